Background: an optimization exercise with open tools, aiming at small area and a short achievable clock period. Do not read the settings as production practice.
Function was checked by simulation only, so behaviour that the tests miss may differ from the original.
Order is by start time. A run may have started before the one above it ended, and the first run may already hold edits.
Some runs may be left out. An edit can pass the tests and still lose a function that they never use.

$ cat flow/config.mk
export PLATFORM = sky130hd
export DESIGN_NAME = advanced_hybrid_controller_fixed
export DESIGN_NICKNAME = advanced_hybrid_controller_fixed
export VERILOG_FILES = /design/flow/design.v
export SDC_FILE = /design/flow/constraint.sdc
export NUM_CORES = 4
export LEC_CHECK = 0
export CAP_MARGIN = 20
export CORE_MARGIN = 2
export CORE_UTILIZATION = 40
export SLEW_MARGIN = 20
$ cat flow/constraint.sdc
create_clock -name core_clock -period 130.0 [get_ports {clk}]
set_input_delay 26.0000 -clock core_clock [delete_from_list [all_inputs] [get_ports {clk}]]
set_output_delay 26.0000 -clock core_clock [all_outputs]
set_load 0.01 [all_outputs]
$ cat flow/design.v
module advanced_hybrid_controller_fixed (
    input wire clk,
    input wire rst_n,
    input wire start,
    output reg done,
    output reg tile_start,
    input wire tile_done,
    output reg imc_mode,
    output reg simultaneous_rows,
    output reg [63:0] row_mask,
    input wire [15:0] zero_ops_skipped,
    input wire [15:0] total_ops_executed,
    input wire [15:0] imc_energy_savings,
    input wire [7:0] computation_snr,
    output reg dram_cmd_valid,
    output reg [1:0] dram_cmd_type,
    output reg [15:0] dram_cmd_addr,
    output reg [15:0] dram_write_data,
    output reg dram_accumulate_en,
    output reg [3:0] dram_bank_activate,
    output reg dram_simultaneous_access,
    output reg [1:0] precision_mode,
    output reg sparsity_optimize_en,
    output reg adaptive_imc_en,
    output reg [7:0] system_efficiency,
    output reg [15:0] total_energy_saved,
    output reg snr_too_low
);
    reg [3:0] state;
    reg [31:0] cycle_count;
    reg [15:0] total_skipped;
    reg [15:0] total_executed;
    reg [7:0] average_snr;
    reg [2:0] imc_aggressiveness;
    reg [15:0] temp_sparsity_ratio;
    reg start_prev;
    localparam SNR_THRESHOLD_LOW = 40;
    localparam SNR_THRESHOLD_HIGH = 80;
    localparam SPARSITY_THRESHOLD = 60;
    localparam S_IDLE = 0, S_LOAD = 1, S_ANALYZE = 2, S_IMC_COMPUTE = 3, 
               S_DIGITAL_COMPUTE = 4, S_DRAM_STORE = 5, S_ADAPT = 6, S_DONE = 7;
    always @(posedge clk or negedge rst_n) begin
        if (!rst_n) begin
            state <= S_IDLE;
            done <= 0;
            precision_mode <= 2'b10;
            sparsity_optimize_en <= 1;
            adaptive_imc_en <= 1;
            imc_aggressiveness <= 3'b100;
            total_energy_saved <= 0;
            system_efficiency <= 0;
            cycle_count <= 0;
            total_skipped <= 0;
            total_executed <= 0;
            average_snr <= 100;
            snr_too_low <= 0;
            start_prev <= 0;
            tile_start <= 0;
            imc_mode <= 0;
            simultaneous_rows <= 0;
            row_mask <= 64'b0;
            dram_cmd_valid <= 0;
            dram_cmd_type <= 0;
            dram_cmd_addr <= 0;
            dram_write_data <= 0;
            dram_accumulate_en <= 0;
            dram_bank_activate <= 0;
            dram_simultaneous_access <= 0;
        end else begin
            start_prev <= start;
            tile_start <= 0;
            dram_cmd_valid <= 0;
            case (state)
                S_IDLE: begin
                    done <= 0;
                    cycle_count <= 0;
                    total_skipped <= 0;
                    total_executed <= 0;
                    average_snr <= 100;
                    if (start) state <= S_LOAD;
                end
                S_LOAD: begin
                    dram_cmd_valid <= 1;
                    dram_cmd_type <= 2'b00;  
                    dram_cmd_addr <= 0;
                    dram_bank_activate <= 4'b1111;
                    state <= S_ANALYZE;
                end
                S_ANALYZE: begin
                    if ((total_skipped + total_executed) != 0)
                        temp_sparsity_ratio = (total_skipped * 100) / (total_skipped + total_executed);
                    else
                        temp_sparsity_ratio = 0;
                    if (adaptive_imc_en) begin
                        if (temp_sparsity_ratio > SPARSITY_THRESHOLD && average_snr > SNR_THRESHOLD_LOW) begin
                            imc_mode <= 1;
                            simultaneous_rows <= 1;
                            row_mask <= 64'hFFFFFFFFFFFFFFFF;
                            imc_aggressiveness <= 3'b111;
                            state <= S_IMC_COMPUTE;
                        end else if (temp_sparsity_ratio > 30 && average_snr > SNR_THRESHOLD_HIGH) begin
                            imc_mode <= 1;
                            simultaneous_rows <= 0;
                            row_mask <= 64'h00000000FFFFFFFF;
                            imc_aggressiveness <= 3'b011;
                            state <= S_IMC_COMPUTE;
                        end else begin
                            imc_mode <= 0;
                            state <= S_DIGITAL_COMPUTE;
                        end
                    end else begin
                        imc_mode <= 1;
                        state <= S_IMC_COMPUTE;
                    end
                    tile_start <= 1;
                end
                S_IMC_COMPUTE: begin
                    if (tile_done) begin
                        total_skipped <= total_skipped + zero_ops_skipped;
                        total_executed <= total_executed + total_ops_executed;
                        total_energy_saved <= total_energy_saved + imc_energy_savings;
                        average_snr <= (average_snr + computation_snr) >> 1;
                        snr_too_low <= (computation_snr < SNR_THRESHOLD_LOW);
                        if ((zero_ops_skipped + total_ops_executed) > 0) begin
                            system_efficiency <= (zero_ops_skipped * 100) / (zero_ops_skipped + total_ops_executed);
                        end
                        state <= S_DRAM_STORE;
                    end
                end
                S_DIGITAL_COMPUTE: begin
                    if (tile_done) begin
                        total_skipped <= total_skipped + zero_ops_skipped;
                        total_executed <= total_executed + total_ops_executed;
                        if ((zero_ops_skipped + total_ops_executed) > 0) begin
                            system_efficiency <= (zero_ops_skipped * 100) / (zero_ops_skipped + total_ops_executed);
                        end
                        state <= S_DRAM_STORE;
                    end
                end
                S_DRAM_STORE: begin
                    dram_cmd_valid <= 1;
                    dram_cmd_type <= 2'b01;  
                    dram_accumulate_en <= 1;
                    dram_simultaneous_access <= 1;
                    dram_bank_activate <= 4'b1111;
                    state <= S_ADAPT;
                end
                S_ADAPT: begin
                    if (snr_too_low) begin
                        if (precision_mode > 0) begin
                            precision_mode <= precision_mode - 1;
                        end else begin
                            adaptive_imc_en <= 0;
                        end
                    end
                    if (cycle_count > 10) begin
                        state <= S_DONE;
                    end else begin
                        state <= S_ANALYZE;
                    end
                    cycle_count <= cycle_count + 1;
                end
                S_DONE: begin
                    done <= 1;
                    if (!start && start_prev) begin
                        done <= 0;
                        state <= S_IDLE;
                    end
                end
            endcase
        end
    end
endmodule
$ cat flow/run.sh
#!/bin/bash
# synth_recipe.tcl (not shown) runs the flow's synth.tcl, then flattens the netlist and writes it again
# the make line also repeats each setting of config.mk as NAME=value (left out here)
make -C /OpenROAD-flow-scripts/flow DESIGN_CONFIG=/design/flow/config.mk WORK_HOME=/design/flow/orfs CLKGATE_MAP_FILE= SYNTH_SCRIPT=/design/flow/synth_recipe.tcl finish
==> results.txt, run 1 <==
Finished Core Util=0.430; Data arrival, critical path=between 100 and 150 ns; Gate Count Post-Synth=12100; crit path launch=zero_ops_skipped[2]; Setup violations, final=0; Levels on crit path=540; reg-to-reg setup timing slack=between 9 and 10 ns; vias per inst=~6.3; fin worst setup slack=6.69 ns; hold path cells=1; Clock transition at path regs=0.11 ns; vias in the first global route=roughly 89000; Critical Path End=system_efficiency[0]$_DFFE_PN0P_; dpl ws=between 2 and 3 ns; DRC=0; initial antenna violation count=14; element type at the critical path end=register; largest net degree at the start of global routing=72; asr flop ratio synth=1.00; Post-synth EDFFs=0; Port-buffer cells=163; Max Clk Rate=a little over 8 MHz; DPL Wire Length=272000 um; Layout Skew=about 0.033 ns; min-delay src=total_energy_saved[15]$_DFFE_PN0P_; Slowest-stage cell, CP=or4b_2; FF-to-FF End=row_mask[62]$_DFFE_PN0P_; most frequent cells after synthesis=nor2_1 (1240), a21oi_1 (1190), ha_1 (1009); Synth Warn #=1; Pre-antenna DRT Iters=8; GRT Resource Usage Total=0.290; layout cells sized above 1=0.116; Clk Latency, worst-skew pair=approximately 0.40 ns; CP startpoint kind=primary input; DR iter-0 viols=approximately 7800; Most used DFF post-synth=dfrtp_1; std cell rows=169; count leader, synth=nor2_1; part of the cycle the worst path needs=0.949; Area contributors post-synth=ha_1 (15%), xnor2_1 (7.3%), a21oi_1 (7.0%), nor2_1 (5.5%), a21o_1 (4.3%); Final min period=123.31 ns; synthesized area per cell=7.06 um^2; total wire length=333000 um; Worst Hold Endpoint=total_energy_saved[15]$_DFFE_PN0P_; CP Class=in -> reg; GP Congestion=about 1; # IOs=198; WP buf/inv=30; Worst Hold Class=reg -> reg; CTS Hold Bufs=0; Worst path most repeated cell=a21o_1; Unique masters post-synth=201; Rel. slew slack=0.256; max-slew violation count=0; DR WL/cell=22.2 um; area grow syn2layout=6.86%; core area=212000 um^2; total gr overflow=0; CTS sink cnt=between 100 and 150; crit-path max cell delay=0.74 ns; final hold vios=0; via count=94000; global-route wire length before repair=512000 um; crit-path max FO=21; share of Yosys cell area claimed by the top area cell type=0.148; Clock Tree Buf Depth=2; Root Buffer=clkbuf_16; WP data required=130.29 ns; cell area after synthesis=85400 um^2; CTS tree=yes; Num CTS Buffers=9; Yosys reg bits=112; htree depth=3; Reg2Reg Depth=566; die area=approximately 220000 um^2; status=no timing/DRC/antenna violations; area leader, netlist=ha_1; sequential area share after synthesis=0.0329; worst slew pin tran=1.11 ns; nets@finish=13300; initial core utilization=0.403; CP top delay family=compound AO/OA/AOI/OAI gates; max cap viols=0; Die X=roughly 470 um; Hold Worst Slack=0.493 ns; chip height=466 um; R2R Path Start=total_skipped[2]$_DFFE_PN0P_; remaining antenna violation count=0
cells by family (layout without fill, tap and decap cells):
kind of cell,after synthesis,count (layout),synth area share
compound gates,4047,4047,0.319
other cells,2,43,0.0000880
buf+inv,950,1026,0.0599
mux,393,393,0.0508
simple gates,4477,4478,0.269
xor+xnor,1067,1067,0.112
fa+ha+maj,1047,1047,0.156
flops,112,112,0.0329
sequential cells by signal, summed over array words and instances (netlist names), 2 cells and up:
name	count
total_skipped	16
precision_mode	2
row_mask	2
total_energy_saved	16
total_executed	16
state	3
cycle_count	32
system_efficiency	8
average_snr	7
cell usage in the layout, fill, tap and decap left out, types with 154 or more instances in the layout:
cell / netlist / routed
nor2_1: 1240 / 1225
a21oi_1: 1190 / 1155
ha_1: 1009 / 1005
nand2_1: 953 / 947
o21ai_0: 718 / 712
xnor2_1: 712 / 703
a21o_1: 493 / 493
inv_1: 494 / 484
nand3_1: 357 / 356
buf_4: 118 / 343
xor2_1: 334 / 328
nor3_1: 327 / 317
mux2_2: 243 / 243
nand4_1: 219 / 219
nand2b_1: 219 / 215
o21a_1: 188 / 186
nor2b_1: 158 / 157
clkdlybuf4s50_1: 0 / 157
o21bai_1: 155 / 154
final cells by class:
cell class / instances / area (um^2)
inverter: 500 / 1890
sequential: 112 / 2810
multi-input combinational: 11100 / 78400
clock inverter: 7 / 72.6
fill: 21800 / 121000
antenna: 9 / 22.5
clock buffer: 9 / 225
timing repair buffer: 510 / 4280
tap: 2821 / 3530
layer usage:
layer	GRT usage	vias up	share of wire
met5	0	-	0.000033
met2	0.495	3352	0.46
met4	0.113	2	0.047
li1	-	45200	-
met3	0.0180	692	0.054
met1	0.380	44700	0.44
stage by stage:
stage                     TNS (ns)  std cells  area [um^2]
after floorplan                  0      12100        85500
after global placement           0      15000        89900
after detailed placement         0      15000        89900
after CTS                        0      15000        90200
after global routing        -0.364      15000        91200
final                            0      15000        91200
repair_timing:
action,CTS,global route
resized for setup,0,146
endpoints found under the setup margin,0,9
setup buffers,0,47
Power of run 1 is not shown: the default activity estimate is doubtful for this run.
==> inputs of run 2 (changes only) <==
==> flow/design.v (replaced) <==
module advanced_hybrid_controller_fixed (
    input wire clk,
    input wire rst_n,
    input wire start,
    output reg done,
    output reg tile_start,
    input wire tile_done,
    output reg imc_mode,
    output wire simultaneous_rows,
    output wire [63:0] row_mask,
    input wire [15:0] zero_ops_skipped,
    input wire [15:0] total_ops_executed,
    input wire [15:0] imc_energy_savings,
    input wire [7:0] computation_snr,
    output reg dram_cmd_valid,
    output wire [1:0] dram_cmd_type,
    output wire [15:0] dram_cmd_addr,
    output wire [15:0] dram_write_data,
    output wire dram_accumulate_en,
    output wire [3:0] dram_bank_activate,
    output wire dram_simultaneous_access,
    output reg [1:0] precision_mode,
    output wire sparsity_optimize_en,
    output reg adaptive_imc_en,
    output wire [7:0] system_efficiency,
    output reg [15:0] total_energy_saved,
    output reg snr_too_low
);
    localparam SNR_THRESHOLD_LOW = 40;
    localparam SNR_THRESHOLD_HIGH = 80;
    localparam [2:0] S_IDLE    = 3'b000,
                     S_LOAD    = 3'b001,
                     S_ANALYZE = 3'b011,
                     S_COMPUTE = 3'b010,
                     S_STORE   = 3'b110,
                     S_ADAPT   = 3'b111,
                     S_DONE    = 3'b101;
    reg [2:0] state;
    reg [3:0] cycle_count;
    reg [15:0] total_skipped;
    reg [15:0] total_executed;
    reg [6:0] average_snr;       
    reg start_prev;
    reg rows_hi, rows_lo;
    reg cmd_type0, bank_act, acc_en;
    reg [6:0] eff;
    assign simultaneous_rows = rows_hi;
    assign row_mask = {{32{rows_hi}}, {32{rows_lo}}};
    assign dram_cmd_type = {1'b0, cmd_type0};
    assign dram_cmd_addr = 16'd0;
    assign dram_write_data = 16'd0;
    assign dram_accumulate_en = acc_en;
    assign dram_simultaneous_access = acc_en;
    assign dram_bank_activate = {4{bank_act}};
    assign sparsity_optimize_en = 1'b1;
    assign system_efficiency = {1'b0, eff};
    wire in_analyze = (state == S_ANALYZE);
    wire [15:0] div_a = in_analyze ? total_skipped : zero_ops_skipped;
    wire [15:0] div_b = in_analyze ? total_executed : total_ops_executed;
    wire div_nz = (|div_a) | (|div_b);
    wire [16:0] div_d = {1'b0, div_a} + {1'b0, div_b};
    wire [23:0] div_n = {8'd0, div_a} * 24'd100;
    reg [23:0] rem;
    reg [6:0] q;
    reg [18:0] diff;
    integer i;
    always @* begin
        rem = div_n;
        for (i = 6; i >= 0; i = i - 1) begin
            diff = {1'b0, rem[i +: 18]} - {2'b00, div_d};
            q[i] = ~diff[18];
            if (~diff[18]) rem[i +: 18] = diff[17:0];
        end
    end
    wire ratio_gt60 = div_nz & (q > 7'd60);
    wire ratio_gt30 = div_nz & (q > 7'd30);
    wire [7:0] snr_sum = {1'b0, average_snr} + computation_snr;
    always @(posedge clk or negedge rst_n) begin
        if (!rst_n) begin
            state <= S_IDLE;
            done <= 0;
            precision_mode <= 2'b10;
            adaptive_imc_en <= 1;
            total_energy_saved <= 0;
            eff <= 0;
            cycle_count <= 0;
            total_skipped <= 0;
            total_executed <= 0;
            average_snr <= 100;
            snr_too_low <= 0;
            start_prev <= 0;
            tile_start <= 0;
            imc_mode <= 0;
            rows_hi <= 0;
            rows_lo <= 0;
            dram_cmd_valid <= 0;
            cmd_type0 <= 0;
            bank_act <= 0;
            acc_en <= 0;
        end else begin
            start_prev <= start;
            tile_start <= 0;
            dram_cmd_valid <= 0;
            done <= 0;
            case (state)
                S_IDLE: begin
                    cycle_count <= 0;
                    total_skipped <= 0;
                    total_executed <= 0;
                    average_snr <= 100;
                    if (start) state <= S_LOAD;
                end
                S_LOAD: begin
                    dram_cmd_valid <= 1;
                    cmd_type0 <= 0;
                    bank_act <= 1;
                    state <= S_ANALYZE;
                end
                S_ANALYZE: begin
                    if (adaptive_imc_en) begin
                        if (ratio_gt60 && average_snr > SNR_THRESHOLD_LOW) begin
                            imc_mode <= 1;
                            rows_hi <= 1;
                            rows_lo <= 1;
                        end else if (ratio_gt30 && average_snr > SNR_THRESHOLD_HIGH) begin
                            imc_mode <= 1;
                            rows_hi <= 0;
                            rows_lo <= 1;
                        end else begin
                            imc_mode <= 0;
                        end
                    end else begin
                        imc_mode <= 1;
                    end
                    tile_start <= 1;
                    state <= S_COMPUTE;
                end
                S_COMPUTE: begin
                    if (tile_done) begin
                        total_skipped <= total_skipped + zero_ops_skipped;
                        total_executed <= total_executed + total_ops_executed;
                        if (imc_mode) begin
                            total_energy_saved <= total_energy_saved + imc_energy_savings;
                            average_snr <= snr_sum[7:1];
                            snr_too_low <= (computation_snr < SNR_THRESHOLD_LOW);
                        end
                        if (div_nz) eff <= q;
                        state <= S_STORE;
                    end
                end
                S_STORE: begin
                    dram_cmd_valid <= 1;
                    cmd_type0 <= 1;
                    acc_en <= 1;
                    bank_act <= 1;
                    state <= S_ADAPT;
                end
                S_ADAPT: begin
                    if (snr_too_low) begin
                        if (precision_mode != 0)
                            precision_mode <= precision_mode - 1;
                        else
                            adaptive_imc_en <= 0;
                    end
                    if (cycle_count > 10) state <= S_DONE;
                    else state <= S_ANALYZE;
                    cycle_count <= cycle_count + 1;
                end
                S_DONE: begin
                    if (!start && start_prev) state <= S_IDLE;
                    else done <= 1;
                end
                default: state <= S_IDLE;
            endcase
        end
    end
endmodule
==> run 2 against run 1 <==
Die area decreased by 81%. Cell count down 83%. Global-route usage is 8.6 points lower. Clock skew shrank 0.024 ns. Routed wire length is 87% lower. First-iteration DRC count down 91%. Critical path type unchanged. Highest routed layer unchanged. Critical path depth shrank 454.
==> results.txt, run 2 <==
std cell rows=slightly above 70; total gr overflow=0; layout cells sized above 1=0.0783; GRT Resource Usage Total=0.204; Setup violations, final=0; Num CTS Buffers=9; vias per inst=5.45; Max Clk Rate=21.0 MHz; DPL Wire Length=approximately 34000 um; die area=40300 um^2; most frequent cells in the layout=ha_1 (239), clkdlybuf4s50_1 (161), nand2_1 (153); Gate Count Post-Synth=1890; Die X=201 um; Pre-antenna DRT Iters=5; status=no timing/DRC/antenna violations; biggest regs=total_energy_saved (16), total_executed (16), total_skipped (16); Yosys reg bits=83; Unique masters post-synth=91; GP Congestion=0.893; Clk Latency, worst-skew pair=~0.34 ns; CTS tree=yes; Worst path most repeated cell=a21oi_1; CP startpoint kind=primary input; ANT cells=0; total wire length=41900 um; element type at the critical path end=register; part of the cycle the worst path needs=0.367; register area=2080 um^2; remaining antenna violation count=0; crit-path max cell delay=0.74 ns; Port-buffer cells=roughly 160; Non-Filler Instances=between 2000 and 2500; asr flop ratio synth=1.00; Final min period=between 40 and 50 ns; final hold vios=0; post-CTS setup buffers=0; DRC=0; # fillers=between 3000 and 4000; largest net degree at the start of global routing=slightly above 70; max-slew violation count=0; share of Yosys cell area claimed by the top area cell type=0.193; worst slew pin tran=1.21 ns; Clock transition at path regs=roughly 0.060 ns; Area contributors post-synth=ha_1 (19%), dfrtp_1 (13%), xnor2_1 (5.9%), buf_4 (5.1%), mux2_2 (4.6%); RSZ-0062 raised after global routing=false; chip height=~200 um; sequential area share after synthesis=0.135; total negative slack=0 ns; commonest non-fill, non-tap cell in the layout=ha_1; Worst Hold Class=reg -> reg; Placed Cells=approximately 2500; Root Buffer=clkbuf_16; CP Class=in -> reg; global-route wire length before repair=67800 um; crit-path max FO=30; DR WL/cell=16.8 um; via count=13600; area grow syn2layout=12.1%; Most used DFF post-synth=dfrtp_1; vias in the first global route=13100; initial core utilization=0.403; # IOs=198; Layout Skew=0.00888 ns; most frequent cells after synthesis=ha_1 (239), nand2_1 (153), a21oi_1 (139); Post-synth EDFFs=0; core area=38400 um^2; cell area after synthesis=15500 um^2; htree depth=3; Synth Warn #=1; DR iter-0 viols=691; nets@finish=2294; Data arrival, critical path=47.88 ns; Slowest-stage cell, CP=mux2i_4; CTS sink cnt=83; CTS Hold Bufs=0; Finished Core Util=0.452; initial antenna violation count=1; synthesized area per cell=8.19 um^2; footprint of the multi-input gates=12100 um^2; Clock Tree Buf Depth=2; WP data required=130.22 ns; post-CTS sizing=0; area leader, netlist=ha_1; max cap viols=0; count leader, synth=ha_1; Rel. slew slack=0.195
==> run 2: cell types whose count changed after synthesis, moves of 180 or more <==
cell      change
xnor2_1     -608
a21oi_1    -1051
nand3_1     -335
a21o_1      -432
o21ai_0     -602
ha_1        -770
inv_1       -371
nand2_1     -800
mux2_2      -180
nor2_1     -1114
nand2b_1    -202
xor2_1      -296
nor3_1      -288
nand4_1     -209
==> run 2: through the flow <==
| stage | hold WS [ns] | setup slack [ns] | cell area, um^2 |
|---|---|---|---|
| 3_5_place_dp | 0.469 | 82.19 | 17100 |
| 2_1_floorplan | 0.459 | 85.26 | 15600 |
| 3_3_place_gp | 0.475 | 82.81 | 17100 |
| 5_1_grt | 0.519 | 80.67 | 17300 |
| 6_report | 0.487 | 82.33 | 17300 |
| 4_1_cts | 0.487 | 82.53 | 17300 |
==> run 2: worst paths after layout <==
path	from	to	slack, ns	depth (start not counted)
setup / recovery	zero_ops_skipped[1]	rows_lo$_DFFE_PN0P_	82.33	86
hold / removal	total_energy_saved[15]$_DFFE_PN0P_	total_energy_saved[15]$_DFFE_PN0P_	0.49	1
setup reg to reg	state[2]$_DFFE_PN0P_	rows_lo$_DFFE_PN0P_	107.08	87
hold reg to reg	total_energy_saved[15]$_DFFE_PN0P_	total_energy_saved[15]$_DFFE_PN0P_	0.49	1
max in group asynchronous	rst_n	total_energy_saved[8]$_DFFE_PN0P_	103.32	2
min in group asynchronous	rst_n	total_skipped[6]$_DFFE_PN0P_	25.51	1
==> run 2: critical path, delay by kind of cell <==
kind,cells,cell delay (ns)
AOI/OAI and AO/OA,48,10.53
and+or+nand+nor,13,3.39
adders and majority gates,9,3.19
muxes,7,2.40
buffers and inverters,7,1.93
xor gates and xnor gates,2,0.35
==> run 2: final cells by class <==
cell class              count  share of cell area
clock buffers              13              0.0144
clock inverters             3             0.00231
inverters                 123              0.0266
multi-input cells        1576               0.697
flip-flops and latches     83               0.120
well taps                 518              0.0374
repair buffers            182               0.102
==> run 2: cells by family (layout without fill, tap and decap cells) <==
logic type,Yosys count,in the layout,synth area share
other cells,2,35,0.000485
mux,116,116,0.0852
buf+inv,264,321,0.0928
xor+xnor,143,143,0.0822
compound gates,548,548,0.236
simple gates,469,469,0.145
flops,83,83,0.135
fa+ha+maj,265,265,0.223
==> run 2: metal layers <==
layer,vias up,routed length [um],part of all wire,track usage
met5,-,13,0.00031,0
met4,2,777,0.019,0.0500
met3,46,1820,0.043,0.0266
met2,261,19500,0.46,0.351
met1,6417,19800,0.47,0.271
li1,6894,-,-,-
Power of run 2 is not shown: default switching activity piles up to over one toggle a cycle in this logic, so the estimate is an artifact.
==> inputs of run 3 (changes only) <==
--- a/flow/config.mk
+++ b/flow/config.mk
@@ -6,6 +6,7 @@
 export NUM_CORES = 4
 export LEC_CHECK = 0
+export ABC_AREA = 1
 export CAP_MARGIN = 20
 export CORE_MARGIN = 2
-export CORE_UTILIZATION = 40
+export CORE_UTILIZATION = 65
 export SLEW_MARGIN = 20
==> run 3 against run 2 <==
Die area shrank 38%. Largest cell class unchanged. Synthesized area decreased by 0.81%. Highest routed layer is now met4. Routed wire length up 2.4%.
==> results.txt, run 3 <==
DR WL/cell=15.7 um; Yosys reg bits=83; Design Area, Final=17000 um^2; CTS tree=yes; total wire length=42900 um; part of the cycle the worst path needs=0.341; commonest non-fill, non-tap cell in the layout=nand2_1; max-slew violation count=0; Slowest-stage cell, CP=fa_1; Max Clk Rate=22.6 MHz; post-synthesis compound-gate area fraction=0.163; status=no timing/DRC/antenna violations; layout cells sized above 1=0.0513; Post-Synth XOR/XNOR Area=0.0679; share of Yosys cell area claimed by the top area cell type=0.195; Die X=about 160 um; Worst Hold Class=reg -> reg; total negative slack=0 ns; WP data required=about 130 ns; GP Congestion=0.964; final hold vios=0; vias per inst=5.55; Setup violations, final=0; worst slew pin tran=approximately 1.1 ns; RSZ-0062 raised after global routing=false; remaining antenna violation count=0; synthesized-area fraction occupied by adder cells=0.221; asr flop ratio synth=1.00; element type at the critical path end=register; Clock Tree Buf Depth=2; CP startpoint kind=primary input; most frequent cells after synthesis=nand2_1 (563), inv_1 (341), ha_1 (239); Placed Area=16700 um^2; Unique masters post-synth=slightly below 60; # IOs=198; crit-path max FO=30; post-CTS setup buffers=0; CTS sink cnt=83; Gate Count Post-Synth=2335; Worst path most repeated cell=nand2_1; sequential area share after synthesis=0.136; vias in the first global route=14100; initial core utilization=0.658; core area=23300 um^2; Post-Synth Simple-Gate Area=0.262; Pre-antenna DRT Iters=6; Hold Worst Slack=0.470 ns; Rel. slew slack=0.275; DPL Wire Length=between 30000 and 40000 um; Num CTS Buffers=9; Final min period=44.27 ns; die area=roughly 25000 um^2; crit-path max cell delay=approximately 0.49 ns; total gr overflow=0; Area contributors post-synth=ha_1 (19%), nand2_1 (14%), dfrtp_1 (13%), inv_1 (8.3%), o21ai_0 (6.4%); chip height=158 um; ANT cells=0; Root Buffer=clkbuf_16; nets@finish=2732; post-CTS sizing=0; main combinational cell family by area after synthesis=simple AND/OR/NAND/NOR gates; area grow syn2layout=10.9%; CTS Hold Bufs=0; CP Class=in -> reg; Clk Latency, worst-skew pair=0.35 ns; Synth Warn #=1; biggest regs=total_energy_saved (16), total_executed (16), total_skipped (16); Port-buffer cells=162; synthesized area per cell=6.57 um^2; Data arrival, critical path=44.55 ns; Most used DFF post-synth=dfrtp_1; max cap viols=0; global-route wire length before repair=around 67000 um; std cell rows=56; initial antenna violation count=0; DR iter-0 viols=1312; mux cell area share after synthesis=0.000652; via count=about 15000; Post-synth EDFFs=0; cell area after synthesis=about 15000 um^2; area leader, netlist=ha_1; most frequent cells in the layout=nand2_1 (563), inv_1 (341), ha_1 (239); count leader, synth=nand2_1; GRT Resource Usage Total=0.338; htree depth=3; largest net degree at the start of global routing=75; Layout Skew=0.00913 ns; Clock transition at path regs=roughly 0.070 ns; DRC=0
## run 3: cell types whose count changed after synthesis, moves of 24 or more
cell	previous run	this run
o21a_1	30	6
xnor2_1	104	63
mux2i_1	39	1
mux2_2	63	0
nand2_1	153	563
a21o_1	61	8
o21ai_0	116	196
nand3_1	22	119
inv_1	123	341
## run 3: routing by layer
layer	global-route usage	wire [um]
met5	0	0
met4	0.141	1740
met3	0.0474	2880
met2	0.577	19900
met1	0.428	18400
## run 3: final cells by class
type | instances | area (um^2)
flip-flops and latches | 83 | 2080
inverters | 356 | 1340
multi-input cells | 1788 | 11100
well taps | 319 | 399
fillers | 2049 | 6310
clock buffers | 11 | 253
clock inverters | 5 | 61.3
repair buffers | 175 | 1740
## run 3: worst max-delay path: cells and delay by family
kind | cells | cell delay [ns]
adders and majority gates | 11 | 3.99
AOI/OAI and AO/OA | 27 | 5.08
and+or+nand+nor | 55 | 6.17
buffers and inverters | 14 | 2.85
xor gates and xnor gates | 1 | 0.36
## run 3: cell families after synthesis
family | after synthesis
buf+inv | 497
compound gates | 449
xor+xnor | 119
other cells | 2
flops | 83
fa+ha+maj | 259
mux | 1
simple gates | 925
## run 3: through the flow
stage | setup slack (ns) | cells | util
after floorplan | 88.58 | 2368 | -
after global placement | 86.26 | 2720 | 0.715
after detailed placement | 85.73 | 2720 | 0.715
after CTS | 86.00 | 2736 | 0.728
after global routing | 83.89 | 2737 | 0.730
final | 85.73 | 2737 | 0.730
## run 3: worst paths after layout
check,end,startpoint,slack [ns],cells after the start
min in group asynchronous,total_energy_saved[7]$_DFFE_PN0P_,rst_n,25.47,1
min,total_energy_saved[15]$_DFFE_PN0P_,total_energy_saved[15]$_DFFE_PN0P_,0.47,1
min reg2reg,total_energy_saved[15]$_DFFE_PN0P_,total_energy_saved[15]$_DFFE_PN0P_,0.47,1
max in group asynchronous,average_snr[5]$_DFFE_PN1P_,rst_n,103.61,3
max reg2reg,rows_hi$_DFFE_PN0P_,state[2]$_DFFE_PN0P_,110.35,110
max,rows_hi$_DFFE_PN0P_,zero_ops_skipped[6],85.73,108
Power of run 3 is left out for the same reason.
==> inputs of run 4 (changes only) <==
--- a/flow/design.v
+++ b/flow/design.v
@@ -54,25 +54,29 @@
     assign dram_bank_activate = {4{bank_act}};
     assign sparsity_optimize_en = 1'b1;
-    assign system_efficiency = {1'b0, eff};
-    wire in_analyze = (state == S_ANALYZE);
-    wire [15:0] div_a = in_analyze ? total_skipped : zero_ops_skipped;
-    wire [15:0] div_b = in_analyze ? total_executed : total_ops_executed;
+    wire in_compute = (state == S_COMPUTE);
+    wire [15:0] div_a = in_compute ? zero_ops_skipped : total_skipped;
+    wire [15:0] div_b = in_compute ? total_ops_executed : total_executed;
     wire div_nz = (|div_a) | (|div_b);
-    wire [16:0] div_d = {1'b0, div_a} + {1'b0, div_b};
-    wire [23:0] div_n = {8'd0, div_a} * 24'd100;
-    reg [23:0] rem;
-    reg [6:0] q;
-    reg [18:0] diff;
-    integer i;
-    always @* begin
-        rem = div_n;
-        for (i = 6; i >= 0; i = i - 1) begin
-            diff = {1'b0, rem[i +: 18]} - {2'b00, div_d};
-            q[i] = ~diff[18];
-            if (~diff[18]) rem[i +: 18] = diff[17:0];
-        end
+    wire [16:0] div_d;
+    wire [23:0] div_rem;
+    wire [2:0] div_qh;
+    hic_div_a u_div_a (.a(div_a), .b(div_b), .d(div_d), .rem(div_rem), .qh(div_qh));
+    reg [16:0] p_d;
+    reg [20:2] p_rem;
+    reg [2:0] p_qh;
+    reg p_nz;
+    always @(posedge clk) begin
+        p_d <= div_d;
+        p_rem <= div_rem[20:2];
+        p_qh <= div_qh;
+        p_nz <= div_nz;
     end
-    wire ratio_gt60 = div_nz & (q > 7'd60);
-    wire ratio_gt30 = div_nz & (q > 7'd30);
+    wire [3:0] div_ql;
+    hic_div_b u_div_b (.d(p_d), .rem({3'd0, p_rem, 2'b00}), .ql(div_ql));
+    wire [6:0] q = {p_qh, div_ql};
+    reg show_new;
+    assign system_efficiency = {1'b0, show_new ? q : eff};
+    wire ratio_gt60 = p_nz & (q > 7'd60);
+    wire ratio_gt30 = p_nz & (q > 7'd30);
     wire [7:0] snr_sum = {1'b0, average_snr} + computation_snr;
     always @(posedge clk or negedge rst_n) begin
@@ -84,4 +88,5 @@
             total_energy_saved <= 0;
             eff <= 0;
+            show_new <= 0;
             cycle_count <= 0;
             total_skipped <= 0;
@@ -100,4 +105,6 @@
         end else begin
             start_prev <= start;
+            show_new <= in_compute & tile_done & div_nz;
+            if (show_new) eff <= q;
             tile_start <= 0;
             dram_cmd_valid <= 0;
@@ -145,5 +152,4 @@
                             snr_too_low <= (computation_snr < SNR_THRESHOLD_LOW);
                         end
-                        if (div_nz) eff <= q;
                         state <= S_STORE;
                     end
@@ -176,2 +182,571 @@
     end
 endmodule
+module hic_div_a (input wire [15:0] a, input wire [15:0] b,
+                  output wire [16:0] d, output wire [23:0] rem,
+                  output wire [2:0] qh);
+    assign d = {1'b0, a} + {1'b0, b};
+    wire [23:0] r7 = {8'd0, a} * 24'd100;
+    wire [17:0] x6 = r7[23:6];
+    wire [17:0] y6 = {1'b0, d};
+    wire [17:0] g6 = x6 & ~y6;
+    wire [17:0] p6 = ~(x6 ^ y6);
+    wire G6_0_1 = g6[1] | (p6[1] & (g6[0] | p6[0]));
+    wire G6_0_3 = g6[3] | (p6[3] & g6[2]);
+    wire P6_0_3 = p6[3] & p6[2];
+    wire G6_0_5 = g6[5] | (p6[5] & g6[4]);
+    wire P6_0_5 = p6[5] & p6[4];
+    wire G6_0_7 = g6[7] | (p6[7] & g6[6]);
+    wire P6_0_7 = p6[7] & p6[6];
+    wire G6_0_9 = g6[9] | (p6[9] & g6[8]);
+    wire P6_0_9 = p6[9] & p6[8];
+    wire G6_0_11 = g6[11] | (p6[11] & g6[10]);
+    wire P6_0_11 = p6[11] & p6[10];
+    wire G6_0_13 = g6[13] | (p6[13] & g6[12]);
+    wire P6_0_13 = p6[13] & p6[12];
+    wire G6_0_15 = g6[15] | (p6[15] & g6[14]);
+    wire P6_0_15 = p6[15] & p6[14];
+    wire G6_0_17 = g6[17] | (p6[17] & g6[16]);
+    wire P6_0_17 = p6[17] & p6[16];
+    wire G6_1_2 = g6[2] | (p6[2] & G6_0_1);
+    wire G6_1_3 = G6_0_3 | (P6_0_3 & G6_0_1);
+    wire G6_1_6 = g6[6] | (p6[6] & G6_0_5);
+    wire P6_1_6 = p6[6] & P6_0_5;
+    wire G6_1_7 = G6_0_7 | (P6_0_7 & G6_0_5);
+    wire P6_1_7 = P6_0_7 & P6_0_5;
+    wire G6_1_10 = g6[10] | (p6[10] & G6_0_9);
+    wire P6_1_10 = p6[10] & P6_0_9;
+    wire G6_1_11 = G6_0_11 | (P6_0_11 & G6_0_9);
+    wire P6_1_11 = P6_0_11 & P6_0_9;
+    wire G6_1_14 = g6[14] | (p6[14] & G6_0_13);
+    wire P6_1_14 = p6[14] & P6_0_13;
+    wire G6_1_15 = G6_0_15 | (P6_0_15 & G6_0_13);
+    wire P6_1_15 = P6_0_15 & P6_0_13;
+    wire G6_2_4 = g6[4] | (p6[4] & G6_1_3);
+    wire G6_2_5 = G6_0_5 | (P6_0_5 & G6_1_3);
+    wire G6_2_6 = G6_1_6 | (P6_1_6 & G6_1_3);
+    wire G6_2_7 = G6_1_7 | (P6_1_7 & G6_1_3);
+    wire G6_2_12 = g6[12] | (p6[12] & G6_1_11);
+    wire P6_2_12 = p6[12] & P6_1_11;
+    wire G6_2_13 = G6_0_13 | (P6_0_13 & G6_1_11);
+    wire P6_2_13 = P6_0_13 & P6_1_11;
+    wire G6_2_14 = G6_1_14 | (P6_1_14 & G6_1_11);
+    wire P6_2_14 = P6_1_14 & P6_1_11;
+    wire G6_2_15 = G6_1_15 | (P6_1_15 & G6_1_11);
+    wire P6_2_15 = P6_1_15 & P6_1_11;
+    wire G6_3_8 = g6[8] | (p6[8] & G6_2_7);
+    wire G6_3_9 = G6_0_9 | (P6_0_9 & G6_2_7);
+    wire G6_3_10 = G6_1_10 | (P6_1_10 & G6_2_7);
+    wire G6_3_11 = G6_1_11 | (P6_1_11 & G6_2_7);
+    wire G6_3_12 = G6_2_12 | (P6_2_12 & G6_2_7);
+    wire G6_3_13 = G6_2_13 | (P6_2_13 & G6_2_7);
+    wire G6_3_14 = G6_2_14 | (P6_2_14 & G6_2_7);
+    wire G6_3_15 = G6_2_15 | (P6_2_15 & G6_2_7);
+    wire G6_4_16 = g6[16] | (p6[16] & G6_3_15);
+    wire G6_4_17 = G6_0_17 | (P6_0_17 & G6_3_15);
+    wire [18:0] c6;
+    assign c6[0] = 1'b1;
+    assign c6[1] = (g6[0] | p6[0]);
+    assign c6[2] = G6_0_1;
+    assign c6[3] = G6_1_2;
+    assign c6[4] = G6_1_3;
+    assign c6[5] = G6_2_4;
+    assign c6[6] = G6_2_5;
+    assign c6[7] = G6_2_6;
+    assign c6[8] = G6_2_7;
+    assign c6[9] = G6_3_8;
+    assign c6[10] = G6_3_9;
+    assign c6[11] = G6_3_10;
+    assign c6[12] = G6_3_11;
+    assign c6[13] = G6_3_12;
+    assign c6[14] = G6_3_13;
+    assign c6[15] = G6_3_14;
+    assign c6[16] = G6_3_15;
+    assign c6[17] = G6_4_16;
+    assign c6[18] = G6_4_17;
+    assign qh[2] = c6[18];
+    wire [17:0] s6 = p6 ^ c6[17:0];
+    wire [23:0] r6 = {(qh[2] ? s6 : x6), r7[5:0]};
+    wire [17:0] x5 = r6[22:5];
+    wire [17:0] y5 = {1'b0, d};
+    wire [17:0] g5 = x5 & ~y5;
+    wire [17:0] p5 = ~(x5 ^ y5);
+    wire G5_0_1 = g5[1] | (p5[1] & (g5[0] | p5[0]));
+    wire G5_0_3 = g5[3] | (p5[3] & g5[2]);
+    wire P5_0_3 = p5[3] & p5[2];
+    wire G5_0_5 = g5[5] | (p5[5] & g5[4]);
+    wire P5_0_5 = p5[5] & p5[4];
+    wire G5_0_7 = g5[7] | (p5[7] & g5[6]);
+    wire P5_0_7 = p5[7] & p5[6];
+    wire G5_0_9 = g5[9] | (p5[9] & g5[8]);
+    wire P5_0_9 = p5[9] & p5[8];
+    wire G5_0_11 = g5[11] | (p5[11] & g5[10]);
+    wire P5_0_11 = p5[11] & p5[10];
+    wire G5_0_13 = g5[13] | (p5[13] & g5[12]);
+    wire P5_0_13 = p5[13] & p5[12];
+    wire G5_0_15 = g5[15] | (p5[15] & g5[14]);
+    wire P5_0_15 = p5[15] & p5[14];
+    wire G5_0_17 = g5[17] | (p5[17] & g5[16]);
+    wire P5_0_17 = p5[17] & p5[16];
+    wire G5_1_2 = g5[2] | (p5[2] & G5_0_1);
+    wire G5_1_3 = G5_0_3 | (P5_0_3 & G5_0_1);
+    wire G5_1_6 = g5[6] | (p5[6] & G5_0_5);
+    wire P5_1_6 = p5[6] & P5_0_5;
+    wire G5_1_7 = G5_0_7 | (P5_0_7 & G5_0_5);
+    wire P5_1_7 = P5_0_7 & P5_0_5;
+    wire G5_1_10 = g5[10] | (p5[10] & G5_0_9);
+    wire P5_1_10 = p5[10] & P5_0_9;
+    wire G5_1_11 = G5_0_11 | (P5_0_11 & G5_0_9);
+    wire P5_1_11 = P5_0_11 & P5_0_9;
+    wire G5_1_14 = g5[14] | (p5[14] & G5_0_13);
+    wire P5_1_14 = p5[14] & P5_0_13;
+    wire G5_1_15 = G5_0_15 | (P5_0_15 & G5_0_13);
+    wire P5_1_15 = P5_0_15 & P5_0_13;
+    wire G5_2_4 = g5[4] | (p5[4] & G5_1_3);
+    wire G5_2_5 = G5_0_5 | (P5_0_5 & G5_1_3);
+    wire G5_2_6 = G5_1_6 | (P5_1_6 & G5_1_3);
+    wire G5_2_7 = G5_1_7 | (P5_1_7 & G5_1_3);
+    wire G5_2_12 = g5[12] | (p5[12] & G5_1_11);
+    wire P5_2_12 = p5[12] & P5_1_11;
+    wire G5_2_13 = G5_0_13 | (P5_0_13 & G5_1_11);
+    wire P5_2_13 = P5_0_13 & P5_1_11;
+    wire G5_2_14 = G5_1_14 | (P5_1_14 & G5_1_11);
+    wire P5_2_14 = P5_1_14 & P5_1_11;
+    wire G5_2_15 = G5_1_15 | (P5_1_15 & G5_1_11);
+    wire P5_2_15 = P5_1_15 & P5_1_11;
+    wire G5_3_8 = g5[8] | (p5[8] & G5_2_7);
+    wire G5_3_9 = G5_0_9 | (P5_0_9 & G5_2_7);
+    wire G5_3_10 = G5_1_10 | (P5_1_10 & G5_2_7);
+    wire G5_3_11 = G5_1_11 | (P5_1_11 & G5_2_7);
+    wire G5_3_12 = G5_2_12 | (P5_2_12 & G5_2_7);
+    wire G5_3_13 = G5_2_13 | (P5_2_13 & G5_2_7);
+    wire G5_3_14 = G5_2_14 | (P5_2_14 & G5_2_7);
+    wire G5_3_15 = G5_2_15 | (P5_2_15 & G5_2_7);
+    wire G5_4_16 = g5[16] | (p5[16] & G5_3_15);
+    wire G5_4_17 = G5_0_17 | (P5_0_17 & G5_3_15);
+    wire [18:0] c5;
+    assign c5[0] = 1'b1;
+    assign c5[1] = (g5[0] | p5[0]);
+    assign c5[2] = G5_0_1;
+    assign c5[3] = G5_1_2;
+    assign c5[4] = G5_1_3;
+    assign c5[5] = G5_2_4;
+    assign c5[6] = G5_2_5;
+    assign c5[7] = G5_2_6;
+    assign c5[8] = G5_2_7;
+    assign c5[9] = G5_3_8;
+    assign c5[10] = G5_3_9;
+    assign c5[11] = G5_3_10;
+    assign c5[12] = G5_3_11;
+    assign c5[13] = G5_3_12;
+    assign c5[14] = G5_3_13;
+    assign c5[15] = G5_3_14;
+    assign c5[16] = G5_3_15;
+    assign c5[17] = G5_4_16;
+    assign c5[18] = G5_4_17;
+    assign qh[1] = c5[18];
+    wire [17:0] s5 = p5 ^ c5[17:0];
+    wire [23:0] r5 = {r6[23:23], (qh[1] ? s5 : x5), r6[4:0]};
+    wire [17:0] x4 = r5[21:4];
+    wire [17:0] y4 = {1'b0, d};
+    wire [17:0] g4 = x4 & ~y4;
+    wire [17:0] p4 = ~(x4 ^ y4);
+    wire G4_0_1 = g4[1] | (p4[1] & (g4[0] | p4[0]));
+    wire G4_0_3 = g4[3] | (p4[3] & g4[2]);
+    wire P4_0_3 = p4[3] & p4[2];
+    wire G4_0_5 = g4[5] | (p4[5] & g4[4]);
+    wire P4_0_5 = p4[5] & p4[4];
+    wire G4_0_7 = g4[7] | (p4[7] & g4[6]);
+    wire P4_0_7 = p4[7] & p4[6];
+    wire G4_0_9 = g4[9] | (p4[9] & g4[8]);
+    wire P4_0_9 = p4[9] & p4[8];
+    wire G4_0_11 = g4[11] | (p4[11] & g4[10]);
+    wire P4_0_11 = p4[11] & p4[10];
+    wire G4_0_13 = g4[13] | (p4[13] & g4[12]);
+    wire P4_0_13 = p4[13] & p4[12];
+    wire G4_0_15 = g4[15] | (p4[15] & g4[14]);
+    wire P4_0_15 = p4[15] & p4[14];
+    wire G4_0_17 = g4[17] | (p4[17] & g4[16]);
+    wire P4_0_17 = p4[17] & p4[16];
+    wire G4_1_2 = g4[2] | (p4[2] & G4_0_1);
+    wire G4_1_3 = G4_0_3 | (P4_0_3 & G4_0_1);
+    wire G4_1_6 = g4[6] | (p4[6] & G4_0_5);
+    wire P4_1_6 = p4[6] & P4_0_5;
+    wire G4_1_7 = G4_0_7 | (P4_0_7 & G4_0_5);
+    wire P4_1_7 = P4_0_7 & P4_0_5;
+    wire G4_1_10 = g4[10] | (p4[10] & G4_0_9);
+    wire P4_1_10 = p4[10] & P4_0_9;
+    wire G4_1_11 = G4_0_11 | (P4_0_11 & G4_0_9);
+    wire P4_1_11 = P4_0_11 & P4_0_9;
+    wire G4_1_14 = g4[14] | (p4[14] & G4_0_13);
+    wire P4_1_14 = p4[14] & P4_0_13;
+    wire G4_1_15 = G4_0_15 | (P4_0_15 & G4_0_13);
+    wire P4_1_15 = P4_0_15 & P4_0_13;
+    wire G4_2_4 = g4[4] | (p4[4] & G4_1_3);
+    wire G4_2_5 = G4_0_5 | (P4_0_5 & G4_1_3);
+    wire G4_2_6 = G4_1_6 | (P4_1_6 & G4_1_3);
+    wire G4_2_7 = G4_1_7 | (P4_1_7 & G4_1_3);
+    wire G4_2_12 = g4[12] | (p4[12] & G4_1_11);
+    wire P4_2_12 = p4[12] & P4_1_11;
+    wire G4_2_13 = G4_0_13 | (P4_0_13 & G4_1_11);
+    wire P4_2_13 = P4_0_13 & P4_1_11;
+    wire G4_2_14 = G4_1_14 | (P4_1_14 & G4_1_11);
+    wire P4_2_14 = P4_1_14 & P4_1_11;
+    wire G4_2_15 = G4_1_15 | (P4_1_15 & G4_1_11);
+    wire P4_2_15 = P4_1_15 & P4_1_11;
+    wire G4_3_8 = g4[8] | (p4[8] & G4_2_7);
+    wire G4_3_9 = G4_0_9 | (P4_0_9 & G4_2_7);
+    wire G4_3_10 = G4_1_10 | (P4_1_10 & G4_2_7);
+    wire G4_3_11 = G4_1_11 | (P4_1_11 & G4_2_7);
+    wire G4_3_12 = G4_2_12 | (P4_2_12 & G4_2_7);
+    wire G4_3_13 = G4_2_13 | (P4_2_13 & G4_2_7);
+    wire G4_3_14 = G4_2_14 | (P4_2_14 & G4_2_7);
+    wire G4_3_15 = G4_2_15 | (P4_2_15 & G4_2_7);
+    wire G4_4_16 = g4[16] | (p4[16] & G4_3_15);
+    wire G4_4_17 = G4_0_17 | (P4_0_17 & G4_3_15);
+    wire [18:0] c4;
+    assign c4[0] = 1'b1;
+    assign c4[1] = (g4[0] | p4[0]);
+    assign c4[2] = G4_0_1;
+    assign c4[3] = G4_1_2;
+    assign c4[4] = G4_1_3;
+    assign c4[5] = G4_2_4;
+    assign c4[6] = G4_2_5;
+    assign c4[7] = G4_2_6;
+    assign c4[8] = G4_2_7;
+    assign c4[9] = G4_3_8;
+    assign c4[10] = G4_3_9;
+    assign c4[11] = G4_3_10;
+    assign c4[12] = G4_3_11;
+    assign c4[13] = G4_3_12;
+    assign c4[14] = G4_3_13;
+    assign c4[15] = G4_3_14;
+    assign c4[16] = G4_3_15;
+    assign c4[17] = G4_4_16;
+    assign c4[18] = G4_4_17;
+    assign qh[0] = c4[18];
+    wire [17:0] s4 = p4 ^ c4[17:0];
+    wire [23:0] r4 = {r5[23:22], (qh[0] ? s4 : x4), r5[3:0]};
+    assign rem = r4;
+endmodule
+module hic_div_b (input wire [16:0] d, input wire [23:0] rem,
+                  output wire [3:0] ql);
+    wire [23:0] r4 = rem;
+    wire [17:0] x3 = r4[20:3];
+    wire [17:0] y3 = {1'b0, d};
+    wire [17:0] g3 = x3 & ~y3;
+    wire [17:0] p3 = ~(x3 ^ y3);
+    wire G3_0_1 = g3[1] | (p3[1] & (g3[0] | p3[0]));
+    wire G3_0_3 = g3[3] | (p3[3] & g3[2]);
+    wire P3_0_3 = p3[3] & p3[2];
+    wire G3_0_5 = g3[5] | (p3[5] & g3[4]);
+    wire P3_0_5 = p3[5] & p3[4];
+    wire G3_0_7 = g3[7] | (p3[7] & g3[6]);
+    wire P3_0_7 = p3[7] & p3[6];
+    wire G3_0_9 = g3[9] | (p3[9] & g3[8]);
+    wire P3_0_9 = p3[9] & p3[8];
+    wire G3_0_11 = g3[11] | (p3[11] & g3[10]);
+    wire P3_0_11 = p3[11] & p3[10];
+    wire G3_0_13 = g3[13] | (p3[13] & g3[12]);
+    wire P3_0_13 = p3[13] & p3[12];
+    wire G3_0_15 = g3[15] | (p3[15] & g3[14]);
+    wire P3_0_15 = p3[15] & p3[14];
+    wire G3_0_17 = g3[17] | (p3[17] & g3[16]);
+    wire P3_0_17 = p3[17] & p3[16];
+    wire G3_1_2 = g3[2] | (p3[2] & G3_0_1);
+    wire G3_1_3 = G3_0_3 | (P3_0_3 & G3_0_1);
+    wire G3_1_6 = g3[6] | (p3[6] & G3_0_5);
+    wire P3_1_6 = p3[6] & P3_0_5;
+    wire G3_1_7 = G3_0_7 | (P3_0_7 & G3_0_5);
+    wire P3_1_7 = P3_0_7 & P3_0_5;
+    wire G3_1_10 = g3[10] | (p3[10] & G3_0_9);
+    wire P3_1_10 = p3[10] & P3_0_9;
+    wire G3_1_11 = G3_0_11 | (P3_0_11 & G3_0_9);
+    wire P3_1_11 = P3_0_11 & P3_0_9;
+    wire G3_1_14 = g3[14] | (p3[14] & G3_0_13);
+    wire P3_1_14 = p3[14] & P3_0_13;
+    wire G3_1_15 = G3_0_15 | (P3_0_15 & G3_0_13);
+    wire P3_1_15 = P3_0_15 & P3_0_13;
+    wire G3_2_4 = g3[4] | (p3[4] & G3_1_3);
+    wire G3_2_5 = G3_0_5 | (P3_0_5 & G3_1_3);
+    wire G3_2_6 = G3_1_6 | (P3_1_6 & G3_1_3);
+    wire G3_2_7 = G3_1_7 | (P3_1_7 & G3_1_3);
+    wire G3_2_12 = g3[12] | (p3[12] & G3_1_11);
+    wire P3_2_12 = p3[12] & P3_1_11;
+    wire G3_2_13 = G3_0_13 | (P3_0_13 & G3_1_11);
+    wire P3_2_13 = P3_0_13 & P3_1_11;
+    wire G3_2_14 = G3_1_14 | (P3_1_14 & G3_1_11);
+    wire P3_2_14 = P3_1_14 & P3_1_11;
+    wire G3_2_15 = G3_1_15 | (P3_1_15 & G3_1_11);
+    wire P3_2_15 = P3_1_15 & P3_1_11;
+    wire G3_3_8 = g3[8] | (p3[8] & G3_2_7);
+    wire G3_3_9 = G3_0_9 | (P3_0_9 & G3_2_7);
+    wire G3_3_10 = G3_1_10 | (P3_1_10 & G3_2_7);
+    wire G3_3_11 = G3_1_11 | (P3_1_11 & G3_2_7);
+    wire G3_3_12 = G3_2_12 | (P3_2_12 & G3_2_7);
+    wire G3_3_13 = G3_2_13 | (P3_2_13 & G3_2_7);
+    wire G3_3_14 = G3_2_14 | (P3_2_14 & G3_2_7);
+    wire G3_3_15 = G3_2_15 | (P3_2_15 & G3_2_7);
+    wire G3_4_16 = g3[16] | (p3[16] & G3_3_15);
+    wire G3_4_17 = G3_0_17 | (P3_0_17 & G3_3_15);
+    wire [18:0] c3;
+    assign c3[0] = 1'b1;
+    assign c3[1] = (g3[0] | p3[0]);
+    assign c3[2] = G3_0_1;
+    assign c3[3] = G3_1_2;
+    assign c3[4] = G3_1_3;
+    assign c3[5] = G3_2_4;
+    assign c3[6] = G3_2_5;
+    assign c3[7] = G3_2_6;
+    assign c3[8] = G3_2_7;
+    assign c3[9] = G3_3_8;
+    assign c3[10] = G3_3_9;
+    assign c3[11] = G3_3_10;
+    assign c3[12] = G3_3_11;
+    assign c3[13] = G3_3_12;
+    assign c3[14] = G3_3_13;
+    assign c3[15] = G3_3_14;
+    assign c3[16] = G3_3_15;
+    assign c3[17] = G3_4_16;
+    assign c3[18] = G3_4_17;
+    assign ql[3] = c3[18];
+    wire [17:0] s3 = p3 ^ c3[17:0];
+    wire [23:0] r3 = {r4[23:21], (ql[3] ? s3 : x3), r4[2:0]};
+    wire [17:0] x2 = r3[19:2];
+    wire [17:0] y2 = {1'b0, d};
+    wire [17:0] g2 = x2 & ~y2;
+    wire [17:0] p2 = ~(x2 ^ y2);
+    wire G2_0_1 = g2[1] | (p2[1] & (g2[0] | p2[0]));
+    wire G2_0_3 = g2[3] | (p2[3] & g2[2]);
+    wire P2_0_3 = p2[3] & p2[2];
+    wire G2_0_5 = g2[5] | (p2[5] & g2[4]);
+    wire P2_0_5 = p2[5] & p2[4];
+    wire G2_0_7 = g2[7] | (p2[7] & g2[6]);
+    wire P2_0_7 = p2[7] & p2[6];
+    wire G2_0_9 = g2[9] | (p2[9] & g2[8]);
+    wire P2_0_9 = p2[9] & p2[8];
+    wire G2_0_11 = g2[11] | (p2[11] & g2[10]);
+    wire P2_0_11 = p2[11] & p2[10];
+    wire G2_0_13 = g2[13] | (p2[13] & g2[12]);
+    wire P2_0_13 = p2[13] & p2[12];
+    wire G2_0_15 = g2[15] | (p2[15] & g2[14]);
+    wire P2_0_15 = p2[15] & p2[14];
+    wire G2_0_17 = g2[17] | (p2[17] & g2[16]);
+    wire P2_0_17 = p2[17] & p2[16];
+    wire G2_1_2 = g2[2] | (p2[2] & G2_0_1);
+    wire G2_1_3 = G2_0_3 | (P2_0_3 & G2_0_1);
+    wire G2_1_6 = g2[6] | (p2[6] & G2_0_5);
+    wire P2_1_6 = p2[6] & P2_0_5;
+    wire G2_1_7 = G2_0_7 | (P2_0_7 & G2_0_5);
+    wire P2_1_7 = P2_0_7 & P2_0_5;
+    wire G2_1_10 = g2[10] | (p2[10] & G2_0_9);
+    wire P2_1_10 = p2[10] & P2_0_9;
+    wire G2_1_11 = G2_0_11 | (P2_0_11 & G2_0_9);
+    wire P2_1_11 = P2_0_11 & P2_0_9;
+    wire G2_1_14 = g2[14] | (p2[14] & G2_0_13);
+    wire P2_1_14 = p2[14] & P2_0_13;
+    wire G2_1_15 = G2_0_15 | (P2_0_15 & G2_0_13);
+    wire P2_1_15 = P2_0_15 & P2_0_13;
+    wire G2_2_4 = g2[4] | (p2[4] & G2_1_3);
+    wire G2_2_5 = G2_0_5 | (P2_0_5 & G2_1_3);
+    wire G2_2_6 = G2_1_6 | (P2_1_6 & G2_1_3);
+    wire G2_2_7 = G2_1_7 | (P2_1_7 & G2_1_3);
+    wire G2_2_12 = g2[12] | (p2[12] & G2_1_11);
+    wire P2_2_12 = p2[12] & P2_1_11;
+    wire G2_2_13 = G2_0_13 | (P2_0_13 & G2_1_11);
+    wire P2_2_13 = P2_0_13 & P2_1_11;
+    wire G2_2_14 = G2_1_14 | (P2_1_14 & G2_1_11);
+    wire P2_2_14 = P2_1_14 & P2_1_11;
+    wire G2_2_15 = G2_1_15 | (P2_1_15 & G2_1_11);
+    wire P2_2_15 = P2_1_15 & P2_1_11;
+    wire G2_3_8 = g2[8] | (p2[8] & G2_2_7);
+    wire G2_3_9 = G2_0_9 | (P2_0_9 & G2_2_7);
+    wire G2_3_10 = G2_1_10 | (P2_1_10 & G2_2_7);
+    wire G2_3_11 = G2_1_11 | (P2_1_11 & G2_2_7);
+    wire G2_3_12 = G2_2_12 | (P2_2_12 & G2_2_7);
+    wire G2_3_13 = G2_2_13 | (P2_2_13 & G2_2_7);
+    wire G2_3_14 = G2_2_14 | (P2_2_14 & G2_2_7);
+    wire G2_3_15 = G2_2_15 | (P2_2_15 & G2_2_7);
+    wire G2_4_16 = g2[16] | (p2[16] & G2_3_15);
+    wire G2_4_17 = G2_0_17 | (P2_0_17 & G2_3_15);
+    wire [18:0] c2;
+    assign c2[0] = 1'b1;
+    assign c2[1] = (g2[0] | p2[0]);
+    assign c2[2] = G2_0_1;
+    assign c2[3] = G2_1_2;
+    assign c2[4] = G2_1_3;
+    assign c2[5] = G2_2_4;
+    assign c2[6] = G2_2_5;
+    assign c2[7] = G2_2_6;
+    assign c2[8] = G2_2_7;
+    assign c2[9] = G2_3_8;
+    assign c2[10] = G2_3_9;
+    assign c2[11] = G2_3_10;
+    assign c2[12] = G2_3_11;
+    assign c2[13] = G2_3_12;
+    assign c2[14] = G2_3_13;
+    assign c2[15] = G2_3_14;
+    assign c2[16] = G2_3_15;
+    assign c2[17] = G2_4_16;
+    assign c2[18] = G2_4_17;
+    assign ql[2] = c2[18];
+    wire [17:0] s2 = p2 ^ c2[17:0];
+    wire [23:0] r2 = {r3[23:20], (ql[2] ? s2 : x2), r3[1:0]};
+    wire [17:0] x1 = r2[18:1];
+    wire [17:0] y1 = {1'b0, d};
+    wire [17:0] g1 = x1 & ~y1;
+    wire [17:0] p1 = ~(x1 ^ y1);
+    wire G1_0_1 = g1[1] | (p1[1] & (g1[0] | p1[0]));
+    wire G1_0_3 = g1[3] | (p1[3] & g1[2]);
+    wire P1_0_3 = p1[3] & p1[2];
+    wire G1_0_5 = g1[5] | (p1[5] & g1[4]);
+    wire P1_0_5 = p1[5] & p1[4];
+    wire G1_0_7 = g1[7] | (p1[7] & g1[6]);
+    wire P1_0_7 = p1[7] & p1[6];
+    wire G1_0_9 = g1[9] | (p1[9] & g1[8]);
+    wire P1_0_9 = p1[9] & p1[8];
+    wire G1_0_11 = g1[11] | (p1[11] & g1[10]);
+    wire P1_0_11 = p1[11] & p1[10];
+    wire G1_0_13 = g1[13] | (p1[13] & g1[12]);
+    wire P1_0_13 = p1[13] & p1[12];
+    wire G1_0_15 = g1[15] | (p1[15] & g1[14]);
+    wire P1_0_15 = p1[15] & p1[14];
+    wire G1_0_17 = g1[17] | (p1[17] & g1[16]);
+    wire P1_0_17 = p1[17] & p1[16];
+    wire G1_1_2 = g1[2] | (p1[2] & G1_0_1);
+    wire G1_1_3 = G1_0_3 | (P1_0_3 & G1_0_1);
+    wire G1_1_6 = g1[6] | (p1[6] & G1_0_5);
+    wire P1_1_6 = p1[6] & P1_0_5;
+    wire G1_1_7 = G1_0_7 | (P1_0_7 & G1_0_5);
+    wire P1_1_7 = P1_0_7 & P1_0_5;
+    wire G1_1_10 = g1[10] | (p1[10] & G1_0_9);
+    wire P1_1_10 = p1[10] & P1_0_9;
+    wire G1_1_11 = G1_0_11 | (P1_0_11 & G1_0_9);
+    wire P1_1_11 = P1_0_11 & P1_0_9;
+    wire G1_1_14 = g1[14] | (p1[14] & G1_0_13);
+    wire P1_1_14 = p1[14] & P1_0_13;
+    wire G1_1_15 = G1_0_15 | (P1_0_15 & G1_0_13);
+    wire P1_1_15 = P1_0_15 & P1_0_13;
+    wire G1_2_4 = g1[4] | (p1[4] & G1_1_3);
+    wire G1_2_5 = G1_0_5 | (P1_0_5 & G1_1_3);
+    wire G1_2_6 = G1_1_6 | (P1_1_6 & G1_1_3);
+    wire G1_2_7 = G1_1_7 | (P1_1_7 & G1_1_3);
+    wire G1_2_12 = g1[12] | (p1[12] & G1_1_11);
+    wire P1_2_12 = p1[12] & P1_1_11;
+    wire G1_2_13 = G1_0_13 | (P1_0_13 & G1_1_11);
+    wire P1_2_13 = P1_0_13 & P1_1_11;
+    wire G1_2_14 = G1_1_14 | (P1_1_14 & G1_1_11);
+    wire P1_2_14 = P1_1_14 & P1_1_11;
+    wire G1_2_15 = G1_1_15 | (P1_1_15 & G1_1_11);
+    wire P1_2_15 = P1_1_15 & P1_1_11;
+    wire G1_3_8 = g1[8] | (p1[8] & G1_2_7);
+    wire G1_3_9 = G1_0_9 | (P1_0_9 & G1_2_7);
+    wire G1_3_10 = G1_1_10 | (P1_1_10 & G1_2_7);
+    wire G1_3_11 = G1_1_11 | (P1_1_11 & G1_2_7);
+    wire G1_3_12 = G1_2_12 | (P1_2_12 & G1_2_7);
+    wire G1_3_13 = G1_2_13 | (P1_2_13 & G1_2_7);
+    wire G1_3_14 = G1_2_14 | (P1_2_14 & G1_2_7);
+    wire G1_3_15 = G1_2_15 | (P1_2_15 & G1_2_7);
+    wire G1_4_16 = g1[16] | (p1[16] & G1_3_15);
+    wire G1_4_17 = G1_0_17 | (P1_0_17 & G1_3_15);
+    wire [18:0] c1;
+    assign c1[0] = 1'b1;
+    assign c1[1] = (g1[0] | p1[0]);
+    assign c1[2] = G1_0_1;
+    assign c1[3] = G1_1_2;
+    assign c1[4] = G1_1_3;
+    assign c1[5] = G1_2_4;
+    assign c1[6] = G1_2_5;
+    assign c1[7] = G1_2_6;
+    assign c1[8] = G1_2_7;
+    assign c1[9] = G1_3_8;
+    assign c1[10] = G1_3_9;
+    assign c1[11] = G1_3_10;
+    assign c1[12] = G1_3_11;
+    assign c1[13] = G1_3_12;
+    assign c1[14] = G1_3_13;
+    assign c1[15] = G1_3_14;
+    assign c1[16] = G1_3_15;
+    assign c1[17] = G1_4_16;
+    assign c1[18] = G1_4_17;
+    assign ql[1] = c1[18];
+    wire [17:0] s1 = p1 ^ c1[17:0];
+    wire [23:0] r1 = {r2[23:19], (ql[1] ? s1 : x1), r2[0:0]};
+    wire [17:0] x0 = r1[17:0];
+    wire [17:0] y0 = {1'b0, d};
+    wire [17:0] g0 = x0 & ~y0;
+    wire [17:0] p0 = ~(x0 ^ y0);
+    wire G0_0_1 = g0[1] | (p0[1] & (g0[0] | p0[0]));
+    wire G0_0_3 = g0[3] | (p0[3] & g0[2]);
+    wire P0_0_3 = p0[3] & p0[2];
+    wire G0_0_5 = g0[5] | (p0[5] & g0[4]);
+    wire P0_0_5 = p0[5] & p0[4];
+    wire G0_0_7 = g0[7] | (p0[7] & g0[6]);
+    wire P0_0_7 = p0[7] & p0[6];
+    wire G0_0_9 = g0[9] | (p0[9] & g0[8]);
+    wire P0_0_9 = p0[9] & p0[8];
+    wire G0_0_11 = g0[11] | (p0[11] & g0[10]);
+    wire P0_0_11 = p0[11] & p0[10];
+    wire G0_0_13 = g0[13] | (p0[13] & g0[12]);
+    wire P0_0_13 = p0[13] & p0[12];
+    wire G0_0_15 = g0[15] | (p0[15] & g0[14]);
+    wire P0_0_15 = p0[15] & p0[14];
+    wire G0_0_17 = g0[17] | (p0[17] & g0[16]);
+    wire P0_0_17 = p0[17] & p0[16];
+    wire G0_1_2 = g0[2] | (p0[2] & G0_0_1);
+    wire G0_1_3 = G0_0_3 | (P0_0_3 & G0_0_1);
+    wire G0_1_6 = g0[6] | (p0[6] & G0_0_5);
+    wire P0_1_6 = p0[6] & P0_0_5;
+    wire G0_1_7 = G0_0_7 | (P0_0_7 & G0_0_5);
+    wire P0_1_7 = P0_0_7 & P0_0_5;
+    wire G0_1_10 = g0[10] | (p0[10] & G0_0_9);
+    wire P0_1_10 = p0[10] & P0_0_9;
+    wire G0_1_11 = G0_0_11 | (P0_0_11 & G0_0_9);
+    wire P0_1_11 = P0_0_11 & P0_0_9;
+    wire G0_1_14 = g0[14] | (p0[14] & G0_0_13);
+    wire P0_1_14 = p0[14] & P0_0_13;
+    wire G0_1_15 = G0_0_15 | (P0_0_15 & G0_0_13);
+    wire P0_1_15 = P0_0_15 & P0_0_13;
+    wire G0_2_4 = g0[4] | (p0[4] & G0_1_3);
+    wire G0_2_5 = G0_0_5 | (P0_0_5 & G0_1_3);
+    wire G0_2_6 = G0_1_6 | (P0_1_6 & G0_1_3);
+    wire G0_2_7 = G0_1_7 | (P0_1_7 & G0_1_3);
+    wire G0_2_12 = g0[12] | (p0[12] & G0_1_11);
+    wire P0_2_12 = p0[12] & P0_1_11;
+    wire G0_2_13 = G0_0_13 | (P0_0_13 & G0_1_11);
+    wire P0_2_13 = P0_0_13 & P0_1_11;
+    wire G0_2_14 = G0_1_14 | (P0_1_14 & G0_1_11);
+    wire P0_2_14 = P0_1_14 & P0_1_11;
+    wire G0_2_15 = G0_1_15 | (P0_1_15 & G0_1_11);
+    wire P0_2_15 = P0_1_15 & P0_1_11;
+    wire G0_3_8 = g0[8] | (p0[8] & G0_2_7);
+    wire G0_3_9 = G0_0_9 | (P0_0_9 & G0_2_7);
+    wire G0_3_10 = G0_1_10 | (P0_1_10 & G0_2_7);
+    wire G0_3_11 = G0_1_11 | (P0_1_11 & G0_2_7);
+    wire G0_3_12 = G0_2_12 | (P0_2_12 & G0_2_7);
+    wire G0_3_13 = G0_2_13 | (P0_2_13 & G0_2_7);
+    wire G0_3_14 = G0_2_14 | (P0_2_14 & G0_2_7);
+    wire G0_3_15 = G0_2_15 | (P0_2_15 & G0_2_7);
+    wire G0_4_16 = g0[16] | (p0[16] & G0_3_15);
+    wire G0_4_17 = G0_0_17 | (P0_0_17 & G0_3_15);
+    wire [18:0] c0;
+    assign c0[0] = 1'b1;
+    assign c0[1] = (g0[0] | p0[0]);
+    assign c0[2] = G0_0_1;
+    assign c0[3] = G0_1_2;
+    assign c0[4] = G0_1_3;
+    assign c0[5] = G0_2_4;
+    assign c0[6] = G0_2_5;
+    assign c0[7] = G0_2_6;
+    assign c0[8] = G0_2_7;
+    assign c0[9] = G0_3_8;
+    assign c0[10] = G0_3_9;
+    assign c0[11] = G0_3_10;
+    assign c0[12] = G0_3_11;
+    assign c0[13] = G0_3_12;
+    assign c0[14] = G0_3_13;
+    assign c0[15] = G0_3_14;
+    assign c0[16] = G0_3_15;
+    assign c0[17] = G0_4_16;
+    assign c0[18] = G0_4_17;
+    assign ql[0] = c0[18];
+endmodule
==> run 4 against run 3 <==
Clock skew grew 0.0065 ns. Routed wire length shrank 17%. Utilization grew 1.1 points. Largest cell class unchanged. Highest routed layer unchanged.
==> results.txt, run 4 <==
share of Yosys cell area claimed by the top area cell type=0.201; Max Clk Rate=26.6 MHz; GP Congestion=0.915; Root Buffer=clkbuf_16; fin worst setup slack=a little over 90 ns; Gate Count Post-Synth=2074; part of the cycle the worst path needs=0.290; dpl ws=approximately 92 ns; CTS sink cnt=124; die area=24300 um^2; post-CTS setup buffers=0; Num CTS Buffers=17; Clock transition at path regs=around 0.050 ns; area grow syn2layout=11.7%; asr flop ratio synth=0.677; worst slew pin tran=1.05 ns; biggest regs=p_rem (19), p_d (17); DR WL/cell=14.5 um; GRT Resource Usage Total=0.301; initial core utilization=0.663; Synth Warn #=1; nets@finish=between 2000 and 2500; RSZ-0062 raised after global routing=false; vias per inst=5.45; largest net degree at the start of global routing=67; crit-path max cell delay=approximately 0.7 ns; chip height=156 um; sequential area share after synthesis=0.194; htree depth=4; Non-Filler Instances=2451; max cap viols=0; count leader, synth=nand2_1; most frequent cells after synthesis=nand2_1 (446), inv_1 (327), ha_1 (241); std cell rows=55; DPL Wire Length=28900 um; Pre-antenna DRT Iters=5; total negative slack=0 ns; Data arrival, critical path=about 38 ns; DR iter-0 viols=795; Final min period=37.65 ns; Yosys reg bits=about 120; initial antenna violation count=0; post-CTS sizing=0; core area=22600 um^2; Slowest-stage cell, CP=fa_1; CP Class=in -> reg; commonest non-fill, non-tap cell in the layout=nand2_1; Area contributors post-synth=ha_1 (20%), dfrtp_1 (13%), nand2_1 (11%), inv_1 (8.2%), o21ai_0 (5.8%); Layout Skew=approximately 0.016 ns; Rel. slew slack=0.301; vias in the first global route=12700; WP data required=130.33 ns; CP startpoint kind=primary input; Placed Cells=approximately 2400; element type at the critical path end=register; max-slew violation count=0; Clock Tree Buf Depth=2; Clk Latency, worst-skew pair=0.42 ns; Post-synth EDFFs=0; max reg flops=19; synthesized area per cell=7.24 um^2; CTS tree=yes; Die X=156 um; Biggest register=p_rem; Unique masters post-synth=63; DRC=0; total gr overflow=0; ANT cells=0; Worst Hold Class=reg -> reg; layout cells sized above 1=0.0402; Port-buffer cells=162; total wire length=35600 um; global-route wire length before repair=roughly 60000 um; cell area after synthesis=15000 um^2; # IOs=198; via count=13400; CTS Hold Bufs=0; Finished Core Util=0.740; remaining antenna violation count=0; area leader, netlist=ha_1; Setup violations, final=0; final hold vios=0; Most used DFF post-synth=dfrtp_1; crit-path max FO=30; status=no timing/DRC/antenna violations; most frequent cells in the layout=nand2_1 (446), inv_1 (326), ha_1 (241)
## run 4: changes by cell type after synthesis, moves of 11 or more
cell	change
nand2_2	-15
o21ai_0	-23
o21ai_1	+15
nand3_1	-66
a21oi_1	-14
dfxtp_1	+40
inv_1	-14
nand2_1	-117
inv_2	-11
xnor2_1	-29
nor2_1	-14
fa_1	+21
## run 4: logic make-up after synthesis
group / share of synthesized area
adders and majority gates: 0.256
buffers and inverters: 0.147
other: 0.000500
DFF: 0.194
AOI/OAI and AO/OA: 0.163
muxes: 0.000667
xor gates and xnor gates: 0.0566
and+or+nand+nor: 0.183
## run 4: worst max-delay path, delay by kind of cell
kind / cells / cell delay (ns)
AND/OR/NAND/NOR: 14 / 1.53
adder cells (fa/ha/maj): 8 / 3.12
AO/OA/AOI/OAI: 23 / 4.70
XOR/XNOR: 1 / 0.17
buffers and inverters: 9 / 2.38
## run 4: stage by stage
stage | area (um^2) | hold slack (ns)
6_report | 16800 | 0.469
5_1_grt | 16800 | 0.494
3_3_place_gp | 16200 | 0.439
2_1_floorplan | 15100 | 0.443
3_5_place_dp | 16200 | 0.440
4_1_cts | 16800 | 0.472
## run 4: worst paths after layout
path / start / endpoint / slack [ns] / depth (start not counted)
max in group asynchronous: rst_n / eff[1]$_DFF_PN0_ / 103.40 / 2
worst min-delay path: eff[4]$_DFF_PN0_ / eff[4]$_DFF_PN0_ / 0.47 / 2
min in group asynchronous: rst_n / total_executed[11]$_DFFE_PN0P_ / 25.45 / 1
worst max-delay path: zero_ops_skipped[1] / p_rem[15]$_DFF_P_ / 92.35 / 55
worst max register to register: state[2]$_DFFE_PN0P_ / p_rem[15]$_DFF_P_ / 117.08 / 58
worst min register to register: eff[4]$_DFF_PN0_ / eff[4]$_DFF_PN0_ / 0.47 / 2
## run 4: area by class of cell
class / instances / area (um^2)
clock inverter: 13 / 131
tap: 285 / 357
inverter: 332 / 1250
fill: 1812 / 5880
multi-input combinational: 1512 / 10000
timing repair buffer: 166 / 1650
sequential: 124 / 2910
clock buffer: 19 / 443
## run 4: routing by layer
| metal | wire length, um | part of all wire | track usage |
|---|---|---|---|
| met1 | 15600 | 0.44 | 0.377 |
| met2 | 16800 | 0.47 | 0.527 |
| met3 | 1930 | 0.054 | 0.0375 |
| met4 | 1340 | 0.038 | 0.118 |
| met5 | 0 | 0 | 0 |
Power of run 4 is left out for the same reason.
==> inputs of run 5 (changes only) <==
--- a/flow/design.v
+++ b/flow/design.v
@@ -60,18 +60,18 @@
     wire [16:0] div_d;
     wire [23:0] div_rem;
-    wire [2:0] div_qh;
+    wire [3:0] div_qh;
     hic_div_a u_div_a (.a(div_a), .b(div_b), .d(div_d), .rem(div_rem), .qh(div_qh));
     reg [16:0] p_d;
-    reg [20:2] p_rem;
-    reg [2:0] p_qh;
+    reg [19:2] p_rem;
+    reg [3:0] p_qh;
     reg p_nz;
     always @(posedge clk) begin
         p_d <= div_d;
-        p_rem <= div_rem[20:2];
+        p_rem <= div_rem[19:2];
         p_qh <= div_qh;
         p_nz <= div_nz;
     end
-    wire [3:0] div_ql;
-    hic_div_b u_div_b (.d(p_d), .rem({3'd0, p_rem, 2'b00}), .ql(div_ql));
+    wire [2:0] div_ql;
+    hic_div_b u_div_b (.d(p_d), .rem({4'd0, p_rem, 2'b00}), .ql(div_ql));
     wire [6:0] q = {p_qh, div_ql};
     reg show_new;
@@ -184,5 +184,5 @@
 module hic_div_a (input wire [15:0] a, input wire [15:0] b,
                   output wire [16:0] d, output wire [23:0] rem,
-                  output wire [2:0] qh);
+                  output wire [3:0] qh);
     assign d = {1'b0, a} + {1'b0, b};
     wire [23:0] r7 = {8'd0, a} * 24'd100;
@@ -264,7 +264,7 @@
     assign c6[17] = G6_4_16;
     assign c6[18] = G6_4_17;
-    assign qh[2] = c6[18];
+    assign qh[3] = c6[18];
     wire [17:0] s6 = p6 ^ c6[17:0];
-    wire [23:0] r6 = {(qh[2] ? s6 : x6), r7[5:0]};
+    wire [23:0] r6 = {(qh[3] ? s6 : x6), r7[5:0]};
     wire [17:0] x5 = r6[22:5];
     wire [17:0] y5 = {1'b0, d};
@@ -344,7 +344,7 @@
     assign c5[17] = G5_4_16;
     assign c5[18] = G5_4_17;
-    assign qh[1] = c5[18];
+    assign qh[2] = c5[18];
     wire [17:0] s5 = p5 ^ c5[17:0];
-    wire [23:0] r5 = {r6[23:23], (qh[1] ? s5 : x5), r6[4:0]};
+    wire [23:0] r5 = {r6[23:23], (qh[2] ? s5 : x5), r6[4:0]};
     wire [17:0] x4 = r5[21:4];
     wire [17:0] y4 = {1'b0, d};
@@ -424,12 +424,7 @@
     assign c4[17] = G4_4_16;
     assign c4[18] = G4_4_17;
-    assign qh[0] = c4[18];
+    assign qh[1] = c4[18];
     wire [17:0] s4 = p4 ^ c4[17:0];
-    wire [23:0] r4 = {r5[23:22], (qh[0] ? s4 : x4), r5[3:0]};
-    assign rem = r4;
-endmodule
-module hic_div_b (input wire [16:0] d, input wire [23:0] rem,
-                  output wire [3:0] ql);
-    wire [23:0] r4 = rem;
+    wire [23:0] r4 = {r5[23:22], (qh[1] ? s4 : x4), r5[3:0]};
     wire [17:0] x3 = r4[20:3];
     wire [17:0] y3 = {1'b0, d};
@@ -509,7 +504,12 @@
     assign c3[17] = G3_4_16;
     assign c3[18] = G3_4_17;
-    assign ql[3] = c3[18];
+    assign qh[0] = c3[18];
     wire [17:0] s3 = p3 ^ c3[17:0];
-    wire [23:0] r3 = {r4[23:21], (ql[3] ? s3 : x3), r4[2:0]};
+    wire [23:0] r3 = {r4[23:21], (qh[0] ? s3 : x3), r4[2:0]};
+    assign rem = r3;
+endmodule
+module hic_div_b (input wire [16:0] d, input wire [23:0] rem,
+                  output wire [2:0] ql);
+    wire [23:0] r3 = rem;
     wire [17:0] x2 = r3[19:2];
     wire [17:0] y2 = {1'b0, d};
==> run 5 against run 4 <==
Synthesized cell count is 1.2% lower. Fmax shrank 4.4%. Critical path depth is 15 higher. Die area about the same. Sequential share of layout area hardly changed. Utilization increased by 0.14 points. Synthesized area hardly changed. Sequential cell count stayed put. Critical endpoint is now p_rem[5]$_DFF_P_.
==> results.txt, run 5 <==
status=no timing/DRC/antenna violations; cell area after synthesis=15000 um^2; initial antenna violation count=0; Setup violations, final=0; met3 usage=0.0344; share of Yosys cell area claimed by the top area cell type=0.192; Synth Warn #=1; die area=24300 um^2; part of the cycle the worst path needs=0.303; max cap viols=0; Die X=156 um; Pre-antenna DRT Iters=5; Area contributors post-synth=ha_1 (19%), dfrtp_1 (13%), nand2_1 (11%), inv_1 (7.6%), dfxtp_1 (5.3%); footprint of the multi-input gates=10100 um^2; commonest non-fill, non-tap cell in the layout=nand2_1; Worst path most repeated cell=nand2_1; Finished Core Util=0.742; Data arrival, critical path=39.71 ns; ANT cells=0; total gr overflow=0; Hold Worst Slack=roughly 0.46 ns; CTS sink cnt=124; WP buf/inv=7; core area=22600 um^2; GR peak layer=met2; CTS Hold Bufs=0; DR iter-0 viols=approximately 700; Num CTS Buffers=17; vias in the first global route=between 10000 and 15000; Post-synth EDFFs=0; Clock transition at path regs=about 0.060 ns; Clk Latency, worst-skew pair=between 0.4 and 0.5 ns; via count=13200; CTS tree=yes; R2R Path Start=state[2]$_DFFE_PN0P_; GRT Resource Usage Total=0.305; htree depth=4; Biggest register=p_rem; worst slew pin tran=0.923 ns; Rel. slew slack=0.378; most frequent cells after synthesis=nand2_1 (423), inv_1 (302), ha_1 (230); DR WL/cell=15.1 um; post-CTS setup buffers=0; min-delay src=adaptive_imc_en$_DFFE_PN1P_; Gate Count Post-Synth=2050; most frequent cells in the layout=nand2_1 (423), inv_1 (302), ha_1 (230); nets@finish=2462; GP Congestion=0.906; Yosys reg bits=124; total wire length=between 30000 and 40000 um; layout cells sized above 1=0.0541; CP top delay family=compound AO/OA/AOI/OAI gates; std cell rows=55; RSZ-0062 raised after global routing=false; # IOs=between 150 and 200; max-slew violation count=0; global-route wire length before repair=59900 um; count leader, synth=nand2_1; max reg flops=18; Most used DFF post-synth=dfrtp_1; DRC=0; largest net degree at the start of global routing=66; CP startpoint kind=primary input; Unique masters post-synth=67; # fillers=1772; Root Buffer=clkbuf_16; Max Clk Rate=approximately 25 MHz; CP Class=in -> reg; DPL Wire Length=29800 um; crit-path max FO=27; synthesized area per cell=7.32 um^2; area leader, netlist=ha_1; post-CTS sizing=0; vias per inst=around 5.5; crit path launch=zero_ops_skipped[1]; Clock Tree Buf Depth=2; met2 GRT Util=0.541; remaining antenna violation count=0; Slowest-stage cell, CP=o21ai_0; register area=2910 um^2; Worst Hold Class=reg -> reg; sequential area share after synthesis=0.194; asr flop ratio synth=0.677; initial core utilization=0.663; area grow syn2layout=11.8%; total negative slack=0 ns; WP data required=130.35 ns; element type at the critical path end=register; Final min period=39.36 ns; biggest regs=p_rem (18), p_d (17); final hold vios=0; GR Layer Usage met1=0.382; Port-buffer cells=162; chip height=156 um; Layout Skew=0.0148 ns; crit-path max cell delay=0.73 ns
[run 5: path summary, 6_finish.rpt]
path | depth (start not counted) | endpoint | slack, ns
setup reg to reg | 70 | p_rem[5]$_DFF_P_ | 115.35
max in group asynchronous | 2 | total_executed[11]$_DFFE_PN0P_ | 103.41
setup / recovery | 70 | p_rem[5]$_DFF_P_ | 90.64
min in group asynchronous | 1 | total_energy_saved[10]$_DFFE_PN0P_ | 25.44
hold / removal | 2 | adaptive_imc_en$_DFFE_PN1P_ | 0.46
hold reg to reg | 2 | adaptive_imc_en$_DFFE_PN1P_ | 0.46
[run 5: area by class of cell]
cell class | instances | share of cell area
tap | 285 | 0.0212
sequential | 124 | 0.173
inverter | 314 | 0.0705
clock inverter | 11 | 0.00872
multi-input combinational | 1506 | 0.600
clock buffer | 21 | 0.0268
timing repair buffer | 169 | 0.0996
[run 5: layer usage]
layer  vias to the layer above  share of wire
met3                        70          0.051
met4                         0          0.033
met2                       397           0.48
met1                      6046           0.44
li1                       6731              -
met5                         -              0
[run 5: cells by family (layout without fill, tap and decap cells)]
logic type      after synthesis  count (layout)  share of synthesized area
other cells                   2              35                   0.000500
fa+ha+maj                   270             270                      0.245
buf+inv                     453             515                      0.144
mux                           4               4                    0.00283
simple gates                660             660                      0.183
flops                       124             124                      0.194
compound gates              430             430                      0.169
xor+xnor                    107             107                     0.0624
[run 5: worst min-delay path, delay by kind of cell, from the launching register on]
| family | cells | cell delay [ns] |
|---|---|---|
| DFF | 1 | 0.38 |
| buffers and inverters | 1 | 0.05 |
| AOI/OAI and AO/OA | 1 | 0.04 |
[run 5: metrics by stage]
step / cell area (um^2) / setup slack [ns] / cells
finish: 16800 / 90.64 / 2430
global placement: 16200 / 90.72 / 2398
detailed placement: 16200 / 90.34 / 2398
global route: 16800 / 89.31 / 2430
CTS: 16800 / 90.74 / 2430
floorplan: 15100 / 93.07 / 2083
Power of run 5 is left out for the same reason.
==> inputs of run 6 (changes only) <==
--- a/flow/design.v
+++ b/flow/design.v
@@ -60,18 +60,18 @@
     wire [16:0] div_d;
     wire [23:0] div_rem;
-    wire [3:0] div_qh;
+    wire [2:0] div_qh;
     hic_div_a u_div_a (.a(div_a), .b(div_b), .d(div_d), .rem(div_rem), .qh(div_qh));
     reg [16:0] p_d;
-    reg [19:2] p_rem;
-    reg [3:0] p_qh;
+    reg [20:2] p_rem;
+    reg [2:0] p_qh;
     reg p_nz;
     always @(posedge clk) begin
         p_d <= div_d;
-        p_rem <= div_rem[19:2];
+        p_rem <= div_rem[20:2];
         p_qh <= div_qh;
         p_nz <= div_nz;
     end
-    wire [2:0] div_ql;
-    hic_div_b u_div_b (.d(p_d), .rem({4'd0, p_rem, 2'b00}), .ql(div_ql));
+    wire [3:0] div_ql;
+    hic_div_b u_div_b (.d(p_d), .rem({3'd0, p_rem, 2'b00}), .ql(div_ql));
     wire [6:0] q = {p_qh, div_ql};
     reg show_new;
@@ -79,5 +79,45 @@
     wire ratio_gt60 = p_nz & (q > 7'd60);
     wire ratio_gt30 = p_nz & (q > 7'd30);
-    wire [7:0] snr_sum = {1'b0, average_snr} + computation_snr;
+    function [15:0] radd16;
+        input [15:0] x;
+        input [15:0] y;
+        integer k;
+        reg c;
+        begin
+            c = 1'b0;
+            for (k = 0; k < 16; k = k + 1) begin
+                radd16[k] = x[k] ^ y[k] ^ c;
+                c = (x[k] & y[k]) | (c & (x[k] ^ y[k]));
+            end
+        end
+    endfunction
+    function [7:0] radd8;
+        input [7:0] x;
+        input [7:0] y;
+        integer k;
+        reg c;
+        begin
+            c = 1'b0;
+            for (k = 0; k < 8; k = k + 1) begin
+                radd8[k] = x[k] ^ y[k] ^ c;
+                c = (x[k] & y[k]) | (c & (x[k] ^ y[k]));
+            end
+        end
+    endfunction
+    wire [7:0] snr_sum = radd8({1'b0, average_snr}, computation_snr);
+    always @(posedge clk) begin
+        if (state == S_IDLE) begin
+            cycle_count <= 0;
+            total_skipped <= 0;
+            total_executed <= 0;
+            average_snr <= 100;
+        end
+        if (in_compute && tile_done) begin
+            total_skipped <= radd16(total_skipped, zero_ops_skipped);
+            total_executed <= radd16(total_executed, total_ops_executed);
+            if (imc_mode) average_snr <= snr_sum[7:1];
+        end
+        if (state == S_ADAPT) cycle_count <= cycle_count + 1;
+    end
     always @(posedge clk or negedge rst_n) begin
         if (!rst_n) begin
@@ -89,8 +129,4 @@
             eff <= 0;
             show_new <= 0;
-            cycle_count <= 0;
-            total_skipped <= 0;
-            total_executed <= 0;
-            average_snr <= 100;
             snr_too_low <= 0;
             start_prev <= 0;
@@ -112,8 +148,4 @@
             case (state)
                 S_IDLE: begin
-                    cycle_count <= 0;
-                    total_skipped <= 0;
-                    total_executed <= 0;
-                    average_snr <= 100;
                     if (start) state <= S_LOAD;
                 end
@@ -145,9 +177,6 @@
                 S_COMPUTE: begin
                     if (tile_done) begin
-                        total_skipped <= total_skipped + zero_ops_skipped;
-                        total_executed <= total_executed + total_ops_executed;
                         if (imc_mode) begin
-                            total_energy_saved <= total_energy_saved + imc_energy_savings;
-                            average_snr <= snr_sum[7:1];
+                            total_energy_saved <= radd16(total_energy_saved, imc_energy_savings);
                             snr_too_low <= (computation_snr < SNR_THRESHOLD_LOW);
                         end
@@ -171,5 +200,4 @@
                     if (cycle_count > 10) state <= S_DONE;
                     else state <= S_ANALYZE;
-                    cycle_count <= cycle_count + 1;
                 end
                 S_DONE: begin
@@ -184,7 +212,207 @@
 module hic_div_a (input wire [15:0] a, input wire [15:0] b,
                   output wire [16:0] d, output wire [23:0] rem,
-                  output wire [3:0] qh);
-    assign d = {1'b0, a} + {1'b0, b};
-    wire [23:0] r7 = {8'd0, a} * 24'd100;
+                  output wire [2:0] qh);
+    wire [15:0] ag0 = a & b;
+    wire [15:0] ap0 = a ^ b;
+    wire AG0_0_1 = ag0[1] | (ap0[1] & ag0[0]);
+    wire AP0_0_1 = ap0[1] & ap0[0];
+    wire AG0_0_3 = ag0[3] | (ap0[3] & ag0[2]);
+    wire AP0_0_3 = ap0[3] & ap0[2];
+    wire AG0_0_5 = ag0[5] | (ap0[5] & ag0[4]);
+    wire AP0_0_5 = ap0[5] & ap0[4];
+    wire AG0_0_7 = ag0[7] | (ap0[7] & ag0[6]);
+    wire AP0_0_7 = ap0[7] & ap0[6];
+    wire AG0_0_9 = ag0[9] | (ap0[9] & ag0[8]);
+    wire AP0_0_9 = ap0[9] & ap0[8];
+    wire AG0_0_11 = ag0[11] | (ap0[11] & ag0[10]);
+    wire AP0_0_11 = ap0[11] & ap0[10];
+    wire AG0_0_13 = ag0[13] | (ap0[13] & ag0[12]);
+    wire AP0_0_13 = ap0[13] & ap0[12];
+    wire AG0_0_15 = ag0[15] | (ap0[15] & ag0[14]);
+    wire AP0_0_15 = ap0[15] & ap0[14];
+    wire AG0_1_2 = ag0[2] | (ap0[2] & AG0_0_1);
+    wire AP0_1_2 = ap0[2] & AP0_0_1;
+    wire AG0_1_3 = AG0_0_3 | (AP0_0_3 & AG0_0_1);
+    wire AP0_1_3 = AP0_0_3 & AP0_0_1;
+    wire AG0_1_6 = ag0[6] | (ap0[6] & AG0_0_5);
+    wire AP0_1_6 = ap0[6] & AP0_0_5;
+    wire AG0_1_7 = AG0_0_7 | (AP0_0_7 & AG0_0_5);
+    wire AP0_1_7 = AP0_0_7 & AP0_0_5;
+    wire AG0_1_10 = ag0[10] | (ap0[10] & AG0_0_9);
+    wire AP0_1_10 = ap0[10] & AP0_0_9;
+    wire AG0_1_11 = AG0_0_11 | (AP0_0_11 & AG0_0_9);
+    wire AP0_1_11 = AP0_0_11 & AP0_0_9;
+    wire AG0_1_14 = ag0[14] | (ap0[14] & AG0_0_13);
+    wire AP0_1_14 = ap0[14] & AP0_0_13;
+    wire AG0_1_15 = AG0_0_15 | (AP0_0_15 & AG0_0_13);
+    wire AP0_1_15 = AP0_0_15 & AP0_0_13;
+    wire AG0_2_4 = ag0[4] | (ap0[4] & AG0_1_3);
+    wire AP0_2_4 = ap0[4] & AP0_1_3;
+    wire AG0_2_5 = AG0_0_5 | (AP0_0_5 & AG0_1_3);
+    wire AP0_2_5 = AP0_0_5 & AP0_1_3;
+    wire AG0_2_6 = AG0_1_6 | (AP0_1_6 & AG0_1_3);
+    wire AP0_2_6 = AP0_1_6 & AP0_1_3;
+    wire AG0_2_7 = AG0_1_7 | (AP0_1_7 & AG0_1_3);
+    wire AP0_2_7 = AP0_1_7 & AP0_1_3;
+    wire AG0_2_12 = ag0[12] | (ap0[12] & AG0_1_11);
+    wire AP0_2_12 = ap0[12] & AP0_1_11;
+    wire AG0_2_13 = AG0_0_13 | (AP0_0_13 & AG0_1_11);
+    wire AP0_2_13 = AP0_0_13 & AP0_1_11;
+    wire AG0_2_14 = AG0_1_14 | (AP0_1_14 & AG0_1_11);
+    wire AP0_2_14 = AP0_1_14 & AP0_1_11;
+    wire AG0_2_15 = AG0_1_15 | (AP0_1_15 & AG0_1_11);
+    wire AP0_2_15 = AP0_1_15 & AP0_1_11;
+    wire AG0_3_8 = ag0[8] | (ap0[8] & AG0_2_7);
+    wire AP0_3_8 = ap0[8] & AP0_2_7;
+    wire AG0_3_9 = AG0_0_9 | (AP0_0_9 & AG0_2_7);
+    wire AP0_3_9 = AP0_0_9 & AP0_2_7;
+    wire AG0_3_10 = AG0_1_10 | (AP0_1_10 & AG0_2_7);
+    wire AP0_3_10 = AP0_1_10 & AP0_2_7;
+    wire AG0_3_11 = AG0_1_11 | (AP0_1_11 & AG0_2_7);
+    wire AP0_3_11 = AP0_1_11 & AP0_2_7;
+    wire AG0_3_12 = AG0_2_12 | (AP0_2_12 & AG0_2_7);
+    wire AP0_3_12 = AP0_2_12 & AP0_2_7;
+    wire AG0_3_13 = AG0_2_13 | (AP0_2_13 & AG0_2_7);
+    wire AP0_3_13 = AP0_2_13 & AP0_2_7;
+    wire AG0_3_14 = AG0_2_14 | (AP0_2_14 & AG0_2_7);
+    wire AP0_3_14 = AP0_2_14 & AP0_2_7;
+    wire AG0_3_15 = AG0_2_15 | (AP0_2_15 & AG0_2_7);
+    wire AP0_3_15 = AP0_2_15 & AP0_2_7;
+    wire [16:0] ac0;
+    assign ac0[0] = 1'b0;
+    assign ac0[1] = ag0[0];
+    assign ac0[2] = AG0_0_1;
+    assign ac0[3] = AG0_1_2;
+    assign ac0[4] = AG0_1_3;
+    assign ac0[5] = AG0_2_4;
+    assign ac0[6] = AG0_2_5;
+    assign ac0[7] = AG0_2_6;
+    assign ac0[8] = AG0_2_7;
+    assign ac0[9] = AG0_3_8;
+    assign ac0[10] = AG0_3_9;
+    assign ac0[11] = AG0_3_10;
+    assign ac0[12] = AG0_3_11;
+    assign ac0[13] = AG0_3_12;
+    assign ac0[14] = AG0_3_13;
+    assign ac0[15] = AG0_3_14;
+    assign ac0[16] = AG0_3_15;
+    assign d = {ac0[16], ap0 ^ ac0[15:0]};
+    wire [20:0] m0 = {a, 4'd0};
+    wire [20:0] m1 = {1'b0, a, 3'd0};
+    wire [20:0] m2 = {5'd0, a};
+    wire [20:0] ms = m0 ^ m1 ^ m2;
+    wire [20:0] mc = {(m0[19:0] & m1[19:0]) | (m0[19:0] & m2[19:0]) | (m1[19:0] & m2[19:0]), 1'b0};
+    wire [21:0] n25;
+    wire [20:0] ag1 = ms & mc;
+    wire [20:0] ap1 = ms ^ mc;
+    wire AG1_0_1 = ag1[1] | (ap1[1] & ag1[0]);
+    wire AP1_0_1 = ap1[1] & ap1[0];
+    wire AG1_0_3 = ag1[3] | (ap1[3] & ag1[2]);
+    wire AP1_0_3 = ap1[3] & ap1[2];
+    wire AG1_0_5 = ag1[5] | (ap1[5] & ag1[4]);
+    wire AP1_0_5 = ap1[5] & ap1[4];
+    wire AG1_0_7 = ag1[7] | (ap1[7] & ag1[6]);
+    wire AP1_0_7 = ap1[7] & ap1[6];
+    wire AG1_0_9 = ag1[9] | (ap1[9] & ag1[8]);
+    wire AP1_0_9 = ap1[9] & ap1[8];
+    wire AG1_0_11 = ag1[11] | (ap1[11] & ag1[10]);
+    wire AP1_0_11 = ap1[11] & ap1[10];
+    wire AG1_0_13 = ag1[13] | (ap1[13] & ag1[12]);
+    wire AP1_0_13 = ap1[13] & ap1[12];
+    wire AG1_0_15 = ag1[15] | (ap1[15] & ag1[14]);
+    wire AP1_0_15 = ap1[15] & ap1[14];
+    wire AG1_0_17 = ag1[17] | (ap1[17] & ag1[16]);
+    wire AP1_0_17 = ap1[17] & ap1[16];
+    wire AG1_0_19 = ag1[19] | (ap1[19] & ag1[18]);
+    wire AP1_0_19 = ap1[19] & ap1[18];
+    wire AG1_1_2 = ag1[2] | (ap1[2] & AG1_0_1);
+    wire AP1_1_2 = ap1[2] & AP1_0_1;
+    wire AG1_1_3 = AG1_0_3 | (AP1_0_3 & AG1_0_1);
+    wire AP1_1_3 = AP1_0_3 & AP1_0_1;
+    wire AG1_1_6 = ag1[6] | (ap1[6] & AG1_0_5);
+    wire AP1_1_6 = ap1[6] & AP1_0_5;
+    wire AG1_1_7 = AG1_0_7 | (AP1_0_7 & AG1_0_5);
+    wire AP1_1_7 = AP1_0_7 & AP1_0_5;
+    wire AG1_1_10 = ag1[10] | (ap1[10] & AG1_0_9);
+    wire AP1_1_10 = ap1[10] & AP1_0_9;
+    wire AG1_1_11 = AG1_0_11 | (AP1_0_11 & AG1_0_9);
+    wire AP1_1_11 = AP1_0_11 & AP1_0_9;
+    wire AG1_1_14 = ag1[14] | (ap1[14] & AG1_0_13);
+    wire AP1_1_14 = ap1[14] & AP1_0_13;
+    wire AG1_1_15 = AG1_0_15 | (AP1_0_15 & AG1_0_13);
+    wire AP1_1_15 = AP1_0_15 & AP1_0_13;
+    wire AG1_1_18 = ag1[18] | (ap1[18] & AG1_0_17);
+    wire AP1_1_18 = ap1[18] & AP1_0_17;
+    wire AG1_1_19 = AG1_0_19 | (AP1_0_19 & AG1_0_17);
+    wire AP1_1_19 = AP1_0_19 & AP1_0_17;
+    wire AG1_2_4 = ag1[4] | (ap1[4] & AG1_1_3);
+    wire AP1_2_4 = ap1[4] & AP1_1_3;
+    wire AG1_2_5 = AG1_0_5 | (AP1_0_5 & AG1_1_3);
+    wire AP1_2_5 = AP1_0_5 & AP1_1_3;
+    wire AG1_2_6 = AG1_1_6 | (AP1_1_6 & AG1_1_3);
+    wire AP1_2_6 = AP1_1_6 & AP1_1_3;
+    wire AG1_2_7 = AG1_1_7 | (AP1_1_7 & AG1_1_3);
+    wire AP1_2_7 = AP1_1_7 & AP1_1_3;
+    wire AG1_2_12 = ag1[12] | (ap1[12] & AG1_1_11);
+    wire AP1_2_12 = ap1[12] & AP1_1_11;
+    wire AG1_2_13 = AG1_0_13 | (AP1_0_13 & AG1_1_11);
+    wire AP1_2_13 = AP1_0_13 & AP1_1_11;
+    wire AG1_2_14 = AG1_1_14 | (AP1_1_14 & AG1_1_11);
+    wire AP1_2_14 = AP1_1_14 & AP1_1_11;
+    wire AG1_2_15 = AG1_1_15 | (AP1_1_15 & AG1_1_11);
+    wire AP1_2_15 = AP1_1_15 & AP1_1_11;
+    wire AG1_2_20 = ag1[20] | (ap1[20] & AG1_1_19);
+    wire AP1_2_20 = ap1[20] & AP1_1_19;
+    wire AG1_3_8 = ag1[8] | (ap1[8] & AG1_2_7);
+    wire AP1_3_8 = ap1[8] & AP1_2_7;
+    wire AG1_3_9 = AG1_0_9 | (AP1_0_9 & AG1_2_7);
+    wire AP1_3_9 = AP1_0_9 & AP1_2_7;
+    wire AG1_3_10 = AG1_1_10 | (AP1_1_10 & AG1_2_7);
+    wire AP1_3_10 = AP1_1_10 & AP1_2_7;
+    wire AG1_3_11 = AG1_1_11 | (AP1_1_11 & AG1_2_7);
+    wire AP1_3_11 = AP1_1_11 & AP1_2_7;
+    wire AG1_3_12 = AG1_2_12 | (AP1_2_12 & AG1_2_7);
+    wire AP1_3_12 = AP1_2_12 & AP1_2_7;
+    wire AG1_3_13 = AG1_2_13 | (AP1_2_13 & AG1_2_7);
+    wire AP1_3_13 = AP1_2_13 & AP1_2_7;
+    wire AG1_3_14 = AG1_2_14 | (AP1_2_14 & AG1_2_7);
+    wire AP1_3_14 = AP1_2_14 & AP1_2_7;
+    wire AG1_3_15 = AG1_2_15 | (AP1_2_15 & AG1_2_7);
+    wire AP1_3_15 = AP1_2_15 & AP1_2_7;
+    wire AG1_4_16 = ag1[16] | (ap1[16] & AG1_3_15);
+    wire AP1_4_16 = ap1[16] & AP1_3_15;
+    wire AG1_4_17 = AG1_0_17 | (AP1_0_17 & AG1_3_15);
+    wire AP1_4_17 = AP1_0_17 & AP1_3_15;
+    wire AG1_4_18 = AG1_1_18 | (AP1_1_18 & AG1_3_15);
+    wire AP1_4_18 = AP1_1_18 & AP1_3_15;
+    wire AG1_4_19 = AG1_1_19 | (AP1_1_19 & AG1_3_15);
+    wire AP1_4_19 = AP1_1_19 & AP1_3_15;
+    wire AG1_4_20 = AG1_2_20 | (AP1_2_20 & AG1_3_15);
+    wire AP1_4_20 = AP1_2_20 & AP1_3_15;
+    wire [21:0] ac1;
+    assign ac1[0] = 1'b0;
+    assign ac1[1] = ag1[0];
+    assign ac1[2] = AG1_0_1;
+    assign ac1[3] = AG1_1_2;
+    assign ac1[4] = AG1_1_3;
+    assign ac1[5] = AG1_2_4;
+    assign ac1[6] = AG1_2_5;
+    assign ac1[7] = AG1_2_6;
+    assign ac1[8] = AG1_2_7;
+    assign ac1[9] = AG1_3_8;
+    assign ac1[10] = AG1_3_9;
+    assign ac1[11] = AG1_3_10;
+    assign ac1[12] = AG1_3_11;
+    assign ac1[13] = AG1_3_12;
+    assign ac1[14] = AG1_3_13;
+    assign ac1[15] = AG1_3_14;
+    assign ac1[16] = AG1_3_15;
+    assign ac1[17] = AG1_4_16;
+    assign ac1[18] = AG1_4_17;
+    assign ac1[19] = AG1_4_18;
+    assign ac1[20] = AG1_4_19;
+    assign ac1[21] = AG1_4_20;
+    assign n25 = {ac1[21], ap1 ^ ac1[20:0]};
+    wire [23:0] r7 = {n25[20:0], 2'b00};
     wire [17:0] x6 = r7[23:6];
     wire [17:0] y6 = {1'b0, d};
@@ -264,7 +492,7 @@
     assign c6[17] = G6_4_16;
     assign c6[18] = G6_4_17;
-    assign qh[3] = c6[18];
+    assign qh[2] = c6[18];
     wire [17:0] s6 = p6 ^ c6[17:0];
-    wire [23:0] r6 = {(qh[3] ? s6 : x6), r7[5:0]};
+    wire [23:0] r6 = {(qh[2] ? s6 : x6), r7[5:0]};
     wire [17:0] x5 = r6[22:5];
     wire [17:0] y5 = {1'b0, d};
@@ -344,7 +572,7 @@
     assign c5[17] = G5_4_16;
     assign c5[18] = G5_4_17;
-    assign qh[2] = c5[18];
+    assign qh[1] = c5[18];
     wire [17:0] s5 = p5 ^ c5[17:0];
-    wire [23:0] r5 = {r6[23:23], (qh[2] ? s5 : x5), r6[4:0]};
+    wire [23:0] r5 = {r6[23:23], (qh[1] ? s5 : x5), r6[4:0]};
     wire [17:0] x4 = r5[21:4];
     wire [17:0] y4 = {1'b0, d};
@@ -424,7 +652,12 @@
     assign c4[17] = G4_4_16;
     assign c4[18] = G4_4_17;
-    assign qh[1] = c4[18];
+    assign qh[0] = c4[18];
     wire [17:0] s4 = p4 ^ c4[17:0];
-    wire [23:0] r4 = {r5[23:22], (qh[1] ? s4 : x4), r5[3:0]};
+    wire [23:0] r4 = {r5[23:22], (qh[0] ? s4 : x4), r5[3:0]};
+    assign rem = r4;
+endmodule
+module hic_div_b (input wire [16:0] d, input wire [23:0] rem,
+                  output wire [3:0] ql);
+    wire [23:0] r4 = rem;
     wire [17:0] x3 = r4[20:3];
     wire [17:0] y3 = {1'b0, d};
@@ -504,12 +737,7 @@
     assign c3[17] = G3_4_16;
     assign c3[18] = G3_4_17;
-    assign qh[0] = c3[18];
+    assign ql[3] = c3[18];
     wire [17:0] s3 = p3 ^ c3[17:0];
-    wire [23:0] r3 = {r4[23:21], (qh[0] ? s3 : x3), r4[2:0]};
-    assign rem = r3;
-endmodule
-module hic_div_b (input wire [16:0] d, input wire [23:0] rem,
-                  output wire [2:0] ql);
-    wire [23:0] r3 = rem;
+    wire [23:0] r3 = {r4[23:21], (ql[3] ? s3 : x3), r4[2:0]};
     wire [17:0] x2 = r3[19:2];
     wire [17:0] y2 = {1'b0, d};
==> run 6 against run 5 <==
Still clean on timing, DRC and antenna. Register-to-register slack improved by 2.4 ns. Final area is 9.1% lower. Synthesized cell count fell by 16%. Worst setup slack improved by 2.3 ns. Die area shrank 9.6%. Non-clock buffer count decreased by 3. Worst hold slack got worse by 0.0017 ns. Clock skew fell by 0.0027 ns. Largest cell class unchanged.
==> results.txt, run 6 <==
status=no timing/DRC/antenna violations; Finished Core Util=0.749; chip height=148 um; hold path cells=2; met2 GRT Util=0.507; synthesized area per cell=7.89 um^2; max-slew violation count=0; count leader, synth=nand2_1; met3 usage=0.0423; Synth Warn #=1; Port-buffer cells=around 160; GP Congestion=0.920; htree depth=4; GR Layer Usage met1=0.355; # IOs=between 150 and 200; global-route wire length before repair=50300 um; Biggest register=p_rem; Worst Hold Class=reg -> reg; CP startpoint kind=primary input; Most used DFF post-synth=dfxtp_1; total negative slack=0 ns; WP data required=~130 ns; Gate Count Post-Synth=between 1500 and 2000; biggest regs=p_rem (19), p_d (17); Unique masters post-synth=57; Non-Filler Instances=approximately 2100; Die X=around 150 um; std cell rows=52; Max Clk Rate=27.0 MHz; share of Yosys cell area claimed by the top area cell type=0.148; Slowest-stage cell, CP=fa_1; Final min period=around 37 ns; remaining antenna violation count=0; element type at the critical path end=register; Rel. slew slack=0.385; largest net degree at the start of global routing=42; Placed Cells=2048; part of the cycle the worst path needs=0.285; post-CTS setup buffers=0; Pre-antenna DRT Iters=4; Area contributors post-synth=ha_1 (15%), fa_1 (14%), nand2_1 (11%), edfxtp_1 (8.0%), inv_1 (7.5%); total gr overflow=0; nets@finish=2111; worst slew pin tran=~0.92 ns; Yosys reg bits=124; Clock Tree Buf Depth=2; Post-synth EDFFs=36; reg-to-reg setup timing slack=about 120 ns; WP buf/inv=7; Clk Latency, worst-skew pair=around 0.43 ns; cell area after synthesis=between 10000 and 15000 um^2; Layout Skew=between 0.01 and 0.015 ns; core area=20400 um^2; max cap viols=0; asr flop ratio synth=0.331; vias per inst=5.20; via count=~11000; GR peak layer=met2; layout cells sized above 1=0.0558; Root Buffer=clkbuf_16; DR WL/cell=14.3 um; initial antenna violation count=0; Levels on crit path=67; min-delay src=adaptive_imc_en$_DFFE_PN1P_; crit-path max FO=22; sequential area share after synthesis=0.225; Worst Hold Endpoint=adaptive_imc_en$_DFFE_PN1P_; Reg2Reg Depth=71; DR iter-0 viols=roughly 640; RSZ-0062 raised after global routing=false; FF-to-FF End=p_rem[6]$_DFF_P_; Num CTS Buffers=17; CP top delay family=compound AO/OA/AOI/OAI gates; Data arrival, critical path=37.39 ns; initial core utilization=0.664; Clock transition at path regs=0.06 ns; DRC=0; DPL Wire Length=24000 um; R2R Path Start=state[1]$_DFFE_PN0P_; GRT Resource Usage Total=0.284; total wire length=29700 um; vias in the first global route=10600; Worst path most repeated cell=nand2_1; most frequent cells after synthesis=nand2_1 (414), inv_1 (271), ha_1 (160); Setup violations, final=0; max reg flops=19; area leader, netlist=ha_1; area grow syn2layout=12.8%; CP Class=in -> reg; CTS sink cnt=approximately 120; crit path launch=zero_ops_skipped[4]; CTS tree=yes; die area=22000 um^2; post-CTS sizing=0; most frequent cells in the layout=nand2_1 (414), inv_1 (271), clkdlybuf4s50_1 (161); crit-path max cell delay=0.68 ns; CTS Hold Bufs=0; final hold vios=0; commonest non-fill, non-tap cell in the layout=nand2_1
-- run 6: kinds of logic after synthesis --
logic type / synth area share
AND/OR/NAND/NOR: 0.191
buffers and inverters: 0.147
adder cells (fa/ha/maj): 0.286
AO/OA/AOI/OAI: 0.0944
flip-flops: 0.225
XOR/XNOR: 0.0550
other: 0.000555
multiplexers: 0.000740
-- run 6: final cells by class --
class | instances | area [um^2]
multi-input combinational | 1213 | 8610
fill | 1589 | 5110
sequential | 124 | 3050
timing repair buffer | 166 | 1650
inverter | 276 | 1040
clock buffer | 17 | 425
tap | 270 | 338
clock inverter | 15 | 136
antenna | 1 | 2.50
-- run 6: worst max path at each step --
stage,to,slack (ns)
2_1_floorplan,p_rem[18]$_DFF_P_,94.58
3_3_place_gp,p_rem[18]$_DFF_P_,93.16
3_5_place_dp,p_rem[14]$_DFF_P_,92.75
4_1_cts,p_rem[6]$_DFF_P_,93.07
5_1_grt,p_rem[11]$_DFF_P_,91.62
6_report,p_rem[6]$_DFF_P_,92.97
-- run 6: routing by layer --
metal,share of wire,up-vias
li1,-,5444
met1,0.43,5053
met2,0.50,283
met3,0.039,50
met4,0.024,0
met5,0,-
-- run 6: worst reg2reg max path: cells and delay by family (launching register included) --
family / cells / cell delay [ns]
fa+ha+maj: 7 / 2.71
compound gates: 16 / 3.58
buf+inv: 9 / 1.87
xor+xnor: 1 / 0.18
simple gates: 38 / 3.56
flops: 1 / 0.38
-- run 6: stage by stage --
stage                     hold slack (ns)  area [um^2]  setup slack (ns)
after floorplan                     0.453        13700             94.58
after global routing                0.461        15300             91.62
after global placement              0.438        14700             93.16
after CTS                           0.459        15200             93.07
final                               0.456        15300             92.97
after detailed placement            0.450        14700             92.75
Power of run 6 is left out for the same reason.
==> inputs of run 7 (changes only) <==
--- a/flow/design.v
+++ b/flow/design.v
@@ -415,84 +415,164 @@
     assign n25 = {ac1[21], ap1 ^ ac1[20:0]};
     wire [23:0] r7 = {n25[20:0], 2'b00};
-    wire [17:0] x6 = r7[23:6];
-    wire [17:0] y6 = {1'b0, d};
-    wire [17:0] g6 = x6 & ~y6;
-    wire [17:0] p6 = ~(x6 ^ y6);
-    wire G6_0_1 = g6[1] | (p6[1] & (g6[0] | p6[0]));
-    wire G6_0_3 = g6[3] | (p6[3] & g6[2]);
-    wire P6_0_3 = p6[3] & p6[2];
-    wire G6_0_5 = g6[5] | (p6[5] & g6[4]);
-    wire P6_0_5 = p6[5] & p6[4];
-    wire G6_0_7 = g6[7] | (p6[7] & g6[6]);
-    wire P6_0_7 = p6[7] & p6[6];
-    wire G6_0_9 = g6[9] | (p6[9] & g6[8]);
-    wire P6_0_9 = p6[9] & p6[8];
-    wire G6_0_11 = g6[11] | (p6[11] & g6[10]);
-    wire P6_0_11 = p6[11] & p6[10];
-    wire G6_0_13 = g6[13] | (p6[13] & g6[12]);
-    wire P6_0_13 = p6[13] & p6[12];
-    wire G6_0_15 = g6[15] | (p6[15] & g6[14]);
-    wire P6_0_15 = p6[15] & p6[14];
-    wire G6_0_17 = g6[17] | (p6[17] & g6[16]);
-    wire P6_0_17 = p6[17] & p6[16];
-    wire G6_1_2 = g6[2] | (p6[2] & G6_0_1);
-    wire G6_1_3 = G6_0_3 | (P6_0_3 & G6_0_1);
-    wire G6_1_6 = g6[6] | (p6[6] & G6_0_5);
-    wire P6_1_6 = p6[6] & P6_0_5;
-    wire G6_1_7 = G6_0_7 | (P6_0_7 & G6_0_5);
-    wire P6_1_7 = P6_0_7 & P6_0_5;
-    wire G6_1_10 = g6[10] | (p6[10] & G6_0_9);
-    wire P6_1_10 = p6[10] & P6_0_9;
-    wire G6_1_11 = G6_0_11 | (P6_0_11 & G6_0_9);
-    wire P6_1_11 = P6_0_11 & P6_0_9;
-    wire G6_1_14 = g6[14] | (p6[14] & G6_0_13);
-    wire P6_1_14 = p6[14] & P6_0_13;
-    wire G6_1_15 = G6_0_15 | (P6_0_15 & G6_0_13);
-    wire P6_1_15 = P6_0_15 & P6_0_13;
-    wire G6_2_4 = g6[4] | (p6[4] & G6_1_3);
-    wire G6_2_5 = G6_0_5 | (P6_0_5 & G6_1_3);
-    wire G6_2_6 = G6_1_6 | (P6_1_6 & G6_1_3);
-    wire G6_2_7 = G6_1_7 | (P6_1_7 & G6_1_3);
-    wire G6_2_12 = g6[12] | (p6[12] & G6_1_11);
-    wire P6_2_12 = p6[12] & P6_1_11;
-    wire G6_2_13 = G6_0_13 | (P6_0_13 & G6_1_11);
-    wire P6_2_13 = P6_0_13 & P6_1_11;
-    wire G6_2_14 = G6_1_14 | (P6_1_14 & G6_1_11);
-    wire P6_2_14 = P6_1_14 & P6_1_11;
-    wire G6_2_15 = G6_1_15 | (P6_1_15 & G6_1_11);
-    wire P6_2_15 = P6_1_15 & P6_1_11;
-    wire G6_3_8 = g6[8] | (p6[8] & G6_2_7);
-    wire G6_3_9 = G6_0_9 | (P6_0_9 & G6_2_7);
-    wire G6_3_10 = G6_1_10 | (P6_1_10 & G6_2_7);
-    wire G6_3_11 = G6_1_11 | (P6_1_11 & G6_2_7);
-    wire G6_3_12 = G6_2_12 | (P6_2_12 & G6_2_7);
-    wire G6_3_13 = G6_2_13 | (P6_2_13 & G6_2_7);
-    wire G6_3_14 = G6_2_14 | (P6_2_14 & G6_2_7);
-    wire G6_3_15 = G6_2_15 | (P6_2_15 & G6_2_7);
-    wire G6_4_16 = g6[16] | (p6[16] & G6_3_15);
-    wire G6_4_17 = G6_0_17 | (P6_0_17 & G6_3_15);
-    wire [18:0] c6;
-    assign c6[0] = 1'b1;
-    assign c6[1] = (g6[0] | p6[0]);
-    assign c6[2] = G6_0_1;
-    assign c6[3] = G6_1_2;
-    assign c6[4] = G6_1_3;
-    assign c6[5] = G6_2_4;
-    assign c6[6] = G6_2_5;
-    assign c6[7] = G6_2_6;
-    assign c6[8] = G6_2_7;
-    assign c6[9] = G6_3_8;
-    assign c6[10] = G6_3_9;
-    assign c6[11] = G6_3_10;
-    assign c6[12] = G6_3_11;
-    assign c6[13] = G6_3_12;
-    assign c6[14] = G6_3_13;
-    assign c6[15] = G6_3_14;
-    assign c6[16] = G6_3_15;
-    assign c6[17] = G6_4_16;
-    assign c6[18] = G6_4_17;
-    assign qh[2] = c6[18];
-    wire [17:0] s6 = p6 ^ c6[17:0];
-    wire [23:0] r6 = {(qh[2] ? s6 : x6), r7[5:0]};
+    wire [26:0] t0 = {6'd0, a, 5'd0};
+    wire [26:0] t1 = {9'd0, a, 2'd0};
+    wire [26:0] t2 = ~{5'd0, b, 6'd0};
+    wire [26:0] ts = t0 ^ t1 ^ t2;
+    wire [26:0] tc = {(t0[25:0] & t1[25:0]) | (t0[25:0] & t2[25:0]) | (t1[25:0] & t2[25:0]), 1'b0};
+    wire [27:0] t6;
+    wire [26:0] ag2 = ts & tc;
+    wire [26:0] ap2 = ts ^ tc;
+    wire AG2_0_1 = ag2[1] | (ap2[1] & (ag2[0] | ap2[0]));
+    wire AP2_0_1 = ap2[1] & ap2[0];
+    wire AG2_0_3 = ag2[3] | (ap2[3] & ag2[2]);
+    wire AP2_0_3 = ap2[3] & ap2[2];
+    wire AG2_0_5 = ag2[5] | (ap2[5] & ag2[4]);
+    wire AP2_0_5 = ap2[5] & ap2[4];
+    wire AG2_0_7 = ag2[7] | (ap2[7] & ag2[6]);
+    wire AP2_0_7 = ap2[7] & ap2[6];
+    wire AG2_0_9 = ag2[9] | (ap2[9] & ag2[8]);
+    wire AP2_0_9 = ap2[9] & ap2[8];
+    wire AG2_0_11 = ag2[11] | (ap2[11] & ag2[10]);
+    wire AP2_0_11 = ap2[11] & ap2[10];
+    wire AG2_0_13 = ag2[13] | (ap2[13] & ag2[12]);
+    wire AP2_0_13 = ap2[13] & ap2[12];
+    wire AG2_0_15 = ag2[15] | (ap2[15] & ag2[14]);
+    wire AP2_0_15 = ap2[15] & ap2[14];
+    wire AG2_0_17 = ag2[17] | (ap2[17] & ag2[16]);
+    wire AP2_0_17 = ap2[17] & ap2[16];
+    wire AG2_0_19 = ag2[19] | (ap2[19] & ag2[18]);
+    wire AP2_0_19 = ap2[19] & ap2[18];
+    wire AG2_0_21 = ag2[21] | (ap2[21] & ag2[20]);
+    wire AP2_0_21 = ap2[21] & ap2[20];
+    wire AG2_0_23 = ag2[23] | (ap2[23] & ag2[22]);
+    wire AP2_0_23 = ap2[23] & ap2[22];
+    wire AG2_0_25 = ag2[25] | (ap2[25] & ag2[24]);
+    wire AP2_0_25 = ap2[25] & ap2[24];
+    wire AG2_1_2 = ag2[2] | (ap2[2] & AG2_0_1);
+    wire AP2_1_2 = ap2[2] & AP2_0_1;
+    wire AG2_1_3 = AG2_0_3 | (AP2_0_3 & AG2_0_1);
+    wire AP2_1_3 = AP2_0_3 & AP2_0_1;
+    wire AG2_1_6 = ag2[6] | (ap2[6] & AG2_0_5);
+    wire AP2_1_6 = ap2[6] & AP2_0_5;
+    wire AG2_1_7 = AG2_0_7 | (AP2_0_7 & AG2_0_5);
+    wire AP2_1_7 = AP2_0_7 & AP2_0_5;
+    wire AG2_1_10 = ag2[10] | (ap2[10] & AG2_0_9);
+    wire AP2_1_10 = ap2[10] & AP2_0_9;
+    wire AG2_1_11 = AG2_0_11 | (AP2_0_11 & AG2_0_9);
+    wire AP2_1_11 = AP2_0_11 & AP2_0_9;
+    wire AG2_1_14 = ag2[14] | (ap2[14] & AG2_0_13);
+    wire AP2_1_14 = ap2[14] & AP2_0_13;
+    wire AG2_1_15 = AG2_0_15 | (AP2_0_15 & AG2_0_13);
+    wire AP2_1_15 = AP2_0_15 & AP2_0_13;
+    wire AG2_1_18 = ag2[18] | (ap2[18] & AG2_0_17);
+    wire AP2_1_18 = ap2[18] & AP2_0_17;
+    wire AG2_1_19 = AG2_0_19 | (AP2_0_19 & AG2_0_17);
+    wire AP2_1_19 = AP2_0_19 & AP2_0_17;
+    wire AG2_1_22 = ag2[22] | (ap2[22] & AG2_0_21);
+    wire AP2_1_22 = ap2[22] & AP2_0_21;
+    wire AG2_1_23 = AG2_0_23 | (AP2_0_23 & AG2_0_21);
+    wire AP2_1_23 = AP2_0_23 & AP2_0_21;
+    wire AG2_1_26 = ag2[26] | (ap2[26] & AG2_0_25);
+    wire AP2_1_26 = ap2[26] & AP2_0_25;
+    wire AG2_2_4 = ag2[4] | (ap2[4] & AG2_1_3);
+    wire AP2_2_4 = ap2[4] & AP2_1_3;
+    wire AG2_2_5 = AG2_0_5 | (AP2_0_5 & AG2_1_3);
+    wire AP2_2_5 = AP2_0_5 & AP2_1_3;
+    wire AG2_2_6 = AG2_1_6 | (AP2_1_6 & AG2_1_3);
+    wire AP2_2_6 = AP2_1_6 & AP2_1_3;
+    wire AG2_2_7 = AG2_1_7 | (AP2_1_7 & AG2_1_3);
+    wire AP2_2_7 = AP2_1_7 & AP2_1_3;
+    wire AG2_2_12 = ag2[12] | (ap2[12] & AG2_1_11);
+    wire AP2_2_12 = ap2[12] & AP2_1_11;
+    wire AG2_2_13 = AG2_0_13 | (AP2_0_13 & AG2_1_11);
+    wire AP2_2_13 = AP2_0_13 & AP2_1_11;
+    wire AG2_2_14 = AG2_1_14 | (AP2_1_14 & AG2_1_11);
+    wire AP2_2_14 = AP2_1_14 & AP2_1_11;
+    wire AG2_2_15 = AG2_1_15 | (AP2_1_15 & AG2_1_11);
+    wire AP2_2_15 = AP2_1_15 & AP2_1_11;
+    wire AG2_2_20 = ag2[20] | (ap2[20] & AG2_1_19);
+    wire AP2_2_20 = ap2[20] & AP2_1_19;
+    wire AG2_2_21 = AG2_0_21 | (AP2_0_21 & AG2_1_19);
+    wire AP2_2_21 = AP2_0_21 & AP2_1_19;
+    wire AG2_2_22 = AG2_1_22 | (AP2_1_22 & AG2_1_19);
+    wire AP2_2_22 = AP2_1_22 & AP2_1_19;
+    wire AG2_2_23 = AG2_1_23 | (AP2_1_23 & AG2_1_19);
+    wire AP2_2_23 = AP2_1_23 & AP2_1_19;
+    wire AG2_3_8 = ag2[8] | (ap2[8] & AG2_2_7);
+    wire AP2_3_8 = ap2[8] & AP2_2_7;
+    wire AG2_3_9 = AG2_0_9 | (AP2_0_9 & AG2_2_7);
+    wire AP2_3_9 = AP2_0_9 & AP2_2_7;
+    wire AG2_3_10 = AG2_1_10 | (AP2_1_10 & AG2_2_7);
+    wire AP2_3_10 = AP2_1_10 & AP2_2_7;
+    wire AG2_3_11 = AG2_1_11 | (AP2_1_11 & AG2_2_7);
+    wire AP2_3_11 = AP2_1_11 & AP2_2_7;
+    wire AG2_3_12 = AG2_2_12 | (AP2_2_12 & AG2_2_7);
+    wire AP2_3_12 = AP2_2_12 & AP2_2_7;
+    wire AG2_3_13 = AG2_2_13 | (AP2_2_13 & AG2_2_7);
+    wire AP2_3_13 = AP2_2_13 & AP2_2_7;
+    wire AG2_3_14 = AG2_2_14 | (AP2_2_14 & AG2_2_7);
+    wire AP2_3_14 = AP2_2_14 & AP2_2_7;
+    wire AG2_3_15 = AG2_2_15 | (AP2_2_15 & AG2_2_7);
+    wire AP2_3_15 = AP2_2_15 & AP2_2_7;
+    wire AG2_3_24 = ag2[24] | (ap2[24] & AG2_2_23);
+    wire AP2_3_24 = ap2[24] & AP2_2_23;
+    wire AG2_3_25 = AG2_0_25 | (AP2_0_25 & AG2_2_23);
+    wire AP2_3_25 = AP2_0_25 & AP2_2_23;
+    wire AG2_3_26 = AG2_1_26 | (AP2_1_26 & AG2_2_23);
+    wire AP2_3_26 = AP2_1_26 & AP2_2_23;
+    wire AG2_4_16 = ag2[16] | (ap2[16] & AG2_3_15);
+    wire AP2_4_16 = ap2[16] & AP2_3_15;
+    wire AG2_4_17 = AG2_0_17 | (AP2_0_17 & AG2_3_15);
+    wire AP2_4_17 = AP2_0_17 & AP2_3_15;
+    wire AG2_4_18 = AG2_1_18 | (AP2_1_18 & AG2_3_15);
+    wire AP2_4_18 = AP2_1_18 & AP2_3_15;
+    wire AG2_4_19 = AG2_1_19 | (AP2_1_19 & AG2_3_15);
+    wire AP2_4_19 = AP2_1_19 & AP2_3_15;
+    wire AG2_4_20 = AG2_2_20 | (AP2_2_20 & AG2_3_15);
+    wire AP2_4_20 = AP2_2_20 & AP2_3_15;
+    wire AG2_4_21 = AG2_2_21 | (AP2_2_21 & AG2_3_15);
+    wire AP2_4_21 = AP2_2_21 & AP2_3_15;
+    wire AG2_4_22 = AG2_2_22 | (AP2_2_22 & AG2_3_15);
+    wire AP2_4_22 = AP2_2_22 & AP2_3_15;
+    wire AG2_4_23 = AG2_2_23 | (AP2_2_23 & AG2_3_15);
+    wire AP2_4_23 = AP2_2_23 & AP2_3_15;
+    wire AG2_4_24 = AG2_3_24 | (AP2_3_24 & AG2_3_15);
+    wire AP2_4_24 = AP2_3_24 & AP2_3_15;
+    wire AG2_4_25 = AG2_3_25 | (AP2_3_25 & AG2_3_15);
+    wire AP2_4_25 = AP2_3_25 & AP2_3_15;
+    wire AG2_4_26 = AG2_3_26 | (AP2_3_26 & AG2_3_15);
+    wire AP2_4_26 = AP2_3_26 & AP2_3_15;
+    wire [27:0] ac2;
+    assign ac2[0] = 1'b1;
+    assign ac2[1] = (ag2[0] | ap2[0]);
+    assign ac2[2] = AG2_0_1;
+    assign ac2[3] = AG2_1_2;
+    assign ac2[4] = AG2_1_3;
+    assign ac2[5] = AG2_2_4;
+    assign ac2[6] = AG2_2_5;
+    assign ac2[7] = AG2_2_6;
+    assign ac2[8] = AG2_2_7;
+    assign ac2[9] = AG2_3_8;
+    assign ac2[10] = AG2_3_9;
+    assign ac2[11] = AG2_3_10;
+    assign ac2[12] = AG2_3_11;
+    assign ac2[13] = AG2_3_12;
+    assign ac2[14] = AG2_3_13;
+    assign ac2[15] = AG2_3_14;
+    assign ac2[16] = AG2_3_15;
+    assign ac2[17] = AG2_4_16;
+    assign ac2[18] = AG2_4_17;
+    assign ac2[19] = AG2_4_18;
+    assign ac2[20] = AG2_4_19;
+    assign ac2[21] = AG2_4_20;
+    assign ac2[22] = AG2_4_21;
+    assign ac2[23] = AG2_4_22;
+    assign ac2[24] = AG2_4_23;
+    assign ac2[25] = AG2_4_24;
+    assign ac2[26] = AG2_4_25;
+    assign ac2[27] = AG2_4_26;
+    assign t6 = {ac2[27], ap2 ^ ac2[26:0]};
+    assign qh[2] = ~t6[26];
+    wire [23:0] r6 = qh[2] ? t6[23:0] : r7;
     wire [17:0] x5 = r6[22:5];
     wire [17:0] y5 = {1'b0, d};
==> run 7 against run 6 <==
Fmax rose by 3.1%. Sequential share of layout area shrank 0.55 points. Clock skew grew 0.0047 ns. Global-route usage decreased by 0.43 points. Critical path depth fell by 22. Cell count grew 1.3%. Synthesized cell count is 1.3% higher. Die area increased by 2.6%. Routed wire length up 0.13%. Utilization fell by 0.29 points.
==> results.txt, run 7 <==
ANT cells=0; Most used DFF post-synth=dfxtp_1; count leader, synth=nand2_1; max-slew violation count=0; Synth Warn #=1; Biggest register=p_rem; Pre-antenna DRT Iters=5; sequential area share after synthesis=0.220; biggest regs=p_rem (19), p_d (17); share of Yosys cell area claimed by the top area cell type=0.150; global-route wire length before repair=around 50000 um; crit-path max cell delay=between 0.5 and 0.6 ns; commonest non-fill, non-tap cell in the layout=nand2_1; most frequent cells after synthesis=nand2_1 (350), inv_1 (292), ha_1 (167); Clk Latency, worst-skew pair=between 0.4 and 0.5 ns; vias in the first global route=10900; Slowest-stage cell, CP=inv_1; DR iter-0 viols=426; Setup violations, final=0; die area=22600 um^2; R2R Path Start=state[1]$_DFFE_PN0P_; GRT Resource Usage Total=0.279; area grow syn2layout=12.9%; post-CTS setup buffers=0; initial antenna violation count=0; Worst Hold Class=reg -> reg; # IOs=198; Placed Area=~15000 um^2; part of the cycle the worst path needs=0.276; max reg flops=19; std cell rows=between 50 and 60; largest net degree at the start of global routing=42; remaining antenna violation count=0; DR WL/cell=14.1 um; Gate Count Post-Synth=1738; layout cells sized above 1=0.0534; Data arrival, critical path=9.93 ns; status=no timing/DRC/antenna violations; max cap viols=0; Clock transition at path regs=0.06 ns; GP Congestion=0.925; synthesized area per cell=7.99 um^2; CP Class=reg -> out; CTS sink cnt=around 120; Post-synth EDFFs=36; Final min period=about 36 ns; Worst path most repeated cell=nand2_1; Rel. slew slack=0.236; core area=21000 um^2; vias per inst=5.16; Design Area, Final=roughly 16000 um^2; Die X=approximately 150 um; most frequent cells in the layout=nand2_1 (350), inv_1 (291), ha_1 (167); CTS Hold Bufs=0; initial core utilization=0.661; CP startpoint kind=register; dpl ws=around 94 ns; crit-path max FO=32; Unique masters post-synth=51; Layout Skew=0.0168 ns; crit path launch=p_d[4]$_DFF_P_; Yosys reg bits=~120; total negative slack=0 ns; final hold vios=0; total wire length=29800 um; chip height=150 um; asr flop ratio synth=0.331; Port-buffer cells=roughly 160; worst slew pin tran=around 1.1 ns; FF-to-FF End=p_rem[5]$_DFF_P_; htree depth=4; Reg2Reg Depth=54; post-CTS sizing=0; DRC=0; total gr overflow=0; Root Buffer=clkbuf_16; Clock Tree Buf Depth=2; nets@finish=2150; DPL Wire Length=24300 um; cell area after synthesis=~14000 um^2; Area contributors post-synth=ha_1 (15%), fa_1 (15%), nand2_1 (9.5%), inv_1 (7.9%), edfxtp_1 (7.8%); Num CTS Buffers=17; Critical Path End=system_efficiency[0]; area leader, netlist=ha_1; reg-to-reg setup timing slack=between 100 and 150 ns; fin worst setup slack=around 94 ns; CTS tree=yes; WP data required=104.00 ns; RSZ-0062 raised after global routing=false; element type at the critical path end=output pin; via count=~11000; Max Clk Rate=27.8 MHz
-- run 7: cell types whose count changed after synthesis, moves of 8 or more --
cell and change:
a21o_1 +8, fa_1 +9, inv_1 +21, nand2_1 -64, nand2_2 -10, nand3_1 +8
o21ai_0 +23, o21ai_1 +8
-- run 7: worst min path at each step --
stage | start | to | slack [ns] | cells after the start
floorplan | adaptive_imc_en$_DFFE_PN1P_ | adaptive_imc_en$_DFFE_PN1P_ | 0.45 | 2
global placement | adaptive_imc_en$_DFFE_PN1P_ | adaptive_imc_en$_DFFE_PN1P_ | 0.44 | 2
detailed placement | adaptive_imc_en$_DFFE_PN1P_ | adaptive_imc_en$_DFFE_PN1P_ | 0.44 | 2
CTS | adaptive_imc_en$_DFFE_PN1P_ | adaptive_imc_en$_DFFE_PN1P_ | 0.45 | 2
global route | adaptive_imc_en$_DFFE_PN1P_ | adaptive_imc_en$_DFFE_PN1P_ | 0.47 | 2
finish | adaptive_imc_en$_DFFE_PN1P_ | adaptive_imc_en$_DFFE_PN1P_ | 0.45 | 2
-- run 7: stage by stage --
stage	hold WS (ns)	cells	utilization
2_1_floorplan	0.453	1771	-
3_3_place_gp	0.443	2076	0.717
3_5_place_dp	0.439	2076	0.717
4_1_cts	0.449	2108	0.745
5_1_grt	0.465	2109	0.746
6_report	0.447	2109	0.746
-- run 7: routing by layer --
layer / up-vias / GRT usage / share of wire
li1: 5568 / - / -
met1: 5038 / 0.358 / 0.44
met2: 232 / 0.489 / 0.50
met3: 41 / 0.0358 / 0.036
met4: 0 / 0.0939 / 0.024
met5: - / 0 / 0
-- run 7: final cells by class --
cell class / instances / area, um^2
Clock buffer: 18 / 429
Timing Repair Buffer: 167 / 1670
Tap cell: 275 / 344
Fill cell: 1592 / 5330
Sequential cell: 124 / 3050
Inverter: 298 / 1120
Multi-Input combinational cell: 1213 / 8910
Clock inverter: 14 / 163
-- run 7: cell families (layout without fill, tap and decap cells) --
kind of cell | count (synthesis) | after routing | synth area share
fa+ha+maj | 269 | 269 | 0.297
flops | 124 | 124 | 0.220
buf+inv | 434 | 497 | 0.148
xor+xnor | 80 | 80 | 0.0504
compound gates | 260 | 260 | 0.106
simple gates | 566 | 566 | 0.176
other cells | 2 | 35 | 0.000541
mux | 3 | 3 | 0.00216
-- run 7: critical path, delay by kind of cell (launching register included) --
kind	cells	cell delay, ns
buf+inv	8	2.22
compound gates	12	2.41
simple gates	21	3.02
flops	1	0.40
fa+ha+maj	4	1.44
Power of run 7 is left out for the same reason.
==> inputs of run 8 (changes only) <==
==> flow/flow/run.sh (new file) <==
#!/bin/bash
# The standard layout, with the port buffers made from the smallest plain
# buffer (sky130_fd_sc_hd__buf_1) instead of the delay cell buffer_ports
# picks on its own. Every input and output port still gets its buffer.
set -euo pipefail
export BUFFER_PORTS_ARGS="-buffer_cell sky130_fd_sc_hd__buf_1"
bash standard.sh > standard_flow.log 2>&1
==> flow/standard.sh (new file) <==
#!/bin/bash
# synth_recipe.tcl (not shown) runs the flow's synth.tcl, then flattens the netlist and writes it again
# the make line also repeats each setting of config.mk as NAME=value (left out here)
make -C /OpenROAD-flow-scripts/flow DESIGN_CONFIG=/design/flow/config.mk WORK_HOME=/design/flow/orfs CLKGATE_MAP_FILE= SYNTH_SCRIPT=/design/flow/synth_recipe.tcl "${@:-finish}"
removed: flow/run.sh
==> run 8 against run 7 <==
Register-to-register slack better by 0.17 ns. Non-clock buffer count is the same. Utilization fell by 4.9 points. Sequential cell count did not move. Largest cell class unchanged. Clock-buffer cell count did not move. Synthesized area did not move.
==> results.txt, run 8 <==
status=no timing/DRC/antenna violations; Worst path most repeated cell=nand2_1; DPL Wire Length=about 24000 um; via count=10800; crit-path max FO=32; Clk Latency, worst-skew pair=0.43 ns; commonest non-fill, non-tap cell in the layout=nand2_1; Area contributors post-synth=ha_1 (15%), fa_1 (15%), nand2_1 (9.5%), inv_1 (7.9%), edfxtp_1 (7.8%); Rel. slew slack=0.247; RSZ-0062 raised after global routing=false; count leader, synth=nand2_1; Gate Count Post-Synth=1738; Final min period=35.66 ns; Data arrival, critical path=9.66 ns; cell area after synthesis=13900 um^2; element type at the critical path end=output pin; Clock transition at path regs=0.06 ns; largest net degree at the start of global routing=42; vias in the first global route=roughly 11000; post-CTS sizing=0; remaining antenna violation count=0; chip height=150 um; Setup violations, final=0; Num CTS Buffers=17; max cap viols=0; DR WL/cell=13.6 um; CP Class=reg -> out; total gr overflow=0; most frequent cells after synthesis=nand2_1 (350), inv_1 (292), ha_1 (167); post-CTS setup buffers=0; asr flop ratio synth=0.331; Placed Area=~14000 um^2; CTS tree=yes; ANT cells=0; Synth Warn #=1; max-slew violation count=0; synthesized area per cell=around 8 um^2; GRT Resource Usage Total=0.270; crit-path max cell delay=0.61 ns; most frequent cells in the layout=nand2_1 (350), inv_1 (292), ha_1 (167); WP data required=104.00 ns; Worst Hold Class=reg -> reg; sequential area share after synthesis=0.220; Most used DFF post-synth=dfxtp_1; DR iter-0 viols=425; CTS Hold Bufs=0; reg-to-reg setup timing slack=~120 ns; Post-synth EDFFs=36; total wire length=28600 um; area grow syn2layout=5.58%; Die X=150 um; layout cells sized above 1=0.0540; max reg flops=19; biggest regs=p_rem (19), p_d (17); htree depth=4; Slowest-stage cell, CP=inv_1; final hold vios=0; initial core utilization=0.661; Placed Cells=around 2100; Port-buffer cells=between 150 and 200; total negative slack=0 ns; Root Buffer=clkbuf_16; CTS sink cnt=roughly 120; footprint of the multi-input gates=between 8000 and 9000 um^2; vias per inst=5.14; Max Clk Rate=28.0 MHz; global-route wire length before repair=49000 um; Yosys reg bits=124; die area=22600 um^2; # IOs=between 150 and 200; DRC=0; register area=slightly above 3000 um^2; CP startpoint kind=register; std cell rows=53; Layout Skew=0.0186 ns; Pre-antenna DRT Iters=6; worst slew pin tran=1.12 ns; Non-Filler Instances=2109; core area=21000 um^2; Design Area, Final=14700 um^2; GP Congestion=between 0.8 and 0.9; share of Yosys cell area claimed by the top area cell type=0.150; Biggest register=p_rem; area leader, netlist=ha_1; Unique masters post-synth=slightly above 50; Clock Tree Buf Depth=2; part of the cycle the worst path needs=0.274; initial antenna violation count=0; # fillers=1800; nets@finish=2150
==> run 8: cell counts after synthesis <==
No cell type changed its count.
==> run 8: layer usage <==
layer / vias up / GRT usage / wire, um
met1: 5029 / 0.356 / 13300
met3: 37 / 0.0318 / 904
met5: - / 0 / 0
met4: 0 / 0.0807 / 598
met2: 219 / 0.468 / 13800
li1: 5546 / - / -
==> run 8: per-stage QoR <==
stage          hold WS [ns]  utilization  worst slack, ns
6_report              0.458        0.698            94.34
5_1_grt               0.506        0.698            93.06
4_1_cts               0.461        0.698            94.33
3_5_place_dp          0.452        0.669            94.69
3_3_place_gp          0.440        0.669            94.78
2_1_floorplan         0.453            -            96.53
==> run 8: logic make-up after synthesis <==
kind of cell | share of synthesized area
muxes | 0.00216
DFF | 0.220
and+or+nand+nor | 0.176
xor gates and xnor gates | 0.0504
AOI/OAI and AO/OA | 0.106
other | 0.000541
buffers and inverters | 0.148
adders and majority gates | 0.297
==> run 8: cell type report <==
class | count | share of cell area
well taps | 275 | 0.0235
clock inverters | 14 | 0.00990
multi-input cells | 1213 | 0.608
flip-flops and latches | 124 | 0.208
clock buffers | 18 | 0.0307
inverters | 298 | 0.0763
repair buffers | 167 | 0.0441
==> run 8: worst max-delay path, delay by kind of cell, from the launching register on <==
family / cells / cell delay (ns)
DFF: 1 / 0.40
AOI/OAI and AO/OA: 9 / 1.59
buffers and inverters: 8 / 2.03
adders and majority gates: 4 / 1.58
and+or+nand+nor: 28 / 3.60
==> run 8: worst paths after layout <==
path	start	end	cells after the start
setup / recovery	p_d[4]$_DFF_P_	system_efficiency[0]	49
hold / removal	adaptive_imc_en$_DFFE_PN1P_	adaptive_imc_en$_DFFE_PN1P_	2
setup reg to reg	state[1]$_DFFE_PN0P_	p_rem[5]$_DFF_P_	54
hold reg to reg	adaptive_imc_en$_DFFE_PN1P_	adaptive_imc_en$_DFFE_PN1P_	2
max in group asynchronous	rst_n	show_new$_DFF_PN0_	1
min in group asynchronous	rst_n	cmd_type0$_DFFE_PN0P_	1
Power of run 8 is left out for the same reason.
==> inputs of run 9 (changes only) <==
--- a/flow/config.mk
+++ b/flow/config.mk
@@ -9,4 +9,5 @@
 export CAP_MARGIN = 20
 export CORE_MARGIN = 2
-export CORE_UTILIZATION = 65
+export CORE_UTILIZATION = 80
+export CTS_BUF_LIST = sky130_fd_sc_hd__clkbuf_8
 export SLEW_MARGIN = 20
==> run 9 against run 8 <==
Still clean on timing, DRC and antenna. Via count rose by 6.0%. Die area decreased by 18%. Highest routed layer unchanged. Clock skew down 0.00056 ns. Critical path type unchanged.
==> results.txt, run 9 <==
vias in the first global route=11200; most frequent cells in the layout=nand2_1 (350), inv_1 (292), ha_1 (167); Pre-antenna DRT Iters=5; CTS tree=yes; Gate Count Post-Synth=1738; min-delay src=adaptive_imc_en$_DFFE_PN1P_; Setup violations, final=0; part of the cycle the worst path needs=0.275; GR Layer Usage met1=0.428; crit-path max cell delay=about 0.63 ns; Hold Worst Slack=between 0.4 and 0.5 ns; asr flop ratio synth=0.331; WP data required=104.00 ns; Clk Latency, worst-skew pair=0.45 ns; std cell rows=48; Non-Filler Instances=approximately 2000; chip height=136 um; final hold vios=0; vias per inst=5.58; Finished Core Util=0.842; element type at the critical path end=output pin; cell area after synthesis=13900 um^2; DPL Wire Length=24400 um; htree depth=4; DR iter-0 viols=about 740; DRC=0; worst slew pin tran=between 1 and 1.5 ns; biggest regs=p_rem (19), p_d (17); core area=around 17000 um^2; DR WL/cell=14.9 um; initial antenna violation count=0; largest net degree at the start of global routing=42; Slowest-stage cell, CP=inv_1; Rel. slew slack=0.220; Root Buffer=clkbuf_8; Port-buffer cells=162; layout cells sized above 1=0.0535; CTS sink cnt=124; Data arrival, critical path=9.79 ns; initial core utilization=0.812; Worst Hold Endpoint=adaptive_imc_en$_DFFE_PN1P_; commonest non-fill, non-tap cell in the layout=nand2_1; synthesized area per cell=7.99 um^2; CP top delay family=simple AND/OR/NAND/NOR gates; Unique masters post-synth=51; global-route wire length before repair=51000 um; R2R Path Start=state[1]$_DFFE_PN0P_; FF-to-FF End=p_rem[5]$_DFF_P_; CP Class=reg -> out; Final min period=35.79 ns; nets@finish=2149; share of Yosys cell area claimed by the top area cell type=0.150; max-slew violation count=0; total negative slack=0 ns; Layout Skew=0.0180 ns; hold path cells=2; remaining antenna violation count=0; WP buf/inv=9; reg-to-reg setup timing slack=119.43 ns; count leader, synth=nand2_1; Yosys reg bits=124; RSZ-0062 raised after global routing=false; area leader, netlist=ha_1; area grow syn2layout=3.73%; die area=18400 um^2; via count=11500; Clock Tree Buf Depth=2; Biggest register=p_rem; most frequent cells after synthesis=nand2_1 (350), inv_1 (292), ha_1 (167); GR peak layer=met2; Max Clk Rate=27.9 MHz; total wire length=approximately 30000 um; Clock transition at path regs=0.08 ns; status=no timing/DRC/antenna violations; post-CTS sizing=0; max cap viols=0; sequential area share after synthesis=0.220; # IOs=slightly below 200; ANT cells=0; Post-synth EDFFs=36; Most used DFF post-synth=dfxtp_1; met3 usage=0.0404; Worst Hold Class=reg -> reg; CTS Hold Bufs=0; Placed Cells=between 2000 and 2500; post-CTS setup buffers=0; Die X=roughly 140 um; Area contributors post-synth=ha_1 (15%), fa_1 (15%), nand2_1 (9.5%), inv_1 (7.9%), edfxtp_1 (7.8%); met2 GRT Util=0.623; Worst path most repeated cell=nand2_1; Synth Warn #=1; Reg2Reg Depth=53; Num CTS Buffers=17; CP startpoint kind=register; GP Congestion=0.907; crit-path max FO=32; max reg flops=19; GRT Resource Usage Total=0.348; total gr overflow=0
[run 9: routing by layer]
layer	up-vias	routed length, um
li1	5552	-
met2	420	15700
met5	-	0
met3	63	1550
met4	0	944
met1	5451	12500
[run 9: how the worst max path moves through the flow]
stage | startpoint | endpoint | slack [ns] | cells after the start
after floorplan | zero_ops_skipped[2] | p_rem[4]$_DFF_P_ | 96.53 | 50
after global placement | zero_ops_skipped[4] | p_rem[5]$_DFF_P_ | 94.90 | 49
after detailed placement | zero_ops_skipped[4] | p_rem[5]$_DFF_P_ | 94.55 | 49
after CTS | p_d[2]$_DFF_P_ | system_efficiency[0] | 94.31 | 51
after global routing | p_d[4]$_DFF_P_ | system_efficiency[0] | 93.27 | 51
final | p_d[2]$_DFF_P_ | system_efficiency[0] | 94.21 | 51
[run 9: tightest hold or removal path, delay by kind of cell (launching register included)]
kind,cells,cell delay [ns]
flip-flops,1,0.38
AO/OA/AOI/OAI,1,0.03
buffers and inverters,1,0.04
[run 9: cell families (layout without fill, tap and decap cells)]
family,after synthesis,after routing,synth area share
muxes,3,3,0.00216
adders and majority gates,269,269,0.297
xor gates and xnor gates,80,80,0.0504
DFF,124,124,0.220
AOI/OAI and AO/OA,260,260,0.106
and+or+nand+nor,566,566,0.176
buffers and inverters,434,496,0.148
other,2,35,0.000541
[run 9: layout make-up]
class / count / area (um^2)
clock buffer: 17 / 234
clock inverter: 15 / 175
fill: 1078 / 2710
inverter: 298 / 1120
multi-input combinational: 1213 / 8910
sequential: 124 / 3050
tap: 225 / 282
timing repair buffer: 166 / 639
[run 9: per-stage QoR]
step / instance area, um^2 / worst slack [ns]
after floorplan: 14000 / 96.53
after global placement: 14000 / 94.90
after detailed placement: 14000 / 94.55
after CTS: 14400 / 94.31
after global routing: 14400 / 93.27
final: 14400 / 94.21
Power of run 9 is left out for the same reason.
==> inputs of run 10 (changes only) <==
--- a/flow/design.v
+++ b/flow/design.v
@@ -3,5 +3,5 @@
     input wire rst_n,
     input wire start,
-    output reg done,
+    output wire done,
     output reg tile_start,
     input wire tile_done,
@@ -35,5 +35,6 @@
                      S_STORE   = 3'b110,
                      S_ADAPT   = 3'b111,
-                     S_DONE    = 3'b101;
+                     S_DONE0   = 3'b101,    
+                     S_DONE    = 3'b100;
     reg [2:0] state;
     reg [3:0] cycle_count;
@@ -45,4 +46,5 @@
     reg cmd_type0, bank_act, acc_en;
     reg [6:0] eff;
+    assign done = (state == S_DONE);
     assign simultaneous_rows = rows_hi;
     assign row_mask = {{32{rows_hi}}, {32{rows_lo}}};
@@ -123,5 +125,4 @@
         if (!rst_n) begin
             state <= S_IDLE;
-            done <= 0;
             precision_mode <= 2'b10;
             adaptive_imc_en <= 1;
@@ -145,5 +146,4 @@
             tile_start <= 0;
             dram_cmd_valid <= 0;
-            done <= 0;
             case (state)
                 S_IDLE: begin
@@ -198,10 +198,10 @@
                             adaptive_imc_en <= 0;
                     end
-                    if (cycle_count > 10) state <= S_DONE;
+                    if (cycle_count > 10) state <= S_DONE0;
                     else state <= S_ANALYZE;
                 end
-                S_DONE: begin
+                S_DONE0, S_DONE: begin
                     if (!start && start_prev) state <= S_IDLE;
-                    else done <= 1;
+                    else state <= S_DONE;
                 end
                 default: state <= S_IDLE;
==> run 10 against run 9 <==
Sequential share of layout area fell by 0.20 points. Die area barely moved. Critical endpoint unchanged. Highest routed layer unchanged. Utilization rose by 0.11 points. Final area rose by 0.13%. Worst setup slack improved by 0.92 ns. First-iteration DRC count fell by 9.4%. Register-to-register slack improved by 0.21 ns.
==> results.txt, run 10 <==
share of Yosys cell area claimed by the top area cell type=0.149; Clock Tree Buf Depth=2; max-slew violation count=0; biggest regs=p_rem (19), p_d (17); Slowest-stage cell, CP=inv_1; commonest non-fill, non-tap cell in the layout=nand2_1; worst slew pin tran=0.949 ns; RSZ-0062 raised after global routing=false; sequential area share after synthesis=0.218; total negative slack=0 ns; core area=17100 um^2; Worst path most repeated cell=nand2_1; vias in the first global route=~11000; global-route wire length before repair=50500 um; cell area after synthesis=13900 um^2; CTS tree=yes; Die X=136 um; initial antenna violation count=0; Worst Hold Class=reg -> reg; reg-to-reg setup timing slack=119.64 ns; CP startpoint kind=register; Final min period=about 35 ns; std cell rows=48; total wire length=30300 um; Pre-antenna DRT Iters=6; chip height=about 140 um; remaining antenna violation count=0; max reg flops=19; ANT cells=0; asr flop ratio synth=0.325; DRC=0; CTS Hold Bufs=0; element type at the critical path end=output pin; vias per inst=5.55; die area=between 15000 and 20000 um^2; Synth Warn #=1; Biggest register=p_rem; DR iter-0 viols=about 670; post-CTS setup buffers=0; Port-buffer cells=approximately 160; status=no timing/DRC/antenna violations; largest net degree at the start of global routing=41; Root Buffer=clkbuf_8; Yosys reg bits=123; most frequent cells after synthesis=nand2_1 (340), inv_1 (282), ha_1 (166); final hold vios=0; post-CTS sizing=0; Area contributors post-synth=ha_1 (15%), fa_1 (15%), nand2_1 (9.2%), edfxtp_1 (7.8%), inv_1 (7.6%); Layout Skew=0.0218 ns; htree depth=4; part of the cycle the worst path needs=0.268; GP Congestion=0.928; Clock transition at path regs=0.09 ns; WP data required=roughly 100 ns; Rel. slew slack=0.361; Post-synth EDFFs=36; Setup violations, final=0; DPL Wire Length=24200 um; Unique masters post-synth=62; via count=11400; initial core utilization=0.812; Clk Latency, worst-skew pair=0.47 ns; # IOs=198; CTS sink cnt=123; CP Class=reg -> out; DR WL/cell=14.8 um; crit-path max cell delay=between 0.6 and 0.7 ns; layout cells sized above 1=0.0659; Max Clk Rate=28.7 MHz; most frequent cells in the layout=nand2_1 (339), inv_1 (283), ha_1 (166); GRT Resource Usage Total=0.342; Most used DFF post-synth=dfxtp_1; total gr overflow=0; area leader, netlist=ha_1; Gate Count Post-Synth=about 1700; crit-path max FO=33; Num CTS Buffers=17; Data arrival, critical path=around 8.9 ns; max cap viols=0; synthesized area per cell=8.06 um^2; nets@finish=2136; area grow syn2layout=3.78%; count leader, synth=nand2_1
[run 10: per-stage QoR]
step           utilization  instance area [um^2]  cells  hold WS [ns]  worst slack (ns)
5_1_grt              0.843                 14400   2046         0.484             93.98
3_5_place_dp         0.818                 14000   2013         0.453             95.14
2_1_floorplan            -                 14000   1758         0.443             96.97
6_report             0.843                 14400   2046         0.474             95.13
3_3_place_gp         0.818                 14000   2013         0.444             95.31
4_1_cts              0.842                 14400   2045         0.467             95.17
[run 10: final cells by class]
cell class	count	area (um^2)
clock buffer	17	234
multi-input combinational	1212	8980
fill	1098	2690
tap	225	282
clock inverter	15	189
inverter	289	1090
timing repair buffer	165	629
sequential	123	3030
[run 10: cells by family (layout without fill, tap and decap cells)]
group                    Yosys count  in the layout  synth area share
AND/OR/NAND/NOR                  563            563             0.176
adder cells (fa/ha/maj)          268            268             0.296
multiplexers                       7              7           0.00531
other                              2             35          0.000540
AO/OA/AOI/OAI                    261            261             0.109
buffers and inverters            423            486             0.145
XOR/XNOR                          78             78            0.0491
flip-flops                       123            123             0.218
[run 10: worst paths after layout]
check,start,to,depth (start not counted)
max in group asynchronous,rst_n,eff[0]$_DFF_PN0_,1
setup / recovery,p_d[0]$_DFF_P_,system_efficiency[0],45
min in group asynchronous,rst_n,precision_mode[0]$_DFFE_PN0P_,1
hold / removal,adaptive_imc_en$_DFFE_PN1P_,adaptive_imc_en$_DFFE_PN1P_,2
hold reg to reg,adaptive_imc_en$_DFFE_PN1P_,adaptive_imc_en$_DFFE_PN1P_,2
setup reg to reg,state[2]$_DFFE_PN0P_,p_rem[10]$_DFF_P_,48
[run 10: worst max-delay path: cells and delay by family (launching register included)]
kind	cells	cell delay (ns)
buffers and inverters	6	1.43
adders and majority gates	5	1.49
DFF	1	0.41
AOI/OAI and AO/OA	12	2.46
and+or+nand+nor	22	2.58
[run 10: metal layers]
layer	wire, um	GRT usage
met5	0	0
met1	12800	0.438
met2	14900	0.588
met4	913	0.137
met3	1600	0.0477
Power of run 10 is left out for the same reason.
==> inputs of run 11 (changes only) <==
--- a/flow/config.mk
+++ b/flow/config.mk
@@ -9,5 +9,5 @@
 export CAP_MARGIN = 20
 export CORE_MARGIN = 2
-export CORE_UTILIZATION = 80
+export CORE_UTILIZATION = 90
 export CTS_BUF_LIST = sky130_fd_sc_hd__clkbuf_8
 export SLEW_MARGIN = 20
==> run 11 against run 10 <==
The flow now stops in global routing. Synthesized cell count unchanged. Synthesized area unchanged.
==> results.txt, run 11 <==
Yosys reg bits=123; Root Buffer=clkbuf_8; Gate Count Post-Synth=1725; CTS Hold Bufs=0; GRT Resource Usage Total=0.752; sequential area share after synthesis=0.218; std cell rows=between 40 and 50; post-synthesis compound-gate area fraction=0.109; total gr overflow=22; count leader, synth=nand2_1; area leader, netlist=ha_1; # IOs=slightly below 200; synthesized area per cell=8.06 um^2; error msg=[ERROR GRT-0232] Routing congestion too high. Check the congestion heatmap in the GUI.; share of Yosys cell area claimed by the top area cell type=0.149; initial core utilization=0.918; cell area after synthesis=13900 um^2; GP Congestion=about 0.94; post-CTS sizing=0; Synth Warn #=1; Clock Tree Buf Depth=2; Post-synth EDFFs=36; asr flop ratio synth=0.325; main combinational cell family by area after synthesis=adder cells; Area contributors post-synth=ha_1 (15%), fa_1 (15%), nand2_1 (9.2%), edfxtp_1 (7.8%), inv_1 (7.6%); synthesized-area fraction occupied by adder cells=0.296; status=aborted with a tool error; chip height=128 um; mux cell area share after synthesis=0.00531; CTS sink cnt=123; Most used DFF post-synth=dfxtp_1; Die X=128 um; Unique masters post-synth=62; post-CTS setup buffers=0; last stage reached=global routing; DPL Wire Length=28100 um; Port-buffer cells=162; largest net degree at the start of global routing=41; most frequent cells after synthesis=nand2_1 (340), inv_1 (282), ha_1 (166); Num CTS Buffers=17; Post-Synth XOR/XNOR Area=0.0491; htree depth=4; Post-Synth Simple-Gate Area=0.176
run 11: cell counts after synthesis:
Identical to the previous run, type by type.
run 11: metal layers:
metal	GRT overflow	track usage
met2	14	0.932
met4	8	0.783
met1	0	0.748
met5	0	0.127
met3	0	0.583
run 11: kinds of logic after synthesis:
logic type | Yosys count
other | 2
AOI/OAI and AO/OA | 261
muxes | 7
and+or+nand+nor | 563
xor gates and xnor gates | 78
buffers and inverters | 423
adders and majority gates | 268
DFF | 123
run 11: worst min path at each step:
stage                                      startpoint                          end  slack, ns
after floorplan                 cmd_type0$_DFFE_PN0P_        cmd_type0$_DFFE_PN0P_       0.44
after global placement    adaptive_imc_en$_DFFE_PN1P_  adaptive_imc_en$_DFFE_PN1P_       0.44
after detailed placement             eff[5]$_DFF_PN0_             eff[5]$_DFF_PN0_       0.46
after CTS                 adaptive_imc_en$_DFFE_PN1P_  adaptive_imc_en$_DFFE_PN1P_       0.48
run 11: stage by stage:
stage / hold WS (ns) / setup WS, ns / std cells / cell area [um^2] / util
2_1_floorplan: 0.443 / 96.97 / 1758 / 14000 / -
3_3_place_gp: 0.439 / 95.41 / 1976 / 14000 / 0.921
3_5_place_dp: 0.462 / 94.71 / 1976 / 14000 / 0.921
4_1_cts: 0.477 / 94.71 / 2008 / 14400 / 0.948
==> inputs of run 12 (changes only) <==
--- a/flow/config.mk
+++ b/flow/config.mk
@@ -9,5 +9,6 @@
 export CAP_MARGIN = 20
 export CORE_MARGIN = 2
-export CORE_UTILIZATION = 90
+export CORE_UTILIZATION = 85
 export CTS_BUF_LIST = sky130_fd_sc_hd__clkbuf_8
+export CTS_CLUSTER_SIZE = 30
 export SLEW_MARGIN = 20
==> run 12 against run 11 <==
Now clean on timing, DRC and antenna. Synthesized area unchanged. Synthesized cell count unchanged.
==> results.txt, run 12 <==
GRT Resource Usage Total=0.403; max reg flops=19; worst slew pin tran=1.09 ns; Rel. slew slack=0.266; most frequent cells in the layout=nand2_1 (339), inv_1 (283), ha_1 (166); remaining antenna violation count=0; element type at the critical path end=output pin; Area contributors post-synth=ha_1 (15%), fa_1 (15%), nand2_1 (9.2%), edfxtp_1 (7.8%), inv_1 (7.6%); DR WL/cell=17.1 um; sequential area share after synthesis=0.218; Setup violations, final=0; Yosys reg bits=approximately 120; htree depth=4; Data arrival, critical path=approximately 9.1 ns; RSZ-0062 raised after global routing=false; initial core utilization=0.872; crit-path max FO=33; Max Clk Rate=28.5 MHz; GP Congestion=0.956; Root Buffer=clkbuf_8; max cap viols=0; Worst path most repeated cell=nand2_1; status=no timing/DRC/antenna violations; crit-path max cell delay=0.56 ns; chip height=132 um; CP startpoint kind=register; Die X=between 100 and 150 um; CTS tree=yes; WP data required=104.00 ns; DPL Wire Length=25600 um; Slowest-stage cell, CP=o21ai_0; # IOs=between 150 and 200; post-CTS setup buffers=0; DR iter-0 viols=between 1000 and 1500; largest net degree at the start of global routing=41; Post-synth EDFFs=36; Port-buffer cells=162; synthesized area per cell=8.06 um^2; initial antenna violation count=0; Clk Latency, worst-skew pair=0.47 ns; Worst Hold Class=reg -> reg; post-CTS sizing=0; Synth Warn #=1; WP buf/inv=8; total wire length=34800 um; Final min period=between 30 and 40 ns; nets@finish=2135; Biggest register=p_rem; total negative slack=0 ns; Clock Tree Buf Depth=2; vias in the first global route=12300; total gr overflow=0; max-slew violation count=0; CP top delay family=compound AO/OA/AOI/OAI gates; Gate Count Post-Synth=between 1500 and 2000; std cell rows=46; die area=17400 um^2; area grow syn2layout=3.47%; DRC=0; commonest non-fill, non-tap cell in the layout=nand2_1; most frequent cells after synthesis=nand2_1 (340), inv_1 (282), ha_1 (166); layout cells sized above 1=0.0654; Unique masters post-synth=62; share of Yosys cell area claimed by the top area cell type=0.149; final hold vios=0; Clock transition at path regs=0.10 ns; asr flop ratio synth=0.325; ANT cells=0; global-route wire length before repair=57000 um; CP Class=reg -> out; via count=12100; Most used DFF post-synth=dfxtp_1; Num CTS Buffers=17; Pre-antenna DRT Iters=5; Layout Skew=0.0205 ns; CTS Hold Bufs=0; CTS sink cnt=roughly 120; core area=15900 um^2; biggest regs=p_rem (19), p_d (17); count leader, synth=nand2_1; part of the cycle the worst path needs=0.270; vias per inst=5.96; cell area after synthesis=13900 um^2; area leader, netlist=ha_1
==> run 12: cell counts after synthesis <==
No cell type changed its count.
==> run 12: layer usage <==
metal  share of wire  vias to the layer above  global-route usage
met2            0.50                      744               0.713
met1            0.37                     5698               0.467
li1                -                     5533                   -
met3           0.079                      163              0.0704
met4           0.050                        0               0.217
met5               0                        -                   0
==> run 12: worst paths after layout <==
path,from,endpoint,slack [ns],cells past startpoint
hold reg to reg,adaptive_imc_en$_DFFE_PN1P_,adaptive_imc_en$_DFFE_PN1P_,0.47,2
max in group asynchronous,rst_n,eff[2]$_DFF_PN0_,103.77,1
min in group asynchronous,rst_n,total_energy_saved[10]$_DFFE_PN0P_,25.66,1
setup / recovery,p_d[0]$_DFF_P_,system_efficiency[0],94.88,44
hold / removal,adaptive_imc_en$_DFFE_PN1P_,adaptive_imc_en$_DFFE_PN1P_,0.47,2
setup reg to reg,state[2]$_DFFE_PN0P_,p_rem[17]$_DFF_P_,119.28,48
==> run 12: metrics by stage <==
step / setup WS [ns] / cells / hold WS, ns / util / area (um^2)
2_1_floorplan: 96.97 / 1758 / 0.443 / - / 14000
3_3_place_gp: 95.37 / 2004 / 0.444 / 0.877 / 14000
3_5_place_dp: 95.04 / 2004 / 0.446 / 0.877 / 14000
4_1_cts: 95.15 / 2036 / 0.465 / 0.902 / 14400
5_1_grt: 94.11 / 2036 / 0.487 / 0.902 / 14400
6_report: 94.88 / 2036 / 0.470 / 0.902 / 14400
==> run 12: worst register-to-register path, delay by kind of cell, from the launching register on <==
| kind | cells | cell delay [ns] |
|---|---|---|
| fa+ha+maj | 4 | 1.63 |
| simple gates | 20 | 2.84 |
| buf+inv | 6 | 1.73 |
| compound gates | 18 | 4.00 |
| flops | 1 | 0.48 |
==> run 12: area by class of cell <==
cell class / count / area [um^2]
Inverter: 289 / 1090
Sequential cell: 123 / 3030
Timing Repair Buffer: 164 / 624
Fill cell: 761 / 1560
Clock buffer: 17 / 234
Multi-Input combinational cell: 1212 / 8980
Tap cell: 216 / 270
Clock inverter: 15 / 163
==> run 12: cell families after synthesis <==
group | share of synthesized area
buf+inv | 0.145
simple gates | 0.176
mux | 0.00531
other cells | 0.000540
fa+ha+maj | 0.296
xor+xnor | 0.0491
compound gates | 0.109
flops | 0.218
Power of run 12 is left out for the same reason.
==> inputs of run 13 (changes only) <==
==> flow/flow/run.sh (replaced) <==
#!/bin/bash
# The standard layout, with two changes: the port buffers are made from the
# smallest plain buffer (sky130_fd_sc_hd__buf_1) instead of the delay cell
# buffer_ports picks on its own (every input and output port still gets its
# buffer), and the constant outputs share synthesis's single tie cell of
# each kind instead of getting one tie cell each.
set -euo pipefail
export BUFFER_PORTS_ARGS="-buffer_cell sky130_fd_sc_hd__buf_1"
export SKIP_REPAIR_TIE_FANOUT=1
bash standard.sh > standard_flow.log 2>&1
--- a/flow/config.mk
+++ b/flow/config.mk
@@ -9,6 +9,5 @@
 export CAP_MARGIN = 20
 export CORE_MARGIN = 2
-export CORE_UTILIZATION = 85
+export CORE_UTILIZATION = 80
 export CTS_BUF_LIST = sky130_fd_sc_hd__clkbuf_8
-export CTS_CLUSTER_SIZE = 30
 export SLEW_MARGIN = 20
==> run 13 against run 12 <==
Worst hold slack worse by 0.019 ns. Critical endpoint unchanged. Largest cell class unchanged. Non-clock buffer count stayed put. Register-to-register slack better by 0.38 ns. Utilization is 6.6 points lower. Die area is 6.1% higher.
==> results.txt, run 13 <==
most frequent cells in the layout=nand2_1 (339), inv_1 (283), ha_1 (166); area leader, netlist=ha_1; initial core utilization=0.812; Clock transition at path regs=0.09 ns; Clk Latency, worst-skew pair=0.47 ns; final hold vios=0; Biggest register=p_rem; vias in the first global route=11300; commonest non-fill, non-tap cell in the layout=nand2_1; asr flop ratio synth=0.325; Synth Warn #=1; Pre-antenna DRT Iters=8; Yosys reg bits=123; Max Clk Rate=28.5 MHz; post-CTS sizing=0; Post-synth EDFFs=36; via count=11300; most frequent cells after synthesis=nand2_1 (340), inv_1 (282), ha_1 (166); CP Class=reg -> out; remaining antenna violation count=0; Num CTS Buffers=17; M1 WL=12700 um; DPL Wire Length=24100 um; Layout Skew=approximately 0.03 ns; Rel. slew slack=0.314; total wire length=30400 um; Hold Worst Slack=0.451 ns; DR iter-0 viols=757; Top Layer Used=met4; WP data required=104.00 ns; total gr overflow=0; Worst Hold Class=reg -> reg; sequential area share after synthesis=0.218; Worst path most repeated cell=nand2_1; Port-buffer cells=roughly 160; part of the cycle the worst path needs=0.270; Root Buffer=clkbuf_8; # fillers=1089; count leader, synth=nand2_1; GP Congestion=between 0.9 and 1; post-CTS setup buffers=0; routed wire length on met3=1620 um; max cap viols=0; vias per inst=5.61; biggest regs=p_rem (19), p_d (17); GRT Resource Usage Total=0.345; nets@finish=2102; initial antenna violation count=0; # IOs=198; Clock Tree Buf Depth=2; synthesized area per cell=8.06 um^2; CTS sink cnt=between 100 and 150; Most used DFF post-synth=dfxtp_1; largest net degree at the start of global routing=41; layout cells sized above 1=0.0666; Slowest-stage cell, CP=inv_1; status=no timing/DRC/antenna violations; std cell rows=48; ANT cells=0; CTS Hold Bufs=0; crit-path max cell delay=0.63 ns; Data arrival, critical path=between 9 and 10 ns; Setup violations, final=0; total negative slack=0 ns; element type at the critical path end=output pin; area grow syn2layout=2.99%; CP startpoint kind=register; htree depth=4; worst slew pin tran=slightly above 1 ns; DR WL/cell=roughly 15 um; chip height=~140 um; max reg flops=19; Die X=about 140 um; core area=roughly 17000 um^2; cell area after synthesis=13900 um^2; DRC=0; global-route wire length before repair=50800 um; Unique masters post-synth=62; CTS tree=yes; Final min period=between 30 and 40 ns; die area=18400 um^2; max-slew violation count=0; Area contributors post-synth=ha_1 (15%), fa_1 (15%), nand2_1 (9.2%), edfxtp_1 (7.8%), inv_1 (7.6%); metal2 WL=15300 um; RSZ-0062 raised after global routing=false; share of Yosys cell area claimed by the top area cell type=0.149; crit-path max FO=33; Gate Count Post-Synth=1725
run 13: cell counts after synthesis:
Identical to the previous run, type by type.
run 13: path summary, 6_finish.rpt:
kind	from	endpoint	slack [ns]	cells after the start
worst max-delay path	p_d[0]$_DFF_P_	system_efficiency[0]	94.94	46
worst min register to register	adaptive_imc_en$_DFFE_PN1P_	adaptive_imc_en$_DFFE_PN1P_	0.45	2
worst min-delay path	adaptive_imc_en$_DFFE_PN1P_	adaptive_imc_en$_DFFE_PN1P_	0.45	2
max in group asynchronous	rst_n	imc_mode$_DFFE_PN0P_	103.75	1
worst max register to register	state[2]$_DFFE_PN0P_	p_rem[18]$_DFF_P_	119.66	49
min in group asynchronous	rst_n	total_energy_saved[11]$_DFFE_PN0P_	25.65	1
run 13: kinds of logic after synthesis:
group | share of synthesized area
multiplexers | 0.00531
buffers and inverters | 0.145
XOR/XNOR | 0.0491
AND/OR/NAND/NOR | 0.176
flip-flops | 0.218
other | 0.000540
AO/OA/AOI/OAI | 0.109
adder cells (fa/ha/maj) | 0.296
run 13: per-stage QoR:
stage / cell area [um^2] / worst slack [ns] / cells / util
4_1_cts: 14300 / 95.06 / 2012 / 0.836
3_3_place_gp: 13900 / 95.36 / 1980 / 0.811
2_1_floorplan: 13900 / 96.97 / 1725 / -
3_5_place_dp: 13900 / 95.20 / 1980 / 0.811
6_report: 14300 / 94.94 / 2012 / 0.836
5_1_grt: 14300 / 93.96 / 2012 / 0.836
run 13: worst max-delay path: cells and delay by family (launching register included):
kind            cells  cell delay (ns)
flops               1             0.41
compound gates     11             2.35
buf+inv             7             1.53
simple gates       23             2.68
fa+ha+maj           5             1.57
run 13: metal layers:
| layer | up-vias | global-route usage |
|---|---|---|
| met5 | - | 0 |
| met4 | 0 | 0.127 |
| met3 | 83 | 0.0645 |
| met2 | 381 | 0.600 |
| met1 | 5345 | 0.429 |
| li1 | 5482 | - |
run 13: layout make-up:
| class | instances | area [um^2] | area share |
|---|---|---|---|
| Multi-Input combinational cell | 1179 | 8860 | 0.619 |
| Sequential cell | 123 | 3030 | 0.211 |
| Inverter | 289 | 1090 | 0.0759 |
| Timing Repair Buffer | 164 | 624 | 0.0436 |
| Tap cell | 225 | 282 | 0.0197 |
| Clock buffer | 17 | 234 | 0.0163 |
| Clock inverter | 15 | 208 | 0.0145 |
Power of run 13 is left out for the same reason.
==> inputs of run 14 (changes only) <==
==> flow/flow/run.sh (replaced) <==
#!/bin/bash
# The standard layout, with three changes:
#  - the port buffers are made from the smallest plain buffer
#    (sky130_fd_sc_hd__buf_1) instead of the delay cell buffer_ports picks on
#    its own; every input and output port still gets its buffer;
#  - the constant outputs share synthesis's single tie cell of each kind
#    instead of getting one tie cell each;
#  - clock tree synthesis adds no dummy loads (the tree is otherwise the
#    standard one: same clustering, clkbuf_8 buffers from config.mk).
set -euo pipefail
export BUFFER_PORTS_ARGS="-buffer_cell sky130_fd_sc_hd__buf_1"
export SKIP_REPAIR_TIE_FANOUT=1
export CTS_ARGS="-sink_clustering_enable -repair_clock_nets -dont_use_dummy_load -buf_list sky130_fd_sc_hd__clkbuf_8"
bash standard.sh > standard_flow.log 2>&1
==> run 14 against run 13 <==
Clock skew is 0.0073 ns higher. Synthesized area is the same. First-iteration DRC count down 17%. Final area down 1.5%. Clock-buffer cell count did not move. Global-route usage decreased by 1.2 points. Non-clock buffer count stayed put. Critical path type unchanged. Cell count down 0.75%. Fmax rose by 0.27%.
==> results.txt, run 14 <==
Setup violations, final=0; Reg2Reg Depth=49; Biggest register=p_rem; Post-synth EDFFs=36; Synth Warn #=1; R2R Path Start=state[1]$_DFFE_PN0P_; crit-path max cell delay=0.63 ns; share of Yosys cell area claimed by the top area cell type=0.149; fin worst setup slack=95.04 ns; total negative slack=0 ns; Worst path most repeated cell=nand2_1; DR iter-0 viols=roughly 630; Max Clk Rate=28.6 MHz; final hold vios=0; chip height=about 140 um; part of the cycle the worst path needs=0.269; Layout Skew=about 0.037 ns; Pre-antenna DRT Iters=5; max reg flops=19; most frequent cells in the layout=nand2_1 (339), inv_1 (282), ha_1 (166); total wire length=29500 um; biggest regs=p_rem (19), p_d (17); CP startpoint kind=register; area grow syn2layout=1.49%; Finished Core Util=0.824; Final min period=roughly 35 ns; CTS tree=yes; Yosys reg bits=123; worst slew pin tran=1.02 ns; total gr overflow=0; asr flop ratio synth=0.325; area leader, netlist=ha_1; vias in the first global route=11000; crit-path max FO=33; Data arrival, critical path=8.96 ns; Area contributors post-synth=ha_1 (15%), fa_1 (15%), nand2_1 (9.2%), edfxtp_1 (7.8%), inv_1 (7.6%); commonest non-fill, non-tap cell in the layout=nand2_1; Clock Tree Buf Depth=2; Root Buffer=clkbuf_8; DR WL/cell=14.8 um; CTS Hold Bufs=0; RSZ-0062 raised after global routing=false; Worst Hold Class=reg -> reg; DPL Wire Length=between 20000 and 25000 um; Die X=136 um; core area=17100 um^2; hold path cells=2; Worst Hold Endpoint=adaptive_imc_en$_DFFE_PN1P_; layout cells sized above 1=0.0593; via count=11200; dpl ws=95.20 ns; cell area after synthesis=13900 um^2; crit path launch=p_d[0]$_DFF_P_; post-CTS setup buffers=0; # IOs=a little under 200; Unique masters post-synth=62; GRT Resource Usage Total=0.332; synthesized area per cell=8.06 um^2; global-route wire length before repair=roughly 49000 um; element type at the critical path end=output pin; std cell rows=48; initial antenna violation count=0; min-delay src=adaptive_imc_en$_DFFE_PN1P_; status=no timing/DRC/antenna violations; initial core utilization=0.812; max-slew violation count=0; Clock transition at path regs=0.08 ns; CP Class=reg -> out; Clk Latency, worst-skew pair=between 0.4 and 0.5 ns; post-CTS sizing=0; DRC=0; remaining antenna violation count=0; ANT cells=0; max cap viols=0; htree depth=4; Rel. slew slack=0.312; Gate Count Post-Synth=1725; CTS sink cnt=123; Num CTS Buffers=17; Most used DFF post-synth=dfxtp_1; vias per inst=roughly 5.6; Slowest-stage cell, CP=inv_1; nets@finish=2102; die area=18400 um^2; largest net degree at the start of global routing=41; WP data required=104.00 ns; GP Congestion=0.928; sequential area share after synthesis=0.218; FF-to-FF End=p_rem[10]$_DFF_P_; most frequent cells after synthesis=nand2_1 (340), inv_1 (282), ha_1 (166); Port-buffer cells=162; reg-to-reg setup timing slack=119.71 ns; count leader, synth=nand2_1
[run 14: changes by cell type in the layout (fill, tap and decap cells not counted)]
cell / delta
inv_1: -1
inv_6: -8
bufinv_16: -4
clkinv_2: -1
clkinv_4: -1
[run 14: worst max-delay path by stage]
| stage | endpoint | slack, ns | depth (start not counted) |
|---|---|---|---|
| after floorplan | p_rem[14]$_DFF_P_ | 96.97 | 45 |
| after global placement | p_rem[10]$_DFF_P_ | 95.36 | 45 |
| after detailed placement | p_rem[20]$_DFF_P_ | 95.20 | 45 |
| after CTS | system_efficiency[0] | 95.10 | 46 |
| after global routing | system_efficiency[0] | 94.01 | 46 |
| final | system_efficiency[0] | 95.04 | 46 |
[run 14: worst max-delay path, delay by kind of cell (launching register included)]
family | cells | cell delay (ns)
flip-flops | 1 | 0.41
AO/OA/AOI/OAI | 11 | 2.34
adder cells (fa/ha/maj) | 5 | 1.59
AND/OR/NAND/NOR | 23 | 2.65
buffers and inverters | 7 | 1.52
[run 14: metrics by stage]
step | area, um^2 | cells | hold slack [ns]
final | 14100 | 1997 | 0.447
after floorplan | 13900 | 1725 | 0.443
after global placement | 13900 | 1980 | 0.444
after detailed placement | 13900 | 1980 | 0.440
after global routing | 14100 | 1997 | 0.469
after CTS | 14100 | 1997 | 0.448
[run 14: cells by family after synthesis]
kind of cell             share of synthesized area
AO/OA/AOI/OAI                                0.109
XOR/XNOR                                    0.0491
adder cells (fa/ha/maj)                      0.296
buffers and inverters                        0.145
flip-flops                                   0.218
multiplexers                               0.00531
other                                     0.000540
AND/OR/NAND/NOR                              0.176
[run 14: final cells by class]
cell class | count | area (um^2)
sequential | 123 | 3030
inverter | 289 | 1090
fill | 1135 | 3010
multi-input combinational | 1179 | 8860
tap | 225 | 282
clock buffer | 17 | 234
timing repair buffer | 164 | 624
[run 14: layer usage]
layer / vias up / track usage / wire, um
met5: - / 0 / 0
li1: 5467 / - / -
met4: 0 / 0.120 / 769
met3: 68 / 0.0529 / 1430
met2: 335 / 0.581 / 14800
met1: 5309 / 0.419 / 12500
Power of run 14 is left out for the same reason.
==> inputs of run 15 (changes only) <==
==> flow/flow/run.sh (replaced) <==
#!/bin/bash
# The standard layout, with three changes:
#  - the port buffers are made from the smallest plain buffer
#    (sky130_fd_sc_hd__buf_1) instead of the delay cell buffer_ports picks on
#    its own; every input and output port still gets its buffer;
#  - the constant outputs share synthesis's single tie cell of each kind
#    instead of getting one tie cell each;
#  - clock tree synthesis adds no dummy loads and clusters the flip-flops
#    into larger groups (up to 40, 400 um across), with clkbuf_8 buffers.
set -euo pipefail
export BUFFER_PORTS_ARGS="-buffer_cell sky130_fd_sc_hd__buf_1"
export SKIP_REPAIR_TIE_FANOUT=1
export CTS_ARGS="-sink_clustering_enable -repair_clock_nets -dont_use_dummy_load -buf_list sky130_fd_sc_hd__clkbuf_8 -sink_clustering_size 40 -sink_clustering_max_diameter 400"
bash standard.sh > standard_flow.log 2>&1
==> run 15 against run 14 <==
Synthesized area stayed put. Critical path depth unchanged. First-iteration DRC count unchanged. Final area stayed put. Sequential cell count unchanged. Clock skew is the same. Non-clock buffer count is the same. Fmax unchanged. Global-route usage did not move. Largest cell class unchanged. Highest routed layer unchanged.
==> results.txt, run 15 <==
std cell rows=48; final hold vios=0; count leader, synth=nand2_1; chip height=136 um; WP data required=104.00 ns; crit path launch=p_d[0]$_DFF_P_; Biggest register=p_rem; status=no timing/DRC/antenna violations; Setup violations, final=0; area grow syn2layout=1.49%; asr flop ratio synth=0.325; DR iter-0 viols=625; initial core utilization=0.812; Slowest-stage cell, CP=inv_1; Die X=136 um; initial antenna violation count=0; Clk Latency, worst-skew pair=0.45 ns; CTS sink cnt=123; max cap viols=0; DR WL/cell=14.8 um; most frequent cells after synthesis=nand2_1 (340), inv_1 (282), ha_1 (166); ANT cells=0; Root Buffer=clkbuf_8; Data arrival, critical path=approximately 9 ns; DRC=0; vias in the first global route=11000; area leader, netlist=ha_1; Clock transition at path regs=0.08 ns; htree depth=4; Finished Core Util=0.824; part of the cycle the worst path needs=0.269; synthesized area per cell=8.06 um^2; max reg flops=19; Gate Count Post-Synth=1725; cell area after synthesis=13900 um^2; post-CTS setup buffers=0; sequential area share after synthesis=0.218; Num CTS Buffers=17; element type at the critical path end=output pin; Synth Warn #=1; footprint of the multi-input gates=between 8000 and 9000 um^2; GP Congestion=0.928; Unique masters post-synth=62; Most used DFF post-synth=dfxtp_1; # fillers=1135; Yosys reg bits=between 100 and 150; RSZ-0062 raised after global routing=false; DPL Wire Length=24100 um; Post-synth EDFFs=36; CTS tree=yes; Layout Skew=roughly 0.037 ns; CTS Hold Bufs=0; Worst Hold Class=reg -> reg; total negative slack=0 ns; total gr overflow=0; vias per inst=5.60; Port-buffer cells=162; Rel. slew slack=0.312; Clock Tree Buf Depth=2; global-route wire length before repair=49200 um; # IOs=roughly 200; GRT Resource Usage Total=0.332; CP Class=reg -> out; register area=3030 um^2; Pre-antenna DRT Iters=5; total wire length=29500 um; remaining antenna violation count=0; most frequent cells in the layout=nand2_1 (339), inv_1 (282), ha_1 (166); nets@finish=2102; CP startpoint kind=register; via count=around 11000; largest net degree at the start of global routing=41; core area=17100 um^2; die area=18400 um^2; worst slew pin tran=approximately 1.0 ns; biggest regs=p_rem (19), p_d (17); crit-path max FO=33; Design Area, Final=14100 um^2; Worst path most repeated cell=nand2_1; max-slew violation count=0; layout cells sized above 1=0.0593; Area contributors post-synth=ha_1 (15%), fa_1 (15%), nand2_1 (9.2%), edfxtp_1 (7.8%), inv_1 (7.6%); share of Yosys cell area claimed by the top area cell type=0.149; Max Clk Rate=28.6 MHz; post-CTS sizing=0; crit-path max cell delay=0.63 ns; R2R Path Start=state[1]$_DFFE_PN0P_; min-delay src=adaptive_imc_en$_DFFE_PN1P_; Final min period=34.96 ns; Placed Area=13900 um^2; commonest non-fill, non-tap cell in the layout=nand2_1
run 15: cell counts in the layout (fill, tap and decap cells not counted):
No cell type changed its count.
run 15: cell type report:
| cell class | count | share of cell area |
|---|---|---|
| multi-input combinational | 1179 | 0.628 |
| inverter | 289 | 0.0771 |
| clock buffer | 17 | 0.0166 |
| sequential | 123 | 0.214 |
| tap | 225 | 0.0200 |
| timing repair buffer | 164 | 0.0442 |
run 15: critical path, delay by kind of cell (launching register included):
family | cells | cell delay (ns)
simple gates | 23 | 2.65
compound gates | 11 | 2.34
fa+ha+maj | 5 | 1.59
buf+inv | 7 | 1.52
flops | 1 | 0.41
run 15: layer usage:
layer  part of all wire  global-route usage  vias up
li1                   -                   -     5467
met1               0.42               0.419     5309
met2               0.50               0.581      335
met3              0.048              0.0529       68
met4              0.026               0.120        0
met5                  0                   0        -
run 15: path summary, 6_finish.rpt:
path / to / slack [ns] / cells after the start
min in group asynchronous: total_energy_saved[11]$_DFFE_PN0P_ / 25.68 / 1
hold reg to reg: adaptive_imc_en$_DFFE_PN1P_ / 0.45 / 2
max in group asynchronous: imc_mode$_DFFE_PN0P_ / 103.72 / 1
setup / recovery: system_efficiency[0] / 95.04 / 46
hold / removal: adaptive_imc_en$_DFFE_PN1P_ / 0.45 / 2
setup reg to reg: p_rem[10]$_DFF_P_ / 119.71 / 49
run 15: cell families (layout without fill, tap and decap cells):
group | count (synthesis) | count (layout) | share of synthesized area
mux | 7 | 7 | 0.00531
fa+ha+maj | 268 | 268 | 0.296
buf+inv | 423 | 470 | 0.145
flops | 123 | 123 | 0.218
simple gates | 563 | 563 | 0.176
xor+xnor | 78 | 78 | 0.0491
other cells | 2 | 2 | 0.000540
compound gates | 261 | 261 | 0.109
run 15: metrics by stage:
stage / setup WS (ns) / cells / hold WS, ns
2_1_floorplan: 96.97 / 1725 / 0.443
3_3_place_gp: 95.36 / 1980 / 0.444
3_5_place_dp: 95.20 / 1980 / 0.440
4_1_cts: 95.10 / 1997 / 0.448
5_1_grt: 94.01 / 1997 / 0.469
6_report: 95.04 / 1997 / 0.447
Power of run 15 is left out for the same reason.
==> inputs of run 16 (changes only) <==
==> flow/flow/run.sh (replaced) <==
#!/bin/bash
# The standard layout, with three changes:
#  - the port buffers are made from the smallest plain buffer
#    (sky130_fd_sc_hd__buf_1) instead of the delay cell buffer_ports picks on
#    its own; every input and output port still gets its buffer;
#  - the constant outputs share synthesis's single tie cell of each kind
#    instead of getting one tie cell each;
#  - clock tree synthesis adds no dummy loads (the tree is otherwise the
#    standard one: same clustering, clkbuf_8 buffers from config.mk).
set -euo pipefail
export BUFFER_PORTS_ARGS="-buffer_cell sky130_fd_sc_hd__buf_1"
export SKIP_REPAIR_TIE_FANOUT=1
export CTS_ARGS="-sink_clustering_enable -repair_clock_nets -dont_use_dummy_load -buf_list sky130_fd_sc_hd__clkbuf_8"
bash standard.sh > standard_flow.log 2>&1
--- a/flow/config.mk
+++ b/flow/config.mk
@@ -9,5 +9,5 @@
 export CAP_MARGIN = 20
 export CORE_MARGIN = 2
-export CORE_UTILIZATION = 80
+export CORE_UTILIZATION = 85
 export CTS_BUF_LIST = sky130_fd_sc_hd__clkbuf_8
 export SLEW_MARGIN = 20
==> run 16 against run 15 <==
Still clean. Worst hold slack better by 0.0091 ns. Clock skew is 0.0015 ns higher. Synthesized cell count stayed put. Non-clock buffer count is 1 higher. Register-to-register slack better by 0.07 ns. Worst setup slack worse by 0.12 ns. First-iteration DRC count is 51% higher. Global-route usage is 4.6 points higher. Clock-buffer cell count stayed put. Routed wire length is 8.3% higher. Fmax is 0.35% lower.
==> results.txt, run 16 <==
status=no timing/DRC/antenna violations; Yosys reg bits=123; post-CTS sizing=0; Pre-antenna DRT Iters=6; Max Clk Rate=28.5 MHz; Rel. slew slack=0.352; element type at the critical path end=output pin; remaining antenna violation count=0; max-slew violation count=0; area leader, netlist=ha_1; post-CTS setup buffers=0; Num CTS Buffers=17; total gr overflow=0; via count=roughly 12000; GP Congestion=approximately 0.95; DRC=0; Worst Hold Class=reg -> reg; global-route wire length before repair=54100 um; Layout Skew=0.0389 ns; Die X=132 um; crit-path max FO=33; std cell rows=46; initial antenna violation count=0; vias per inst=5.88; Hold Worst Slack=0.456 ns; die area=17400 um^2; max cap viols=0; layout cells sized above 1=0.0598; chip height=132 um; ANT cells=0; register area=a little over 3000 um^2; GRT Resource Usage Total=0.379; Clock Tree Buf Depth=2; nets@finish=about 2100; DR WL/cell=~16 um; # IOs=198; area grow syn2layout=1.47%; Setup violations, final=0; max reg flops=19; Clk Latency, worst-skew pair=0.46 ns; worst slew pin tran=0.962 ns; final hold vios=0; asr flop ratio synth=0.325; CTS sink cnt=123; Post-synth EDFFs=36; CTS Hold Bufs=0; Slowest-stage cell, CP=inv_1; Port-buffer cells=162; Synth Warn #=1; WP data required=104.00 ns; sequential area share after synthesis=0.218; Data arrival, critical path=9.09 ns; Most used DFF post-synth=dfxtp_1; CTS tree=yes; Biggest register=p_rem; DPL Wire Length=between 20000 and 30000 um; Worst path most repeated cell=nand2_1; commonest non-fill, non-tap cell in the layout=nand2_1; CP Class=reg -> out; initial core utilization=0.872; footprint of the multi-input gates=8860 um^2; Root Buffer=clkbuf_8; CP startpoint kind=register; DR iter-0 viols=roughly 950; most frequent cells after synthesis=nand2_1 (340), inv_1 (282), ha_1 (166); part of the cycle the worst path needs=0.270; # fillers=850; Final min period=35.09 ns; most frequent cells in the layout=nand2_1 (339), inv_1 (282), ha_1 (166); vias in the first global route=12100; RSZ-0062 raised after global routing=false; synthesized area per cell=8.06 um^2; total negative slack=0 ns; count leader, synth=nand2_1; Clock transition at path regs=0.06 ns; share of Yosys cell area claimed by the top area cell type=0.149; cell area after synthesis=13900 um^2; largest net degree at the start of global routing=41; crit-path max cell delay=~0.65 ns; Gate Count Post-Synth=1725; Area contributors post-synth=ha_1 (15%), fa_1 (15%), nand2_1 (9.2%), edfxtp_1 (7.8%), inv_1 (7.6%); biggest regs=p_rem (19), p_d (17); Unique masters post-synth=just over 60; htree depth=4; core area=15900 um^2; total wire length=31900 um
[run 16: cell type report]
| type | instances | area share |
|---|---|---|
| sequential | 123 | 0.214 |
| tap | 216 | 0.0192 |
| inverter | 289 | 0.0771 |
| clock buffer | 17 | 0.0166 |
| multi-input combinational | 1179 | 0.628 |
| timing repair buffer | 165 | 0.0448 |
[run 16: through the flow]
stage               setup WS (ns)  instances  instance area [um^2]   util
floorplan                   96.97       1725                 13900      -
global placement            95.38       1972                 13900  0.870
detailed placement          95.11       1972                 13900  0.870
CTS                         95.02       1989                 14100  0.885
global route                94.03       1989                 14100  0.885
finish                      94.91       1989                 14100  0.885
[run 16: critical path, delay by kind of cell, from the launching register on]
kind,cells,cell delay (ns)
AOI/OAI and AO/OA,11,2.14
adders and majority gates,4,1.39
buffers and inverters,5,1.48
DFF,1,0.41
muxes,1,0.41
and+or+nand+nor,22,2.80
[run 16: routing by layer]
layer / global-route usage / share of wire
met1: 0.447 / 0.39
met2: 0.681 / 0.51
met3: 0.0596 / 0.066
met5: 0 / 0
met4: 0.172 / 0.035
[run 16: path summary, 6_finish.rpt]
check	start	to	slack, ns	cells past startpoint
worst min-delay path	adaptive_imc_en$_DFFE_PN1P_	adaptive_imc_en$_DFFE_PN1P_	0.46	2
worst max-delay path	p_d[4]$_DFF_P_	system_efficiency[0]	94.91	43
worst min register to register	adaptive_imc_en$_DFFE_PN1P_	adaptive_imc_en$_DFFE_PN1P_	0.46	2
worst max register to register	state[2]$_DFFE_PN0P_	p_rem[10]$_DFF_P_	119.78	49
min in group asynchronous	rst_n	total_energy_saved[10]$_DFFE_PN0P_	25.66	1
max in group asynchronous	rst_n	imc_mode$_DFFE_PN0P_	103.75	1
[run 16: cell families (layout without fill, tap and decap cells)]
group	after synthesis	after routing	share of synthesized area
mux	7	7	0.00531
fa+ha+maj	268	268	0.296
flops	123	123	0.218
buf+inv	423	471	0.145
simple gates	563	563	0.176
other cells	2	2	0.000540
xor+xnor	78	78	0.0491
compound gates	261	261	0.109
Power of run 16 is left out for the same reason.
==> inputs of run 17 (changes only) <==
--- a/flow/config.mk
+++ b/flow/config.mk
@@ -6,8 +6,8 @@
 export NUM_CORES = 4
 export LEC_CHECK = 0
-export ABC_AREA = 1
+export ABC_AREA = 0
 export CAP_MARGIN = 20
 export CORE_MARGIN = 2
-export CORE_UTILIZATION = 85
+export CORE_UTILIZATION = 80
 export CTS_BUF_LIST = sky130_fd_sc_hd__clkbuf_8
 export SLEW_MARGIN = 20
==> run 17 against run 16 <==
Register-to-register slack got worse by 0.88 ns. Worst setup slack got worse by 1.4 ns. Critical path depth fell by 3. Synthesized cell count fell by 13%. Highest routed layer unchanged.
==> results.txt, run 17 <==
DPL Wire Length=around 25000 um; Max Clk Rate=around 27 MHz; part of the cycle the worst path needs=0.280; most frequent cells in the layout=ha_1 (166), buf_1 (161), inv_1 (155); GRT Resource Usage Total=0.347; Unique masters post-synth=84; Biggest register=p_rem; Pre-antenna DRT Iters=7; CTS Hold Bufs=0; Setup violations, final=0; max cap viols=0; crit-path max FO=26; Root Buffer=clkbuf_8; initial core utilization=0.815; area leader, netlist=ha_1; CP startpoint kind=register; total gr overflow=0; RSZ-0062 raised after global routing=false; Hold Worst Slack=approximately 0.47 ns; DRC=0; worst slew pin tran=0.924 ns; ANT cells=0; crit path launch=p_d[0]$_DFF_P_; WP data required=104.00 ns; CTS sink cnt=123; CP top delay family=compound AO/OA/AOI/OAI gates; global-route wire length before repair=between 50000 and 60000 um; vias in the first global route=10700; post-CTS sizing=0; Layout Skew=0.0285 ns; WP buf/inv=5; min-delay src=adaptive_imc_en$_DFFE_PN1P_; R2R Path Start=state[1]$_DFFE_PN0P_; Clock transition at path regs=~0.07 ns; std cell rows=48; CP Class=reg -> out; element type at the critical path end=output pin; Placed Area=approximately 14000 um^2; htree depth=4; Clk Latency, worst-skew pair=around 0.45 ns; DR WL/cell=17.3 um; Port-buffer cells=162; max reg flops=19; count leader, synth=ha_1; CTS tree=yes; Post-synth EDFFs=36; nets@finish=1879; most frequent cells after synthesis=ha_1 (166), inv_1 (155), nand2_1 (123); biggest regs=p_rem (19), p_d (17); total negative slack=0 ns; asr flop ratio synth=0.325; # IOs=a little under 200; Yosys reg bits=123; total wire length=30800 um; initial antenna violation count=0; GP Congestion=approximately 0.96; Gate Count Post-Synth=1499; Worst Hold Class=reg -> reg; chip height=136 um; via count=10800; max-slew violation count=0; final hold vios=0; area grow syn2layout=1.80%; layout cells sized above 1=0.0568; Synth Warn #=1; remaining antenna violation count=0; Slowest-stage cell, CP=fa_1; status=no timing/DRC/antenna violations; Rel. slew slack=0.382; Most used DFF post-synth=dfxtp_1; largest net degree at the start of global routing=41; share of Yosys cell area claimed by the top area cell type=0.148; synthesized area per cell=9.33 um^2; die area=18600 um^2; Final min period=36.44 ns; Die X=around 140 um; core area=17200 um^2; post-CTS setup buffers=0; Design Area, Final=14200 um^2; DR iter-0 viols=606; Data arrival, critical path=10.44 ns; sequential area share after synthesis=0.216; cell area after synthesis=14000 um^2; vias per inst=about 6.1; Area contributors post-synth=ha_1 (15%), fa_1 (15%), edfxtp_1 (7.7%), dfrtp_1 (6.8%), dfxtp_1 (6.7%); crit-path max cell delay=0.43 ns; Num CTS Buffers=17; Clock Tree Buf Depth=2; commonest non-fill, non-tap cell in the layout=ha_1
run 17: cells by family (layout without fill, tap and decap cells):
kind of cell / after synthesis / count (layout) / share of synthesized area
compound gates: 287 / 287 / 0.139
xor+xnor: 90 / 90 / 0.0563
fa+ha+maj: 268 / 268 / 0.294
buf+inv: 294 / 344 / 0.110
flops: 123 / 123 / 0.216
mux: 83 / 83 / 0.0645
other cells: 2 / 2 / 0.000537
simple gates: 352 / 352 / 0.119
run 17: area by class of cell:
class,count,area [um^2]
repair buffers,170,669
well taps,225,282
clock buffers,17,234
flip-flops and latches,123,3030
inverters,157,592
fillers,1155,2930
multi-input cells,1082,9440
run 17: metrics by stage:
step	utilization	instances	worst slack, ns
2_1_floorplan	-	1499	94.81
3_3_place_gp	0.815	1757	94.17
5_1_grt	0.829	1774	92.71
4_1_cts	0.829	1774	93.36
6_report	0.829	1774	93.56
3_5_place_dp	0.815	1757	93.84
run 17: path summary, 6_finish.rpt:
path | to | slack, ns | cells after the start
min reg2reg | adaptive_imc_en$_DFFE_PN1P_ | 0.47 | 2
min in group asynchronous | total_energy_saved[11]$_DFFE_PN0P_ | 25.67 | 1
max in group asynchronous | eff[1]$_DFF_PN0_ | 103.75 | 1
max | system_efficiency[0] | 93.56 | 40
max reg2reg | p_rem[7]$_DFF_P_ | 118.90 | 37
min | adaptive_imc_en$_DFFE_PN1P_ | 0.47 | 2
run 17: tightest hold or removal path, cell delays in order, from the launching register on:
cell	delay, ns
dfstp_2	0.39
inv_1	0.05
a31oi_1	0.03
run 17: routing by layer:
layer	up-vias	part of all wire	routed length [um]	GRT usage
met4	0	0.058	1790	0.203
met5	-	0	0	0
li1	5132	-	-	-
met1	5164	0.40	12400	0.424
met3	104	0.053	1640	0.0459
met2	415	0.48	14900	0.590
Power of run 17 is left out for the same reason.
==> inputs of run 18 (changes only) <==
--- a/flow/design.v
+++ b/flow/design.v
@@ -13,5 +13,5 @@
     input wire [15:0] imc_energy_savings,
     input wire [7:0] computation_snr,
-    output reg dram_cmd_valid,
+    output wire dram_cmd_valid,
     output wire [1:0] dram_cmd_type,
     output wire [15:0] dram_cmd_addr,
@@ -44,5 +44,5 @@
     reg start_prev;
     reg rows_hi, rows_lo;
-    reg cmd_type0, bank_act, acc_en;
+    reg cmd_type0, acc_en;
     reg [6:0] eff;
     assign done = (state == S_DONE);
@@ -54,5 +54,6 @@
     assign dram_accumulate_en = acc_en;
     assign dram_simultaneous_access = acc_en;
-    assign dram_bank_activate = {4{bank_act}};
+    assign dram_cmd_valid = ((state == S_ANALYZE) & ~cmd_type0) | (state == S_ADAPT);
+    assign dram_bank_activate = {4{acc_en | state[2] | state[1]}};
     assign sparsity_optimize_en = 1'b1;
     wire in_compute = (state == S_COMPUTE);
@@ -136,7 +137,5 @@
             rows_hi <= 0;
             rows_lo <= 0;
-            dram_cmd_valid <= 0;
             cmd_type0 <= 0;
-            bank_act <= 0;
             acc_en <= 0;
         end else begin
@@ -145,5 +144,4 @@
             if (show_new) eff <= q;
             tile_start <= 0;
-            dram_cmd_valid <= 0;
             case (state)
                 S_IDLE: begin
@@ -151,7 +149,5 @@
                 end
                 S_LOAD: begin
-                    dram_cmd_valid <= 1;
                     cmd_type0 <= 0;
-                    bank_act <= 1;
                     state <= S_ANALYZE;
                 end
@@ -185,8 +181,6 @@
                 end
                 S_STORE: begin
-                    dram_cmd_valid <= 1;
                     cmd_type0 <= 1;
                     acc_en <= 1;
-                    bank_act <= 1;
                     state <= S_ADAPT;
                 end
--- a/flow/config.mk
+++ b/flow/config.mk
@@ -6,5 +6,5 @@
 export NUM_CORES = 4
 export LEC_CHECK = 0
-export ABC_AREA = 0
+export ABC_AREA = 1
 export CAP_MARGIN = 20
 export CORE_MARGIN = 2
==> run 18 against run 17 <==
Global-route usage shrank 0.37 points. Utilization shrank 0.82 points. Via count grew 4.1%. Critical path depth grew 10. Synthesized area shrank 0.97%. Cell count grew 14%. Critical endpoint unchanged. Largest cell class unchanged.
==> results.txt, run 18 <==
layout cells sized above 1=0.0496; area grow syn2layout=1.42%; core area=17100 um^2; Setup violations, final=0; Unique masters post-synth=56; die area=18400 um^2; Num CTS Buffers=17; remaining antenna violation count=0; DR WL/cell=15.3 um; sequential area share after synthesis=0.215; nets@finish=2125; # IOs=198; GRT Resource Usage Total=0.343; Pre-antenna DRT Iters=5; initial antenna violation count=0; DR iter-0 viols=649; share of Yosys cell area claimed by the top area cell type=0.150; Area contributors post-synth=ha_1 (15%), fa_1 (15%), nand2_1 (10%), edfxtp_1 (7.8%), inv_1 (7.7%); Gate Count Post-Synth=1749; CP startpoint kind=register; asr flop ratio synth=0.314; CTS Hold Bufs=0; Data arrival, critical path=10.03 ns; R2R Path Start=state[1]$_DFFE_PN0P_; Slowest-stage cell, CP=inv_1; initial core utilization=0.810; total wire length=30800 um; Clock transition at path regs=0.05 ns; Post-Synth Simple-Gate Area=0.186; total negative slack=0 ns; chip height=between 100 and 150 um; htree depth=4; part of the cycle the worst path needs=0.277; Layout Skew=roughly 0.040 ns; Worst Hold Class=reg -> reg; synthesized area per cell=7.92 um^2; fin worst setup slack=about 94 ns; max cap viols=0; Most used DFF post-synth=dfxtp_1; vias in the first global route=10900; Placed Area=about 14000 um^2; vias per inst=5.58; Post-Synth XOR/XNOR Area=0.0474; RSZ-0062 raised after global routing=false; main combinational cell family by area after synthesis=adder cells; global-route wire length before repair=49900 um; std cell rows=48; dpl ws=94.47 ns; Max Clk Rate=27.8 MHz; largest net degree at the start of global routing=39; mux cell area share after synthesis=0.00144; crit path launch=p_d[2]$_DFF_P_; Yosys reg bits=around 120; Port-buffer cells=~160; WP data required=about 100 ns; post-CTS sizing=0; element type at the critical path end=output pin; min-delay src=adaptive_imc_en$_DFFE_PN1P_; post-synthesis compound-gate area fraction=0.106; Reg2Reg Depth=50; Biggest register=p_rem; GP Congestion=0.908; ANT cells=0; area leader, netlist=ha_1; worst slew pin tran=0.987 ns; FF-to-FF End=p_rem[18]$_DFF_P_; most frequent cells after synthesis=nand2_1 (383), inv_1 (283), ha_1 (166); max reg flops=19; Design Area, Final=14100 um^2; Clk Latency, worst-skew pair=between 0.4 and 0.5 ns; synthesized-area fraction occupied by adder cells=0.297; post-CTS setup buffers=0; cell area after synthesis=13900 um^2; status=no timing/DRC/antenna violations; max-slew violation count=0; Die X=between 100 and 150 um; hold path cells=2; CTS tree=yes; DPL Wire Length=between 20000 and 30000 um; reg-to-reg setup timing slack=roughly 120 ns; Root Buffer=clkbuf_8; Clock Tree Buf Depth=2; crit-path max FO=31; via count=11300; Post-synth EDFFs=36; CP Class=reg -> out; # fillers=roughly 1200; Worst path most repeated cell=nand2_1; Final min period=36.03 ns; final hold vios=0; crit-path max cell delay=roughly 0.73 ns; biggest regs=p_rem (19), p_d (17); Finished Core Util=0.821; commonest non-fill, non-tap cell in the layout=nand2_1; most frequent cells in the layout=nand2_1 (382), inv_1 (283), ha_1 (166); DRC=0; Synth Warn #=1; CTS sink cnt=roughly 120; count leader, synth=nand2_1; total gr overflow=0; Worst Hold Endpoint=adaptive_imc_en$_DFFE_PN1P_; Rel. slew slack=0.335
==> run 18: worst max path at each step <==
stage                                 to  slack [ns]
finish              system_efficiency[0]       93.97
global route        system_efficiency[0]       92.93
CTS                 system_efficiency[0]       93.94
detailed placement  system_efficiency[0]       94.47
global placement    system_efficiency[0]       94.72
floorplan               p_rem[5]$_DFF_P_       96.94
==> run 18: routing by layer <==
layer  track usage  part of all wire  up-vias
met5             0                 0        -
met4         0.124             0.028        0
met3        0.0468             0.040       76
met2         0.616              0.51      310
met1         0.423              0.42     5345
li1              -                 -     5531
==> run 18: cell families (layout without fill, tap and decap cells) <==
family / Yosys count / count (layout)
AND/OR/NAND/NOR: 603 / 603
buffers and inverters: 424 / 470
adder cells (fa/ha/maj): 268 / 268
AO/OA/AOI/OAI: 254 / 254
flip-flops: 121 / 121
XOR/XNOR: 75 / 75
other: 2 / 2
multiplexers: 2 / 2
==> run 18: stage by stage <==
stage,hold slack [ns],cells
floorplan,0.453,1749
global placement,0.443,2003
detailed placement,0.461,2003
CTS,0.470,2020
global route,0.490,2020
finish,0.472,2020
==> run 18: critical path, delay by kind of cell (launching register included) <==
family          cells  cell delay (ns)
simple gates       28             3.74
buf+inv             9             2.30
fa+ha+maj           4             1.55
compound gates      9             1.52
flops               1             0.43
==> run 18: final cells by class <==
type                            count  area [um^2]  share of cell area
Clock buffer                       17          234              0.0167
Inverter                          289         1090              0.0776
Multi-Input combinational cell   1204         8850               0.630
Sequential cell                   121         2980               0.212
Tap cell                          225          282              0.0200
Timing Repair Buffer              164          624              0.0444
Power of run 18 is left out for the same reason.
==> inputs of run 19 (changes only) <==
--- a/flow/design.v
+++ b/flow/design.v
@@ -78,5 +78,5 @@
     hic_div_b u_div_b (.d(p_d), .rem({3'd0, p_rem, 2'b00}), .ql(div_ql));
     wire [6:0] q = {p_qh, div_ql};
-    reg show_new;
+    wire show_new = (state == S_STORE) & p_nz;
     assign system_efficiency = {1'b0, show_new ? q : eff};
     wire ratio_gt60 = p_nz & (q > 7'd60);
@@ -130,5 +130,4 @@
             total_energy_saved <= 0;
             eff <= 0;
-            show_new <= 0;
             snr_too_low <= 0;
             start_prev <= 0;
@@ -141,5 +140,4 @@
         end else begin
             start_prev <= start;
-            show_new <= in_compute & tile_done & div_nz;
             if (show_new) eff <= q;
             tile_start <= 0;
==> run 19 against run 18 <==
Via count is 1.6% lower. Register-to-register slack worse by 0.49 ns. Worst setup slack gained 0.92 ns. Synthesized cell count decreased by 1.1%. Die area decreased by 0.89%. Global-route usage shrank 0.44 points. Highest routed layer unchanged.
==> results.txt, run 19 <==
status=no timing/DRC/antenna violations; Port-buffer cells=162; WP buf/inv=8; RSZ-0062 raised after global routing=false; worst slew pin tran=between 1 and 1.5 ns; max cap viols=0; DR iter-0 viols=586; area grow syn2layout=1.52%; Pre-antenna DRT Iters=7; ANT cells=0; count leader, synth=nand2_1; Post-synth EDFFs=36; CTS tree=yes; htree depth=4; global-route wire length before repair=49600 um; CP startpoint kind=register; via count=11100; Slowest-stage cell, CP=inv_1; Rel. slew slack=0.283; most frequent cells in the layout=nand2_1 (376), inv_1 (284), ha_1 (167); post-CTS sizing=0; crit-path max FO=33; Clock Tree Buf Depth=2; largest net degree at the start of global routing=39; met2 GRT Util=0.606; part of the cycle the worst path needs=0.270; DR WL/cell=approximately 15 um; die area=18200 um^2; initial antenna violation count=0; GP Congestion=0.943; DRC=0; Clk Latency, worst-skew pair=0.45 ns; Data arrival, critical path=around 9.1 ns; vias in the first global route=11200; initial core utilization=0.822; post-CTS setup buffers=0; crit-path max cell delay=0.65 ns; Num CTS Buffers=17; biggest regs=p_rem (19), p_d (17); core area=16700 um^2; GR Layer Usage met1=0.414; remaining antenna violation count=0; Placed Area=13700 um^2; # IOs=between 150 and 200; cell area after synthesis=about 14000 um^2; Unique masters post-synth=52; Layout Skew=0.0425 ns; DPL Wire Length=24500 um; vias per inst=5.55; met3 usage=0.0428; final hold vios=0; Worst Hold Class=reg -> reg; CTS sink cnt=120; Clock transition at path regs=0.08 ns; Worst path most repeated cell=nand2_1; element type at the critical path end=output pin; Biggest register=p_rem; Gate Count Post-Synth=1729; total negative slack=0 ns; commonest non-fill, non-tap cell in the layout=nand2_1; area leader, netlist=ha_1; Die X=135 um; Design Area, Final=approximately 14000 um^2; synthesized area per cell=7.94 um^2; std cell rows=47; reg-to-reg setup timing slack=119.27 ns; max-slew violation count=0; Root Buffer=clkbuf_8; CP top delay family=simple AND/OR/NAND/NOR gates; asr flop ratio synth=0.308; max reg flops=19; CP Class=reg -> out; # fillers=around 1100; Area contributors post-synth=ha_1 (15%), fa_1 (15%), nand2_1 (10%), edfxtp_1 (7.9%), inv_1 (7.8%); nets@finish=2108; Synth Warn #=1; Yosys reg bits=120; Finished Core Util=0.835; Setup violations, final=0; sequential area share after synthesis=0.215; most frequent cells after synthesis=nand2_1 (376), inv_1 (284), ha_1 (167); share of Yosys cell area claimed by the top area cell type=0.152; Final min period=35.11 ns; Max Clk Rate=28.5 MHz; GRT Resource Usage Total=0.339; WP data required=between 100 and 150 ns; total wire length=between 20000 and 30000 um; layout cells sized above 1=0.0473; chip height=135 um; CTS Hold Bufs=0; Most used DFF post-synth=dfxtp_1; GR peak layer=met2; total gr overflow=0
-- run 19: changes by cell type after synthesis, sizes merged, moves of 5 or more --
cell / previous run / this run
nor2: 78 / 72
a21oi: 78 / 71
nand2: 391 / 383
a21o: 10 / 15
xnor2: 30 / 38
or2: 40 / 33
o21ai: 122 / 137
-- run 19: layout make-up --
cell class | count | area (um^2) | share of cell area
Multi-Input combinational cell | 1185 | 8750 | 0.628
Timing Repair Buffer | 166 | 639 | 0.0459
Tap cell | 220 | 275 | 0.0197
Inverter | 289 | 1080 | 0.0778
Sequential cell | 120 | 2950 | 0.212
Clock buffer | 17 | 234 | 0.0168
-- run 19: path summary, 6_finish.rpt --
check	from	endpoint	depth (start not counted)
setup / recovery	p_d[4]$_DFF_P_	system_efficiency[0]	46
hold / removal	adaptive_imc_en$_DFFE_PN1P_	adaptive_imc_en$_DFFE_PN1P_	2
setup reg to reg	state[1]$_DFFE_PN0P_	p_rem[5]$_DFF_P_	53
hold reg to reg	adaptive_imc_en$_DFFE_PN1P_	adaptive_imc_en$_DFFE_PN1P_	2
max in group asynchronous	rst_n	total_energy_saved[10]$_DFFE_PN0P_	1
min in group asynchronous	rst_n	total_energy_saved[2]$_DFFE_PN0P_	1
-- run 19: logic make-up (layout without fill, tap and decap cells) --
| kind of cell | Yosys count | in the layout | share of synthesized area |
|---|---|---|---|
| other | 2 | 2 | 0.000547 |
| adder cells (fa/ha/maj) | 269 | 269 | 0.301 |
| AND/OR/NAND/NOR | 568 | 568 | 0.174 |
| buffers and inverters | 424 | 472 | 0.147 |
| flip-flops | 120 | 120 | 0.215 |
| AO/OA/AOI/OAI | 263 | 263 | 0.110 |
| XOR/XNOR | 83 | 83 | 0.0529 |
-- run 19: per-layer routing --
layer,share of wire,vias up
li1,-,5477
met1,0.41,5188
met2,0.51,355
met3,0.052,67
met4,0.029,0
met5,0,-
-- run 19: per-stage QoR --
| stage | worst slack [ns] | cells | hold slack (ns) |
|---|---|---|---|
| after floorplan | 96.28 | 1729 | 0.453 |
| after global placement | 95.06 | 1980 | 0.449 |
| after detailed placement | 94.81 | 1980 | 0.457 |
| after CTS | 94.95 | 1997 | 0.472 |
| after global routing | 94.04 | 1997 | 0.486 |
| final | 94.89 | 1997 | 0.477 |
-- run 19: tightest hold or removal path, delay by kind of cell, from the launching register on --
kind            cells  cell delay [ns]
flops               1             0.39
compound gates      1             0.04
buf+inv             1             0.05
Power of run 19 is left out for the same reason.
==> inputs of run 20 (changes only) <==
--- a/flow/config.mk
+++ b/flow/config.mk
@@ -7,5 +7,5 @@
 export LEC_CHECK = 0
 export ABC_AREA = 1
-export CAP_MARGIN = 20
+export CAP_MARGIN = 60
 export CORE_MARGIN = 2
 export CORE_UTILIZATION = 80
==> run 20 against run 19 <==
Cell count increased by 1.2%. Register-to-register slack improved by 0.54 ns. Clock skew increased by 0.0018 ns. Sequential share of layout area decreased by 0.33 points. Synthesized cell count unchanged. Global-route usage increased by 0.74 points. Die area unchanged. Still clean. Critical path depth increased by 3. Fmax increased by 1.2%. Routed wire length increased by 2.7%. Final area increased by 1.6%.
==> results.txt, run 20 <==
CP Class=reg -> out; Final min period=34.69 ns; vias in the first global route=between 10000 and 15000; Biggest register=p_rem; reg-to-reg setup timing slack=119.81 ns; Layout Skew=0.0443 ns; register area=2950 um^2; count leader, synth=nand2_1; core area=between 15000 and 20000 um^2; crit-path max cell delay=0.44 ns; GP Congestion=0.943; footprint of the multi-input gates=8750 um^2; synthesized area per cell=7.94 um^2; Clock transition at path regs=0.08 ns; post-CTS sizing=0; total wire length=30600 um; Max Clk Rate=approximately 29 MHz; Num CTS Buffers=17; CP startpoint kind=register; Clock Tree Buf Depth=2; # IOs=198; max-slew violation count=0; CTS tree=yes; Worst Hold Endpoint=adaptive_imc_en$_DFFE_PN1P_; Worst Hold Class=reg -> reg; via count=11200; Worst path most repeated cell=nand2_1; initial antenna violation count=0; DR WL/cell=15.2 um; status=no timing/DRC/antenna violations; CTS Hold Bufs=0; part of the cycle the worst path needs=0.267; DR iter-0 viols=just under 600; Rel. slew slack=0.621; hold path cells=2; Slowest-stage cell, CP=fa_1; Unique masters post-synth=52; Pre-antenna DRT Iters=5; global-route wire length before repair=50300 um; commonest non-fill, non-tap cell in the layout=nand2_1; most frequent cells in the layout=nand2_1 (376), inv_1 (284), ha_1 (167); R2R Path Start=state[2]$_DFFE_PN0P_; Port-buffer cells=162; die area=roughly 18000 um^2; Setup violations, final=0; asr flop ratio synth=0.308; Post-synth EDFFs=36; element type at the critical path end=output pin; DRC=0; total negative slack=0 ns; crit-path max FO=24; cell area after synthesis=13700 um^2; Reg2Reg Depth=between 50 and 60; FF-to-FF End=p_rem[5]$_DFF_P_; area leader, netlist=ha_1; Clk Latency, worst-skew pair=0.46 ns; biggest regs=p_rem (19), p_d (17); Gate Count Post-Synth=1729; nets@finish=between 2000 and 2500; layout cells sized above 1=0.0583; Die X=around 140 um; final hold vios=0; htree depth=4; DPL Wire Length=24700 um; Yosys reg bits=120; share of Yosys cell area claimed by the top area cell type=0.152; remaining antenna violation count=0; max reg flops=19; CTS sink cnt=120; std cell rows=47; min-delay src=adaptive_imc_en$_DFFE_PN1P_; RSZ-0062 raised after global routing=false; Synth Warn #=1; # fillers=1033; post-CTS setup buffers=0; largest net degree at the start of global routing=39; area grow syn2layout=3.11%; vias per inst=roughly 5.5; Most used DFF post-synth=dfxtp_1; Data arrival, critical path=roughly 8.7 ns; ANT cells=0; WP data required=104.00 ns; GRT Resource Usage Total=0.346; chip height=135 um; Root Buffer=clkbuf_8; max cap viols=0; most frequent cells after synthesis=nand2_1 (376), inv_1 (284), ha_1 (167); sequential area share after synthesis=0.215; initial core utilization=0.822; Area contributors post-synth=ha_1 (15%), fa_1 (15%), nand2_1 (10%), edfxtp_1 (7.9%), inv_1 (7.8%); total gr overflow=0; worst slew pin tran=0.562 ns
## run 20: cell counts after synthesis
No cell type changed its count.
## run 20: final cells by class
class                      instances  area share
multi-input combinational       1185       0.618
sequential                       120       0.208
inverter                         289      0.0766
timing repair buffer             189      0.0605
tap                              220      0.0194
clock buffer                      17      0.0165
## run 20: through the flow
step	setup WS [ns]	hold slack [ns]	cell area, um^2	instances	util
3_5_place_dp	95.29	0.458	13900	2002	0.833
5_1_grt	94.58	0.481	14200	2020	0.848
2_1_floorplan	96.28	0.453	13700	1729	-
6_report	95.31	0.472	14200	2020	0.848
4_1_cts	95.40	0.470	14200	2019	0.847
3_3_place_gp	95.06	0.449	13700	1980	0.821
## run 20: how the worst max path moves through the flow
stage                        start                   end  cells past startpoint
3_5_place_dp   zero_ops_skipped[4]      p_rem[9]$_DFF_P_                     49
6_report            p_d[4]$_DFF_P_  system_efficiency[0]                     49
2_1_floorplan  zero_ops_skipped[2]     p_rem[10]$_DFF_P_                     46
5_1_grt             p_d[4]$_DFF_P_  system_efficiency[0]                     51
3_3_place_gp   zero_ops_skipped[3]      p_rem[5]$_DFF_P_                     45
4_1_cts             p_d[4]$_DFF_P_  system_efficiency[0]                     51
## run 20: metal layers
layer  share of wire  vias up  track usage
li1                -     5502            -
met1            0.40     5235        0.416
met2            0.51      373        0.622
met3           0.052       86       0.0526
met4           0.032        0        0.144
met5               0        -            0
## run 20: kinds of logic after synthesis
kind of cell / Yosys count / synth area share
AOI/OAI and AO/OA: 263 / 0.110
xor gates and xnor gates: 83 / 0.0529
adders and majority gates: 269 / 0.301
buffers and inverters: 424 / 0.147
DFF: 120 / 0.215
other: 2 / 0.000547
and+or+nand+nor: 568 / 0.174
## run 20: critical path: cells and delay by family (launching register included)
kind            cells  cell delay, ns
flops               1            0.42
fa+ha+maj           4            1.38
compound gates     11            2.07
buf+inv            10            1.68
simple gates       24            2.69
Power of run 20 is left out for the same reason.
==> inputs of run 21 (changes only) <==
--- a/flow/config.mk
+++ b/flow/config.mk
@@ -7,7 +7,7 @@
 export LEC_CHECK = 0
 export ABC_AREA = 1
-export CAP_MARGIN = 60
+export CAP_MARGIN = 20
 export CORE_MARGIN = 2
 export CORE_UTILIZATION = 80
 export CTS_BUF_LIST = sky130_fd_sc_hd__clkbuf_8
-export SLEW_MARGIN = 20
+export SLEW_MARGIN = 75
==> run 21 against run 20 <==
Via count grew 1.3%. Synthesized cell count is the same. Critical path depth rose by 2. Register-to-register slack improved by 0.35 ns. Final area about the same. Fmax is 1.7% higher. Clock skew hardly changed. Die area unchanged. Non-clock buffer count is 20 lower. First-iteration DRC count grew 23%. Clock-buffer cell count unchanged.
==> results.txt, run 21 <==
status=no timing/DRC/antenna violations; initial antenna violation count=0; Area contributors post-synth=ha_1 (15%), fa_1 (15%), nand2_1 (10%), edfxtp_1 (7.9%), inv_1 (7.8%); core area=16700 um^2; Final min period=34.11 ns; Most used DFF post-synth=dfxtp_1; Clk Latency, worst-skew pair=approximately 0.46 ns; GP Congestion=about 0.94; Pre-antenna DRT Iters=6; Slowest-stage cell, CP=fa_1; DR iter-0 viols=712; element type at the critical path end=register; biggest regs=p_rem (19), p_d (17); Setup violations, final=0; GRT Resource Usage Total=0.350; part of the cycle the worst path needs=0.262; CTS sink cnt=120; largest net degree at the start of global routing=39; # IOs=198; cell area after synthesis=13700 um^2; Root Buffer=clkbuf_8; final hold vios=0; crit-path max cell delay=slightly above 0.6 ns; register area=2960 um^2; min-delay src=total_energy_saved[15]$_DFFE_PN0P_; asr flop ratio synth=0.308; vias in the first global route=11400; total wire length=31300 um; max reg flops=19; FF-to-FF End=p_rem[9]$_DFF_P_; global-route wire length before repair=51000 um; die area=approximately 18000 um^2; Finished Core Util=0.848; Placed Area=13900 um^2; chip height=135 um; DR WL/cell=between 15 and 20 um; post-CTS setup buffers=0; most frequent cells after synthesis=nand2_1 (376), inv_1 (284), ha_1 (167); nets@finish=about 2100; commonest non-fill, non-tap cell in the layout=nand2_1; max cap viols=0; Yosys reg bits=between 100 and 150; Num CTS Buffers=17; post-CTS sizing=0; dpl ws=95.19 ns; Worst Hold Class=reg -> reg; Worst path most repeated cell=nand2_1; via count=11300; Synth Warn #=1; R2R Path Start=state[1]$_DFFE_PN0P_; layout cells sized above 1=0.0702; Reg2Reg Depth=56; CTS Hold Bufs=0; ANT cells=0; RSZ-0062 raised after global routing=false; most frequent cells in the layout=nand2_1 (375), inv_1 (277), ha_1 (167); Worst Hold Endpoint=total_energy_saved[15]$_DFFE_PN0P_; max-slew violation count=0; remaining antenna violation count=0; vias per inst=between 5 and 6; Layout Skew=0.0444 ns; Clock Tree Buf Depth=2; DRC=0; sequential area share after synthesis=0.215; area grow syn2layout=3.20%; Data arrival, critical path=34.46 ns; synthesized area per cell=7.94 um^2; CP startpoint kind=primary input; crit-path max FO=18; Port-buffer cells=162; # fillers=roughly 1000; WP data required=roughly 130 ns; area leader, netlist=ha_1; initial core utilization=0.822; Biggest register=p_rem; CP Class=in -> reg; Gate Count Post-Synth=roughly 1700; DPL Wire Length=around 25000 um; fin worst setup slack=around 96 ns; Unique masters post-synth=52; std cell rows=47; htree depth=4; CTS tree=yes; hold path cells=1; Max Clk Rate=29.3 MHz; Die X=around 140 um; share of Yosys cell area claimed by the top area cell type=0.152; count leader, synth=nand2_1; total negative slack=0 ns; Post-synth EDFFs=36; Design Area, Final=around 14000 um^2; total gr overflow=0; Clock transition at path regs=0.08 ns; footprint of the multi-input gates=around 8900 um^2; reg-to-reg setup timing slack=120.16 ns
==> run 21: worst max-delay path by stage <==
stage	end	slack, ns	cells after the start	startpoint
after floorplan	p_rem[10]$_DFF_P_	96.28	46	zero_ops_skipped[2]
after CTS	p_rem[9]$_DFF_P_	95.66	49	zero_ops_skipped[4]
after global placement	p_rem[5]$_DFF_P_	95.06	45	zero_ops_skipped[3]
after global routing	p_rem[9]$_DFF_P_	94.94	51	zero_ops_skipped[2]
after detailed placement	p_rem[9]$_DFF_P_	95.19	49	zero_ops_skipped[4]
final	p_rem[9]$_DFF_P_	95.89	51	zero_ops_skipped[2]
==> run 21: worst max-delay path: cells and delay by family <==
kind | cells | cell delay [ns]
AOI/OAI and AO/OA | 18 | 3.37
xor gates and xnor gates | 1 | 0.15
adders and majority gates | 5 | 1.93
buffers and inverters | 11 | 1.57
and+or+nand+nor | 16 | 1.43
==> run 21: metal layers <==
metal | track usage | wire, um | vias to the layer above
li1 | - | - | 5478
met1 | 0.422 | 12500 | 5362
met2 | 0.626 | 15900 | 407
met3 | 0.0443 | 1650 | 90
met4 | 0.163 | 1160 | 0
met5 | 0 | 0 | -
==> run 21: metrics by stage <==
stage	std cells	hold WS, ns
4_1_cts	1999	0.476
3_5_place_dp	1982	0.455
3_3_place_gp	1980	0.449
6_report	2000	0.474
5_1_grt	2000	0.501
2_1_floorplan	1729	0.453
==> run 21: area by class of cell <==
cell class / count / share of cell area
multi-input cells: 1185 / 0.628
repair buffers: 169 / 0.0495
well taps: 220 / 0.0194
inverters: 289 / 0.0776
clock buffers: 17 / 0.0165
flip-flops and latches: 120 / 0.209
==> run 21: logic make-up after synthesis <==
logic type | Yosys count | synth area share
AOI/OAI and AO/OA | 263 | 0.110
xor gates and xnor gates | 83 | 0.0529
adders and majority gates | 269 | 0.301
buffers and inverters | 424 | 0.147
DFF | 120 | 0.215
other | 2 | 0.000547
and+or+nand+nor | 568 | 0.174
Power of run 21 is left out for the same reason.
==> inputs of run 22 (changes only) <==
--- a/flow/config.mk
+++ b/flow/config.mk
@@ -7,7 +7,7 @@
 export LEC_CHECK = 0
 export ABC_AREA = 1
-export CAP_MARGIN = 20
+export CAP_MARGIN = 40
 export CORE_MARGIN = 2
 export CORE_UTILIZATION = 80
 export CTS_BUF_LIST = sky130_fd_sc_hd__clkbuf_8
-export SLEW_MARGIN = 75
+export SLEW_MARGIN = 80
==> run 22 against run 21 <==
Still clean on timing, DRC and antenna. Synthesized cell count did not move. Critical path depth grew 1. Final area increased by 2.3%. Critical endpoint unchanged.
==> results.txt, run 22 <==
DR WL/cell=15.8 um; count leader, synth=nand2_1; post-CTS sizing=0; area grow syn2layout=5.56%; Clock transition at path regs=about 0.080 ns; global-route wire length before repair=51200 um; ANT cells=0; Setup violations, final=0; asr flop ratio synth=0.308; initial antenna violation count=0; Die X=135 um; core area=16700 um^2; Clk Latency, worst-skew pair=0.46 ns; Synth Warn #=1; element type at the critical path end=register; vias per inst=around 5.6; RSZ-0062 raised after global routing=false; most frequent cells in the layout=nand2_1 (375), inv_1 (274), ha_1 (167); CTS Hold Bufs=0; Most used DFF post-synth=dfxtp_1; WP data required=130.34 ns; Post-synth EDFFs=36; via count=approximately 11000; Clock Tree Buf Depth=2; crit-path max cell delay=0.54 ns; DPL Wire Length=25100 um; max cap viols=0; vias in the first global route=approximately 11000; part of the cycle the worst path needs=0.263; crit-path max FO=25; Unique masters post-synth=52; Worst path most repeated cell=nand2_1; max reg flops=19; Yosys reg bits=120; CP Class=in -> reg; final hold vios=0; GRT Resource Usage Total=0.352; GP Congestion=0.943; max-slew violation count=0; Pre-antenna DRT Iters=5; CTS tree=yes; std cell rows=between 40 and 50; total wire length=31700 um; cell area after synthesis=13700 um^2; layout cells sized above 1=0.0901; share of Yosys cell area claimed by the top area cell type=0.152; # IOs=198; Biggest register=p_rem; Port-buffer cells=approximately 160; die area=18200 um^2; sequential area share after synthesis=0.215; post-CTS setup buffers=0; DR iter-0 viols=635; chip height=135 um; Max Clk Rate=about 29 MHz; Num CTS Buffers=17; largest net degree at the start of global routing=35; CTS sink cnt=120; status=no timing/DRC/antenna violations; Slowest-stage cell, CP=fa_1; Root Buffer=clkbuf_8; DRC=0; remaining antenna violation count=0; Data arrival, critical path=34.50 ns; Final min period=approximately 34 ns; total negative slack=0 ns; initial core utilization=0.822; Gate Count Post-Synth=about 1700; Layout Skew=0.0341 ns; most frequent cells after synthesis=nand2_1 (376), inv_1 (284), ha_1 (167); CP startpoint kind=primary input; commonest non-fill, non-tap cell in the layout=nand2_1; area leader, netlist=ha_1; htree depth=4; nets@finish=approximately 2100; biggest regs=p_rem (19), p_d (17); Worst Hold Class=reg -> reg; Area contributors post-synth=ha_1 (15%), fa_1 (15%), nand2_1 (10%), edfxtp_1 (7.9%), inv_1 (7.8%); total gr overflow=0; synthesized area per cell=a little under 8 um^2
==> run 22: area by class of cell <==
type                            count  area (um^2)
Sequential cell                   120         2960
Timing Repair Buffer              176          800
Multi-Input combinational cell   1185         9120
Fill cell                         946         2210
Tap cell                          220          275
Inverter                          289         1110
Clock buffer                       17          234
==> run 22: logic make-up (layout without fill, tap and decap cells) <==
| logic type | after synthesis | after routing | share of synthesized area |
|---|---|---|---|
| other cells | 2 | 2 | 0.000547 |
| compound gates | 263 | 263 | 0.110 |
| buf+inv | 424 | 482 | 0.147 |
| flops | 120 | 120 | 0.215 |
| xor+xnor | 83 | 83 | 0.0529 |
| fa+ha+maj | 269 | 269 | 0.301 |
| simple gates | 568 | 568 | 0.174 |
==> run 22: worst paths after layout <==
| path | cells after the start | from | slack (ns) | end |
|---|---|---|---|---|
| max in group asynchronous | 2 | rst_n | 104.22 | precision_mode[1]$_DFFE_PN1P_ |
| worst max-delay path | 52 | zero_ops_skipped[1] | 95.84 | p_rem[9]$_DFF_P_ |
| worst min-delay path | 2 | adaptive_imc_en$_DFFE_PN1P_ | 0.47 | adaptive_imc_en$_DFFE_PN1P_ |
| min in group asynchronous | 1 | rst_n | 25.36 | total_energy_saved[2]$_DFFE_PN0P_ |
| worst max register to register | 58 | state[1]$_DFFE_PN0P_ | 120.09 | p_rem[9]$_DFF_P_ |
| worst min register to register | 2 | adaptive_imc_en$_DFFE_PN1P_ | 0.47 | adaptive_imc_en$_DFFE_PN1P_ |
==> run 22: worst max-delay path: cells and delay by family <==
family	cells	cell delay [ns]
simple gates	18	1.80
fa+ha+maj	4	1.57
compound gates	20	3.48
buf+inv	10	1.62
==> run 22: metal layers <==
| metal | vias to the layer above | global-route usage | routed length (um) |
|---|---|---|---|
| met5 | - | 0 | 0 |
| met3 | 76 | 0.0495 | 1590 |
| met2 | 408 | 0.636 | 16600 |
| met1 | 5314 | 0.421 | 12500 |
| met4 | 0 | 0.150 | 1000 |
| li1 | 5490 | - | - |
==> run 22: through the flow <==
step	area (um^2)	utilization	instances	setup slack [ns]	hold slack, ns
floorplan	13700	-	1729	96.28	0.453
global placement	13700	0.821	1980	95.06	0.449
detailed placement	14100	0.844	1987	95.24	0.452
CTS	14300	0.858	2004	95.64	0.464
global route	14500	0.868	2007	95.02	0.495
finish	14500	0.868	2007	95.84	0.468
Power of run 22 is left out for the same reason.
==> inputs of run 23 (changes only) <==
--- a/flow/config.mk
+++ b/flow/config.mk
@@ -7,7 +7,7 @@
 export LEC_CHECK = 0
 export ABC_AREA = 1
-export CAP_MARGIN = 40
+export CAP_MARGIN = 20
 export CORE_MARGIN = 2
 export CORE_UTILIZATION = 80
 export CTS_BUF_LIST = sky130_fd_sc_hd__clkbuf_8
-export SLEW_MARGIN = 80
+export SLEW_MARGIN = 88
==> run 23 against run 22 <==
The run now fails in detailed placement. Synthesized cell count is the same. Synthesized area unchanged.
==> results.txt, run 23 <==
Post-synth EDFFs=36; status=aborted with a tool error; sequential area share after synthesis=0.215; initial core utilization=0.822; area leader, netlist=ha_1; Most used DFF post-synth=dfxtp_1; Port-buffer cells=162; Die X=135 um; count leader, synth=nand2_1; Unique masters post-synth=52; Yosys reg bits=between 100 and 150; std cell rows=47; GP Congestion=0.943; asr flop ratio synth=0.308; share of Yosys cell area claimed by the top area cell type=0.152; Gate Count Post-Synth=1729; synthesized area per cell=7.94 um^2; last stage reached=detailed placement; Area contributors post-synth=ha_1 (15%), fa_1 (15%), nand2_1 (10%), edfxtp_1 (7.9%), inv_1 (7.8%); cell area after synthesis=13700 um^2; DPL Wire Length=around 50000 um; error msg=[ERROR DPL-0033] detailed placement checks failed during check placement.; # IOs=198; Synth Warn #=1; most frequent cells after synthesis=nand2_1 (376), inv_1 (284), ha_1 (167); chip height=135 um
run 23: how the worst max path moves through the flow:
stage	start	slack, ns	to
2_1_floorplan	zero_ops_skipped[2]	96.28	p_rem[10]$_DFF_P_
3_3_place_gp	zero_ops_skipped[3]	95.06	p_rem[5]$_DFF_P_
run 23: cell families after synthesis:
kind of cell,after synthesis,share of synthesized area
xor gates and xnor gates,83,0.0529
buffers and inverters,424,0.147
and+or+nand+nor,568,0.174
AOI/OAI and AO/OA,263,0.110
DFF,120,0.215
other,2,0.000547
adders and majority gates,269,0.301
run 23: stage by stage:
stage | std cells | worst slack (ns) | instance area [um^2]
2_1_floorplan | 1729 | 96.28 | 13700
3_3_place_gp | 1980 | 95.06 | 13700
==> inputs of run 24 (changes only) <==
--- a/flow/config.mk
+++ b/flow/config.mk
@@ -11,3 +11,3 @@
 export CORE_UTILIZATION = 80
 export CTS_BUF_LIST = sky130_fd_sc_hd__clkbuf_8
-export SLEW_MARGIN = 88
+export SLEW_MARGIN = 65
==> run 24 against run 23 <==
The run now finishes clean. Synthesized cell count is the same. Synthesized area is the same.
==> results.txt, run 24 <==
Clk Latency, worst-skew pair=0.46 ns; GP Congestion=0.943; DRC=0; total wire length=30100 um; remaining antenna violation count=0; status=no timing/DRC/antenna violations; initial core utilization=0.822; sequential area share after synthesis=0.215; Layout Skew=around 0.042 ns; Unique masters post-synth=52; final hold vios=0; CTS sink cnt=120; count leader, synth=nand2_1; vias in the first global route=11100; Num CTS Buffers=17; min-delay src=total_energy_saved[15]$_DFFE_PN0P_; element type at the critical path end=output pin; Root Buffer=clkbuf_8; most frequent cells in the layout=nand2_1 (375), inv_1 (279), ha_1 (167); CTS tree=yes; Port-buffer cells=162; crit-path max cell delay=~0.45 ns; Worst path most repeated cell=nand2_1; cell area after synthesis=13700 um^2; Finished Core Util=0.838; via count=11100; RSZ-0062 raised after global routing=false; core area=16700 um^2; global-route wire length before repair=50200 um; total negative slack=0 ns; part of the cycle the worst path needs=0.265; crit path launch=p_d[4]$_DFF_P_; Worst Hold Class=reg -> reg; Gate Count Post-Synth=1729; post-CTS setup buffers=0; ANT cells=0; Yosys reg bits=120; chip height=around 140 um; synthesized-area fraction occupied by adder cells=0.301; biggest regs=p_rem (19), p_d (17); main combinational cell family by area after synthesis=adder cells; mux cell area share after synthesis=0; post-CTS sizing=0; crit-path max FO=33; CTS Hold Bufs=0; Slowest-stage cell, CP=fa_1; initial antenna violation count=0; max-slew violation count=0; nets@finish=2109; CP startpoint kind=register; largest net degree at the start of global routing=39; DR iter-0 viols=a little over 700; most frequent cells after synthesis=nand2_1 (376), inv_1 (284), ha_1 (167); htree depth=4; Clock Tree Buf Depth=2; Hold Worst Slack=0.473 ns; post-synthesis compound-gate area fraction=0.110; GRT Resource Usage Total=0.343; layout cells sized above 1=0.0574; DR WL/cell=15.1 um; area grow syn2layout=1.99%; synthesized area per cell=between 7 and 8 um^2; share of Yosys cell area claimed by the top area cell type=0.152; CP Class=reg -> out; max reg flops=19; std cell rows=47; Final min period=34.39 ns; die area=around 18000 um^2; Synth Warn #=1; area leader, netlist=ha_1; Setup violations, final=0; Area contributors post-synth=ha_1 (15%), fa_1 (15%), nand2_1 (10%), edfxtp_1 (7.9%), inv_1 (7.8%); Die X=135 um; Clock transition at path regs=0.08 ns; # IOs=198; commonest non-fill, non-tap cell in the layout=nand2_1; Biggest register=p_rem; max cap viols=0; asr flop ratio synth=0.308; Data arrival, critical path=~8.4 ns; total gr overflow=0; R2R Path Start=state[1]$_DFFE_PN0P_; Post-synth EDFFs=36; Post-Synth Simple-Gate Area=0.174; vias per inst=5.53; DPL Wire Length=24400 um; Most used DFF post-synth=dfxtp_1; WP data required=between 100 and 150 ns; Post-Synth XOR/XNOR Area=0.0529; Pre-antenna DRT Iters=5; Max Clk Rate=a little under 30 MHz
==> run 24: cell counts after synthesis <==
Identical to the previous run, type by type.
==> run 24: worst paths after layout <==
path                       slack (ns)  cells past startpoint                            endpoint
hold / removal                   0.47                      1  total_energy_saved[15]$_DFFE_PN0P_
setup reg to reg               119.78                     54                    p_rem[5]$_DFF_P_
min in group asynchronous       25.43                      1                    eff[3]$_DFF_PN0_
hold reg to reg                  0.47                      1  total_energy_saved[15]$_DFFE_PN0P_
max in group asynchronous      104.28                      1       precision_mode[1]$_DFFE_PN1P_
setup / recovery                95.61                     47                system_efficiency[0]
==> run 24: critical path, delay by kind of cell, from the launching register on <==
kind | cells | cell delay, ns
DFF | 1 | 0.41
AOI/OAI and AO/OA | 11 | 2.17
and+or+nand+nor | 24 | 2.60
buffers and inverters | 8 | 1.34
adders and majority gates | 4 | 1.40
==> run 24: through the flow <==
stage	cells	worst slack, ns	area [um^2]
after floorplan	1729	96.28	13700
after global routing	1998	94.64	14000
after detailed placement	1981	95.12	13700
final	1998	95.61	14000
after CTS	1998	95.46	14000
after global placement	1980	95.06	13700
==> run 24: per-layer routing <==
metal	vias up	GRT usage	part of all wire
li1	5474	-	-
met1	5211	0.429	0.42
met2	308	0.615	0.51
met3	63	0.0375	0.045
met4	0	0.129	0.026
met5	-	0	0
==> run 24: cell type report <==
cell class,instances,area (um^2)
timing repair buffer,167,656
inverter,289,1090
sequential,120,2950
fill,1065,2700
clock buffer,17,234
tap,220,275
multi-input combinational,1185,8800
==> run 24: logic make-up after synthesis <==
| group | after synthesis |
|---|---|
| and+or+nand+nor | 568 |
| buffers and inverters | 424 |
| adders and majority gates | 269 |
| AOI/OAI and AO/OA | 263 |
| DFF | 120 |
| xor gates and xnor gates | 83 |
| other | 2 |
Power of run 24 is left out for the same reason.
==> inputs of run 25 (changes only) <==
--- a/flow/config.mk
+++ b/flow/config.mk
@@ -11,3 +11,3 @@
 export CORE_UTILIZATION = 80
 export CTS_BUF_LIST = sky130_fd_sc_hd__clkbuf_8
-export SLEW_MARGIN = 65
+export SLEW_MARGIN = 80
==> run 25 against run 24 <==
Register-to-register slack improved by 0.31 ns. Sequential share of layout area decreased by 0.68 points. Worst setup slack improved by 0.24 ns. Non-clock buffer count increased by 9. Critical endpoint is now p_rem[9]$_DFF_P_. Synthesized area unchanged. Clock skew decreased by 0.0081 ns. Critical path type is now in -> reg. Cell count increased by 0.45%. Global-route usage increased by 0.89 points. Fmax increased by 0.70%. Die area unchanged. Final area increased by 3.5%.
==> results.txt, run 25 <==
status=no timing/DRC/antenna violations; post-CTS setup buffers=0; max cap viols=0; synthesized-area fraction occupied by adder cells=0.301; std cell rows=47; post-synthesis compound-gate area fraction=0.110; # IOs=198; crit-path max FO=25; Reg2Reg Depth=58; via count=11300; WP data required=130.34 ns; Clock Tree Buf Depth=2; sequential area share after synthesis=0.215; Area contributors post-synth=ha_1 (15%), fa_1 (15%), nand2_1 (10%), edfxtp_1 (7.9%), inv_1 (7.8%); post-CTS sizing=0; Final min period=34.16 ns; initial antenna violation count=0; global-route wire length before repair=51200 um; biggest regs=p_rem (19), p_d (17); CP Class=in -> reg; synthesized area per cell=just under 8 um^2; htree depth=4; Max Clk Rate=29.3 MHz; commonest non-fill, non-tap cell in the layout=nand2_1; chip height=135 um; vias per inst=5.62; Biggest register=p_rem; most frequent cells in the layout=nand2_1 (375), inv_1 (274), ha_1 (167); CP startpoint kind=primary input; Post-Synth XOR/XNOR Area=0.0529; final hold vios=0; largest net degree at the start of global routing=35; Post-synth EDFFs=36; GP Congestion=0.943; Pre-antenna DRT Iters=5; Worst Hold Class=reg -> reg; Worst path most repeated cell=nand2_1; main combinational cell family by area after synthesis=adder cells; Non-Filler Instances=2007; DR iter-0 viols=~640; total negative slack=0 ns; die area=around 18000 um^2; initial core utilization=0.822; asr flop ratio synth=0.308; nets@finish=2118; Placed Area=14100 um^2; ANT cells=0; Yosys reg bits=120; total wire length=31700 um; Setup violations, final=0; vias in the first global route=11300; share of Yosys cell area claimed by the top area cell type=0.152; CTS tree=yes; CTS Hold Bufs=0; Die X=between 100 and 150 um; Design Area, Final=roughly 14000 um^2; cell area after synthesis=roughly 14000 um^2; Clk Latency, worst-skew pair=0.46 ns; max reg flops=19; hold path cells=2; CTS sink cnt=120; Num CTS Buffers=17; Finished Core Util=0.868; Slowest-stage cell, CP=fa_1; DR WL/cell=15.8 um; part of the cycle the worst path needs=0.263; Clock transition at path regs=0.08 ns; Gate Count Post-Synth=between 1500 and 2000; area leader, netlist=ha_1; max-slew violation count=0; crit-path max cell delay=0.54 ns; core area=16700 um^2; total gr overflow=0; Root Buffer=clkbuf_8; Unique masters post-synth=52; layout cells sized above 1=0.0901; Post-Synth Simple-Gate Area=0.174; mux cell area share after synthesis=0; DRC=0; count leader, synth=nand2_1; Port-buffer cells=roughly 160; GRT Resource Usage Total=0.352; Synth Warn #=1; Placed Cells=1987; Data arrival, critical path=34.50 ns; most frequent cells after synthesis=nand2_1 (376), inv_1 (284), ha_1 (167); Most used DFF post-synth=dfxtp_1; area grow syn2layout=5.56%; RSZ-0062 raised after global routing=false; Layout Skew=0.0341 ns; element type at the critical path end=register; remaining antenna violation count=0; DPL Wire Length=25100 um
run 25: per-layer routing:
metal  track usage  share of wire
met1         0.421           0.39
met3        0.0495          0.050
met5             0              0
met2         0.636           0.52
met4         0.150          0.032
run 25: stage by stage:
step	worst slack, ns	hold WS [ns]
2_1_floorplan	96.28	0.453
3_3_place_gp	95.06	0.449
3_5_place_dp	95.24	0.452
4_1_cts	95.64	0.464
5_1_grt	95.02	0.495
6_report	95.84	0.468
run 25: worst paths after layout:
kind | start | to | slack (ns)
setup / recovery | zero_ops_skipped[1] | p_rem[9]$_DFF_P_ | 95.84
hold / removal | adaptive_imc_en$_DFFE_PN1P_ | adaptive_imc_en$_DFFE_PN1P_ | 0.47
setup reg to reg | state[1]$_DFFE_PN0P_ | p_rem[9]$_DFF_P_ | 120.09
hold reg to reg | adaptive_imc_en$_DFFE_PN1P_ | adaptive_imc_en$_DFFE_PN1P_ | 0.47
max in group asynchronous | rst_n | precision_mode[1]$_DFFE_PN1P_ | 104.22
min in group asynchronous | rst_n | total_energy_saved[2]$_DFFE_PN0P_ | 25.36
run 25: final cells by class:
type	instances	area, um^2
timing repair buffer	176	800
inverter	289	1110
tap	220	275
clock buffer	17	234
fill	946	2210
multi-input combinational	1185	9120
sequential	120	2960
run 25: cell families (layout without fill, tap and decap cells):
kind of cell             Yosys count  after routing
AO/OA/AOI/OAI                    263            263
flip-flops                       120            120
XOR/XNOR                          83             83
AND/OR/NAND/NOR                  568            568
adder cells (fa/ha/maj)          269            269
other                              2              2
buffers and inverters            424            482
run 25: critical path, delay by kind of cell:
kind,cells,cell delay (ns)
AND/OR/NAND/NOR,18,1.80
buffers and inverters,10,1.62
adder cells (fa/ha/maj),4,1.57
AO/OA/AOI/OAI,20,3.48
Power of run 25 is left out for the same reason.
==> inputs of run 26 (changes only) <==
--- a/flow/config.mk
+++ b/flow/config.mk
@@ -11,3 +11,3 @@
 export CORE_UTILIZATION = 80
 export CTS_BUF_LIST = sky130_fd_sc_hd__clkbuf_8
-export SLEW_MARGIN = 80
+export SLEW_MARGIN = 55
==> run 26 against run 25 <==
Critical path type is now reg -> out. Final area is 3.6% lower. Via count decreased by 0.37%. Clock skew rose by 0.011 ns. Die area stayed put. Synthesized area unchanged. Clock-buffer cell count did not move. Highest routed layer unchanged. Worst hold slack better by 0.0050 ns. Register-to-register slack lost 0.48 ns. Non-clock buffer count down 9. Worst setup slack worse by 0.48 ns. Routed wire length is 3.6% lower. Critical endpoint is now system_efficiency[0]. Synthesized cell count unchanged.
==> results.txt, run 26 <==
Root Buffer=clkbuf_8; Unique masters post-synth=between 50 and 60; max-slew violation count=0; mux cell area share after synthesis=0; R2R Path Start=state[2]$_DFFE_PN0P_; total gr overflow=0; # IOs=198; reg-to-reg setup timing slack=119.61 ns; max cap viols=0; WP buf/inv=8; vias in the first global route=11200; Post-synth EDFFs=36; Port-buffer cells=about 160; DRC=0; chip height=roughly 140 um; Slowest-stage cell, CP=fa_1; most frequent cells after synthesis=nand2_1 (376), inv_1 (284), ha_1 (167); CTS Hold Bufs=0; Num CTS Buffers=17; post-CTS setup buffers=0; crit-path max cell delay=0.47 ns; Yosys reg bits=120; post-synthesis compound-gate area fraction=0.110; initial core utilization=0.822; via count=11200; synthesized area per cell=7.94 um^2; Synth Warn #=1; Pre-antenna DRT Iters=5; asr flop ratio synth=0.308; FF-to-FF End=p_rem[5]$_DFF_P_; nets@finish=2109; initial antenna violation count=0; Layout Skew=about 0.045 ns; commonest non-fill, non-tap cell in the layout=nand2_1; largest net degree at the start of global routing=39; Critical Path End=system_efficiency[0]; remaining antenna violation count=0; Clock Tree Buf Depth=2; most frequent cells in the layout=nand2_1 (375), inv_1 (279), ha_1 (167); Final min period=34.63 ns; CTS sink cnt=120; total negative slack=0 ns; DR WL/cell=15.3 um; max reg flops=19; DR iter-0 viols=550; part of the cycle the worst path needs=0.266; area grow syn2layout=1.71%; hold path cells=2; status=no timing/DRC/antenna violations; layout cells sized above 1=0.0534; crit path launch=p_d[4]$_DFF_P_; Reg2Reg Depth=53; CP startpoint kind=register; sequential area share after synthesis=0.215; post-CTS sizing=0; RSZ-0062 raised after global routing=false; final hold vios=0; Levels on crit path=50; Worst Hold Class=reg -> reg; Data arrival, critical path=about 8.6 ns; total wire length=30600 um; std cell rows=47; main combinational cell family by area after synthesis=adder cells; area leader, netlist=ha_1; Most used DFF post-synth=dfxtp_1; element type at the critical path end=output pin; core area=around 17000 um^2; Setup violations, final=0; DPL Wire Length=24500 um; crit-path max FO=33; CTS tree=yes; CP top delay family=simple AND/OR/NAND/NOR gates; Max Clk Rate=28.9 MHz; cell area after synthesis=~14000 um^2; Rel. slew slack=0.599; htree depth=4; global-route wire length before repair=around 50000 um; die area=18200 um^2; Post-Synth XOR/XNOR Area=0.0529; share of Yosys cell area claimed by the top area cell type=0.152; Post-Synth Simple-Gate Area=0.174; Clk Latency, worst-skew pair=0.46 ns; biggest regs=p_rem (19), p_d (17); Clock transition at path regs=0.08 ns; Die X=roughly 140 um; worst slew pin tran=0.601 ns; Hold Worst Slack=roughly 0.47 ns; WP data required=104.00 ns; Gate Count Post-Synth=1729; CP Class=reg -> out; GP Congestion=0.943; synthesized-area fraction occupied by adder cells=0.301; Worst path most repeated cell=nand2_1; Biggest register=p_rem; GRT Resource Usage Total=0.346; count leader, synth=nand2_1; ANT cells=0; Area contributors post-synth=ha_1 (15%), fa_1 (15%), nand2_1 (10%), edfxtp_1 (7.9%), inv_1 (7.8%); vias per inst=5.63
run 26: cell counts after synthesis:
No cell type changed its count.
run 26: worst min-delay path by stage:
stage                                startpoint                          end  slack (ns)
floorplan           adaptive_imc_en$_DFFE_PN1P_  adaptive_imc_en$_DFFE_PN1P_        0.45
global placement    adaptive_imc_en$_DFFE_PN1P_  adaptive_imc_en$_DFFE_PN1P_        0.45
detailed placement  adaptive_imc_en$_DFFE_PN1P_  adaptive_imc_en$_DFFE_PN1P_        0.46
CTS                 adaptive_imc_en$_DFFE_PN1P_  adaptive_imc_en$_DFFE_PN1P_        0.47
global route        adaptive_imc_en$_DFFE_PN1P_  adaptive_imc_en$_DFFE_PN1P_        0.49
finish              adaptive_imc_en$_DFFE_PN1P_  adaptive_imc_en$_DFFE_PN1P_        0.47
run 26: worst register-to-register path: cells and delay by family (launching register included):
| family | cells | cell delay [ns] |
|---|---|---|
| AOI/OAI and AO/OA | 21 | 4.53 |
| adders and majority gates | 4 | 1.45 |
| buffers and inverters | 8 | 1.76 |
| DFF | 1 | 0.46 |
| and+or+nand+nor | 20 | 2.08 |
run 26: cell type report:
cell class | count | area, um^2
clock buffer | 17 | 234
fill | 1105 | 2740
inverter | 289 | 1080
multi-input combinational | 1185 | 8760
sequential | 120 | 2950
tap | 220 | 275
timing repair buffer | 167 | 653
run 26: routing by layer:
layer	global-route usage	vias up	wire length, um
met4	0.137	0	879
met1	0.425	5339	12600
li1	-	5481	-
met5	0	-	0
met3	0.0428	66	1450
met2	0.620	360	15700
run 26: cell families (layout without fill, tap and decap cells):
kind of cell | after synthesis | in the layout
compound gates | 263 | 263
xor+xnor | 83 | 83
fa+ha+maj | 269 | 269
buf+inv | 424 | 473
flops | 120 | 120
other cells | 2 | 2
simple gates | 568 | 568
run 26: through the flow:
stage | util | cells | worst slack [ns] | area [um^2]
after global placement | 0.821 | 1980 | 95.06 | 13700
after global routing | 0.836 | 1998 | 94.54 | 14000
after floorplan | - | 1729 | 96.28 | 13700
after CTS | 0.835 | 1997 | 95.21 | 13900
final | 0.836 | 1998 | 95.37 | 14000
after detailed placement | 0.821 | 1980 | 95.05 | 13700
Power of run 26 is left out for the same reason.
==> inputs of run 27 (changes only) <==
--- a/flow/config.mk
+++ b/flow/config.mk
@@ -11,3 +11,3 @@
 export CORE_UTILIZATION = 80
 export CTS_BUF_LIST = sky130_fd_sc_hd__clkbuf_8
-export SLEW_MARGIN = 55
+export SLEW_MARGIN = 70
==> run 27 against run 26 <==
Still clean. Sequential cell count stayed put. Sequential share of layout area is 0.12 points lower. Via count is 0.26% lower. Non-clock buffer count is 1 higher. Worst hold slack worse by 0.0031 ns. Clock skew hardly changed. Utilization is 0.61 points higher. Worst setup slack better by 0.21 ns. Routed wire length is 0.67% lower. Global-route usage is 0.40 points lower. Die area stayed put. Critical path depth stayed put. Critical endpoint is now p_rem[9]$_DFF_P_. Largest cell class unchanged.
==> results.txt, run 27 <==
CTS Hold Bufs=0; layout cells sized above 1=0.0630; Area contributors post-synth=ha_1 (15%), fa_1 (15%), nand2_1 (10%), edfxtp_1 (7.9%), inv_1 (7.8%); Slowest-stage cell, CP=fa_1; synthesized area per cell=7.94 um^2; final hold vios=0; core area=16700 um^2; DR WL/cell=15.2 um; total gr overflow=0; Synth Warn #=1; Layout Skew=~0.045 ns; GP Congestion=0.943; Num CTS Buffers=17; biggest regs=p_rem (19), p_d (17); initial antenna violation count=0; Biggest register=p_rem; commonest non-fill, non-tap cell in the layout=nand2_1; via count=11200; area grow syn2layout=2.45%; vias per inst=about 5.6; RSZ-0062 raised after global routing=false; max reg flops=19; max cap viols=0; asr flop ratio synth=0.308; total negative slack=0 ns; CP startpoint kind=primary input; Port-buffer cells=162; share of Yosys cell area claimed by the top area cell type=0.152; Root Buffer=clkbuf_8; total wire length=30400 um; hold path cells=2; Pre-antenna DRT Iters=7; # IOs=198; # fillers=1059; most frequent cells in the layout=nand2_1 (375), inv_1 (278), ha_1 (167); min-delay src=adaptive_imc_en$_DFFE_PN1P_; most frequent cells after synthesis=nand2_1 (376), inv_1 (284), ha_1 (167); Clk Latency, worst-skew pair=0.45 ns; DPL Wire Length=24600 um; Yosys reg bits=120; std cell rows=47; initial core utilization=0.822; nets@finish=2110; part of the cycle the worst path needs=0.265; reg-to-reg setup timing slack=119.69 ns; post-CTS sizing=0; footprint of the multi-input gates=8840 um^2; crit-path max FO=18; Most used DFF post-synth=dfxtp_1; global-route wire length before repair=approximately 50000 um; max-slew violation count=0; Worst Hold Class=reg -> reg; register area=2960 um^2; CP Class=in -> reg; remaining antenna violation count=0; crit-path max cell delay=0.62 ns; GRT Resource Usage Total=0.342; element type at the critical path end=register; Post-synth EDFFs=36; cell area after synthesis=between 10000 and 15000 um^2; R2R Path Start=state[1]$_DFFE_PN0P_; Clock transition at path regs=0.08 ns; Clock Tree Buf Depth=2; post-CTS setup buffers=0; largest net degree at the start of global routing=39; Data arrival, critical path=34.76 ns; DRC=0; htree depth=4; Die X=between 100 and 150 um; area leader, netlist=ha_1; WP data required=130.34 ns; Reg2Reg Depth=54; sequential area share after synthesis=0.215; Worst path most repeated cell=nand2_1; Final min period=34.42 ns; Gate Count Post-Synth=around 1700; Max Clk Rate=29.1 MHz; status=no timing/DRC/antenna violations; FF-to-FF End=p_rem[9]$_DFF_P_; Worst Hold Endpoint=adaptive_imc_en$_DFFE_PN1P_; Setup violations, final=0; count leader, synth=nand2_1; die area=18200 um^2; Unique masters post-synth=52; CTS tree=yes; ANT cells=0; chip height=135 um; CTS sink cnt=120; vias in the first global route=11200; crit path launch=zero_ops_skipped[2]; DR iter-0 viols=610
## run 27: per-layer routing
| metal | vias up | global-route usage | wire length (um) |
|---|---|---|---|
| met5 | - | 0 | 0 |
| met4 | 0 | 0.148 | 1120 |
| met3 | 87 | 0.0413 | 1450 |
| met2 | 375 | 0.607 | 15300 |
| met1 | 5273 | 0.420 | 12500 |
| li1 | 5482 | - | - |
## run 27: kinds of logic (layout without fill, tap and decap cells)
group	count (synthesis)	after routing	synth area share
compound gates	263	263	0.110
xor+xnor	83	83	0.0529
fa+ha+maj	269	269	0.301
buf+inv	424	474	0.147
flops	120	120	0.215
other cells	2	2	0.000547
simple gates	568	568	0.174
## run 27: worst max path at each step
stage          slack, ns           endpoint
2_1_floorplan      96.28  p_rem[10]$_DFF_P_
3_3_place_gp       95.06   p_rem[5]$_DFF_P_
3_5_place_dp       95.21   p_rem[9]$_DFF_P_
4_1_cts            95.66   p_rem[9]$_DFF_P_
5_1_grt            94.70   p_rem[9]$_DFF_P_
6_report           95.58   p_rem[9]$_DFF_P_
## run 27: area by class of cell
cell class              instances  area share
well taps                     220      0.0196
multi-input cells            1185       0.628
clock buffers                  17      0.0166
flip-flops and latches        120       0.210
inverters                     289      0.0776
repair buffers                168      0.0477
## run 27: metrics by stage
step           hold WS, ns  utilization  instances  area [um^2]  worst slack [ns]
2_1_floorplan        0.453            -       1729        13700             96.28
3_3_place_gp         0.449        0.821       1980        13700             95.06
3_5_place_dp         0.456        0.826       1982        13800             95.21
4_1_cts              0.468        0.840       1999        14000             95.66
5_1_grt              0.482        0.842       1999        14100             94.70
6_report             0.470        0.842       1999        14100             95.58
## run 27: worst max-delay path: cells and delay by family
kind	cells	cell delay [ns]
fa+ha+maj	5	2.03
buf+inv	12	1.69
compound gates	18	3.66
simple gates	14	1.22
xor+xnor	1	0.15
Power of run 27 is left out for the same reason.

[port drivers added, routing unchanged]
The results above use ideal ports. As a check the final layouts listed here were re-extracted and re-timed, cells and wires unchanged. Step 1 (the two cells are an assumption about what drives the block):
set clk [get_ports {clk}]
set_driving_cell -lib_cell sky130_fd_sc_hd__clkbuf_16 $clk
set_driving_cell -lib_cell sky130_fd_sc_hd__buf_2 [delete_from_list [all_inputs] $clk]
Step 2 moves the port delays by t, midway between the first and last clock arrival at a register: inputs arrive t later, outputs are due t later. That takes back most of the time a late clock gives input paths. Three values: ideal ports, drivers, drivers and shift; two values: the first two.
| run | t, ns | setup WS [ns] | latest minus earliest clock arrival (ns) | slew at the worst register clock pin (ns) | worst slew at a driven data input, ns |
|---|---|---|---|---|---|
| run 1 | 0.437 | 6.694 / 6.713 / 6.276 | 0.037 / 0.036 | 0.11 / 0.11 | 0.18 |
| run 2 | 0.381 | 82.334 / 82.341 / 81.960 | 0.008 / 0.009 | 0.06 / 0.06 | 0.07 |
| run 3 | 0.385 | 85.730 / 85.753 / 85.368 | 0.009 / 0.009 | 0.07 / 0.07 | 0.06 |
| run 4 | 0.465 | 92.353 / 92.345 / 91.880 | 0.017 / 0.018 | 0.07 / 0.07 | 0.08 |
| run 5 | 0.467 | 90.638 / 90.663 / 90.196 | 0.016 / 0.017 | 0.06 / 0.06 | 0.07 |
| run 6 | 0.472 | 92.968 / 92.995 / 92.523 | 0.012 / 0.012 | 0.06 / 0.06 | 0.06 |
| run 7 | 0.477 | 94.067 / 94.017 / 94.322 | 0.017 / 0.017 | 0.07 / 0.07 | 0.05 |
| run 8 | 0.468 | 94.344 / 94.294 / 94.748 | 0.019 / 0.019 | 0.07 / 0.07 | 0.06 |
| run 9 | 0.486 | 94.210 / 94.164 / 94.407 | 0.023 / 0.023 | 0.10 / 0.10 | 0.05 |
| run 10 | 0.497 | 95.130 / 95.089 / 94.958 | 0.022 / 0.022 | 0.09 / 0.09 | 0.05 |
| run 12 | 0.504 | 94.880 / 94.836 / 94.757 | 0.023 / 0.023 | 0.10 / 0.10 | 0.05 |
| run 13 | 0.503 | 94.942 / 94.899 / 95.025 | 0.030 / 0.030 | 0.10 / 0.10 | 0.04 |
| run 14 | 0.472 | 95.038 / 94.996 / 95.078 | 0.037 / 0.038 | 0.09 / 0.09 | 0.04 |
| run 15 | 0.472 | 95.038 / 94.996 / 95.078 | 0.037 / 0.038 | 0.09 / 0.09 | 0.04 |
| run 16 | 0.480 | 94.915 / 94.873 / 94.879 | 0.039 / 0.039 | 0.09 / 0.09 | 0.05 |
| run 17 | 0.483 | 93.562 / 93.517 / 94.000 | 0.037 / 0.037 | 0.09 / 0.09 | 0.05 |
| run 18 | 0.493 | 93.971 / 93.925 / 94.418 | 0.040 / 0.040 | 0.09 / 0.09 | 0.04 |
| run 19 | 0.476 | 94.893 / 94.849 / 94.680 | 0.043 / 0.042 | 0.08 / 0.08 | 0.04 |
| run 20 | 0.483 | 95.307 / 95.263 / 95.175 | 0.045 / 0.044 | 0.09 / 0.09 | 0.04 |
| run 21 | 0.478 | 95.886 / 95.900 / 95.429 | 0.044 / 0.045 | 0.09 / 0.09 | 0.04 |
| run 22 | 0.494 | 95.845 / 95.869 / 95.375 | 0.037 / 0.036 | 0.09 / 0.09 | 0.05 |
| run 24 | 0.487 | 95.607 / 95.565 / 95.155 | 0.042 / 0.043 | 0.09 / 0.09 | 0.04 |
| run 25 | 0.494 | 95.845 / 95.869 / 95.375 | 0.037 / 0.036 | 0.09 / 0.09 | 0.05 |
| run 26 | 0.484 | 95.368 / 95.323 / 95.021 | 0.045 / 0.045 | 0.09 / 0.09 | 0.04 |
| run 27 | 0.477 | 95.577 / 95.599 / 95.122 | 0.045 / 0.045 | 0.09 / 0.09 | 0.05 |
After both steps every run listed still meets setup and hold. The setup slack of run 4, which loses most, moves by -0.008 ns with the drivers and by -0.473 ns with both steps.
